Source: an optimization exercise on an open RTL-to-GDS flow (aim: small area). Production flows keep margins and buffers that such runs may drop.
RTL that was checked went through simulation tests only; none was proved equivalent to the original.
Runs are listed by start time; runs that overlapped did not see each other's results, and the first one shown may already differ from the original design.
Not every run is shown, and edits may drop behaviour that the tests do not exercise.
No functional check of the RTL was part of runs 8 to 11, 13 and 14.
No activity file was given, so power comes from the tool's default toggle rates. The clock port is modelled as an ideal driver; clocking choices that lean on that would not hold on a real chip.

[flow/config.mk]
export PLATFORM = sky130hd
export DESIGN_NAME = Loto
export DESIGN_NICKNAME = Loto
export VERILOG_FILES = /design/flow/design.v
export SDC_FILE = /design/flow/constraint.sdc
export NUM_CORES = 4
export LEC_CHECK = 0
export CAP_MARGIN = 20
export CORE_MARGIN = 2
export CORE_UTILIZATION = 40
export SLEW_MARGIN = 20
[flow/constraint.sdc]
create_clock -name core_clock -period 15.0 [get_ports {Clk}]
set_input_delay 3.0000 -clock core_clock [delete_from_list [all_inputs] [get_ports {Clk}]]
set_output_delay 3.0000 -clock core_clock [all_outputs]
set_load 0.01 [all_outputs]
[flow/design.v]
module Memory(clk, latch, RW, DataBusIn, DataBusOut, addIn);
parameter BUS_SIZE = 7;
parameter MEMORY_SIZE = 90;
parameter BLOCK_SIZE = 7;
parameter POL_LATCH = 1;
parameter POL_RW = 1;
input clk;
input latch, RW;
input [(BUS_SIZE-1):0] addIn;
input [(BLOCK_SIZE-1):0] DataBusIn;
wire ilatch, iRW;
output [(BLOCK_SIZE-1):0] DataBusOut;
reg [(BLOCK_SIZE-1):0] DataBusOut;
reg [(BLOCK_SIZE-1):0] memory[0:(MEMORY_SIZE-1)];
assign ilatch = (POL_LATCH == 1) ? latch : ~latch;
assign iRW = (POL_RW == 1) ? RW : ~RW;
always @(posedge clk)
begin
	if (ilatch)
	begin
		if (iRW)
		begin
			DataBusOut <= memory[addIn];
		end
		else
		begin
			memory[addIn] <= DataBusIn;
		end
	end
end
endmodule
module CmpModuloReglable(clk, S, nSet, nReset, modulo);
parameter MODULO = 90;
parameter BUS_SIZE = 7;
parameter POLARITY_NSET = 0;
parameter POLARITY_NRESET = 1;
input clk;
input nSet, nReset;
input [(BUS_SIZE-1):0] modulo;
output [(BUS_SIZE-1):0] S;
reg [(BUS_SIZE-1):0] S;
always @(posedge clk)
begin
	if (nReset == POLARITY_NRESET)
	begin
		S <= 0;
	end
	else
	begin
		if (nSet == POLARITY_NSET)
		begin
			S <= (MODULO - 1) - modulo;
		end
		else
		begin
			if (S >= (MODULO-1) - modulo)
			begin
				S <= 0;
			end
			else
			begin
				S <= S+1;
			end
		end
	end
end
endmodule
module ModuleTirage (Clk, CntModuloReg, TriggerTirage, NbrTire);
input Clk;
input [6:0] CntModuloReg;
input TriggerTirage;
output [6:0] NbrTire;
reg [6:0] NbrTire;
always @(posedge Clk)
begin
	if (TriggerTirage)
		NbrTire <= CntModuloReg;
end
endmodule
module GestionMemLibre (Clk, Reset, Go, AdModulo, AdMax, DataBusOut, DataOutTir,
                        DataBusIn, AdMem, RW, Latch, Done);
parameter ETAT_INIT = 0;
parameter ETAT_IDLE = 1;
parameter ETAT_RD_IDX = 2;
parameter ETAT_RD_LAST = 3;
parameter ETAT_WR = 4;
parameter SIZE_MEM = 90;
input Clk, Reset, Go;
input [6:0] AdModulo;
input [6:0] AdMax;
input [6:0] DataBusOut;
output [6:0] DataOutTir;
output [6:0] DataBusIn;
output [6:0] AdMem;
output RW;
output Latch;
output Done;
reg [6:0] DataOutTir;
reg [6:0] DataBusIn;
reg [6:0] AdMem;
reg RW, Latch;
reg [2:0] EtatActuel;
reg [6:0] i;
assign Done = (EtatActuel == ETAT_WR);
always @(posedge Clk)
begin
	if (Reset)
	begin
		EtatActuel <= ETAT_INIT;
		i <= 0;
		DataOutTir <= 0;
	end
	else
	begin
		case (EtatActuel)
			ETAT_INIT:
				begin
					i <= i + 1;
					if (i == SIZE_MEM - 1)
						EtatActuel <= ETAT_IDLE;
				end
			ETAT_IDLE:
				if (Go)
					EtatActuel <= ETAT_RD_IDX;
			ETAT_RD_IDX:
				EtatActuel <= ETAT_RD_LAST;
			ETAT_RD_LAST:
				begin
					DataOutTir <= DataBusOut;
					EtatActuel <= ETAT_WR;
				end
			ETAT_WR:
				EtatActuel <= ETAT_IDLE;
			default:
				EtatActuel <= ETAT_IDLE;
		endcase
	end
end
always @(*)
begin
	Latch = 0;
	RW = 1;
	AdMem = AdModulo;
	DataBusIn = DataBusOut;
	case (EtatActuel)
		ETAT_INIT:
			begin
				Latch = ~Reset;
				RW = 0;
				AdMem = i;
				DataBusIn = i + 1;
			end
		ETAT_RD_IDX:
			begin
				Latch = 1;
				RW = 1;
				AdMem = AdModulo;
			end
		ETAT_RD_LAST:
			begin
				Latch = 1;
				RW = 1;
				AdMem = SIZE_MEM - AdMax;
			end
		ETAT_WR:
			begin
				Latch = 1;
				RW = 0;
				AdMem = AdModulo;
				DataBusIn = DataBusOut;
			end
		default: ;
	endcase
end
endmodule
module GestionMemoirSauvegarde(Clk, Write, AddIn, DataIn, AddOut, DataOut);
input Clk, Write;
input [6:0] AddIn;
input [6:0] DataIn;
input [6:0] AddOut;
output [6:0] DataOut;
wire RW;
wire [6:0] AdMem;
assign RW = ~Write;
assign AdMem = Write ? AddIn : AddOut;
Memory #(.BUS_SIZE(7), .MEMORY_SIZE(90), .BLOCK_SIZE(7))
	MemSave(.clk(Clk), .latch(1'b1), .RW(RW), .DataBusIn(DataIn), .DataBusOut(DataOut), .addIn(AdMem));
endmodule
module GestionAd (Clk, Reset, RetourArriere, Mode, AdMax, AdOut1);
parameter MODE = 1;  
input Clk, Reset;
input RetourArriere;
input Mode;
input [6:0] AdMax;
output [6:0] AdOut1;
reg [6:0] AdOut1;
wire PolMode;
assign PolMode = (MODE == 1) ? Mode : ~Mode;
always @(posedge Clk)
begin
	if (Reset)
		AdOut1 <= 0;
	else if (PolMode == 1)
		AdOut1 <= AdMax;
	else if (RetourArriere && AdOut1 > 1)
		AdOut1 <= AdOut1 - 1;
end
endmodule
module ConvertisseurBCD(binaireIn,bcdOut);
    input [7:0] binaireIn;
    output [7:0] bcdOut;
    reg [7 : 0] bcdOut; 
    reg [3:0] i;   
     always @(binaireIn)
        begin
            bcdOut = 0; 
            for (i = 0; i < 8; i = i+1) 
            begin
                bcdOut = {bcdOut[7:0],binaireIn[7-i]}; 
                if(i < 7 && bcdOut[3:0] > 4) 
                    bcdOut[3:0] = bcdOut[3:0] + 3;
                if(i < 7 && bcdOut[7:4] > 4)
                    bcdOut[7:4] = bcdOut[7:4] + 3;
            end
        end     
endmodule
module Aff7SegHexa (Byte, Msq, Lsq);
parameter OUTPUT_POLARITY = 1;  
input [7:0] Byte;
output [0:6] Msq;
output [0:6] Lsq;
reg [0:6] iLsq;
reg [0:6] iMsq;
always @(Byte)
begin
	case (Byte[7:4])
		4'b0000 : iMsq[0:6] <= 7'b1111110;
		4'b0001 : iMsq[0:6] <= 7'b0110000;
		4'b0010 : iMsq[0:6] <= 7'b1101101;
		4'b0011 : iMsq[0:6] <= 7'b1111001;
		4'b0100 : iMsq[0:6] <= 7'b0110011;
		4'b0101 : iMsq[0:6] <= 7'b1011011;
		4'b0110 : iMsq[0:6] <= 7'b1011111;
		4'b0111 : iMsq[0:6] <= 7'b1110000;
		4'b1000 : iMsq[0:6] <= 7'b1111111;
		4'b1001 : iMsq[0:6] <= 7'b1111011;
		4'b1010 : iMsq[0:6] <= 7'b1110111;
		4'b1011 : iMsq[0:6] <= 7'b0011111;
		4'b1100 : iMsq[0:6] <= 7'b1001110;
		4'b1101 : iMsq[0:6] <= 7'b0111101;
		4'b1110 : iMsq[0:6] <= 7'b1001111;
		4'b1111 : iMsq[0:6] <= 7'b1000111;
	endcase
	case (Byte[3:0])
		4'b0000 : iLsq[0:6] <= 7'b1111110;
		4'b0001 : iLsq[0:6] <= 7'b0110000;
		4'b0010 : iLsq[0:6] <= 7'b1101101;
		4'b0011 : iLsq[0:6] <= 7'b1111001;
		4'b0100 : iLsq[0:6] <= 7'b0110011;
		4'b0101 : iLsq[0:6] <= 7'b1011011;
		4'b0110 : iLsq[0:6] <= 7'b1011111;
		4'b0111 : iLsq[0:6] <= 7'b1110000;
		4'b1000 : iLsq[0:6] <= 7'b1111111;
		4'b1001 : iLsq[0:6] <= 7'b1111011;
		4'b1010 : iLsq[0:6] <= 7'b1110111;
		4'b1011 : iLsq[0:6] <= 7'b0011111;
		4'b1100 : iLsq[0:6] <= 7'b1001110;
		4'b1101 : iLsq[0:6] <= 7'b0111101;
		4'b1110 : iLsq[0:6] <= 7'b1001111;
		4'b1111 : iLsq[0:6] <= 7'b1000111;
	endcase
end
assign Msq = (OUTPUT_POLARITY==1)?iMsq:~iMsq;
assign Lsq = (OUTPUT_POLARITY==1)?iLsq:~iLsq;
endmodule
module Loto (Clk, BPBack, BPReview, BPReset, BPTirage, A1, A2, A3, A4);
input Clk, BPBack, BPReview, BPReset, BPTirage;
output [6:0] A1;
output [6:0] A2;
output [6:0] A3;
output [6:0] A4;
reg PrevTirage, PrevBack;
reg [6:0] NbTirages;
reg Go;
wire [6:0] S;
wire [6:0] NbrTire;
wire [6:0] AdLibre, DataLibreIn, DataLibreOut, DataOutTir;
wire RWLibre, LatchLibre, Done;
wire [6:0] AdReview;
wire [6:0] DataSave;
wire [7:0] BCD12, BCD34;
wire EvTirage = BPTirage & ~PrevTirage & ~BPReset & ~BPReview & (NbTirages != 7'd90);
wire EvBack = BPBack & ~PrevBack & ~BPReset & BPReview;
always @(posedge Clk)
begin
	PrevTirage <= BPTirage;
	PrevBack <= BPBack;
	if (BPReset)
	begin
		NbTirages <= 0;
		Go <= 0;
	end
	else
	begin
		Go <= EvTirage;
		if (EvTirage)
			NbTirages <= NbTirages + 1;
	end
end
CmpModuloReglable #(.MODULO(90), .BUS_SIZE(7))
	CntModReg(.clk(Clk), .S(S), .nSet(1'b1), .nReset(BPReset), .modulo(NbTirages));
ModuleTirage
	ModTir(.Clk(Clk), .CntModuloReg(S), .TriggerTirage(EvTirage), .NbrTire(NbrTire));
GestionMemLibre #(.SIZE_MEM(90))
	GestionMemoireLibre(.Clk(Clk), .Reset(BPReset), .Go(Go), .AdModulo(NbrTire), .AdMax(NbTirages),
		.DataBusOut(DataLibreOut), .DataOutTir(DataOutTir), .DataBusIn(DataLibreIn), .AdMem(AdLibre),
		.RW(RWLibre), .Latch(LatchLibre), .Done(Done));
Memory #(.BUS_SIZE(7), .MEMORY_SIZE(90), .BLOCK_SIZE(7))
	MemLibre(.clk(Clk), .latch(LatchLibre), .RW(RWLibre), .DataBusIn(DataLibreIn),
		.DataBusOut(DataLibreOut), .addIn(AdLibre));
GestionAd #(.MODE(0))
	GestionAdresse(.Clk(Clk), .Reset(BPReset), .RetourArriere(EvBack), .Mode(BPReview),
		.AdMax(NbTirages), .AdOut1(AdReview));
GestionMemoirSauvegarde
	GestionMemSave(.Clk(Clk), .Write(Done), .AddIn(NbTirages - 7'd1), .DataIn(DataOutTir),
		.AddOut((AdReview == 0) ? 7'd0 : AdReview - 7'd1), .DataOut(DataSave));
wire [6:0] Nombre = BPReview ? ((AdReview == 0) ? 7'd0 : DataSave) : DataOutTir;
wire [6:0] Rang = BPReview ? AdReview : NbTirages;
ConvertisseurBCD
	ConvAff12(.binaireIn({1'b0, Nombre}), .bcdOut(BCD12));
ConvertisseurBCD
	ConvAff34(.binaireIn({1'b0, Rang}), .bcdOut(BCD34));
Aff7SegHexa #(.OUTPUT_POLARITY(1))
	Aff12(.Byte(BCD12), .Msq(A1), .Lsq(A2));
Aff7SegHexa #(.OUTPUT_POLARITY(1))
	Aff34(.Byte(BCD34), .Msq(A3), .Lsq(A4));
endmodule
[flow/run.sh]
#!/bin/bash
# synth_recipe.tcl (not shown) runs the flow's synth.tcl, then flattens the netlist and writes it again
# the make line also repeats each setting of config.mk as NAME=value (left out here)
make -C /OpenROAD-flow-scripts/flow DESIGN_CONFIG=/design/flow/config.mk WORK_HOME=/design/flow/orfs CLKGATE_MAP_FILE= SYNTH_SCRIPT=/design/flow/synth_recipe.tcl finish
==> results.toml, run 1 <==
[status]
outcome = "no timing/DRC/antenna violations"

[final_layout]
stdcell_area_um2 = 59100
nets = 3540
fillers = 11540
n_antenna_cell = 0
syn2layout_area_growth_pct = 12.0
final_core_util_pct = 45.1
drive_gt1_share_pct = 9.23

[drt]
viasPerCell = 5.98
drc = 0
wl_um = 139000
drt_iter0_markers = 4095
wl_per_cell_um = 26.1
first_pass_iters = 8
ant_nets = 0
vias = 31872

[sta]
setup_ws_ns = 2.63
setup_viol = 0
worstMarginPinSlew_ns = 1.16
rsz0062_at_grt = "no"
post-route-period-util_pct = 82.5
min_period_ns = 12.37
setup_tns_ns = 0
clock_skew_ns = 0.0223
fmaxAchievable_ghz = 0.0808
maxSlewViolCount = 0
hold_viol = 0
slew_headroom_pct = 22.4

[placed_design]
post_dp_cell_area_um2 = 55200
gp_congestion = 0.864
dp_hpwl_um = 79800
io_buffer_count = 32
place_ws_ns = 2.71

[pwr]
p_per_area_nw_per_um2 = 142
p_int_mw = 6.25
p_leak_nw = 18.9
p_clk_share_pct = 36.1
finalPower_mw = 8.40
ir_worst_vdd_mv = 0.0949
pwr-share-comb_pct = 15.7
swShare_pct = 25.6
seqPwrFrac_pct = 48.3
power.switching_mw = 2.15

[job]
maxCapViolCount = 0

[synthesis]
ys_ff_latch = 1322
synth_ff_type = "edfxtp_1"
synth_cell_types = 94
ys_warn_count = 8
syn_nets = 3535
netlist_instances = 3467
syn_avg_cell_area_um2 = 15.2
synth_edf_count = 1281
syn-cell-area_um2 = 52700
async_flop_share_pct = 0
ys_seq_area_share_pct = 74.5

[floorplan]
core_area_um2 = 131000
dieArea_um2 = 135000
dieWidth_um = 367
pin_count = 33
rows = 133
die_h_um = 367
start_util_pct = 40.2

[clock_network]
cts_buffer_depth = 3
cts_tree = "built"
cts_setup_buffers = 0
cts.sink_count = 1322
clk_pin_slew_ns = 0.07
clock_latency_ns = 0.72
root_buffer = "clkbuf_16"
htree_levels = 3
cts_buffers = 118
cts_hold_buf = 0
postCtsResizedCells = 0

[worst_setup_path]
worstPathArrival_ns = 9.37
crit_fanout = 32
required_ns = 12.00
cp-end-kind = "primary output"
startpoint_type = "primary input"
setup.worst_path.class = "in2out"

[grt]
grt_pass1_vias = 30235
grt_max_degree = 116
antenna_found_initial = 1
grt-ovfl-total = 0
groute.usage.overall_pct = 20.2
grt_pass1_wl_um = 206000

[min_path]
hp-class = "reg2reg"
[synth_stat cells (7+ instances only)]
cell type	number	area share [%]
a2111oi_0	13	0.22
a211oi_1	37	0.53
a21o_1	9	0.13
a21oi_1	140	1.3
a221o_1	10	0.19
a221oi_1	104	1.7
a222oi_1	72	1.4
a22o_1	39	0.65
a22oi_1	253	3.6
a31oi_1	34	0.40
and3_1	19	0.23
buf_1	37	0.26
buf_2	42	0.40
clkbuf_1	141	1.0
dfxtp_1	41	1.6
edfxtp_1	1281	73
ha_1	63	1.5
inv_1	39	0.28
mux2_2	10	0.21
mux2i_1	71	1.3
nand2_1	260	1.9
nand2b_1	8	0.095
nand3_1	78	0.74
nand4_1	14	0.17
nor2_1	281	2.0
nor2b_1	7	0.083
nor3_1	39	0.37
nor3b_1	9	0.13
nor4_1	21	0.25
o211ai_1	7	0.10
o21ai_0	66	0.63
o22a_1	9	0.15
o22ai_1	29	0.34
o311ai_0	11	0.18
or3_1	7	0.083
xnor2_1	33	0.55
xor2_1	21	0.35
[layout by cell type, fill, tap and decap left out, types with 23 or more instances in the layout]
cell type | Yosys | layout
ha_1 | 63 | 63
a22oi_1 | 253 | 253
buf_4 | 3 | 74
o21ai_0 | 66 | 60
nor3_1 | 39 | 31
clkdlybuf4s50_1 | 0 | 32
nor2_1 | 281 | 275
inv_1 | 39 | 39
a21oi_1 | 140 | 138
clkbuf_16 | 0 | 120
clkinv_1 | 0 | 33
a22o_1 | 39 | 39
a31oi_1 | 34 | 33
dfxtp_1 | 41 | 34
a211oi_1 | 37 | 37
mux2i_1 | 71 | 71
a222oi_1 | 72 | 72
nand2_1 | 260 | 260
edfxtp_1 | 1281 | 1281
a221oi_1 | 104 | 104
xnor2_1 | 33 | 33
clkbuf_1 | 141 | 23
nand3_1 | 78 | 78
o22ai_1 | 29 | 26
[layer usage]
layer	vias up	wire [um]	global-route usage, %
met5	-	67	0.249
met4	3	3050	5.41
met3	214	12500	3.06
met2	1554	64300	31.3
met1	16183	59300	29.8
li1	13918	-	-
[registers in the layout, indices dropped and copies added (netlist names)]
register	count
GestionMemSave.MemSave.memory	630
MemLibre.memory	630
Go	1
PrevBack	1
GestionMemoireLibre.i	7
PrevTirage	1
ModTir.NbrTire	7
CntModReg.S	7
GestionAdresse.AdOut1	7
GestionMemSave.MemSave.DataBusOut	7
GestionMemoireLibre.EtatActuel	3
MemLibre.DataBusOut	7
GestionMemoireLibre.DataOutTir	7
NbTirages	7
[stage by stage]
stage | instances | hold slack, ns
2_1_floorplan | 3467 | 0.400
3_3_place_gp | 5106 | 0.468
3_5_place_dp | 5106 | 0.464
4_1_cts | 5329 | 0.475
5_1_grt | 5330 | 0.516
6_report | 5330 | 0.478
[final cells by class]
type	instances	area [um^2]	share of cell area [%]
inverter	40	150	0.254
timing repair buffer	110	963	1.63
clock inverter	80	763	1.29
sequential	1322	39300	66.5
tap	1755	2200	3.72
multi-input combinational	1880	12600	21.4
clock buffer	143	3090	5.23
[worst paths after layout]
check / start / endpoint / slack [ns] / cells after the start
setup / recovery: BPReview / A4[5] / 2.63 / 28
hold / removal: Go$_SDFF_PP0_ / GestionMemoireLibre.EtatActuel[1]$_SDFFE_PP0P_ / 0.48 / 2
hold reg to reg: Go$_SDFF_PP0_ / GestionMemoireLibre.EtatActuel[1]$_SDFFE_PP0P_ / 0.48 / 2
setup reg to reg: GestionMemoireLibre.EtatActuel[2]$_SDFFE_PP0P_ / GestionMemSave.MemSave.memory[65][2]$_DFFE_PP_ / 9.56 / 9
[worst max-delay path, cell delays in order]
cell	delay [ns]
clkdlybuf4s50_1	0.48
buf_4	0.35
mux2i_1	0.36
ha_1	0.23
inv_1	0.06
ha_1	0.22
xor2_1	0.27
ha_1	0.26
inv_1	0.05
a21oi_1	0.24
xnor2_1	0.24
ha_1	0.29
inv_1	0.08
a21bo_2	0.21
xor2_1	0.19
ha_1	0.27
inv_1	0.08
o21ai_0	0.08
a22oi_1	0.16
nor2_1	0.06
nor2_1	0.27
xor2_1	0.45
inv_1	0.18
ha_1	0.33
mux2i_1	0.14
nor2_1	0.05
a31oi_1	0.16
clkdlybuf4s50_1	0.57
[power by group through the flow]
stage                     Sequential [mW]  Combinational [mW]  Clock, mW
final                                4.05                1.32       3.03
after global routing                 4.05                1.41       3.20
after CTS                            4.05                1.31       3.06
after detailed placement             4.13                1.30          0
after global placement               4.13                1.29          0
after floorplan                      4.13               0.821          0
[cell families (layout without fill, tap and decap cells)]
family	count (synthesis)	after routing	synth area share, %
adders and majority gates	63	63	1.49
and+or+nand+nor	770	770	6.46
AOI/OAI and AO/OA	904	904	12.8
muxes	88	88	1.83
DFF	1322	1322	74.5
xor gates and xnor gates	55	55	0.927
buffers and inverters	265	373	2.04
==> run 2: changes to the inputs <==
==> flow/design.v (replaced) <==
module Loto (Clk, BPBack, BPReview, BPReset, BPTirage, A1, A2, A3, A4);
input Clk, BPBack, BPReview, BPReset, BPTirage;
output [6:0] A1;
output [6:0] A2;
output [6:0] A3;
output [6:0] A4;
reg [209:0] R0, R1, R2;    
reg [4:0] r;               
reg Fill;                  
reg PrevTirage, PrevBack;
reg [6:0] S;               
reg [6:0] M;               
reg [6:0] D;               
reg [6:0] A;               
reg [6:0] TA;              
reg [6:0] TB;              
reg Busy, First, Pass2, FA, FB;
function [6:0] inc;
	input [6:0] x;
	inc = (x[1:0] == 2'd2) ? {x[6:2] + 5'd1, 2'd0} : {x[6:2], x[1:0] + 2'd1};
endfunction
function [6:0] dec;
	input [6:0] x;
	dec = (x[1:0] == 2'd0) ? {x[6:2] - 5'd1, 2'd2} : {x[6:2], x[1:0] - 2'd1};
endfunction
wire CLt90 = (M[6:2] != 5'd31);
wire EvTirage = BPTirage & ~PrevTirage & ~BPReset & ~BPReview & CLt90;
wire EvBack = BPBack & ~PrevBack & ~BPReset & BPReview;
wire [6:0] H0 = R0[6:0];
wire [6:0] H1 = R1[6:0];
wire [6:0] H2 = R2[6:0];
wire HitAg = (A[6:2] == r);
wire HitDg = (D[6:2] == r);
wire [2:0] HitA = {HitAg & (A[1:0] == 2'd2), HitAg & (A[1:0] == 2'd1), HitAg & (A[1:0] == 2'd0)};
wire [2:0] HitD = {HitDg & (D[1:0] == 2'd2), HitDg & (D[1:0] == 2'd1), HitDg & (D[1:0] == 2'd0)};
wire [1:0] SelT = Busy ? A[1:0] : D[1:0];
wire [6:0] HT = (SelT == 2'd0) ? H0 : (SelT == 2'd1) ? H1 : H2;
wire [6:0] HD = (D[1:0] == 2'd0) ? H0 : (D[1:0] == 2'd1) ? H1 : H2;
wire Pass1 = Busy & ~First & ~Pass2;
wire Wr = Busy & Pass2;
wire [6:0] In0 = Fill ? {r, 2'd0} : (Wr & HitA[0]) ? TB : (Wr & HitD[0]) ? TA : H0;
wire [6:0] In1 = Fill ? {r, 2'd1} : (Wr & HitA[1]) ? TB : (Wr & HitD[1]) ? TA : H1;
wire [6:0] In2 = Fill ? {r, 2'd2} : (Wr & HitA[2]) ? TB : (Wr & HitD[2]) ? TA : H2;
always @(posedge Clk)
begin
	R0 <= {In0, R0[209:7]};
	R1 <= {In1, R1[209:7]};
	R2 <= {In2, R2[209:7]};
	PrevTirage <= BPTirage;
	PrevBack <= BPBack;
	if (BPReset)
	begin
		r <= 0;
		Fill <= 1;
		S <= 0;
		M <= {5'd29, 2'd2};
		D <= {5'd30, 2'd0};
		Busy <= 0;
	end
	else
	begin
		r <= (r == 5'd29) ? 5'd0 : r + 5'd1;
		if (r == 5'd29)
			Fill <= 0;
		if (CLt90)
			S <= (S >= M) ? 7'd0 : inc(S);
		if (EvTirage)
			M <= dec(M);
		if (~BPReview)
			D <= inc(M);
		else if (EvBack && D < {5'd29, 2'd2})
			D <= inc(D);
		if (EvTirage)
		begin
			A <= S;
			Busy <= 1;
			First <= 1;
			Pass2 <= 0;
			FA <= 0;
			FB <= 0;
		end
		else if (First)
			First <= 0;
		else if (Busy)
		begin
			if ((FA | HitAg) & (FB | HitDg))
			begin
				FA <= 0;
				FB <= 0;
				Pass2 <= 1;
				if (Pass2)
					Busy <= 0;
			end
			else
			begin
				FA <= FA | HitAg;
				FB <= FB | HitDg;
			end
		end
	end
	if (Busy ? (Pass1 & HitAg) : HitDg)
		TA <= HT;
	if (Pass1 & HitDg)
		TB <= HD;
end
wire [6:0] Nombre = (D[6:2] == 5'd30) ? 7'd0 : {TA[6:2], 1'b0} + {2'b0, TA[6:2]} + {5'd0, TA[1:0]} + 7'd1;
wire [6:0] Rang = 7'd90 - ({D[6:2], 1'b0} + {2'b0, D[6:2]} + {5'd0, D[1:0]});
function [6:0] seg;
	input [3:0] d;
	case (d)
		4'd0: seg = 7'b1111110;
		4'd1: seg = 7'b0110000;
		4'd2: seg = 7'b1101101;
		4'd3: seg = 7'b1111001;
		4'd4: seg = 7'b0110011;
		4'd5: seg = 7'b1011011;
		4'd6: seg = 7'b1011111;
		4'd7: seg = 7'b1110000;
		4'd8: seg = 7'b1111111;
		default: seg = 7'b1111011;
	endcase
endfunction
assign A1 = seg(Nombre / 7'd10);
assign A2 = seg(Nombre % 7'd10);
assign A3 = seg(Rang / 7'd10);
assign A4 = seg(Rang % 7'd10);
endmodule
==> results.toml, run 2 <==
[status]
outcome = "no timing/DRC/antenna violations"

[floorplan]
start_util_pct = 40.7
die_h_um = 219
dieWidth_um = 219
core_area_um2 = 45600
dieArea_um2 = 48100
pin_count = 33
rows = 78

[synthesis]
ys_ff_latch = 685
yosysMostFrequentCell = "dfxtp_1"
synth_cell_types = 82
ys_seq_area_share_pct = 75.3
syn_nets = 1441
async_flop_share_pct = 0
yosysTopAreaCellShare_pct = 71.3
ys_top_cells_by_count = "dfxtp_1 (660), nor2_1 (78), ha_1 (69)"
syn-cell-area_um2 = 18500
netlist_instances = 1361
synth_top_area_cell = "dfxtp_1"
synth_ff_type = "dfxtp_1"
synth_edf_count = 25
synth.area.top_cells = "dfxtp_1 (71%), ha_1 (4.7%), edfxtp_1 (4.0%)"
ys_warn_count = 1
syn_avg_cell_area_um2 = 13.6

[worst_setup_path]
crit_fanout = 8
cp_num_buf_inv = 7
cpPeakStageDelay_ns = 0.48
r2r_cells = 10
required_ns = 12.00
path_common_cell = "inv_1"
worstPathArrival_ns = 7.93
cp_top_family = "adder cells"
startpoint_type = "register"
setup.worst_path.class = "reg2out"
slowest_stage = "o311ai_2"
critical_path_cell_count = 28
cp-end-kind = "primary output"

[drt]
drc = 0
wl_per_cell_um = 13.1
first_pass_iters = 5
wl_um = 27200
drt_iter0_markers = 482
ant_nets = 0
vias = 9161
viasPerCell = 4.42

[sta]
fmaxAchievable_ghz = 0.0915
setup_tns_ns = 0
worstMarginPinSlew_ns = 1.08
slew_headroom_pct = 27.7
clock_skew_ns = 0.0197
maxSlewViolCount = 0
setup_ws_ns = 4.07
setup_viol = 0
post-route-period-util_pct = 72.9
min_period_ns = 10.93
hold_viol = 0
rsz0062_at_grt = "no"

[placed_design]
gp_congestion = 0.805
dp_hpwl_um = 17300
io_buffer_count = 32
place_ws_ns = 4.70

[pwr]
p_per_area_nw_per_um2 = 187
p_leak_nw = 8.82
ir_worst_vdd_mv = 0.124

[grt]
grt_pass1_wl_um = 45500
grt_max_degree = 28
antenna_found_initial = 0
grt-ovfl-total = 0
groute.usage.overall_pct = 11.7
grt_pass1_vias = 9008

[final_layout]
syn2layout_area_growth_pct = 15.9
drive_gt1_share_pct = 8.35
final_core_util_pct = 47.2
nets = 1507
reg_top3 = "R0 x210, R1 x210, R2 x210"
layout_common_cells = "dfxtp_1 (660), nor2_1 (78), ha_1 (69)"
fillers = 3999
mostFrequentLayoutCell = "dfxtp_1"

[clock_network]
cts_tree = "built"
cts_buffer_depth = 3
htree_levels = 2
root_buffer = "clkbuf_16"
clk_pin_slew_ns = 0.06
cts_buffers = 59
cts_setup_buffers = 0
cts.sink_count = 685
cts_hold_buf = 0
clock_latency_ns = 0.59
postCtsResizedCells = 0

[min_path]
whs_path_depth = 0
hp-class = "reg2reg"

[job]
maxCapViolCount = 0
## run 2: changes by cell type after synthesis, sizes merged, moves of 76 or more
cell,before,now
a22oi,253,5
edfxtp,1281,25
nor2,282,79
buf,84,8
dfxtp,41,660
a221oi,104,1
a21oi,141,52
nand2,260,60
clkbuf,141,22
## run 2: layout make-up
| cell class | count | area, um^2 | share of cell area, % |
|---|---|---|---|
| Antenna cell | 1 | 2.50 | 0.0116 |
| Clock buffer | 86 | 1720 | 8.00 |
| Clock inverter | 21 | 268 | 1.25 |
| Inverter | 58 | 218 | 1.01 |
| Timing Repair Buffer | 35 | 343 | 1.59 |
| Tap cell | 600 | 751 | 3.49 |
| Sequential cell | 685 | 14000 | 65.0 |
| Multi-Input combinational cell | 588 | 4230 | 19.7 |
## run 2: routing by layer
metal  wire length [um]  GRT usage, %  vias to the layer above
met5                  0             0                        -
met4                497          3.81                        0
met3               1030          2.47                       47
met2              11500          17.8                      133
met1              14200          16.5                     4316
li1                   -             -                     4665
## run 2: cell families (layout without fill, tap and decap cells)
family	after synthesis	after routing	synth area share [%]
flip-flops	685	685	75.3
adder cells (fa/ha/maj)	75	75	5.30
XOR/XNOR	42	42	2.10
other	0	1	0
buffers and inverters	88	200	1.94
AO/OA/AOI/OAI	179	179	6.41
AND/OR/NAND/NOR	247	247	6.49
multiplexers	45	45	2.46
## run 2: through the flow
| step | std cells | cell area, um^2 | hold slack (ns) | power, mW |
|---|---|---|---|---|
| global route | 2073 | 21500 | 0.318 | 4.20 |
| CTS | 2073 | 21500 | 0.309 | 4.06 |
| detailed placement | 1966 | 19500 | 0.312 | 2.55 |
| global placement | 1966 | 19500 | 0.310 | 2.54 |
| finish | 2074 | 21500 | 0.312 | 4.01 |
| floorplan | 1361 | 18500 | 0.310 | 2.34 |
## run 2: report_power, final
group | internal (mW) | switching, mW | total [mW]
clock | 0.871 | 0.630 | 1.50
combinational | 0.279 | 0.314 | 0.593
sequential | 1.89 | 0.0221 | 1.92
total | 3.04 | 0.967 | 4.01
## run 2: worst register-to-register path, delay by kind of cell, from the launching register on
family / cells / cell delay (ns)
buffers and inverters: 1 / 0.12
XOR/XNOR: 1 / 0.13
multiplexers: 1 / 0.17
AO/OA/AOI/OAI: 2 / 0.67
AND/OR/NAND/NOR: 5 / 1.27
flip-flops: 1 / 0.53
## run 2: path summary, 6_finish.rpt
kind,start,to,slack (ns)
max,TA[2]$_DFFE_PP_,A2[2],4.07
min,R2[74]$_DFF_P_,R2[67]$_DFF_P_,0.31
max reg2reg,r[3]$_SDFF_PP0_,R2[208]$_DFF_P_,11.95
min reg2reg,R2[74]$_DFF_P_,R2[67]$_DFF_P_,0.31
==> run 3: changes to the inputs <==
--- a/flow/config.mk
+++ b/flow/config.mk
@@ -7,5 +7,8 @@
 export LEC_CHECK = 0
+export ABC_AREA = 1
 export CAP_MARGIN = 20
 export CORE_MARGIN = 2
-export CORE_UTILIZATION = 40
+export CORE_UTILIZATION = 60
+export CTS_BUF_LIST = sky130_fd_sc_hd__clkbuf_8
+export CTS_CLUSTER_SIZE = 50
 export SLEW_MARGIN = 20
==> results.toml, run 3 <==
[worst_setup_path]
slowest_stage = "clkdlybuf4s50_1"
required_ns = 12.00
worstPathArrival_ns = 6.49
setup.worst_path.class = "reg2out"
r2r_end = "R2[209]$_DFF_P_"
cpPeakStageDelay_ns = 0.56
startpoint_type = "register"
cp_num_buf_inv = 8
r2r_cells = 11
cp-end-kind = "primary output"
r2r-start = "D[6]$_SDFFE_PP1P_"
crit_fanout = 10
rrSetupSlack_ns = 11.98
path_common_cell = "inv_1"
cp_top_family = "adder cells"

[drt]
ant_nets = 0
drt_iter0_markers = 464
viasPerCell = 4.71
vias = 9589
drc = 0
wl_um = 26000
first_pass_iters = 5
wl_per_cell_um = 12.8

[floorplan]
dieArea_um2 = 32100
dieWidth_um = 179
core_area_um2 = 30400
die_h_um = 179
start_util_pct = 60.5
rows = 64
pin_count = 33

[clock_network]
cts_setup_buffers = 0
root_buffer = "clkbuf_8"
postCtsResizedCells = 0
cts_tree = "built"
cts_buffer_depth = 3
clk_pin_slew_ns = 0.07
clock_latency_ns = 0.63
cts_buffers = 94
htree_levels = 3
cts_hold_buf = 0
cts.sink_count = 685

[synthesis]
ys_top_cells_by_count = "dfxtp_1 (660), nand2_1 (194), inv_1 (140)"
netlist_instances = 1464
ys_ff_latch = 685
synth_edf_count = 25
yosysTopAreaCellShare_pct = 71.8
ys_seq_area_share_pct = 75.9
synth_ff_type = "dfxtp_1"
syn_nets = 1544
async_flop_share_pct = 0
yosysMostFrequentCell = "dfxtp_1"
syn_avg_cell_area_um2 = 12.6
ys_warn_count = 1
syn-cell-area_um2 = 18400
synth_top_area_cell = "dfxtp_1"
synth.area.top_cells = "dfxtp_1 (72%), ha_1 (4.7%), edfxtp_1 (4.1%)"
synth_cell_types = 42

[grt]
grt_max_degree = 22
antenna_found_initial = 1
grt_pass1_wl_um = 43000
groute.usage.overall_pct = 16.9
grt_pass1_vias = 9081
grt-ovfl-total = 0

[final_layout]
layout_common_cells = "dfxtp_1 (660), nand2_1 (194), inv_1 (171)"
syn2layout_area_growth_pct = 14.1
drive_gt1_share_pct = 11.5
multi_input_area_um2 = 3830
n_antenna_cell = 0
fillers = 2214
nets = 1657
reg_top3 = "R0 x210, R1 x210, R2 x210"
regArea_um2 = 14000
mostFrequentLayoutCell = "dfxtp_1"

[min_path]
min_to = "R0[78]$_DFF_P_"
hp-class = "reg2reg"
min-delay-start = "R0[85]$_DFF_P_"
whs_path_depth = 0

[placed_design]
gp_congestion = 0.872
io_buffer_count = 32
dp_hpwl_um = 16700

[pwr]
ir_worst_vdd_mv = 0.167
p_leak_nw = 9.23
p_per_area_nw_per_um2 = 187
finalPower_mw = 3.92

[sta]
hold_viol = 0
clock_skew_ns = 0.0320
rsz0062_at_grt = "no"
setup_tns_ns = 0
maxSlewViolCount = 0
setup_viol = 0
fmaxAchievable_ghz = 0.105
min_period_ns = 9.49
post-route-period-util_pct = 63.3
slew_headroom_pct = 25.8
worstMarginPinSlew_ns = 1.10

[job]
maxCapViolCount = 0

[status]
outcome = "no timing/DRC/antenna violations"
[run 3: cell types whose count changed in the layout (fill, tap and decap cells not counted), sizes merged, moves of 26 or more]
| cell | before | now |
|---|---|---|
| clkbuf | 86 | 112 |
| inv | 64 | 181 |
| mux2i | 41 | 0 |
| nand2 | 60 | 216 |
| nand3 | 18 | 80 |
| nor2 | 79 | 51 |
[run 3: report_power, final]
part           leakage [nW]  switching [mW]  internal [mW]
Sequential             5.62          0.0224           1.90
Clock                  1.05           0.620          0.714
Combinational          2.55           0.373          0.298
Total                  9.23            1.02           2.91
[run 3: worst max-delay path by stage]
stage,from,endpoint,cells past startpoint
after floorplan,D[1]$_SDFFE_PP0P_,A4[6],28
after global placement,D[1]$_SDFFE_PP0P_,A4[6],30
after detailed placement,D[1]$_SDFFE_PP0P_,A4[6],30
after CTS,D[1]$_SDFFE_PP0P_,A4[6],30
after global routing,D[1]$_SDFFE_PP0P_,A4[6],31
final,D[1]$_SDFFE_PP0P_,A4[6],31
[run 3: layout make-up]
class	instances	share of cell area, %
multi-input combinational	616	18.2
sequential	685	66.5
clock inverter	46	1.39
clock buffer	112	7.34
inverter	147	2.65
timing repair buffer	33	1.56
tap	396	2.36
[run 3: per-stage QoR]
step / util (%) / std cells / hold slack (ns) / setup slack [ns] / cell area (um^2)
floorplan: - / 1464 / 0.310 / 7.19 / 18400
global placement: 63.0 / 1877 / 0.309 / 6.40 / 19200
detailed placement: 63.0 / 1877 / 0.312 / 6.19 / 19200
CTS: 69.0 / 2035 / 0.309 / 5.48 / 21000
global route: 69.0 / 2035 / 0.310 / 4.89 / 21000
finish: 69.0 / 2035 / 0.302 / 5.51 / 21000
[run 3: layer usage]
metal | routed length (um) | GRT usage (%)
met4 | 590 | 7.02
met2 | 11100 | 25.0
met1 | 13000 | 23.5
met5 | 7 | 0
met3 | 1350 | 4.47
[run 3: cells by family after synthesis]
group | Yosys count | synth area share [%]
AOI/OAI and AO/OA | 139 | 4.36
xor gates and xnor gates | 22 | 1.05
adders and majority gates | 75 | 5.34
buffers and inverters | 163 | 3.35
DFF | 685 | 75.9
and+or+nand+nor | 380 | 10.0
==> run 4: changes to the inputs <==
==> flow/config.mk (replaced) <==
export PLATFORM = sky130hd
export DESIGN_NAME = Loto
export DESIGN_NICKNAME = Loto
export VERILOG_FILES = /design/flow/design.v
export SDC_FILE = /design/flow/constraint.sdc
export NUM_CORES = 4
export LEC_CHECK = 0
export CAP_MARGIN = 20
export CORE_MARGIN = 2
export CORE_UTILIZATION = 40
export CTS_BUF_LIST = sky130_fd_sc_hd__clkbuf_4
export CTS_CLUSTER_SIZE = 30
export SLEW_MARGIN = 20
==> results.toml, run 4 <==
[clock_network]
clock_latency_ns = 0.83
clk_pin_slew_ns = 0.06
cts_setup_buffers = 0
root_buffer = "clkbuf_4"
cts_hold_buf = 0
htree_levels = 4
cts_buffer_depth = 3
cts_tree = "built"
postCtsResizedCells = 0
cts.sink_count = 685
cts_buffers = 154

[floorplan]
dieWidth_um = 219
pin_count = 33
rows = 78
dieArea_um2 = 48100
start_util_pct = 40.7
die_h_um = 219
core_area_um2 = 45600

[placed_design]
post_dp_cell_area_um2 = 19500
io_buffer_count = 32
place_ws_ns = 4.70
dpl.cell_count = 1966
dp_hpwl_um = 17300
gp_congestion = 0.805

[synthesis]
yosysTopAreaCellShare_pct = 71.3
yosysMostFrequentCell = "dfxtp_1"
async_flop_share_pct = 0
syn_avg_cell_area_um2 = 13.6
synth.area.top_cells = "dfxtp_1 (71%), ha_1 (4.7%), edfxtp_1 (4.0%)"
ys_top_cells_by_count = "dfxtp_1 (660), nor2_1 (78), ha_1 (69)"
ys_ff_latch = 685
synth_cell_types = 82
ys_warn_count = 1
syn-cell-area_um2 = 18500
synth_top_area_cell = "dfxtp_1"
ys_seq_area_share_pct = 75.3
netlist_instances = 1361
syn_nets = 1441
synth_edf_count = 25
synth_ff_type = "dfxtp_1"

[worst_setup_path]
slowest_stage = "clkdlybuf4s50_1"
cpPeakStageDelay_ns = 0.47
required_ns = 12.00
rrSetupSlack_ns = 11.98
cp_top_family = "compound AO/OA/AOI/OAI gates"
worstPathArrival_ns = 8.16
cp_num_buf_inv = 7
path_common_cell = "inv_1"
cp-end-kind = "primary output"
setup.worst_path.class = "reg2out"
crit_fanout = 8
startpoint_type = "register"

[sta]
maxSlewViolCount = 0
hold_viol = 0
slew_headroom_pct = 25.9
setup_ws_ns = 3.84
min_period_ns = 11.16
setup_viol = 0
rsz0062_at_grt = "no"
clock_skew_ns = 0.0455
post-route-period-util_pct = 74.4
setup_tns_ns = 0
fmaxAchievable_ghz = 0.0896
worstMarginPinSlew_ns = 1.11
holdWs_ns = 0.294

[drt]
vias = 9717
ant_nets = 0
wl_per_cell_um = 12.6
viasPerCell = 4.37
first_pass_iters = 5
drc = 0
drt_iter0_markers = 430
wl_um = 27900

[pwr]
p_per_area_nw_per_um2 = 183
finalPower_mw = 3.93
pwr-share-comb_pct = 15.1
p_clk_share_pct = 36.1
swShare_pct = 24.9
power.switching_uw = 977
p_int_mw = 2.95
p_leak_nw = 8.99
ir_worst_vdd_mv = 0.125
seqPwrFrac_pct = 48.8

[final_layout]
reg_top3 = "R0 x210, R1 x210, R2 x210"
fillers = 4067
syn2layout_area_growth_pct = 15.9
regArea_um2 = 14000
stdcell_area_um2 = 21500
instances_no_fill = 2224
multi_input_area_um2 = 4230
final_core_util_pct = 47.2
nets = 1602
drive_gt1_share_pct = 16.5
mostFrequentLayoutCell = "dfxtp_1"
layout_common_cells = "dfxtp_1 (660), clkbuf_4 (220), nor2_1 (78)"

[grt]
antenna_found_initial = 1
grt_max_degree = 28
grt_pass1_wl_um = 47400
groute.usage.overall_pct = 12.4
grt-ovfl-total = 0
grt_pass1_vias = 9909

[job]
maxCapViolCount = 0

[min_path]
hp-class = "reg2reg"

[status]
outcome = "no timing/DRC/antenna violations"
## run 4: final cells by class
type                    count  area share [%]
diodes                      3          0.0349
clock buffers             220            7.69
clock inverters            35            1.51
inverters                  58            1.01
multi-input cells         588            19.7
flip-flops and latches    685            65.0
well taps                 600            3.49
repair buffers             35            1.60
## run 4: kinds of logic after synthesis
group,count (synthesis),share of synthesized area (%)
AOI/OAI and AO/OA,179,6.41
xor gates and xnor gates,42,2.10
adders and majority gates,75,5.30
buffers and inverters,88,1.94
DFF,685,75.3
muxes,45,2.46
and+or+nand+nor,247,6.49
## run 4: worst register-to-register path: stages, from the launching register on
cell     delay, ns
dfxtp_1       0.52
xor2_1        0.12
nor3_1        0.18
nand3_1       0.10
inv_1         0.12
nand3_1       0.11
nor2_1        0.75
mux2i_1       0.17
nor2_1        0.12
a21oi_1       0.05
o21ai_0       0.61
## run 4: power groups by stage
stage / logic [mW] / clock network [mW] / registers (mW)
CTS: 0.597 / 1.48 / 1.92
detailed placement: 0.592 / 0 / 1.96
global placement: 0.579 / 0 / 1.96
floorplan: 0.394 / 0 / 1.95
finish: 0.592 / 1.42 / 1.92
global route: 0.658 / 1.58 / 1.92
## run 4: final timing paths
path,start,endpoint,cells past startpoint
worst max register to register,r[3]$_SDFF_PP0_,R2[208]$_DFF_P_,10
worst max-delay path,TA[2]$_DFFE_PP_,A2[2],29
worst min-delay path,R1[24]$_DFF_P_,R1[17]$_DFF_P_,0
worst min register to register,R1[24]$_DFF_P_,R1[17]$_DFF_P_,0
## run 4: routing by layer
layer,part of all wire (%),global-route usage (%)
met4,2.3,6.76
met1,50,16.3
met2,43,18.0
met3,4.5,3.98
met5,0,0
==> run 5: changes to the inputs <==
==> flow/design.v (replaced) <==
module Loto (Clk, BPBack, BPReview, BPReset, BPTirage, A1, A2, A3, A4);
input Clk, BPBack, BPReview, BPReset, BPTirage;
output [6:0] A1;
output [6:0] A2;
output [6:0] A3;
output [6:0] A4;
reg [209:0] R0, R1, R2;    
reg [4:0] r;               
reg Fill;                  
reg PrevTirage, PrevBack;
reg [6:0] S;               
reg [6:0] M;               
reg [6:0] D;               
reg [6:0] A;               
reg [6:0] TA;              
reg [6:0] TB;              
reg Busy, First, Pass2, FA, FB;
function [6:0] inc;
	input [6:0] x;
	inc = (x[4:0] == 5'd29) ? {x[6:5] + 2'd1, 5'd0} : {x[6:5], x[4:0] + 5'd1};
endfunction
function [6:0] dec;
	input [6:0] x;
	dec = (x[4:0] == 5'd0) ? {x[6:5] - 2'd1, 5'd29} : {x[6:5], x[4:0] - 5'd1};
endfunction
wire CLt90 = (M[6:5] != 2'd3);
wire EvTirage = BPTirage & ~PrevTirage & ~BPReset & ~BPReview & CLt90;
wire EvBack = BPBack & ~PrevBack & ~BPReset & BPReview;
wire [6:0] H0 = R0[6:0];
wire [6:0] H1 = R1[6:0];
wire [6:0] H2 = R2[6:0];
wire HitAg = (A[4:0] == r);
wire HitDg = (D[4:0] == r);
wire [2:0] HitA = {HitAg & (A[6:5] == 2'd2), HitAg & (A[6:5] == 2'd1), HitAg & (A[6:5] == 2'd0)};
wire [2:0] HitD = {HitDg & (D[6:5] == 2'd2), HitDg & (D[6:5] == 2'd1), HitDg & (D[6:5] == 2'd0)};
wire [1:0] SelT = Busy ? A[6:5] : D[6:5];
wire [6:0] HT = (SelT == 2'd0) ? H0 : (SelT == 2'd1) ? H1 : H2;
wire [6:0] HD = (D[6:5] == 2'd0) ? H0 : (D[6:5] == 2'd1) ? H1 : H2;
wire Pass1 = Busy & ~First & ~Pass2;
wire Wr = Busy & Pass2;
wire [6:0] In0 = Fill ? {2'd0, r} : (Wr & HitA[0]) ? TB : (Wr & HitD[0]) ? TA : H0;
wire [6:0] In1 = Fill ? {2'd1, r} : (Wr & HitA[1]) ? TB : (Wr & HitD[1]) ? TA : H1;
wire [6:0] In2 = Fill ? {2'd2, r} : (Wr & HitA[2]) ? TB : (Wr & HitD[2]) ? TA : H2;
always @(posedge Clk)
begin
	R0 <= {In0, R0[209:7]};
	R1 <= {In1, R1[209:7]};
	R2 <= {In2, R2[209:7]};
	PrevTirage <= BPTirage;
	PrevBack <= BPBack;
	if (BPReset)
	begin
		r <= 0;
		Fill <= 1;
		S <= 0;
		M <= {2'd2, 5'd29};
		D <= {2'd3, 5'd0};
		Busy <= 0;
	end
	else
	begin
		r <= (r == 5'd29) ? 5'd0 : r + 5'd1;
		if (r == 5'd29)
			Fill <= 0;
		if (CLt90)
			S <= (S >= M) ? 7'd0 : inc(S);
		if (EvTirage)
			M <= dec(M);
		if (~BPReview)
			D <= inc(M);
		else if (EvBack && D < {2'd2, 5'd29})
			D <= inc(D);
		if (EvTirage)
		begin
			A <= S;
			Busy <= 1;
			First <= 1;
			Pass2 <= 0;
			FA <= 0;
			FB <= 0;
		end
		else if (First)
			First <= 0;
		else if (Busy)
		begin
			if ((FA | HitAg) & (FB | HitDg))
			begin
				FA <= 0;
				FB <= 0;
				Pass2 <= 1;
				if (Pass2)
					Busy <= 0;
			end
			else
			begin
				FA <= FA | HitAg;
				FB <= FB | HitDg;
			end
		end
	end
	if (Busy ? (Pass1 & HitAg) : HitDg)
		TA <= HT;
	if (Pass1 & HitDg)
		TB <= HD;
end
wire [7:0] NumIn = {D[6:5] == 2'd3, TA};
wire [13:0] NumSeg, RankSeg;
assign A1 = NumSeg[13:7];
assign A2 = NumSeg[6:0];
assign A3 = RankSeg[13:7];
assign A4 = RankSeg[6:0];
  wire dn_000;
  wire dn_001;
  wire dn_002;
  wire dn_003;
  wire dn_004;
  wire dn_005;
  wire dn_006;
  wire dn_007;
  wire dn_008;
  wire dn_009;
  wire dn_010;
  wire dn_011;
  wire dn_012;
  wire dn_013;
  wire dn_014;
  wire dn_015;
  wire dn_016;
  wire dn_017;
  wire dn_018;
  wire dn_019;
  wire dn_020;
  wire dn_021;
  wire dn_022;
  wire dn_023;
  wire dn_024;
  wire dn_025;
  wire dn_026;
  wire dn_027;
  wire dn_028;
  wire dn_029;
  wire dn_030;
  wire dn_031;
  wire dn_032;
  wire dn_033;
  wire dn_034;
  wire dn_035;
  wire dn_036;
  wire dn_037;
  wire dn_038;
  wire dn_039;
  wire dn_040;
  wire dn_041;
  wire dn_042;
  wire dn_043;
  wire dn_044;
  wire dn_045;
  wire dn_046;
  wire dn_047;
  wire dn_048;
  wire dn_049;
  wire dn_050;
  wire dn_051;
  wire dn_052;
  wire dn_053;
  wire dn_054;
  wire dn_055;
  wire dn_056;
  wire dn_057;
  wire dn_058;
  wire dn_059;
  wire dn_060;
  wire dn_061;
  wire dn_062;
  wire dn_063;
  wire dn_064;
  wire dn_065;
  wire dn_066;
  wire dn_067;
  wire dn_068;
  wire dn_069;
  wire dn_070;
  wire dn_071;
  wire dn_072;
  wire dn_073;
  wire dn_074;
  wire dn_075;
  wire dn_076;
  wire dn_077;
  wire dn_078;
  wire dn_079;
  wire dn_080;
  wire dn_081;
  wire dn_082;
  wire dn_083;
  assign dn_017 = ~(NumIn[1] & NumIn[0]);
  assign dn_018 = ~(NumIn[2] | NumIn[3]);
  assign dn_019 = ~(dn_017 & dn_018);
  assign dn_020 = NumIn[4] & dn_019;
  assign dn_021 = ~(NumIn[6] | dn_020);
  assign dn_022 = NumIn[5] & ~(NumIn[6]);
  assign dn_023 = ~(NumIn[1] | NumIn[0]);
  assign dn_024 = NumIn[2] | ~(dn_023);
  assign dn_025 = NumIn[3] & dn_024;
  assign dn_026 = ~(NumIn[4] | dn_025);
  assign dn_027 = dn_022 | dn_026;
  assign dn_028 = NumIn[6] ? dn_026 : NumIn[5];
  assign dn_029 = NumIn[7] | ~(dn_028);
  assign NumSeg[12] = dn_021 | dn_029;
  assign dn_030 = NumIn[7] | ~(dn_020);
  assign dn_031 = NumIn[2] & NumIn[0];
  assign dn_032 = ~(NumIn[3] & dn_031);
  assign dn_033 = dn_020 & dn_032;
  assign dn_034 = ~(NumIn[7] | NumIn[5]);
  assign dn_035 = dn_034 & ~(NumIn[6]);
  assign NumSeg[11] = ~(dn_033 & dn_035);
  assign dn_036 = NumIn[7] | dn_020;
  assign NumSeg[10] = dn_026 | dn_036;
  assign dn_037 = NumIn[4] & ~(dn_032);
  assign dn_038 = dn_037 | ~(dn_022);
  assign dn_039 = dn_027 | dn_033;
  assign dn_040 = dn_038 & dn_039;
  assign NumSeg[9] = NumIn[7] | dn_040;
  assign dn_041 = ~(dn_022 ^ dn_026);
  assign dn_042 = NumIn[6] & dn_020;
  assign dn_043 = ~(NumIn[7] | dn_042);
  assign NumSeg[8] = ~(dn_041 & dn_043);
  assign NumSeg[7] = ~(dn_029 & dn_030);
  assign dn_044 = NumIn[1] & ~(NumIn[0]);
  assign dn_045 = ~(NumIn[1] ^ NumIn[0]);
  assign dn_046 = ~(dn_018 & dn_045);
  assign dn_047 = NumIn[3] & ~(NumIn[1]);
  assign dn_048 = ~(dn_031 & dn_047);
  assign dn_049 = NumIn[3] & ~(NumIn[2]);
  assign dn_050 = ~(dn_044 & dn_049);
  assign dn_051 = dn_046 & dn_050;
  assign dn_052 = ~(dn_048 & dn_051);
  assign dn_053 = NumIn[4] | dn_052;
  assign dn_054 = NumIn[2] & ~(NumIn[3]);
  assign dn_055 = ~(dn_045 & dn_054);
  assign dn_056 = NumIn[4] & dn_055;
  assign dn_057 = ~(NumIn[7] | dn_056);
  assign dn_058 = NumIn[4] & ~(NumIn[3]);
  assign NumSeg[6] = ~(dn_053 & dn_057);
  assign dn_059 = NumIn[1] & ~(NumIn[3]);
  assign dn_060 = ~(dn_047 | dn_059);
  assign dn_061 = NumIn[2] & ~(NumIn[4]);
  assign dn_062 = ~(dn_060 & dn_061);
  assign dn_063 = NumIn[4] & ~(NumIn[2]);
  assign dn_064 = ~(dn_047 & dn_063);
  assign dn_065 = dn_062 & dn_064;
  assign NumSeg[5] = NumIn[7] | dn_065;
  assign dn_066 = dn_060 & ~(NumIn[2]);
  assign dn_067 = ~(dn_031 & dn_058);
  assign dn_068 = NumIn[1] | dn_067;
  assign dn_069 = NumIn[0] & ~(NumIn[4]);
  assign dn_070 = ~(dn_066 & dn_069);
  assign dn_071 = dn_068 & dn_070;
  assign NumSeg[4] = NumIn[7] | dn_071;
  assign dn_072 = NumIn[4] & dn_050;
  assign dn_073 = ~(dn_018 & dn_023);
  assign dn_074 = dn_055 & dn_073;
  assign dn_075 = dn_072 & dn_074;
  assign dn_076 = dn_044 & dn_054;
  assign dn_077 = ~(NumIn[4] | dn_076);
  assign dn_078 = dn_052 | ~(dn_077);
  assign dn_079 = ~(NumIn[7] | dn_075);
  assign NumSeg[3] = ~(dn_078 & dn_079);
  assign dn_080 = ~(dn_061 | dn_063);
  assign dn_081 = ~(dn_059 & dn_080);
  assign dn_082 = ~(dn_047 & dn_061);
  assign dn_083 = NumIn[0] & dn_082;
  assign dn_000 = dn_081 & dn_083;
  assign NumSeg[2] = NumIn[7] | dn_000;
  assign dn_001 = NumIn[0] | dn_049;
  assign dn_002 = dn_060 ? NumIn[2] : dn_001;
  assign dn_003 = NumIn[4] | ~(dn_002);
  assign dn_004 = ~(NumIn[2] | dn_023);
  assign dn_005 = NumIn[3] | ~(dn_017);
  assign dn_006 = dn_004 | dn_005;
  assign dn_007 = dn_072 & dn_006;
  assign dn_008 = ~(NumIn[7] | dn_007);
  assign NumSeg[1] = ~(dn_003 & dn_008);
  assign dn_009 = dn_045 | ~(dn_049);
  assign dn_010 = dn_073 & dn_077;
  assign dn_011 = ~(dn_009 & dn_010);
  assign dn_012 = ~(NumIn[3] | dn_031);
  assign dn_013 = ~(dn_045 & dn_012);
  assign dn_014 = dn_032 & dn_072;
  assign dn_015 = ~(dn_013 & dn_014);
  assign dn_016 = dn_011 & dn_015;
  assign NumSeg[0] = ~(NumIn[7] | dn_016);
  assign NumSeg[13] = NumIn[6] | NumSeg[10];
  wire dr_000;
  wire dr_001;
  wire dr_002;
  wire dr_003;
  wire dr_004;
  wire dr_005;
  wire dr_006;
  wire dr_007;
  wire dr_008;
  wire dr_009;
  wire dr_010;
  wire dr_011;
  wire dr_012;
  wire dr_013;
  wire dr_014;
  wire dr_015;
  wire dr_016;
  wire dr_017;
  wire dr_018;
  wire dr_019;
  wire dr_020;
  wire dr_021;
  wire dr_022;
  wire dr_023;
  wire dr_024;
  wire dr_025;
  wire dr_026;
  wire dr_027;
  wire dr_028;
  wire dr_029;
  wire dr_030;
  wire dr_031;
  wire dr_032;
  wire dr_033;
  wire dr_034;
  wire dr_035;
  wire dr_036;
  wire dr_037;
  wire dr_038;
  wire dr_039;
  wire dr_040;
  wire dr_041;
  wire dr_042;
  wire dr_043;
  wire dr_044;
  wire dr_045;
  wire dr_046;
  wire dr_047;
  wire dr_048;
  wire dr_049;
  wire dr_050;
  wire dr_051;
  wire dr_052;
  wire dr_053;
  wire dr_054;
  wire dr_055;
  wire dr_056;
  wire dr_057;
  wire dr_058;
  wire dr_059;
  wire dr_060;
  wire dr_061;
  wire dr_062;
  wire dr_063;
  wire dr_064;
  wire dr_065;
  wire dr_066;
  wire dr_067;
  wire dr_068;
  wire dr_069;
  wire dr_070;
  wire dr_071;
  wire dr_072;
  wire dr_073;
  wire dr_074;
  wire dr_075;
  wire dr_076;
  wire dr_077;
  wire dr_078;
  wire dr_079;
  wire dr_080;
  wire dr_081;
  wire dr_082;
  wire dr_083;
  wire dr_084;
  wire dr_085;
  wire dr_086;
  wire dr_087;
  wire dr_088;
  assign dr_020 = ~D[3];
  assign dr_021 = D[1] & D[0];
  assign dr_022 = D[2] | dr_021;
  assign dr_023 = D[3] & dr_022;
  assign dr_024 = ~(D[4] | dr_023);
  assign dr_025 = D[5] & ~(dr_024);
  assign dr_026 = ~(D[1] | D[0]);
  assign dr_027 = dr_020 & dr_026;
  assign dr_028 = ~(D[2] | D[3]);
  assign dr_029 = dr_027 | dr_028;
  assign dr_030 = D[4] & ~(dr_029);
  assign dr_031 = D[5] | dr_030;
  assign dr_032 = ~(D[6] | dr_025);
  assign RankSeg[12] = ~(dr_031 & dr_032);
  assign dr_033 = ~(dr_026 & dr_028);
  assign dr_034 = D[6] & ~(D[5]);
  assign dr_035 = dr_024 & dr_034;
  assign RankSeg[11] = ~(dr_033 & dr_035);
  assign dr_036 = D[4] ? dr_029 : dr_023;
  assign dr_037 = ~(D[5] & D[6]);
  assign RankSeg[10] = ~(dr_036 & dr_037);
  assign dr_038 = ~(D[4] | dr_033);
  assign dr_039 = D[6] | dr_038;
  assign dr_040 = ~(D[5] & dr_039);
  assign dr_041 = D[5] | dr_038;
  assign dr_042 = dr_036 | dr_041;
  assign RankSeg[9] = ~(dr_040 & dr_042);
  assign dr_043 = dr_036 & ~(D[5]);
  assign dr_044 = ~(D[6] | dr_043);
  assign dr_045 = ~(D[5] & dr_030);
  assign dr_046 = ~(dr_044 & dr_045);
  assign dr_047 = ~(D[6] & dr_031);
  assign RankSeg[8] = ~(dr_046 & dr_047);
  assign RankSeg[7] = dr_035 | dr_044;
  assign dr_048 = D[0] | ~(D[2]);
  assign dr_049 = D[3] & dr_048;
  assign dr_050 = D[1] & ~(D[0]);
  assign dr_051 = D[2] | dr_050;
  assign dr_052 = ~(dr_049 & dr_051);
  assign dr_053 = dr_021 | dr_026;
  assign dr_054 = ~(dr_028 & dr_053);
  assign dr_055 = ~(dr_052 & dr_054);
  assign dr_056 = ~(D[4] & dr_055);
  assign dr_057 = D[3] & ~(D[1]);
  assign dr_058 = ~(D[0] & dr_057);
  assign dr_059 = D[1] & ~(D[3]);
  assign dr_060 = ~(D[2] & dr_059);
  assign dr_061 = ~(dr_058 & dr_060);
  assign dr_062 = D[0] & D[2];
  assign dr_063 = ~(D[4] | dr_062);
  assign dr_064 = ~(dr_061 & dr_063);
  assign dr_065 = ~(dr_056 & dr_064);
  assign RankSeg[6] = ~(dr_037 & dr_065);
  assign dr_066 = D[4] & ~(D[2]);
  assign dr_067 = ~(dr_057 & dr_066);
  assign dr_068 = ~(dr_057 | dr_059);
  assign dr_069 = D[2] & ~(D[4]);
  assign dr_070 = ~(dr_068 & dr_069);
  assign dr_071 = ~(dr_067 & dr_070);
  assign RankSeg[5] = ~(dr_037 & dr_071);
  assign dr_072 = ~(dr_028 & dr_050);
  assign dr_073 = ~(D[4] & dr_048);
  assign dr_074 = ~(D[3] & dr_073);
  assign dr_075 = ~(dr_072 & dr_074);
  assign dr_076 = D[3] & dr_026;
  assign dr_077 = D[4] | dr_076;
  assign dr_078 = dr_037 & ~(dr_069);
  assign dr_079 = dr_077 & dr_078;
  assign RankSeg[4] = ~(dr_075 & dr_079);
  assign dr_080 = ~(D[0] & dr_059);
  assign dr_081 = D[4] & dr_080;
  assign dr_082 = dr_052 & dr_081;
  assign dr_083 = ~(dr_033 & dr_082);
  assign dr_084 = dr_020 & dr_022;
  assign dr_085 = dr_050 | ~(D[2]);
  assign dr_086 = dr_084 & dr_085;
  assign dr_087 = D[4] | ~(dr_058);
  assign dr_088 = dr_086 | dr_087;
  assign dr_000 = dr_037 & dr_083;
  assign RankSeg[3] = ~(dr_088 & dr_000);
  assign dr_001 = ~(dr_066 & dr_068);
  assign dr_002 = dr_059 & dr_069;
  assign dr_003 = ~(D[0] | dr_002);
  assign dr_004 = ~(dr_001 & dr_003);
  assign RankSeg[2] = ~(dr_037 & dr_004);
  assign dr_005 = dr_028 & ~(dr_026);
  assign dr_006 = dr_023 | dr_005;
  assign dr_007 = ~(D[4] & dr_006);
  assign dr_008 = ~(dr_048 & dr_057);
  assign dr_009 = dr_080 & dr_008;
  assign dr_010 = dr_081 | dr_009;
  assign dr_011 = ~(dr_007 & dr_010);
  assign RankSeg[1] = ~(dr_037 & dr_011);
  assign dr_012 = ~(dr_053 & dr_084);
  assign dr_013 = ~(D[3] & dr_062);
  assign dr_014 = ~(dr_012 & dr_013);
  assign dr_015 = ~(D[4] & dr_014);
  assign dr_016 = dr_053 ? dr_028 : dr_049;
  assign dr_017 = D[4] | ~(dr_016);
  assign dr_018 = dr_037 & dr_017;
  assign RankSeg[0] = dr_015 & dr_018;
  assign dr_019 = ~(D[5] | D[6]);
  assign RankSeg[13] = RankSeg[10] | dr_019;
endmodule
--- a/flow/config.mk
+++ b/flow/config.mk
@@ -10,4 +10,2 @@
 export CORE_UTILIZATION = 40
-export CTS_BUF_LIST = sky130_fd_sc_hd__clkbuf_4
-export CTS_CLUSTER_SIZE = 30
 export SLEW_MARGIN = 20
==> results.toml, run 5 <==
[worst_setup_path]
cp-end-kind = "primary output"
critPathCapture = "A3[6]"
crit_fanout = 17
crit_start = "D[2]$_SDFFE_PP0P_"
required_ns = 12.00
rrSetupSlack_ns = 12.48
r2r_end = "TA[6]$_DFFE_PP_"
r2r-start = "D[4]$_SDFFE_PP0P_"
worstPathArrival_ns = 3.03
startpoint_type = "register"
r2r_cells = 4
setup.worst_path.class = "reg2out"

[clock_network]
cts_setup_buffers = 0
root_buffer = "clkbuf_16"
cts_buffer_depth = 3
cts_hold_buf = 0
htree_levels = 2
clk_pin_slew_ns = 0.07
cts_tree = "built"
cts.sink_count = 685
clock_latency_ns = 0.58
cts_buffers = 57
postCtsResizedCells = 0

[sta]
slew_headroom_pct = 38.2
clock_skew_ns = 0.0175
min_period_ns = 6.03
fmaxAchievable_ghz = 0.166
worstMarginPinSlew_ns = 0.927
setup_viol = 0
post-route-period-util_pct = 40.2
setup_tns_ns = 0
holdWs_ns = 0.318
rsz0062_at_grt = "no"
maxSlewViolCount = 0
setup_ws_ns = 8.97
hold_viol = 0

[drt]
vias = 7997
viasPerCell = 4.43
ant_nets = 0
drt_iter0_markers = 422
first_pass_iters = 5
wl_um = 24300
drc = 0
wl_per_cell_um = 13.5

[synthesis]
syn_nets = 1192
synth_top_area_cell = "dfxtp_1"
ys_ff_latch = 685
ys_top_cells_by_count = "dfxtp_1 (660), nand2_1 (53), nor2_1 (51)"
ys_warn_count = 1
async_flop_share_pct = 0
yosysTopAreaCellShare_pct = 77.6
syn-cell-area_um2 = 17000
synth_edf_count = 25
ys_seq_area_share_pct = 82.0
synth_ff_type = "dfxtp_1"
netlist_instances = 1153
synth_cell_types = 60
synth.area.top_cells = "dfxtp_1 (78%), edfxtp_1 (4.4%), ha_1 (2.5%)"
syn_avg_cell_area_um2 = 14.8
yosysMostFrequentCell = "dfxtp_1"

[final_layout]
syn2layout_area_growth_pct = 16.2
layout_common_cells = "dfxtp_1 (660), clkbuf_16 (58), nand2_1 (53)"
n_antenna_cell = 0
drive_gt1_share_pct = 9.00
reg_top3 = "R0 x210, R1 x210, R2 x210"
nets = 1257
mostFrequentLayoutCell = "dfxtp_1"
stdcell_area_um2 = 19800

[placed_design]
dp_hpwl_um = 14600
post_dp_cell_area_um2 = 17900
place_ws_ns = 9.60
io_buffer_count = 32
gp_congestion = 0.792

[floorplan]
dieArea_um2 = 44200
dieWidth_um = 210
rows = 75
die_h_um = 210
start_util_pct = 40.6
core_area_um2 = 41900
pin_count = 33

[min_path]
hp-class = "reg2reg"

[pwr]
p_leak_nw = 7.95
finalPower_mw = 3.45
ir_worst_vdd_mv = 0.124
p_per_area_nw_per_um2 = 174

[grt]
met2_usage_pct = 16.5
grt_pass1_vias = 7718
groute.usage.overall_pct = 11.2
grt_use_met3_pct = 2.56
met1_usage_pct = 16.1
busiest_layer = "met2"
antenna_found_initial = 0
grt-ovfl-total = 0
grt_pass1_wl_um = 39700
grt_max_degree = 24

[job]
maxCapViolCount = 0

[status]
outcome = "no timing/DRC/antenna violations"
run 5: cell types whose count changed after synthesis, sizes merged, moves of 16 or more:
cell | before | now
o21ai | 48 | 32
a21oi | 52 | 35
ha | 69 | 34
xnor2 | 27 | 8
nor2 | 79 | 52
inv | 58 | 26
run 5: worst max-delay path, stage by stage (launching register included):
cell and delay [ns]:
dfxtp_1 0.70, inv_1 0.19, ha_1 0.26, inv_1 0.09, a21oi_1 0.15, nand2b_1 0.23
or3_1 0.32, clkdlybuf4s50_1 0.49
run 5: cell families (layout without fill, tap and decap cells):
family,after synthesis,in the layout,synth area share [%]
flops,685,685,82.0
fa+ha+maj,34,34,2.50
buf+inv,56,170,1.42
simple gates,180,180,5.37
xor+xnor,24,24,1.24
compound gates,133,133,5.00
mux,41,41,2.43
run 5: how the worst min path moves through the flow:
stage,start,to,slack (ns),cells past startpoint
2_1_floorplan,R0[7]$_DFF_P_,R0[0]$_DFF_P_,0.31,0
3_3_place_gp,R1[196]$_DFF_P_,R1[189]$_DFF_P_,0.31,0
3_5_place_dp,R0[137]$_DFF_P_,R0[130]$_DFF_P_,0.31,0
4_1_cts,R1[149]$_DFF_P_,R1[142]$_DFF_P_,0.32,0
5_1_grt,R0[93]$_DFF_P_,R0[86]$_DFF_P_,0.33,0
6_report,R0[23]$_DFF_P_,R0[16]$_DFF_P_,0.32,0
run 5: cell type report:
type                       instances  area [um^2]
sequential                       685        14000
multi-input combinational        412         2810
fill                            3576        22200
timing repair buffer              33          328
tap                              539          674
inverter                          29          110
clock buffer                      78         1610
clock inverter                    30          283
run 5: stage by stage:
stage | instances | util [%]
global placement | 1698 | 42.6
detailed placement | 1698 | 42.6
finish | 1806 | 47.2
global route | 1806 | 47.2
CTS | 1806 | 47.2
floorplan | 1153 | -
run 5: power breakdown:
group	total, mW	internal [mW]	switching (mW)
sequential	1.93	1.90	0.0322
clock	1.44	0.812	0.624
combinational	0.0846	0.0363	0.0483
total	3.45	2.75	0.704
run 5: layer usage:
layer	part of all wire (%)	up-vias
met5	0	-
met4	2.3	0
met3	4.4	50
met2	43	167
met1	51	3778
li1	-	4002
==> run 6: changes to the inputs <==
==> flow/flow/run.sh (new file) <==
#!/bin/bash
# The standard layout (standard.sh), with clock tree synthesis told to use small
# clock buffers, larger sink clusters and no dummy loads.
set -euo pipefail
export CTS_ARGS="-sink_clustering_enable -repair_clock_nets -dont_use_dummy_load -buf_list {sky130_fd_sc_hd__clkbuf_4 sky130_fd_sc_hd__clkbuf_8} -sink_clustering_size 20 -sink_clustering_max_diameter 60"
bash standard.sh > standard.log 2>&1
==> flow/standard.sh (new file) <==
#!/bin/bash
# synth_recipe.tcl (not shown) runs the flow's synth.tcl, then flattens the netlist and writes it again
# the make line also repeats each setting of config.mk as NAME=value (left out here)
make -C /OpenROAD-flow-scripts/flow DESIGN_CONFIG=/design/flow/config.mk WORK_HOME=/design/flow/orfs CLKGATE_MAP_FILE= SYNTH_SCRIPT=/design/flow/synth_recipe.tcl "${@:-finish}"
removed: flow/run.sh
==> results.toml, run 6 <==
[final_layout]
n_antenna_cell = 0
layout_common_cells = "dfxtp_1 (660), nand2_1 (53), nor2_1 (51)"
mostFrequentLayoutCell = "dfxtp_1"
nets = 1243
drive_gt1_share_pct = 5.07
syn2layout_area_growth_pct = 8.59
reg_top3 = "R0 x210, R1 x210, R2 x210"
instances_no_fill = 1741
fillers = 3710

[floorplan]
core_area_um2 = 41900
rows = 75
dieArea_um2 = 44200
start_util_pct = 40.6
pin_count = 33
dieWidth_um = 210
die_h_um = 210

[sta]
slew_headroom_pct = 38.6
rsz0062_at_grt = "no"
post-route-period-util_pct = 39.7
setup_viol = 0
worstMarginPinSlew_ns = 0.921
maxSlewViolCount = 0
clock_skew_ns = 0.0765
setup_tns_ns = 0
fmaxAchievable_ghz = 0.168
hold_viol = 0
min_period_ns = 5.96

[clock_network]
cts_hold_buf = 0
clock_latency_ns = 0.58
cts_setup_buffers = 0
cts_buffer_depth = 3
cts_tree = "built"
cts_buffers = 43
root_buffer = "clkbuf_8"
clk_pin_slew_ns = 0.11
cts.sink_count = 685
htree_levels = 2
postCtsResizedCells = 0

[synthesis]
synth_cell_types = 60
synth_top_family_by_area = "simple AND/OR/NAND/NOR gates"
syn_nets = 1192
synth-compound-area-share_pct = 5.00
yosysMostFrequentCell = "dfxtp_1"
ys_seq_area_share_pct = 82.0
async_flop_share_pct = 0
synth_top_area_cell = "dfxtp_1"
ys_top_cells_by_count = "dfxtp_1 (660), nand2_1 (53), nor2_1 (51)"
yosysTopAreaCellShare_pct = 77.6
syn_avg_cell_area_um2 = 14.8
synth_edf_count = 25
ys_warn_count = 1
netlist_instances = 1153
ys_ff_latch = 685
synthXorXnorAreaFrac_pct = 1.24
syn-cell-area_um2 = 17000
synth_mux_area_share_pct = 2.43
synth_ff_type = "dfxtp_1"
synth-simple-area-share_pct = 5.37
synth.area.top_cells = "dfxtp_1 (78%), edfxtp_1 (4.4%), ha_1 (2.5%)"
synth_fa_ha_area_share_pct = 2.50

[job]
maxCapViolCount = 0

[grt]
grt_pass1_wl_um = 37900
antenna_found_initial = 0
grt_pass1_vias = 7365
grt_max_degree = 24
groute.usage.overall_pct = 10.7
grt-ovfl-total = 0

[pwr]
ir_worst_vdd_mv = 0.0917
p_leak_nw = 7.33
p_per_area_nw_per_um2 = 149

[placed_design]
gp_congestion = 0.792
io_buffer_count = 32
dpl.cell_count = 1698
dp_hpwl_um = 14600

[drt]
ant_nets = 0
wl_um = 23400
viasPerCell = 4.48
drc = 0
drt_iter0_markers = 396
vias = 7807
wl_per_cell_um = 13.5
first_pass_iters = 4

[min_path]
min-delay-start = "R1[71]$_DFF_P_"
hp-class = "reg2reg"

[worst_setup_path]
startpoint_type = "register"
setup.worst_path.class = "reg2out"
cpPeakStageDelay_ns = 0.57
r2r-start = "D[4]$_SDFFE_PP0P_"
cp_num_buf_inv = 3
crit_fanout = 11
worstPathArrival_ns = 2.96
cp-end-kind = "primary output"
crit_start = "TA[0]$_DFFE_PP_"
required_ns = 12.00
cp_top_family = "buffers and inverters"
path_cells = "inv_1 -> ha_1 -> nand2b_1 -> a21oi_1 -> inv_1 -> ha_1 -> a211o_1 -> clkdlybuf4s50_1"
slowest_stage = "edfxtp_1"

[status]
outcome = "no timing/DRC/antenna violations"
-- run 6: cell counts after synthesis --
Identical to the previous run, type by type.
-- run 6: metrics by stage --
stage	area [um^2]	setup slack (ns)	hold WS, ns	power [mW]	util (%)
final	18500	9.04	0.284	2.75	44.1
after global routing	18500	8.81	0.293	2.88	44.1
after CTS	18500	8.99	0.293	2.80	44.1
after detailed placement	17900	9.60	0.312	2.06	42.6
after global placement	17900	9.66	0.310	2.05	42.6
after floorplan	17000	10.27	0.310	2.02	-
-- run 6: path summary, 6_finish.rpt --
check | end | slack (ns) | cells after the start
setup / recovery | A1[1] | 9.04 | 8
hold / removal | R1[64]$_DFF_P_ | 0.28 | 0
setup reg to reg | TA[4]$_DFFE_PP_ | 12.49 | 4
hold reg to reg | R1[64]$_DFF_P_ | 0.28 | 0
-- run 6: final cells by class --
cell class                      count  area, um^2  share of cell area (%)
Sequential cell                   685       14000                    75.6
Tap cell                          539         674                    3.65
Inverter                           29         110                   0.596
Clock buffer                       43         592                    3.20
Timing Repair Buffer               33         328                    1.77
Multi-Input combinational cell    412        2810                    15.2
-- run 6: worst reg2reg max path, delay by kind of cell (launching register included) --
kind,cells,cell delay (ns)
and+or+nand+nor,2,0.46
AOI/OAI and AO/OA,1,0.72
DFF,1,0.75
xor gates and xnor gates,1,0.21
-- run 6: kinds of logic (layout without fill, tap and decap cells) --
family | after synthesis | in the layout
flops | 685 | 685
simple gates | 180 | 180
compound gates | 133 | 133
buf+inv | 56 | 105
mux | 41 | 41
fa+ha+maj | 34 | 34
xor+xnor | 24 | 24
-- run 6: report_power, final --
part           total (mW)  leakage (nW)  switching, mW  internal [mW]
sequential           1.93          5.62         0.0316           1.90
combinational      0.0845          1.40         0.0482         0.0363
clock               0.741         0.309          0.481          0.259
total                2.75          7.33          0.561           2.19
-- run 6: metal layers --
layer | vias to the layer above | global-route usage (%) | part of all wire [%]
li1 | 3897 | - | -
met5 | - | 0 | 0
met4 | 0 | 3.62 | 1.9
met1 | 3730 | 15.7 | 52
met2 | 143 | 15.6 | 42
met3 | 37 | 2.49 | 4.8
==> run 7: changes to the inputs <==
--- a/flow/design.v
+++ b/flow/design.v
@@ -6,3 +6,3 @@
 output [6:0] A4;
-reg [209:0] R0, R1, R2;    
+reg [149:0] R0, R1, R2, RJ;   
 reg [4:0] r;               
@@ -11,3 +11,3 @@
 reg [6:0] S;               
-reg [6:0] M;               
+reg [6:0] K;               
 reg [6:0] D;               
@@ -25,8 +25,17 @@
 endfunction
-wire CLt90 = (M[6:5] != 2'd3);
-wire EvTirage = BPTirage & ~PrevTirage & ~BPReset & ~BPReview & CLt90;
+function [4:0] jpack;
+	input [1:0] j0, j1, j2;
+	jpack = ~j2[1] ? {j0, j1, j2[0]} : ~j1[1] ? {j0, 2'b11, j1[0]} : {2'b11, j0, 1'b0};
+endfunction
+function [5:0] junpack;
+	input [4:0] c;
+	junpack = (c[4:3] == 2'b11) ? {c[2:1], 2'd2, 2'd2} :
+		(c[2:1] == 2'b11) ? {c[4:3], 1'b0, c[0], 2'd2} : {c[4:1], 1'b0, c[0]};
+endfunction
+wire EvTirage = BPTirage & ~PrevTirage & ~BPReset & ~BPReview & (K != 7'd0);
 wire EvBack = BPBack & ~PrevBack & ~BPReset & BPReview;
-wire [6:0] H0 = R0[6:0];
-wire [6:0] H1 = R1[6:0];
-wire [6:0] H2 = R2[6:0];
+wire [5:0] J = junpack(RJ[4:0]);
+wire [6:0] H0 = {J[5:4], R0[4:0]};
+wire [6:0] H1 = {J[3:2], R1[4:0]};
+wire [6:0] H2 = {J[1:0], R2[4:0]};
 wire HitAg = (A[4:0] == r);
@@ -43,7 +52,9 @@
 wire [6:0] In2 = Fill ? {2'd2, r} : (Wr & HitA[2]) ? TB : (Wr & HitD[2]) ? TA : H2;
+wire [6:0] IncS = inc(S);
 always @(posedge Clk)
 begin
-	R0 <= {In0, R0[209:7]};
-	R1 <= {In1, R1[209:7]};
-	R2 <= {In2, R2[209:7]};
+	R0 <= {In0[4:0], R0[149:5]};
+	R1 <= {In1[4:0], R1[149:5]};
+	R2 <= {In2[4:0], R2[149:5]};
+	RJ <= {jpack(In0[6:5], In1[6:5], In2[6:5]), RJ[149:5]};
 	PrevTirage <= BPTirage;
@@ -55,3 +66,3 @@
 		S <= 0;
-		M <= {2'd2, 5'd29};
+		K <= {2'd3, 5'd0};
 		D <= {2'd3, 5'd0};
@@ -64,8 +75,8 @@
 			Fill <= 0;
-		if (CLt90)
-			S <= (S >= M) ? 7'd0 : inc(S);
+		if (K != 7'd0)
+			S <= (IncS == K || S == K) ? 7'd0 : IncS;
 		if (EvTirage)
-			M <= dec(M);
+			K <= dec(K);
 		if (~BPReview)
-			D <= inc(M);
+			D <= K;
 		else if (EvBack && D < {2'd2, 5'd29})
==> flow/flow/run.sh (replaced) <==
#!/bin/bash
# The standard layout (standard.sh) with three changes that save cell area:
# clock tree synthesis uses small clock buffers, larger sink clusters and no
# dummy loads; ports get the smallest buffer; and after global routing the
# resizer's power recovery downsizes gates that have timing slack to spare.
set -euo pipefail
export CTS_ARGS="-sink_clustering_enable -repair_clock_nets -dont_use_dummy_load -buf_list {sky130_fd_sc_hd__clkbuf_4 sky130_fd_sc_hd__clkbuf_8} -sink_clustering_size 20 -sink_clustering_max_diameter 60"
export BUFFER_PORTS_ARGS="-buffer_cell sky130_fd_sc_hd__buf_1"
export RECOVER_POWER=100
bash standard.sh > standard.log 2>&1
==> results.toml, run 7 <==
[status]
outcome = "no timing/DRC/antenna violations"

[sta]
hold_viol = 0
maxSlewViolCount = 0
setup_ws_ns = 9.32
holdWs_ns = 0.260
setup_viol = 0
min_period_ns = 5.68
fmaxAchievable_ghz = 0.176
rsz0062_at_grt = "no"
slew_headroom_pct = 26.6
clock_skew_ns = 0.0801
setup_tns_ns = 0
worstMarginPinSlew_ns = 1.09
post-route-period-util_pct = 37.9

[worst_setup_path]
r2r_end = "RJ[147]$_DFF_P_"
worstPathArrival_ns = 2.68
setup.worst_path.class = "reg2out"
crit_start = "TA[2]$_DFFE_PP_"
required_ns = 12.00
r2r-start = "D[4]$_SDFFE_PP0P_"
cp-end-kind = "primary output"
crit_fanout = 16
r2r_cells = 7
rrSetupSlack_ns = 11.38
startpoint_type = "register"
critPathCapture = "A1[2]"

[synthesis]
ys_ff_latch = 655
syn_nets = 1240
synth_edf_count = 25
async_flop_share_pct = 0
netlist_instances = 1210
synth.area.top_cells = "dfxtp_1 (76%), edfxtp_1 (4.5%), ha_1 (1.9%)"
synth_cell_types = 62
syn_avg_cell_area_um2 = 13.8
synth_top_area_cell = "dfxtp_1"
yosysTopAreaCellShare_pct = 75.6
yosysMostFrequentCell = "dfxtp_1"
synth_ff_type = "dfxtp_1"
ys_seq_area_share_pct = 80.1
ys_top_cells_by_count = "dfxtp_1 (630), nand2_1 (81), o21ai_0 (60)"
ys_warn_count = 1
syn-cell-area_um2 = 16700

[job]
maxCapViolCount = 0

[clock_network]
cts_buffers = 41
clock_latency_ns = 0.59
cts_setup_buffers = 0
postCtsResizedCells = 0
htree_levels = 2
clk_pin_slew_ns = 0.10
cts.sink_count = 655
cts_buffer_depth = 3
root_buffer = "clkbuf_8"
cts_hold_buf = 0
cts_tree = "built"

[final_layout]
final_core_util_pct = 43.4
drive_gt1_share_pct = 4.67
regArea_um2 = 13400
fillers = 3775
mostFrequentLayoutCell = "dfxtp_1"
syn2layout_area_growth_pct = 6.82
nets = 1273
n_antenna_cell = 0
layout_common_cells = "dfxtp_1 (630), nand2_1 (81), o21ai_0 (65)"
multi_input_area_um2 = 2980

[drt]
drt_iter0_markers = 522
drc = 0
wl_um = 24600
vias = 8069
wl_per_cell_um = 13.9
ant_nets = 0
first_pass_iters = 5
viasPerCell = 4.55

[grt]
grt_pass1_wl_um = 40700
groute.usage.overall_pct = 11.6
grt-ovfl-total = 0
grt_pass1_vias = 7858
met2_usage_pct = 16.5
busiest_layer = "met1"
grt_max_degree = 28
antenna_found_initial = 0
met1_usage_pct = 17.3
grt_use_met3_pct = 2.55

[floorplan]
dieArea_um2 = 43300
core_area_um2 = 41000
rows = 74
start_util_pct = 40.7
dieWidth_um = 208
die_h_um = 208
pin_count = 33

[pwr]
p_leak_nw = 6.83
ir_worst_vdd_mv = 0.0552
finalPower_mw = 2.63
p_per_area_nw_per_um2 = 148

[min_path]
hp-class = "reg2reg"
min-delay-start = "RJ[142]$_DFF_P_"

[placed_design]
place_ws_ns = 9.91
io_buffer_count = 32
dp_hpwl_um = 15200
gp_congestion = 0.829
## run 7: worst min-delay path by stage
| stage | to | slack, ns | cells after the start |
|---|---|---|---|
| after floorplan | R0[0]$_DFF_P_ | 0.31 | 0 |
| after global placement | RJ[69]$_DFF_P_ | 0.31 | 0 |
| after detailed placement | R0[111]$_DFF_P_ | 0.31 | 0 |
| after CTS | RJ[137]$_DFF_P_ | 0.26 | 0 |
| after global routing | RJ[137]$_DFF_P_ | 0.25 | 0 |
| final | RJ[137]$_DFF_P_ | 0.26 | 0 |
## run 7: area by class of cell
cell class | count | share of cell area (%)
timing repair buffer | 36 | 0.780
sequential | 655 | 75.0
multi-input combinational | 481 | 16.7
clock buffer | 41 | 3.17
inverter | 28 | 0.590
tap | 532 | 3.74
## run 7: through the flow
| stage | cells | cell area [um^2] |
|---|---|---|
| after floorplan | 1210 | 16700 |
| after global placement | 1732 | 17300 |
| after detailed placement | 1732 | 17300 |
| after CTS | 1773 | 17900 |
| after global routing | 1773 | 17800 |
| final | 1773 | 17800 |
## run 7: kinds of logic (layout without fill, tap and decap cells)
family / after synthesis / after routing / synth area share (%)
AOI/OAI and AO/OA: 176 / 176 / 6.51
xor gates and xnor gates: 26 / 26 / 1.37
adders and majority gates: 25 / 25 / 1.88
buffers and inverters: 74 / 105 / 1.84
DFF: 655 / 655 / 80.1
muxes: 24 / 24 / 1.51
and+or+nand+nor: 230 / 230 / 6.78
## run 7: power by group
group	switching [mW]	leakage [nW]	internal (mW)
Clock	0.467	0.295	0.247
Combinational	0.0427	1.16	0.0265
Sequential	0.0308	5.37	1.82
Total	0.540	6.83	2.09
## run 7: critical path: stages, from the launching register on
cell and delay [ns]:
edfxtp_1 0.66, clkinv_1 0.36, a21oi_1 0.23, nor2_1 0.10
inv_1 0.11, ha_1 0.17, nand2_1 0.06, a211o_1 0.28
buf_1 0.13
## run 7: layer usage
metal	vias up	wire length, um
met2	152	9920
li1	4061	-
met5	-	0
met3	51	1130
met1	3805	13000
met4	0	599
==> run 8: changes to the inputs <==
--- a/flow/design.v
+++ b/flow/design.v
@@ -8,3 +8,2 @@
 reg [4:0] r;               
-reg Fill;                  
 reg PrevTirage, PrevBack;
@@ -17,2 +16,3 @@
 reg Busy, First, Pass2, FA, FB;
+wire Fill = First & ~Busy;  
 function [6:0] inc;
@@ -49,5 +49,6 @@
 wire Wr = Busy & Pass2;
-wire [6:0] In0 = Fill ? {2'd0, r} : (Wr & HitA[0]) ? TB : (Wr & HitD[0]) ? TA : H0;
-wire [6:0] In1 = Fill ? {2'd1, r} : (Wr & HitA[1]) ? TB : (Wr & HitD[1]) ? TA : H1;
-wire [6:0] In2 = Fill ? {2'd2, r} : (Wr & HitA[2]) ? TB : (Wr & HitD[2]) ? TA : H2;
+wire [6:0] In0 = (Wr & HitA[0]) ? TB : (Fill | Wr & HitD[0]) ? TA : H0;
+wire [6:0] In1 = (Wr & HitA[1]) ? TB : (Fill | Wr & HitD[1]) ? TA : H1;
+wire [6:0] In2 = (Wr & HitA[2]) ? TB : (Fill | Wr & HitD[2]) ? TA : H2;
+wire [4:0] RNext = (r == 5'd29) ? 5'd0 : r + 5'd1;
 wire [6:0] IncS = inc(S);
@@ -58,3 +59,3 @@
 	R2 <= {In2[4:0], R2[149:5]};
-	RJ <= {jpack(In0[6:5], In1[6:5], In2[6:5]), RJ[149:5]};
+	RJ <= {Fill ? jpack(2'd0, 2'd1, 2'd2) : jpack(In0[6:5], In1[6:5], In2[6:5]), RJ[149:5]};
 	PrevTirage <= BPTirage;
@@ -64,3 +65,3 @@
 		r <= 0;
-		Fill <= 1;
+		First <= 1;
 		S <= 0;
@@ -72,7 +73,5 @@
 	begin
-		r <= (r == 5'd29) ? 5'd0 : r + 5'd1;
-		if (r == 5'd29)
-			Fill <= 0;
+		r <= RNext;
 		if (K != 7'd0)
-			S <= (IncS == K || S == K) ? 7'd0 : IncS;
+			S <= (IncS >= K) ? 7'd0 : IncS;
 		if (EvTirage)
@@ -93,3 +92,6 @@
 		else if (First)
-			First <= 0;
+		begin
+			if (Busy | r == 5'd29)
+				First <= 0;
+		end
 		else if (Busy)
@@ -111,3 +113,5 @@
 	end
-	if (Busy ? (Pass1 & HitAg) : HitDg)
+	if (BPReset | Fill)
+		TA[4:0] <= BPReset ? 5'd0 : RNext;
+	else if (Busy ? (Pass1 & HitAg) : HitDg)
 		TA <= HT;
==> flow/flow/run.sh (replaced) <==
#!/bin/bash
# The standard layout (standard.sh) with changes that save cell area:
# - after placement resizing, the resizer's power recovery downsizes gates that
#   have timing slack to spare, then repair_design fixes slew and capacitance
#   again (flow/post_resize.tcl);
# - ports get the smallest buffer;
# - clock tree synthesis uses small clock buffers, larger sink clusters and no
#   dummy loads.
set -euo pipefail
export POST_RESIZE_TCL="$PWD/flow/post_resize.tcl"
export BUFFER_PORTS_ARGS="-buffer_cell sky130_fd_sc_hd__buf_1"
export CTS_ARGS="-sink_clustering_enable -repair_clock_nets -dont_use_dummy_load -buf_list {sky130_fd_sc_hd__clkbuf_4 sky130_fd_sc_hd__clkbuf_8} -sink_clustering_size 20 -sink_clustering_max_diameter 60"
bash standard.sh > standard.log 2>&1
==> flow/flow/post_resize.tcl (new file) <==
# Sourced by ORFS's resize.tcl after repair_design (POST_RESIZE_TCL).
log_cmd estimate_parasitics -placement
log_cmd repair_timing -recover_power 100 -verbose
log_cmd estimate_parasitics -placement
repair_design_helper
==> results.toml, run 8 <==
[status]
outcome = "no timing/DRC/antenna violations"

[final_layout]
syn2layout_area_growth_pct = 7.49
layout_common_cells = "dfxtp_1 (630), nor2_1 (69), nand2_1 (60)"
fillers = 3688
mostFrequentLayoutCell = "dfxtp_1"
drive_gt1_share_pct = 5.20
nets = 1249

[synthesis]
synth_mux_area_share_pct = 2.21
synth-compound-area-share_pct = 5.67
async_flop_share_pct = 0
syn_avg_cell_area_um2 = 14.1
syn_nets = 1204
synth_top_area_cell = "dfxtp_1"
syn-cell-area_um2 = 16500
ys_warn_count = 1
synth_ff_type = "dfxtp_1"
synth.area.top_cells = "dfxtp_1 (77%), edfxtp_1 (4.4%), ha_1 (2.4%)"
synth_cell_types = 56
yosysTopAreaCellShare_pct = 76.7
ys_seq_area_share_pct = 81.0
synthXorXnorAreaFrac_pct = 1.06
synth-simple-area-share_pct = 6.05
yosysMostFrequentCell = "dfxtp_1"
ys_ff_latch = 654
synth_fa_ha_area_share_pct = 2.36
synth_top_family_by_area = "simple AND/OR/NAND/NOR gates"
synth_edf_count = 24
ys_top_cells_by_count = "dfxtp_1 (630), nor2_1 (69), nand2_1 (60)"
netlist_instances = 1168

[grt]
groute.usage.overall_pct = 11.0
grt_pass1_vias = 7341
grt_max_degree = 32
grt-ovfl-total = 0
antenna_found_initial = 0
grt_pass1_wl_um = 37000

[floorplan]
pin_count = 33
die_h_um = 207
rows = 74
core_area_um2 = 40700
dieArea_um2 = 42800
dieWidth_um = 207
start_util_pct = 40.4

[clock_network]
clock_latency_ns = 0.63
cts_setup_buffers = 0
clk_pin_slew_ns = 0.11
cts_buffers = 42
htree_levels = 2
postCtsResizedCells = 0
root_buffer = "clkbuf_8"
cts_tree = "built"
cts_hold_buf = 0
cts_buffer_depth = 3
cts.sink_count = 654

[drt]
wl_um = 22700
wl_per_cell_um = 13.0
first_pass_iters = 5
drc = 0
ant_nets = 0
viasPerCell = 4.39
vias = 7669
drt_iter0_markers = 429

[min_path]
whs_path_depth = 0
hp-class = "reg2reg"

[sta]
setup_tns_ns = 0
slew_headroom_pct = 20.1
min_period_ns = 5.57
clock_skew_ns = 0.0899
rsz0062_at_grt = "no"
maxSlewViolCount = 0
post-route-period-util_pct = 37.1
holdWs_ns = 0.282
worstMarginPinSlew_ns = 1.17
fmaxAchievable_ghz = 0.179
setup_viol = 0
hold_viol = 0

[worst_setup_path]
worstPathArrival_ns = 2.57
path_cells = "inv_1 -> ha_1 -> nand2_1 -> a21oi_1 -> inv_1 -> ha_1 -> nor3_1 -> a211o_1 -> buf_1"
setup.worst_path.class = "reg2out"
cpPeakStageDelay_ns = 0.52
crit_fanout = 7
required_ns = 12.00
r2r_cells = 7
cp-end-kind = "primary output"
startpoint_type = "register"
slowest_stage = "edfxtp_1"

[placed_design]
dp_hpwl_um = 14500
io_buffer_count = 32
gp_congestion = 0.811

[pwr]
p_leak_nw = 6.85
p_per_area_nw_per_um2 = 154
ir_worst_vdd_mv = 0.0803
finalPower_mw = 2.73

[job]
maxCapViolCount = 0
==> run 8: cell types whose count changed after synthesis, sizes merged, moves of 8 or more <==
cell / change
nor2: +12
clkbuf: -8
o21ai: -33
a21oi: +21
o211ai: -14
xor2: -9
nand2: -22
==> run 8: area by class of cell <==
| cell class | instances | area, um^2 | area share (%) |
|---|---|---|---|
| Antenna cell | 2 | 5.00 | 0.0283 |
| Multi-Input combinational cell | 448 | 2850 | 16.1 |
| Timing Repair Buffer | 35 | 133 | 0.750 |
| Inverter | 32 | 120 | 0.679 |
| Tap cell | 532 | 666 | 3.76 |
| Clock buffer | 42 | 578 | 3.27 |
| Sequential cell | 654 | 13300 | 75.4 |
==> run 8: worst max-delay path: cells and delay by family, from the launching register on <==
kind                     cells  cell delay (ns)
flip-flops                   1             0.52
adder cells (fa/ha/maj)      2             0.39
buffers and inverters        3             0.45
AND/OR/NAND/NOR              2             0.26
AO/OA/AOI/OAI                2             0.37
==> run 8: cells by family (layout without fill, tap and decap cells) <==
logic type | Yosys count | count (layout)
other | 0 | 2
adder cells (fa/ha/maj) | 31 | 31
AO/OA/AOI/OAI | 152 | 152
flip-flops | 654 | 654
buffers and inverters | 66 | 109
AND/OR/NAND/NOR | 211 | 211
multiplexers | 34 | 34
XOR/XNOR | 20 | 20
==> run 8: path summary, 6_finish.rpt <==
check / slack [ns] / end / startpoint
worst max-delay path: 9.43 / A1[2] / TA[0]$_DFFE_PP_
worst min-delay path: 0.28 / R1[65]$_DFF_P_ / R1[70]$_DFF_P_
worst max register to register: 11.95 / RJ[149]$_SDFF_PP0_ / D[6]$_SDFFE_PP1P_
worst min register to register: 0.28 / R1[65]$_DFF_P_ / R1[70]$_DFF_P_
==> run 8: where the power goes <==
group,switching (mW),internal [mW],leakage [nW],total (mW)
combinational,0.0477,0.0291,1.14,0.0768
sequential,0.0432,1.90,5.40,1.94
clock,0.459,0.253,0.302,0.712
==> run 8: layer usage <==
metal | part of all wire (%) | track usage [%] | up-vias
met3 | 4.5 | 2.51 | 42
met1 | 53 | 15.8 | 3562
li1 | - | - | 3928
met2 | 40 | 15.8 | 137
met4 | 2.7 | 4.66 | 0
met5 | 0 | 0 | -
==> run 8: per-stage QoR <==
step / util, % / worst slack, ns / cells / area (um^2)
after CTS: 43.4 / 9.38 / 1743 / 17700
final: 43.4 / 9.43 / 1745 / 17700
after global routing: 43.4 / 9.20 / 1743 / 17700
after global placement: 42.0 / 10.03 / 1701 / 17100
after detailed placement: 42.0 / 9.73 / 1701 / 17100
after floorplan: - / 10.36 / 1168 / 16500
==> run 9: changes to the inputs <==
--- a/flow/design.v
+++ b/flow/design.v
@@ -80,4 +80,4 @@
 			D <= K;
-		else if (EvBack && D < {2'd2, 5'd29})
-			D <= inc(D);
+		else if (FA & ~Busy & HitDg)
+			D <= {D[6:5] + {1'b0, r == 5'd29}, RNext};
 		if (EvTirage)
@@ -96,3 +96,5 @@
 		end
-		else if (Busy)
+		else if (~Busy)
+			FA <= FA & ~HitDg | EvBack & (D < {2'd2, 5'd29});
+		else
 		begin
--- a/flow/flow/run.sh
+++ b/flow/flow/run.sh
@@ -11,3 +11,3 @@
 export BUFFER_PORTS_ARGS="-buffer_cell sky130_fd_sc_hd__buf_1"
-export CTS_ARGS="-sink_clustering_enable -repair_clock_nets -dont_use_dummy_load -buf_list {sky130_fd_sc_hd__clkbuf_4 sky130_fd_sc_hd__clkbuf_8} -sink_clustering_size 20 -sink_clustering_max_diameter 60"
+export CTS_ARGS="-sink_clustering_enable -repair_clock_nets -dont_use_dummy_load -buf_list {sky130_fd_sc_hd__clkbuf_16} -sink_clustering_size 35 -sink_clustering_max_diameter 50"
 bash standard.sh > standard.log 2>&1
==> results.toml, run 9 <==
[pwr]
pwr-share-comb_pct = 3.1
seqPwrFrac_pct = 65.1
swShare_pct = 19.9
p_leak_nw = 7.16
ir_worst_vdd_mv = 0.0878
p_int_mw = 2.40
p_clk_share_pct = 31.8
power.switching_uw = 595
p_per_area_nw_per_um2 = 165

[synthesis]
ys_top_cells_by_count = "dfxtp_1 (630), nor2_1 (78), a21oi_1 (67)"
async_flop_share_pct = 0
synth_fa_ha_area_share_pct = 1.98
syn_nets = 1200
synth_ff_type = "dfxtp_1"
synth_top_area_cell = "dfxtp_1"
synth-compound-area-share_pct = 6.04
syn-cell-area_um2 = 16500
synth.area.top_cells = "dfxtp_1 (77%), edfxtp_1 (4.4%), mux2i_1 (2.1%)"
synth_mux_area_share_pct = 2.70
ys_seq_area_share_pct = 80.9
synth-simple-area-share_pct = 5.74
ys_ff_latch = 654
synth_cell_types = 62
syn_avg_cell_area_um2 = 14.1
netlist_instances = 1169
yosysMostFrequentCell = "dfxtp_1"
yosysTopAreaCellShare_pct = 76.6
ys_warn_count = 1
synthXorXnorAreaFrac_pct = 1.01
synth_edf_count = 24
synth_top_family_by_area = "compound AO/OA/AOI/OAI gates"

[job]
maxCapViolCount = 0

[worst_setup_path]
crit_fanout = 18
setup.worst_path.class = "reg2out"
worstPathArrival_ns = 2.68
r2r-start = "D[2]$_SDFFE_PP0P_"
cp-end-kind = "primary output"
startpoint_type = "register"
required_ns = 12.00
r2r_cells = 7
r2r_end = "RJ[147]$_SDFF_PP1_"
rrSetupSlack_ns = 11.25

[floorplan]
pin_count = 33
dieArea_um2 = 42800
dieWidth_um = 207
die_h_um = 207
start_util_pct = 40.4
rows = 74
core_area_um2 = 40700

[final_layout]
nets = 1244
layout_common_cells = "dfxtp_1 (630), nor2_1 (77), a21oi_1 (67)"
drive_gt1_share_pct = 5.45
instances_no_fill = 1743
regArea_um2 = 13300
syn2layout_area_growth_pct = 10.0
mostFrequentLayoutCell = "dfxtp_1"
fillers = 3669
stdcell_area_um2 = 18100
n_antenna_cell = 0
final_core_util_pct = 44.5
multi_input_area_um2 = 2870

[clock_network]
htree_levels = 2
postCtsResizedCells = 0
cts_hold_buf = 0
clock_latency_ns = 0.58
cts_tree = "built"
cts_buffers = 39
clk_pin_slew_ns = 0.11
cts_buffer_depth = 3
root_buffer = "clkbuf_16"
cts_setup_buffers = 0
cts.sink_count = 654

[placed_design]
io_buffer_count = 32
dp_hpwl_um = 15300
place_ws_ns = 9.52
dpl.cell_count = 1703
gp_congestion = 0.800
post_dp_cell_area_um2 = 17100

[grt]
grt_pass1_vias = 7316
antenna_found_initial = 1
grt-ovfl-total = 0
groute.usage.overall_pct = 11.3
grt_pass1_wl_um = 38000
grt_max_degree = 36

[sta]
setup_tns_ns = 0
slew_headroom_pct = 41.7
worstMarginPinSlew_ns = 0.858
maxSlewViolCount = 0
fmaxAchievable_ghz = 0.176
hold_viol = 0
rsz0062_at_grt = "no"
setup_viol = 0
min_period_ns = 5.68
setup_ws_ns = 9.32
clock_skew_ns = 0.0800
post-route-period-util_pct = 37.8

[status]
outcome = "no timing/DRC/antenna violations"

[drt]
ant_nets = 0
drc = 0
vias = 7911
wl_per_cell_um = 13.6
wl_um = 23700
drt_iter0_markers = 479
first_pass_iters = 5
viasPerCell = 4.54

[min_path]
whs_path_depth = 0
hp-class = "reg2reg"
min-delay-start = "R2[110]$_DFF_P_"
min_to = "R2[105]$_DFF_P_"
## run 9: changes by cell type after synthesis, sizes merged, moves of 4 or more
cell | previous run | this run
mux2i | 24 | 34
nand3 | 12 | 22
nor2 | 69 | 78
a21oi | 59 | 67
nand2 | 60 | 52
clkbuf | 25 | 32
a211oi | 5 | 11
inv | 30 | 24
ha | 31 | 26
o2bb2ai | 5 | 0
or2 | 7 | 2
buf | 9 | 5
nand2b | 10 | 6
or3 | 8 | 4
## run 9: worst max-delay path by stage
| stage | start | end |
|---|---|---|
| 2_1_floorplan | D[0]$_SDFFE_PP0P_ | A3[2] |
| 3_3_place_gp | TA[2]$_DFFE_PP_ | A2[2] |
| 3_5_place_dp | BPReset | K[3]$_SDFFE_PP0P_ |
| 4_1_cts | TA[2]$_DFFE_PP_ | A2[2] |
| 5_1_grt | TA[2]$_DFFE_PP_ | A2[2] |
| 6_report | TA[2]$_DFFE_PP_ | A2[2] |
## run 9: routing by layer
layer / global-route usage [%] / up-vias / part of all wire (%)
met2: 16.2 / 144 / 40
met3: 2.65 / 54 / 5.1
li1: - / 3958 / -
met5: 0 / - / 0
met4: 4.31 / 0 / 2.9
met1: 16.5 / 3755 / 52
## run 9: power groups by stage
stage               sequential, mW  combinational (mW)  clock (mW)
finish                        1.95              0.0935       0.952
detailed placement            1.99              0.0917           0
floorplan                     1.97              0.0736           0
global placement              1.99              0.0922           0
CTS                           1.95              0.0925       0.988
global route                  1.97               0.104        1.05
## run 9: per-stage QoR
step	power [mW]	hold WS [ns]
after floorplan	2.04	0.310
after global placement	2.08	0.310
after detailed placement	2.08	0.312
after CTS	3.03	0.256
after global routing	3.12	0.259
final	2.99	0.253
## run 9: logic make-up (layout without fill, tap and decap cells)
family,Yosys count,after routing
AO/OA/AOI/OAI,160,160
XOR/XNOR,19,19
adder cells (fa/ha/maj),26,26
buffers and inverters,64,106
flip-flops,654,654
multiplexers,43,43
AND/OR/NAND/NOR,203,203
## run 9: worst max-delay path, stage by stage, from the launching register on
cell and delay (ns):
edfxtp_1 0.70, clkinv_1 0.38, ha_1 0.39, a22o_1 0.20, o21ai_0 0.21, buf_1 0.26
## run 9: layout make-up
cell class	count	share of cell area (%)
well taps	532	3.67
multi-input cells	451	15.8
clock buffers	39	5.38
flip-flops and latches	654	73.6
repair buffers	40	1.01
inverters	27	0.559
==> run 10: changes to the inputs <==
--- a/flow/design.v
+++ b/flow/design.v
@@ -80,4 +80,4 @@
 			D <= K;
-		else if (FA & ~Busy & HitDg)
-			D <= {D[6:5] + {1'b0, r == 5'd29}, RNext};
+		else if (EvBack && D < {2'd2, 5'd29})
+			D <= inc(D);
 		if (EvTirage)
@@ -96,5 +96,3 @@
 		end
-		else if (~Busy)
-			FA <= FA & ~HitDg | EvBack & (D < {2'd2, 5'd29});
-		else
+		else if (Busy)
 		begin
--- a/flow/flow/run.sh
+++ b/flow/flow/run.sh
@@ -11,3 +11,3 @@
 export BUFFER_PORTS_ARGS="-buffer_cell sky130_fd_sc_hd__buf_1"
-export CTS_ARGS="-sink_clustering_enable -repair_clock_nets -dont_use_dummy_load -buf_list {sky130_fd_sc_hd__clkbuf_16} -sink_clustering_size 35 -sink_clustering_max_diameter 50"
+export CTS_ARGS="-sink_clustering_enable -repair_clock_nets -dont_use_dummy_load -buf_list {sky130_fd_sc_hd__clkbuf_4 sky130_fd_sc_hd__clkbuf_8} -sink_clustering_size 20 -sink_clustering_max_diameter 60"
 bash standard.sh > standard.log 2>&1
--- a/flow/config.mk
+++ b/flow/config.mk
@@ -9,3 +9,3 @@
 export CORE_MARGIN = 2
-export CORE_UTILIZATION = 40
+export CORE_UTILIZATION = 60
 export SLEW_MARGIN = 20
==> results.toml, run 10 <==
[worst_setup_path]
cp_num_buf_inv = 3
worstPathArrival_ns = 2.54
path_cells = "ha_1 -> inv_1 -> ha_1 -> inv_1 -> nand2_1 -> nand2b_1 -> nand2_1 -> or3_1 -> buf_1"
required_ns = 12.00
cpPeakStageDelay_ns = 0.62
cp-end-kind = "primary output"
setup.worst_path.class = "reg2out"
cp_top_family = "simple AND/OR/NAND/NOR gates"
slowest_stage = "dfxtp_1"
startpoint_type = "register"
crit_fanout = 13

[drt]
ant_nets = 0
wl_um = 22200
vias = 7617
wl_per_cell_um = 14.3
drc = 0
viasPerCell = 4.90
first_pass_iters = 11
drt_iter0_markers = 505

[pwr]
p_clk_share_pct = 25.5
p_per_area_nw_per_um2 = 155
power.switching_uw = 541
p_leak_nw = 6.84
seqPwrFrac_pct = 71.7
ir_worst_vdd_mv = 0.113
swShare_pct = 20.0
finalPower_mw = 2.71
pwr-share-comb_pct = 2.8
p_int_mw = 2.17

[grt]
antenna_found_initial = 0
grt_max_degree = 32
grt-ovfl-total = 0
groute.usage.overall_pct = 15.6
grt_pass1_vias = 7013
grt_pass1_wl_um = 35400

[synthesis]
yosysMostFrequentCell = "dfxtp_1"
ys_seq_area_share_pct = 81.0
syn-cell-area_um2 = 16500
synth_cell_types = 56
netlist_instances = 1168
syn_avg_cell_area_um2 = 14.1
synth_ff_type = "dfxtp_1"
ys_top_cells_by_count = "dfxtp_1 (630), nor2_1 (69), nand2_1 (60)"
synth_edf_count = 24
syn_nets = 1204
ys_ff_latch = 654
synth.area.top_cells = "dfxtp_1 (77%), edfxtp_1 (4.4%), ha_1 (2.4%)"
ys_warn_count = 1
async_flop_share_pct = 0
synth_top_area_cell = "dfxtp_1"
yosysTopAreaCellShare_pct = 76.7

[final_layout]
fillers = 2062
nets = 1248
layout_common_cells = "dfxtp_1 (630), nor2_1 (69), nand2_1 (60)"
final_core_util_pct = 64.7
mostFrequentLayoutCell = "dfxtp_1"
syn2layout_area_growth_pct = 5.95
drive_gt1_share_pct = 5.29

[placed_design]
dp_hpwl_um = 14000
gp_congestion = 0.830
io_buffer_count = 32
place_ws_ns = 9.70

[sta]
setup_viol = 0
slew_headroom_pct = 33.3
setup_ws_ns = 9.46
rsz0062_at_grt = "no"
post-route-period-util_pct = 36.9
maxSlewViolCount = 0
setup_tns_ns = 0
worstMarginPinSlew_ns = 0.999
hold_viol = 0
fmaxAchievable_ghz = 0.181
clock_skew_ns = 0.0831
min_period_ns = 5.54

[clock_network]
cts_tree = "built"
root_buffer = "clkbuf_8"
cts.sink_count = 654
clock_latency_ns = 0.58
htree_levels = 2
cts_buffers = 40
cts_hold_buf = 0
cts_buffer_depth = 3
postCtsResizedCells = 0
clk_pin_slew_ns = 0.12
cts_setup_buffers = 0

[status]
outcome = "no timing/DRC/antenna violations"

[floorplan]
die_h_um = 170
start_util_pct = 61.0
dieWidth_um = 170
dieArea_um2 = 28800
pin_count = 33
rows = 60
core_area_um2 = 27000

[job]
maxCapViolCount = 0

[min_path]
hp-class = "reg2reg"
[run 10: cell types whose count changed after synthesis, sizes merged, moves of 7 or more]
cell,change
nand2,+8
nand3,-10
a21oi,-8
nor2,-9
mux2i,-10
clkbuf,-7
[run 10: final timing paths]
check | from | to | slack, ns | cells past startpoint
max | D[0]$_SDFFE_PP0P_ | A3[6] | 9.46 | 9
min | R0[140]$_DFF_P_ | R0[135]$_DFF_P_ | 0.28 | 0
min reg2reg | R0[140]$_DFF_P_ | R0[135]$_DFF_P_ | 0.28 | 0
max reg2reg | D[3]$_SDFFE_PP0P_ | RJ[149]$_SDFF_PP0_ | 11.89 | 7
[run 10: cells by family after synthesis]
family | Yosys count | synth area share, %
flops | 654 | 81.0
simple gates | 211 | 6.05
compound gates | 152 | 5.67
buf+inv | 66 | 1.61
mux | 34 | 2.21
fa+ha+maj | 31 | 2.36
xor+xnor | 20 | 1.06
[run 10: stage by stage]
stage          instances  cell area, um^2  hold slack, ns
4_1_cts             1550            17400           0.282
3_5_place_dp        1510            16900           0.312
3_3_place_gp        1510            16900           0.310
6_report            1553            17400           0.281
2_1_floorplan       1168            16500           0.310
5_1_grt             1551            17400           0.276
[run 10: per-layer routing]
metal  vias up  global-route usage, %  part of all wire (%)
li1       3923                      -                     -
met1      3512                   24.3                    53
met4         0                   5.05                   2.4
met5         -                      0                     0
met2       136                   21.8                    40
met3        46                   2.96                   4.5
[run 10: power by group through the flow]
stage	combinational (mW)	clock (mW)	sequential, mW
after floorplan	0.0606	0	1.96
after global placement	0.0748	0	1.98
after detailed placement	0.0743	0	1.98
after CTS	0.0751	0.723	1.94
after global routing	0.0850	0.785	1.96
final	0.0761	0.691	1.94
[run 10: final cells by class]
cell class / count / area (um^2) / area share (%)
flip-flops and latches: 654 / 13300 / 76.5
multi-input cells: 448 / 2860 / 16.4
clock buffers: 40 / 551 / 3.16
well taps: 341 / 427 / 2.45
repair buffers: 36 / 141 / 0.811
inverters: 32 / 120 / 0.689
diodes: 2 / 5.00 / 0.0287
==> run 11: changes to the inputs <==
--- a/flow/flow/run.sh
+++ b/flow/flow/run.sh
@@ -11,3 +11,3 @@
 export BUFFER_PORTS_ARGS="-buffer_cell sky130_fd_sc_hd__buf_1"
-export CTS_ARGS="-sink_clustering_enable -repair_clock_nets -dont_use_dummy_load -buf_list {sky130_fd_sc_hd__clkbuf_4 sky130_fd_sc_hd__clkbuf_8} -sink_clustering_size 20 -sink_clustering_max_diameter 60"
+export CTS_ARGS="-sink_clustering_enable -repair_clock_nets -dont_use_dummy_load -buf_list {sky130_fd_sc_hd__clkbuf_4 sky130_fd_sc_hd__clkbuf_8} -sink_clustering_size 14 -sink_clustering_max_diameter 40"
 bash standard.sh > standard.log 2>&1
--- a/flow/config.mk
+++ b/flow/config.mk
@@ -9,3 +9,3 @@
 export CORE_MARGIN = 2
-export CORE_UTILIZATION = 60
+export CORE_UTILIZATION = 40
 export SLEW_MARGIN = 20
==> results.toml, run 11 <==
[grt]
grt_max_degree = 32
grt-ovfl-total = 0
groute.usage.overall_pct = 11.1
grt_pass1_wl_um = 37400
antenna_found_initial = 0
grt_pass1_vias = 7512

[drt]
wl_per_cell_um = 13.1
vias = 7827
drc = 0
first_pass_iters = 5
drt_iter0_markers = 481
viasPerCell = 4.44
wl_um = 23000
ant_nets = 0

[sta]
post-route-period-util_pct = 37.3
fmaxAchievable_ghz = 0.179
hold_viol = 0
worstMarginPinSlew_ns = 1.16
setup_ws_ns = 9.41
holdWs_ns = 0.271
min_period_ns = 5.59
setup_tns_ns = 0
maxSlewViolCount = 0
slew_headroom_pct = 20.5
rsz0062_at_grt = "no"
setup_viol = 0
clock_skew_ns = 0.108

[worst_setup_path]
startpoint_type = "register"
path_cells = "ha_1 -> inv_1 -> ha_1 -> inv_1 -> nand2_1 -> nand2b_1 -> nand2_1 -> or3_1 -> buf_1"
required_ns = 12.00
cpPeakStageDelay_ns = 0.61
cp-end-kind = "primary output"
slowest_stage = "dfxtp_1"
setup.worst_path.class = "reg2out"
worstPathArrival_ns = 2.59
crit_fanout = 13

[clock_network]
cts_buffers = 60
cts_tree = "built"
clock_latency_ns = 0.67
cts_buffer_depth = 3
clk_pin_slew_ns = 0.08
cts_hold_buf = 0
root_buffer = "clkbuf_8"
postCtsResizedCells = 0
cts.sink_count = 654
cts_setup_buffers = 0
htree_levels = 2

[synthesis]
synth_fa_ha_area_share_pct = 2.36
synth_mux_area_share_pct = 2.21
synth_top_family_by_area = "simple AND/OR/NAND/NOR gates"
synth.area.top_cells = "dfxtp_1 (77%), edfxtp_1 (4.4%), ha_1 (2.4%)"
synth-simple-area-share_pct = 6.05
synth-compound-area-share_pct = 5.67
yosysMostFrequentCell = "dfxtp_1"
ys_warn_count = 1
synthXorXnorAreaFrac_pct = 1.06
ys_top_cells_by_count = "dfxtp_1 (630), nor2_1 (69), nand2_1 (60)"
syn-cell-area_um2 = 16500
netlist_instances = 1168
ys_ff_latch = 654
synth_cell_types = 56
async_flop_share_pct = 0
synth_ff_type = "dfxtp_1"
yosysTopAreaCellShare_pct = 76.7
synth_top_area_cell = "dfxtp_1"
synth_edf_count = 24
syn_avg_cell_area_um2 = 14.1
ys_seq_area_share_pct = 81.0
syn_nets = 1204

[final_layout]
syn2layout_area_growth_pct = 9.00
stdcell_area_um2 = 17900
mostFrequentLayoutCell = "dfxtp_1"
layout_common_cells = "dfxtp_1 (630), nor2_1 (69), nand2_1 (60), clkbuf_8 (60), a21oi_1 (59)"
drive_gt1_share_pct = 6.59
instances_no_fill = 1763
fillers = 3691
nets = 1267

[job]
maxCapViolCount = 0

[pwr]
p_per_area_nw_per_um2 = 159
p_leak_nw = 6.98
ir_worst_vdd_mv = 0.109

[floorplan]
dieWidth_um = 207
rows = 74
dieArea_um2 = 42800
pin_count = 33
core_area_um2 = 40700
start_util_pct = 40.4
die_h_um = 207

[placed_design]
dpl.cell_count = 1701
io_buffer_count = 32
gp_congestion = 0.811
post_dp_cell_area_um2 = 17100
place_ws_ns = 9.73
dp_hpwl_um = 14500

[min_path]
hp-class = "reg2reg"

[status]
outcome = "no timing/DRC/antenna violations"
[run 11: path summary, 6_finish.rpt]
path	startpoint	endpoint	slack, ns	cells past startpoint
setup / recovery	D[0]$_SDFFE_PP0P_	A3[6]	9.41	9
hold / removal	R1[120]$_DFF_P_	R1[115]$_DFF_P_	0.27	0
setup reg to reg	D[6]$_SDFFE_PP1P_	RJ[149]$_SDFF_PP0_	11.92	7
hold reg to reg	R1[120]$_DFF_P_	R1[115]$_DFF_P_	0.27	0
[run 11: layout make-up]
class,instances,area (um^2),area share (%)
Tap cell,532,666,3.71
Sequential cell,654,13300,74.3
Timing Repair Buffer,35,133,0.740
Inverter,32,120,0.670
Clock buffer,60,826,4.60
Antenna cell,2,5.00,0.0279
Multi-Input combinational cell,448,2850,15.9
[run 11: stage by stage]
| step | total power, mW | utilization [%] |
|---|---|---|
| final | 2.86 | 44.0 |
| after global routing | 2.99 | 44.0 |
| after CTS | 2.90 | 44.0 |
| after floorplan | 2.02 | - |
| after detailed placement | 2.06 | 42.0 |
| after global placement | 2.06 | 42.0 |
[run 11: worst max-delay path: cells and delay by family, from the launching register on]
kind | cells | cell delay [ns]
DFF | 1 | 0.61
buffers and inverters | 3 | 0.29
and+or+nand+nor | 4 | 0.67
adders and majority gates | 2 | 0.43
[run 11: routing by layer]
metal	vias up	global-route usage (%)	wire length (um)
met5	-	0	0
met1	3659	15.6	12000
met2	155	16.1	9220
met4	0	5.14	707
li1	3957	-	-
met3	56	2.61	1100
[run 11: logic make-up after synthesis]
logic type	count (synthesis)
xor+xnor	20
simple gates	211
fa+ha+maj	31
compound gates	152
buf+inv	66
mux	34
flops	654
[run 11: where the power goes]
| group | internal [mW] | total, mW | switching [mW] |
|---|---|---|---|
| clock network | 0.354 | 0.839 | 0.485 |
| registers | 1.90 | 1.94 | 0.0434 |
| logic | 0.0291 | 0.0769 | 0.0478 |
| total | 2.28 | 2.86 | 0.576 |
==> run 12: changes to the inputs <==
==> flow/design.v (replaced) <==
module Loto (Clk, BPBack, BPReview, BPReset, BPTirage, A1, A2, A3, A4);
input Clk, BPBack, BPReview, BPReset, BPTirage;
output [6:0] A1;
output [6:0] A2;
output [6:0] A3;
output [6:0] A4;
reg [149:0] R0, R1, R2, RJ;   
reg [4:0] r;               
reg PrevTirage, PrevBack;
reg [6:0] S;               
reg [6:0] K;               
reg [6:0] D;               
reg [6:0] A;               
reg [6:0] TA;              
reg [6:0] TB;              
reg Busy, First, Pass2, FA, FB;
wire Fill = First & ~Busy;  
function [6:0] inc;
	input [6:0] x;
	inc = (x[4:0] == 5'd29) ? {x[6:5] + 2'd1, 5'd0} : {x[6:5], x[4:0] + 5'd1};
endfunction
function [6:0] dec;
	input [6:0] x;
	dec = (x[4:0] == 5'd0) ? {x[6:5] - 2'd1, 5'd29} : {x[6:5], x[4:0] - 5'd1};
endfunction
function [4:0] jpack;
	input [1:0] j0, j1, j2;
	jpack = ~j2[1] ? {j0, j1, j2[0]} : ~j1[1] ? {j0, 2'b11, j1[0]} : {2'b11, j0, 1'b0};
endfunction
function [5:0] junpack;
	input [4:0] c;
	junpack = (c[4:3] == 2'b11) ? {c[2:1], 2'd2, 2'd2} :
		(c[2:1] == 2'b11) ? {c[4:3], 1'b0, c[0], 2'd2} : {c[4:1], 1'b0, c[0]};
endfunction
wire EvTirage = BPTirage & ~PrevTirage & ~BPReset & ~BPReview & (K != 7'd0);
wire EvBack = BPBack & ~PrevBack & ~BPReset & BPReview;
wire [5:0] J = junpack(RJ[4:0]);
wire [6:0] H0 = {J[5:4], R0[4:0]};
wire [6:0] H1 = {J[3:2], R1[4:0]};
wire [6:0] H2 = {J[1:0], R2[4:0]};
wire HitAg = (A[4:0] == r);
wire HitDg = (D[4:0] == r);
wire [2:0] HitA = {HitAg & (A[6:5] == 2'd2), HitAg & (A[6:5] == 2'd1), HitAg & (A[6:5] == 2'd0)};
wire [2:0] HitD = {HitDg & (D[6:5] == 2'd2), HitDg & (D[6:5] == 2'd1), HitDg & (D[6:5] == 2'd0)};
wire [1:0] SelT = Busy ? A[6:5] : D[6:5];
wire [6:0] HT = (SelT == 2'd0) ? H0 : (SelT == 2'd1) ? H1 : H2;
wire [6:0] HD = (D[6:5] == 2'd0) ? H0 : (D[6:5] == 2'd1) ? H1 : H2;
wire Pass1 = Busy & ~First & ~Pass2;
wire Wr = Busy & Pass2;
wire [6:0] In0 = (Wr & HitA[0]) ? TB : (Fill | Wr & HitD[0]) ? TA : H0;
wire [6:0] In1 = (Wr & HitA[1]) ? TB : (Fill | Wr & HitD[1]) ? TA : H1;
wire [6:0] In2 = (Wr & HitA[2]) ? TB : (Fill | Wr & HitD[2]) ? TA : H2;
wire [4:0] RNext = (r == 5'd29) ? 5'd0 : r + 5'd1;
wire [6:0] IncS = inc(S);
always @(posedge Clk)
begin
	R0 <= {In0[4:0], R0[149:5]};
	R1 <= {In1[4:0], R1[149:5]};
	R2 <= {In2[4:0], R2[149:5]};
	RJ <= {Fill ? jpack(2'd0, 2'd1, 2'd2) : jpack(In0[6:5], In1[6:5], In2[6:5]), RJ[149:5]};
	PrevTirage <= BPTirage;
	PrevBack <= BPBack;
	if (BPReset)
	begin
		r <= 0;
		First <= 1;
		S <= 0;
		K <= {2'd3, 5'd0};
		D <= {2'd3, 5'd0};
		Busy <= 0;
	end
	else
	begin
		r <= RNext;
		if (K != 7'd0)
			S <= (IncS >= K) ? 7'd0 : IncS;
		if (EvTirage)
			K <= dec(K);
		if (~BPReview)
			D <= K;
		else if (EvBack && D < {2'd2, 5'd29})
			D <= inc(D);
		if (EvTirage)
		begin
			A <= S;
			Busy <= 1;
			First <= 1;
			Pass2 <= 0;
			FA <= 0;
			FB <= 0;
		end
		else if (First)
		begin
			if (Busy | r == 5'd29)
				First <= 0;
		end
		else if (Busy)
		begin
			if ((FA | HitAg) & (FB | HitDg))
			begin
				FA <= 0;
				FB <= 0;
				Pass2 <= 1;
				if (Pass2)
					Busy <= 0;
			end
			else
			begin
				FA <= FA | HitAg;
				FB <= FB | HitDg;
			end
		end
	end
	if (BPReset | Fill)
		TA[4:0] <= BPReset ? 5'd0 : RNext;
	else if (Busy ? (Pass1 & HitAg) : HitDg)
		TA <= HT;
	if (Pass1 & HitDg)
		TB <= HD;
end
wire [7:0] NumIn = {D[6:5] == 2'd3, TA};
wire [13:0] NumSeg, RankSeg;
assign A1 = NumSeg[13:7];
assign A2 = NumSeg[6:0];
assign A3 = RankSeg[13:7];
assign A4 = RankSeg[6:0];
  wire dn_000;
  wire dn_001;
  wire dn_002;
  wire dn_003;
  wire dn_004;
  wire dn_005;
  wire dn_006;
  wire dn_007;
  wire dn_008;
  wire dn_009;
  wire dn_010;
  wire dn_011;
  wire dn_012;
  wire dn_013;
  wire dn_014;
  wire dn_015;
  wire dn_016;
  wire dn_017;
  wire dn_018;
  wire dn_019;
  wire dn_020;
  wire dn_021;
  wire dn_022;
  wire dn_023;
  wire dn_024;
  wire dn_025;
  wire dn_026;
  wire dn_027;
  wire dn_028;
  wire dn_029;
  wire dn_030;
  wire dn_031;
  wire dn_032;
  wire dn_033;
  wire dn_034;
  wire dn_035;
  wire dn_036;
  wire dn_037;
  wire dn_038;
  wire dn_039;
  wire dn_040;
  wire dn_041;
  wire dn_042;
  wire dn_043;
  wire dn_044;
  wire dn_045;
  wire dn_046;
  wire dn_047;
  wire dn_048;
  wire dn_049;
  wire dn_050;
  wire dn_051;
  assign dn_000 = ~NumIn[6];
  assign dn_001 = ~NumIn[5];
  assign dn_002 = ~NumIn[0];
  assign dn_003 = NumIn[1] | NumIn[2];
  assign dn_004 = dn_002 & ~(dn_003);
  assign dn_005 = NumIn[3] & ~(dn_004);
  assign dn_006 = dn_005 | NumIn[4];
  assign dn_007 = dn_000 ? dn_001 : dn_006;
  assign dn_008 = ~(NumIn[0] & NumIn[1]);
  assign dn_009 = NumIn[3] | NumIn[2];
  assign dn_010 = dn_008 & ~(dn_009);
  assign dn_011 = NumIn[4] & ~(dn_010);
  assign dn_012 = dn_000 & ~(dn_011);
  assign dn_013 = dn_012 | NumIn[7];
  assign NumSeg[12] = dn_013 | dn_007;
  assign dn_014 = NumIn[6] | ~(NumIn[5]);
  assign dn_015 = dn_006 & ~(dn_014);
  assign dn_016 = ~NumIn[7];
  assign dn_017 = dn_007 & ~(dn_011);
  assign NumSeg[7] = dn_016 & ~(dn_017);
  assign dn_018 = ~(NumSeg[7] & dn_000);
  assign dn_019 = ~(dn_006 & dn_016);
  assign dn_020 = ~(dn_019 | dn_011);
  assign dn_021 = dn_018 & ~(dn_020);
  assign NumSeg[8] = dn_021 | dn_015;
  assign dn_022 = ~(NumIn[3] & NumIn[2]);
  assign dn_023 = NumIn[0] & ~(dn_022);
  assign dn_024 = dn_014 | ~(dn_023);
  assign dn_025 = dn_014 & ~(dn_023);
  assign dn_026 = dn_025 | NumIn[7];
  assign dn_027 = dn_026 | ~(dn_024);
  assign NumSeg[9] = dn_027 & ~(dn_020);
  assign NumSeg[11] = NumSeg[8] | ~(NumSeg[9]);
  assign NumSeg[10] = ~dn_020;
  assign dn_028 = NumIn[4] | ~(NumIn[2]);
  assign dn_029 = dn_028 & ~(NumIn[3]);
  assign dn_030 = ~(dn_022 & NumIn[1]);
  assign dn_031 = dn_029 ? NumIn[1] : dn_030;
  assign dn_032 = dn_031 | NumIn[7];
  assign dn_033 = NumIn[2] | ~(NumIn[4]);
  assign dn_034 = dn_033 & dn_028;
  assign dn_035 = dn_034 & ~(dn_032);
  assign dn_036 = dn_002 & ~(dn_035);
  assign dn_037 = ~(NumIn[7] | NumIn[0]);
  assign dn_038 = NumIn[3] | ~(NumIn[1]);
  assign dn_039 = dn_033 & ~(dn_038);
  assign dn_040 = ~(NumIn[4] | NumIn[1]);
  assign dn_041 = dn_040 & ~(dn_022);
  assign dn_042 = dn_041 | dn_039;
  assign dn_043 = ~(dn_042 & dn_016);
  assign dn_044 = dn_031 & ~(dn_043);
  assign NumSeg[2] = ~(dn_044 | dn_037);
  assign NumSeg[6] = NumSeg[2] | dn_036;
  assign dn_045 = dn_042 | ~(dn_031);
  assign dn_046 = ~(dn_038 & dn_016);
  assign dn_047 = dn_046 | dn_034;
  assign NumSeg[5] = dn_047 | dn_045;
  assign NumSeg[4] = ~(dn_035 & NumIn[0]);
  assign dn_048 = dn_002 & ~(dn_032);
  assign NumSeg[3] = NumSeg[6] & ~(dn_048);
  assign dn_049 = ~(dn_045 & dn_037);
  assign NumSeg[1] = dn_049 & ~(dn_035);
  assign dn_050 = ~(NumSeg[2] & dn_032);
  assign dn_051 = dn_050 | ~(NumSeg[5]);
  assign NumSeg[0] = dn_051 & ~(dn_048);
  assign NumSeg[13] = dn_019 | ~(dn_012);
  wire dr_000;
  wire dr_001;
  wire dr_002;
  wire dr_003;
  wire dr_004;
  wire dr_005;
  wire dr_006;
  wire dr_007;
  wire dr_008;
  wire dr_009;
  wire dr_010;
  wire dr_011;
  wire dr_012;
  wire dr_013;
  wire dr_014;
  wire dr_015;
  wire dr_016;
  wire dr_017;
  wire dr_018;
  wire dr_019;
  wire dr_020;
  wire dr_021;
  wire dr_022;
  wire dr_023;
  wire dr_024;
  wire dr_025;
  wire dr_026;
  wire dr_027;
  wire dr_028;
  wire dr_029;
  wire dr_030;
  wire dr_031;
  wire dr_032;
  wire dr_033;
  wire dr_034;
  wire dr_035;
  wire dr_036;
  wire dr_037;
  wire dr_038;
  wire dr_039;
  wire dr_040;
  wire dr_041;
  wire dr_042;
  wire dr_043;
  wire dr_044;
  wire dr_045;
  wire dr_046;
  wire dr_047;
  assign dr_000 = D[4] | ~(D[3]);
  assign dr_001 = D[2] & ~(dr_000);
  assign dr_002 = ~D[3];
  assign dr_003 = D[2] | ~(D[4]);
  assign dr_004 = dr_002 & ~(dr_003);
  assign dr_005 = ~(dr_004 | dr_001);
  assign dr_006 = D[3] | D[1];
  assign dr_007 = dr_006 | D[0];
  assign dr_008 = D[4] & ~(dr_007);
  assign dr_009 = ~D[1];
  assign dr_010 = dr_000 | dr_009;
  assign dr_011 = D[0] & ~(dr_010);
  assign dr_012 = dr_011 | dr_008;
  assign dr_013 = dr_005 & ~(dr_012);
  assign dr_014 = ~(D[5] & D[4]);
  assign dr_015 = dr_013 & ~(dr_014);
  assign dr_016 = dr_015 | D[6];
  assign dr_017 = ~(D[5] | D[4]);
  assign dr_018 = dr_017 | ~(dr_013);
  assign RankSeg[12] = dr_018 | dr_016;
  assign dr_019 = dr_013 | D[5];
  assign dr_020 = D[6] ? dr_017 : dr_015;
  assign RankSeg[8] = dr_019 & ~(dr_020);
  assign dr_021 = D[6] & D[5];
  assign RankSeg[10] = dr_021 | dr_013;
  assign dr_022 = dr_007 | D[2];
  assign dr_023 = D[5] | ~(dr_022);
  assign dr_024 = D[5] & ~(dr_022);
  assign dr_025 = dr_024 | dr_021;
  assign dr_026 = dr_023 & ~(dr_025);
  assign RankSeg[9] = RankSeg[10] & ~(dr_026);
  assign RankSeg[11] = RankSeg[8] | ~(RankSeg[9]);
  assign dr_027 = D[6] & ~(dr_017);
  assign RankSeg[7] = dr_019 & ~(dr_027);
  assign dr_028 = ~(D[4] ^ D[2]);
  assign dr_029 = ~dr_028;
  assign dr_030 = ~(dr_029 & dr_005);
  assign dr_031 = dr_009 ? D[3] : dr_000;
  assign dr_032 = dr_031 & dr_030;
  assign dr_033 = ~(dr_000 & dr_009);
  assign dr_034 = ~(dr_033 | dr_004);
  assign dr_035 = dr_034 | ~(dr_010);
  assign dr_036 = dr_035 | dr_032;
  assign dr_037 = dr_036 & ~(D[0]);
  assign RankSeg[2] = dr_037 | dr_021;
  assign dr_038 = D[0] & ~(dr_032);
  assign RankSeg[3] = dr_038 | RankSeg[2];
  assign dr_039 = dr_028 & ~(D[3]);
  assign dr_040 = dr_039 | dr_001;
  assign RankSeg[6] = dr_040 | RankSeg[3];
  assign dr_041 = dr_028 | dr_021;
  assign RankSeg[5] = dr_041 | ~(dr_035);
  assign dr_042 = dr_028 & ~(dr_031);
  assign dr_043 = D[0] ? dr_032 : dr_042;
  assign RankSeg[0] = ~(dr_043 | dr_021);
  assign dr_044 = dr_040 | ~(dr_032);
  assign RankSeg[4] = dr_044 | ~(RankSeg[0]);
  assign dr_045 = D[0] & ~(dr_035);
  assign dr_046 = dr_044 & ~(dr_045);
  assign RankSeg[1] = dr_046 | dr_021;
  assign dr_047 = ~(D[6] | D[5]);
  assign RankSeg[13] = dr_047 | RankSeg[10];
endmodule
--- a/flow/flow/run.sh
+++ b/flow/flow/run.sh
@@ -11,3 +11,3 @@
 export BUFFER_PORTS_ARGS="-buffer_cell sky130_fd_sc_hd__buf_1"
-export CTS_ARGS="-sink_clustering_enable -repair_clock_nets -dont_use_dummy_load -buf_list {sky130_fd_sc_hd__clkbuf_4 sky130_fd_sc_hd__clkbuf_8} -sink_clustering_size 14 -sink_clustering_max_diameter 40"
+export CTS_ARGS="-sink_clustering_enable -repair_clock_nets -dont_use_dummy_load -buf_list {sky130_fd_sc_hd__clkbuf_4 sky130_fd_sc_hd__clkbuf_8} -sink_clustering_size 20 -sink_clustering_max_diameter 60"
 bash standard.sh > standard.log 2>&1
==> results.toml, run 12 <==
[synthesis]
syn-cell-area_um2 = 16300
synth_cell_types = 65
ys_top_cells_by_count = "dfxtp_1 (630), nor2_1 (61), a21oi_1 (54)"
ys_seq_area_share_pct = 81.9
synth_edf_count = 24
ys_ff_latch = 654
syn_nets = 1151
async_flop_share_pct = 0
synth.area.top_cells = "dfxtp_1 (77%), edfxtp_1 (4.4%), a21oi_1 (1.7%)"
yosysMostFrequentCell = "dfxtp_1"
synth_top_area_cell = "dfxtp_1"
ys_warn_count = 1
syn_avg_cell_area_um2 = 14.5
synth_ff_type = "dfxtp_1"
yosysTopAreaCellShare_pct = 77.5
netlist_instances = 1125

[sta]
clock_skew_ns = 0.0851
holdWs_ns = 0.277
post-route-period-util_pct = 39.4
setup_tns_ns = 0
rsz0062_at_grt = "no"
min_period_ns = 5.92
worstMarginPinSlew_ns = 0.824
hold_viol = 0
setup_viol = 0
setup_ws_ns = 9.08
fmaxAchievable_ghz = 0.169
slew_headroom_pct = 44.5
maxSlewViolCount = 0

[drt]
drt_iter0_markers = 424
wl_um = 22200
drc = 0
vias = 7485
first_pass_iters = 5
viasPerCell = 4.41
wl_per_cell_um = 13.1
ant_nets = 0

[grt]
grt_pass1_wl_um = 35300
groute.usage.overall_pct = 10.6
grt_max_degree = 32
antenna_found_initial = 2
grt_pass1_vias = 6914
grt-ovfl-total = 0

[floorplan]
start_util_pct = 40.8
dieArea_um2 = 42300
pin_count = 33
rows = 73
die_h_um = 206
core_area_um2 = 39900
dieWidth_um = 206

[final_layout]
mostFrequentLayoutCell = "dfxtp_1"
layout_common_cells = "dfxtp_1 (630), nor2_1 (61), a21oi_1 (54)"
stdcell_area_um2 = 17400
drive_gt1_share_pct = 5.12
final_core_util_pct = 43.7
instances_no_fill = 1696
nets = 1199
n_antenna_cell = 0
syn2layout_area_growth_pct = 7.13

[worst_setup_path]
crit_fanout = 10
startpoint_type = "register"
worstPathArrival_ns = 2.92
cp-end-kind = "primary output"
required_ns = 12.00
setup.worst_path.class = "reg2out"

[clock_network]
cts_buffers = 40
cts_setup_buffers = 0
root_buffer = "clkbuf_8"
cts_buffer_depth = 3
cts.sink_count = 654
clock_latency_ns = 0.61
cts_tree = "built"
postCtsResizedCells = 0
htree_levels = 2
clk_pin_slew_ns = 0.10
cts_hold_buf = 0

[placed_design]
post_dp_cell_area_um2 = 16900
io_buffer_count = 32
dpl.cell_count = 1656
dp_hpwl_um = 13700
gp_congestion = 0.804
place_ws_ns = 9.71

[pwr]
ir_worst_vdd_mv = 0.0872
finalPower_mw = 2.72
p_per_area_nw_per_um2 = 156
p_leak_nw = 6.72

[status]
outcome = "no timing/DRC/antenna violations"

[min_path]
hp-class = "reg2reg"

[job]
maxCapViolCount = 0
## run 12: changes by cell type in the layout (fill, tap and decap cells not counted), sizes merged, moves of 4 or more
cell and delta:
clkbuf -19, nand2 -14, ha -10, inv -7, nor2 -7, a21oi -5
mux2 -4, o21ai -4
## run 12: cells by family (layout without fill, tap and decap cells)
| group | after synthesis | in the layout | synth area share [%] |
|---|---|---|---|
| buffers and inverters | 55 | 101 | 1.55 |
| flip-flops | 654 | 654 | 81.9 |
| adder cells (fa/ha/maj) | 21 | 21 | 1.61 |
| multiplexers | 33 | 33 | 2.14 |
| AO/OA/AOI/OAI | 138 | 138 | 5.35 |
| XOR/XNOR | 25 | 25 | 1.39 |
| AND/OR/NAND/NOR | 199 | 199 | 6.06 |
## run 12: path summary, 6_finish.rpt
path	startpoint	cells past startpoint	endpoint	slack (ns)
worst max-delay path	D[2]$_SDFFE_PP0P_	10	A4[6]	9.08
worst min-delay path	R2[131]$_DFF_P_	0	R2[126]$_DFF_P_	0.28
worst max register to register	D[5]$_SDFFE_PP1P_	6	RJ[149]$_SDFF_PP0_	11.69
worst min register to register	R2[131]$_DFF_P_	0	R2[126]$_DFF_P_	0.28
## run 12: routing by layer
metal | GRT usage (%) | vias up | routed length [um]
met5 | 0 | - | 0
met4 | 4.27 | 0 | 670
met3 | 2.50 | 54 | 1100
met2 | 15.0 | 151 | 8610
met1 | 15.4 | 3512 | 11800
li1 | - | 3768 | -
## run 12: final cells by class
class | instances | area (um^2)
Clock buffer | 40 | 551
Fill cell | 3567 | 22500
Inverter | 24 | 90.1
Multi-Input combinational cell | 416 | 2670
Sequential cell | 654 | 13300
Tap cell | 525 | 657
Timing Repair Buffer | 37 | 144
## run 12: worst max-delay path, cell delays in order (launching register included)
cell	delay, ns
dfxtp_1	0.56
inv_1	0.14
ha_1	0.38
o21ai_0	0.16
nor2_1	0.05
o22a_1	0.23
nand2b_1	0.16
a21o_1	0.19
o21bai_1	0.17
nand2b_1	0.15
buf_1	0.13
## run 12: power by group
group / leakage [nW] / internal (mW) / total [mW] / switching, mW
registers: 5.40 / 1.90 / 1.94 / 0.0417
logic: 1.03 / 0.0279 / 0.0732 / 0.0452
clock network: 0.288 / 0.242 / 0.701 / 0.459
total: 6.72 / 2.17 / 2.72 / 0.546
==> run 13: changes to the inputs <==
--- a/flow/design.v
+++ b/flow/design.v
@@ -74,4 +74,3 @@
 		r <= RNext;
-		if (K != 7'd0)
-			S <= (IncS >= K) ? 7'd0 : IncS;
+		S <= (IncS >= K) ? 7'd0 : IncS;    
 		if (EvTirage)
--- a/flow/flow/run.sh
+++ b/flow/flow/run.sh
@@ -11,3 +11,3 @@
 export BUFFER_PORTS_ARGS="-buffer_cell sky130_fd_sc_hd__buf_1"
-export CTS_ARGS="-sink_clustering_enable -repair_clock_nets -dont_use_dummy_load -buf_list {sky130_fd_sc_hd__clkbuf_4 sky130_fd_sc_hd__clkbuf_8} -sink_clustering_size 20 -sink_clustering_max_diameter 60"
+export CTS_ARGS="-sink_clustering_enable -repair_clock_nets -dont_use_dummy_load -buf_list {sky130_fd_sc_hd__clkbuf_4 sky130_fd_sc_hd__clkbuf_8} -sink_clustering_size 20 -sink_clustering_max_diameter 80"
 bash standard.sh > standard.log 2>&1
==> results.toml, run 13 <==
[clock_network]
cts_buffers = 39
htree_levels = 2
cts_hold_buf = 0
postCtsResizedCells = 0
cts_setup_buffers = 0
cts_tree = "built"
cts_buffer_depth = 3
root_buffer = "clkbuf_8"
clock_latency_ns = 0.59
clk_pin_slew_ns = 0.11
cts.sink_count = 654

[floorplan]
dieArea_um2 = 42200
dieWidth_um = 205
rows = 73
core_area_um2 = 39900
die_h_um = 205
pin_count = 33
start_util_pct = 40.6

[worst_setup_path]
startpoint_type = "register"
setup.worst_path.class = "reg2out"
slowest_stage = "dfxtp_1"
crit_fanout = 10
cp_top_family = "compound AO/OA/AOI/OAI gates"
cp_num_buf_inv = 2
path_common_cell = "nand2b_1"
required_ns = 12.00
r2r_end = "RJ[149]$_SDFF_PP0_"
worstPathArrival_ns = 2.96
r2r_cells = 7
rrSetupSlack_ns = 11.95
cpPeakStageDelay_ns = 0.56
path_cells = "inv_1 -> ha_1 -> o21ai_0 -> nor2_1 -> o22a_1 -> nand2b_1 -> a21o_1 -> o21bai_1 -> nand2b_1 -> buf_1"
r2r-start = "D[5]$_SDFFE_PP1P_"
cp-end-kind = "primary output"

[final_layout]
final_core_util_pct = 43.4
drive_gt1_share_pct = 4.67
syn2layout_area_growth_pct = 6.95
layout_common_cells = "dfxtp_1 (630), nand2_1 (58), nor2_1 (50)"
mostFrequentLayoutCell = "dfxtp_1"
instances_no_fill = 1683
nets = 1185

[sta]
holdWs_ns = 0.279
slew_headroom_pct = 33.0
post-route-period-util_pct = 39.7
setup_tns_ns = 0
rsz0062_at_grt = "no"
maxSlewViolCount = 0
min_period_ns = 5.96
clock_skew_ns = 0.0611
fmaxAchievable_ghz = 0.168
worstMarginPinSlew_ns = 0.991
hold_viol = 0
setup_viol = 0

[drt]
drt_iter0_markers = 394
drc = 0
ant_nets = 0
vias = 7291
first_pass_iters = 5
viasPerCell = 4.33
wl_per_cell_um = 12.9
wl_um = 21700

[pwr]
p_per_area_nw_per_um2 = 156
p_clk_share_pct = 25.7
seqPwrFrac_pct = 71.7
p_int_mw = 2.16
finalPower_mw = 2.71
power.switching_uw = 547
p_leak_nw = 6.66
ir_worst_vdd_mv = 0.105
swShare_pct = 20.2
pwr-share-comb_pct = 2.7

[grt]
grt_max_degree = 26
groute.usage.overall_pct = 10.4
grt_pass1_vias = 6831
grt_pass1_wl_um = 34800
antenna_found_initial = 1
grt-ovfl-total = 0

[placed_design]
gp_congestion = 0.815
dp_hpwl_um = 13500
io_buffer_count = 32
dpl.cell_count = 1643

[synthesis]
synth_top_area_cell = "dfxtp_1"
synth_edf_count = 24
synth_ff_type = "dfxtp_1"
yosysMostFrequentCell = "dfxtp_1"
synth_cell_types = 58
ys_top_cells_by_count = "dfxtp_1 (630), nand2_1 (58), nor2_1 (49)"
ys_warn_count = 1
async_flop_share_pct = 0
ys_ff_latch = 654
syn_avg_cell_area_um2 = 14.6
syn-cell-area_um2 = 16200
ys_seq_area_share_pct = 82.2
yosysTopAreaCellShare_pct = 77.8
syn_nets = 1140
netlist_instances = 1114
synth.area.top_cells = "dfxtp_1 (78%), edfxtp_1 (4.4%), mux2i_1 (2.0%)"

[min_path]
min_to = "R2[65]$_DFF_P_"
whs_path_depth = 0
min-delay-start = "R2[70]$_DFF_P_"
hp-class = "reg2reg"

[status]
outcome = "no timing/DRC/antenna violations"

[job]
maxCapViolCount = 0
==> run 13: worst max-delay path by stage <==
stage / depth (start not counted) / end / from / slack (ns)
floorplan: 10 / A4[6] / D[2]$_SDFFE_PP0P_ / 9.99
global placement: 10 / A4[6] / D[2]$_SDFFE_PP0P_ / 9.79
detailed placement: 7 / FA$_SDFFCE_PN0P_ / BPReset / 9.02
CTS: 10 / A4[6] / D[2]$_SDFFE_PP0P_ / 9.05
global route: 10 / A4[6] / D[2]$_SDFFE_PP0P_ / 8.82
finish: 10 / A4[6] / D[2]$_SDFFE_PP0P_ / 9.04
==> run 13: cells by family after synthesis <==
logic type | share of synthesized area, %
AO/OA/AOI/OAI | 5.26
XOR/XNOR | 1.23
adder cells (fa/ha/maj) | 1.62
buffers and inverters | 1.51
flip-flops | 82.2
multiplexers | 2.26
AND/OR/NAND/NOR | 5.87
==> run 13: worst register-to-register path, cell delays in order, from the launching register on <==
cell and delay [ns]:
dfxtp_1 0.59, ha_1 0.63, nand3_1 0.16, o31a_1 0.49
mux2i_1 0.22, o21ai_2 0.23, nand2_1 0.10, a21oi_1 0.47
==> run 13: area by class of cell <==
class,count,area [um^2]
Fill cell,3565,22600
Clock buffer,39,537
Tap cell,525,657
Timing Repair Buffer,34,133
Multi-Input combinational cell,404,2580
Antenna cell,1,2.50
Sequential cell,654,13300
Inverter,26,97.6
==> run 13: power by group through the flow <==
stage	sequential (mW)	clock, mW	combinational, mW
after floorplan	1.96	0	0.0606
after global placement	1.98	0	0.0734
after detailed placement	1.98	0	0.0722
after CTS	1.95	0.733	0.0728
after global routing	1.96	0.796	0.0817
final	1.94	0.695	0.0728
==> run 13: per-layer routing <==
| layer | vias up | GRT usage, % | wire, um |
|---|---|---|---|
| met5 | - | 0 | 0 |
| met4 | 0 | 4.34 | 625 |
| met1 | 3398 | 15.3 | 11400 |
| met3 | 53 | 2.61 | 1110 |
| met2 | 124 | 14.6 | 8500 |
| li1 | 3716 | - | - |
==> run 13: through the flow <==
| step | instance area (um^2) | worst slack [ns] |
|---|---|---|
| 2_1_floorplan | 16200 | 9.99 |
| 3_3_place_gp | 16900 | 9.79 |
| 3_5_place_dp | 16800 | 9.02 |
| 4_1_cts | 17300 | 9.05 |
| 5_1_grt | 17300 | 8.82 |
| 6_report | 17300 | 9.04 |
==> run 14: changes to the inputs <==
--- a/flow/flow/run.sh
+++ b/flow/flow/run.sh
@@ -11,3 +11,3 @@
 export BUFFER_PORTS_ARGS="-buffer_cell sky130_fd_sc_hd__buf_1"
-export CTS_ARGS="-sink_clustering_enable -repair_clock_nets -dont_use_dummy_load -buf_list {sky130_fd_sc_hd__clkbuf_4 sky130_fd_sc_hd__clkbuf_8} -sink_clustering_size 20 -sink_clustering_max_diameter 80"
+export CTS_ARGS="-sink_clustering_enable -repair_clock_nets -dont_use_dummy_load -buf_list {sky130_fd_sc_hd__clkbuf_8} -sink_clustering_size 22 -sink_clustering_max_diameter 60"
 bash standard.sh > standard.log 2>&1
==> results.toml, run 14 <==
[clock_network]
clock_latency_ns = 0.54
cts_buffers = 38
cts_setup_buffers = 0
cts.sink_count = 654
cts_buffer_depth = 3
root_buffer = "clkbuf_8"
htree_levels = 2
postCtsResizedCells = 0
cts_hold_buf = 0
cts_tree = "built"
clk_pin_slew_ns = 0.11

[floorplan]
rows = 73
die_h_um = 205
pin_count = 33
core_area_um2 = 39900
dieArea_um2 = 42200
start_util_pct = 40.6
dieWidth_um = 205

[synthesis]
syn_avg_cell_area_um2 = 14.6
synth.area.top_cells = "dfxtp_1 (78%), edfxtp_1 (4.4%), mux2i_1 (2.0%)"
yosysTopAreaCellShare_pct = 77.8
async_flop_share_pct = 0
yosysMostFrequentCell = "dfxtp_1"
netlist_instances = 1114
ys_ff_latch = 654
syn-cell-area_um2 = 16200
synth_ff_type = "dfxtp_1"
ys_top_cells_by_count = "dfxtp_1 (630), nand2_1 (58), nor2_1 (49)"
syn_nets = 1140
synth_cell_types = 58
ys_seq_area_share_pct = 82.2
ys_warn_count = 1
synth_edf_count = 24
synth_top_area_cell = "dfxtp_1"

[worst_setup_path]
required_ns = 12.00
setup.worst_path.class = "reg2out"
cp-end-kind = "primary output"
startpoint_type = "register"
crit_fanout = 10
worstPathArrival_ns = 2.92

[final_layout]
syn2layout_area_growth_pct = 6.88
fillers = 3552
nets = 1184
drive_gt1_share_pct = 4.58
mostFrequentLayoutCell = "dfxtp_1"
instances_no_fill = 1683
multi_input_area_um2 = 2580
layout_common_cells = "dfxtp_1 (630), nand2_1 (58), nor2_1 (50)"
regArea_um2 = 13300
stdcell_area_um2 = 17300

[pwr]
p_per_area_nw_per_um2 = 156
ir_worst_vdd_mv = 0.0854
p_leak_nw = 6.65
finalPower_mw = 2.70

[sta]
maxSlewViolCount = 0
setup_viol = 0
rsz0062_at_grt = "no"
min_period_ns = 5.92
worstMarginPinSlew_ns = 0.995
setup_tns_ns = 0
fmaxAchievable_ghz = 0.169
hold_viol = 0
setup_ws_ns = 9.08
post-route-period-util_pct = 39.5
clock_skew_ns = 0.0719
slew_headroom_pct = 32.8

[grt]
groute.usage.overall_pct = 10.4
met1_usage_pct = 15.1
grt_pass1_vias = 6790
grt_pass1_wl_um = 34500
grt_use_met3_pct = 2.60
antenna_found_initial = 1
busiest_layer = "met1"
grt-ovfl-total = 0
grt_max_degree = 26
met2_usage_pct = 14.6

[drt]
drt_iter0_markers = 414
viasPerCell = 4.33
first_pass_iters = 4
drc = 0
wl_um = 21700
wl_per_cell_um = 12.9
ant_nets = 0
vias = 7290

[placed_design]
post_dp_cell_area_um2 = 16800
io_buffer_count = 32
gp_congestion = 0.815
dpl.cell_count = 1643
dp_hpwl_um = 13500
place_ws_ns = 9.02

[min_path]
hp-class = "reg2reg"

[job]
maxCapViolCount = 0

[status]
outcome = "no timing/DRC/antenna violations"
run 14: cell counts after synthesis:
No cell type changed its count.
run 14: through the flow:
step | util, % | hold WS [ns]
after floorplan | - | 0.310
after global placement | 42.2 | 0.310
after detailed placement | 42.1 | 0.312
after CTS | 43.4 | 0.253
after global routing | 43.4 | 0.245
final | 43.4 | 0.251
run 14: final cells by class:
| class | count | share of cell area [%] |
|---|---|---|
| multi-input combinational | 404 | 14.9 |
| tap | 525 | 3.79 |
| inverter | 26 | 0.563 |
| antenna | 2 | 0.0289 |
| sequential | 654 | 76.9 |
| timing repair buffer | 34 | 0.765 |
| clock buffer | 38 | 3.02 |
run 14: worst max-delay path, stage by stage (launching register included):
cell and delay, ns:
dfxtp_1 0.56, inv_1 0.14, ha_1 0.38, o21ai_0 0.17
nor2_1 0.06, o22a_1 0.24, nand2b_1 0.17, a21o_1 0.21
o21bai_1 0.19, nand2b_1 0.15, buf_1 0.13
run 14: cells by family (layout without fill, tap and decap cells):
logic type / Yosys count / count (layout) / synth area share [%]
AO/OA/AOI/OAI: 134 / 134 / 5.26
AND/OR/NAND/NOR: 191 / 191 / 5.87
buffers and inverters: 56 / 98 / 1.51
other: 0 / 2 / 0
adder cells (fa/ha/maj): 21 / 21 / 1.62
flip-flops: 654 / 654 / 82.2
XOR/XNOR: 22 / 22 / 1.23
multiplexers: 36 / 36 / 2.26
run 14: worst paths after layout:
kind	from	end	slack, ns	cells past startpoint
worst min register to register	R2[103]$_DFF_P_	R2[98]$_DFF_P_	0.25	0
worst max-delay path	D[2]$_SDFFE_PP0P_	A4[6]	9.08	10
worst min-delay path	R2[103]$_DFF_P_	R2[98]$_DFF_P_	0.25	0
worst max register to register	D[5]$_SDFFE_PP1P_	RJ[148]$_SDFF_PP0_	11.97	7
run 14: routing by layer:
layer,up-vias,routed length (um)
met5,-,0
li1,3713,-
met4,0,666
met1,3387,11300
met2,142,8440
met3,48,1240
run 14: power breakdown:
group	internal (mW)	switching, mW	leakage (nW)
registers	1.90	0.0438	5.40
clock network	0.230	0.458	0.273
logic	0.0284	0.0449	0.977
==> run 15: changes to the inputs <==
--- a/flow/design.v
+++ b/flow/design.v
@@ -45,3 +45,3 @@
 wire [1:0] SelT = Busy ? A[6:5] : D[6:5];
-wire [6:0] HT = (SelT == 2'd0) ? H0 : (SelT == 2'd1) ? H1 : H2;
+wire [6:0] HT = (SelT == 2'd0) ? H0 : (SelT == 2'd1) ? H1 : (SelT == 2'd2) ? H2 : {2'd3, H2[4:0]};
 wire [6:0] HD = (D[6:5] == 2'd0) ? H0 : (D[6:5] == 2'd1) ? H1 : H2;
@@ -52,3 +52,3 @@
 wire [6:0] In2 = (Wr & HitA[2]) ? TB : (Fill | Wr & HitD[2]) ? TA : H2;
-wire [4:0] RNext = (r == 5'd29) ? 5'd0 : r + 5'd1;
+wire [4:0] RNext = (BPReset | r == 5'd29) ? 5'd0 : r + 5'd1;
 wire [6:0] IncS = inc(S);
@@ -56,2 +56,3 @@
 begin
+	r <= RNext;
 	R0 <= {In0[4:0], R0[149:5]};
@@ -64,3 +65,2 @@
 	begin
-		r <= 0;
 		First <= 1;
@@ -73,3 +73,2 @@
 	begin
-		r <= RNext;
 		S <= (IncS >= K) ? 7'd0 : IncS;    
@@ -113,3 +112,3 @@
 	if (BPReset | Fill)
-		TA[4:0] <= BPReset ? 5'd0 : RNext;
+		TA[4:0] <= RNext;
 	else if (Busy ? (Pass1 & HitAg) : HitDg)
@@ -119,3 +118,2 @@
 end
-wire [7:0] NumIn = {D[6:5] == 2'd3, TA};
 wire [13:0] NumSeg, RankSeg;
@@ -169,76 +167,60 @@
   wire dn_043;
-  wire dn_044;
-  wire dn_045;
-  wire dn_046;
-  wire dn_047;
-  wire dn_048;
-  wire dn_049;
-  wire dn_050;
-  wire dn_051;
-  assign dn_000 = ~NumIn[6];
-  assign dn_001 = ~NumIn[5];
-  assign dn_002 = ~NumIn[0];
-  assign dn_003 = NumIn[1] | NumIn[2];
-  assign dn_004 = dn_002 & ~(dn_003);
-  assign dn_005 = NumIn[3] & ~(dn_004);
-  assign dn_006 = dn_005 | NumIn[4];
-  assign dn_007 = dn_000 ? dn_001 : dn_006;
-  assign dn_008 = ~(NumIn[0] & NumIn[1]);
-  assign dn_009 = NumIn[3] | NumIn[2];
-  assign dn_010 = dn_008 & ~(dn_009);
-  assign dn_011 = NumIn[4] & ~(dn_010);
-  assign dn_012 = dn_000 & ~(dn_011);
-  assign dn_013 = dn_012 | NumIn[7];
-  assign NumSeg[12] = dn_013 | dn_007;
-  assign dn_014 = NumIn[6] | ~(NumIn[5]);
-  assign dn_015 = dn_006 & ~(dn_014);
-  assign dn_016 = ~NumIn[7];
-  assign dn_017 = dn_007 & ~(dn_011);
-  assign NumSeg[7] = dn_016 & ~(dn_017);
-  assign dn_018 = ~(NumSeg[7] & dn_000);
-  assign dn_019 = ~(dn_006 & dn_016);
-  assign dn_020 = ~(dn_019 | dn_011);
-  assign dn_021 = dn_018 & ~(dn_020);
-  assign NumSeg[8] = dn_021 | dn_015;
-  assign dn_022 = ~(NumIn[3] & NumIn[2]);
-  assign dn_023 = NumIn[0] & ~(dn_022);
-  assign dn_024 = dn_014 | ~(dn_023);
-  assign dn_025 = dn_014 & ~(dn_023);
-  assign dn_026 = dn_025 | NumIn[7];
-  assign dn_027 = dn_026 | ~(dn_024);
-  assign NumSeg[9] = dn_027 & ~(dn_020);
+  assign dn_000 = ~TA[0];
+  assign dn_001 = ~TA[1];
+  assign dn_002 = TA[4] | ~(TA[2]);
+  assign dn_003 = dn_002 & ~(TA[3]);
+  assign dn_004 = TA[3] & TA[2];
+  assign dn_005 = TA[1] & ~(dn_004);
+  assign dn_006 = dn_003 ? dn_001 : dn_005;
+  assign dn_007 = dn_006 | dn_000;
+  assign dn_008 = TA[3] | TA[2];
+  assign dn_009 = dn_007 & ~(dn_008);
+  assign dn_010 = dn_009 | ~(TA[4]);
+  assign dn_011 = TA[6] ? TA[5] : dn_010;
+  assign dn_012 = dn_004 | TA[4];
+  assign dn_013 = ~(TA[4] | TA[1]);
+  assign dn_014 = TA[3] & ~(dn_013);
+  assign dn_015 = dn_012 & ~(dn_014);
+  assign dn_016 = dn_015 | dn_005;
+  assign dn_017 = TA[2] | ~(TA[4]);
+  assign dn_018 = dn_017 & dn_002;
+  assign dn_019 = ~(dn_018 | dn_016);
+  assign dn_020 = ~(dn_019 | dn_007);
+  assign dn_021 = ~(dn_017 | dn_006);
+  assign dn_022 = dn_016 & ~(dn_021);
+  assign dn_023 = dn_022 | ~(dn_020);
+  assign dn_024 = dn_014 | dn_012;
+  assign dn_025 = dn_023 & ~(dn_024);
+  assign dn_026 = dn_025 ^ TA[5];
+  assign NumSeg[12] = dn_011 | ~(dn_026);
+  assign dn_027 = dn_025 | ~(dn_010);
+  assign dn_028 = dn_027 & TA[6];
+  assign NumSeg[8] = dn_028 | dn_026;
+  assign dn_029 = TA[6] & TA[5];
+  assign NumSeg[10] = dn_027 | dn_029;
+  assign dn_030 = ~TA[5];
+  assign dn_031 = dn_004 & ~(dn_000);
+  assign dn_032 = TA[5] & ~(TA[6]);
+  assign dn_033 = dn_031 ? dn_030 : dn_032;
+  assign NumSeg[9] = NumSeg[10] & ~(dn_033);
   assign NumSeg[11] = NumSeg[8] | ~(NumSeg[9]);
-  assign NumSeg[10] = ~dn_020;
-  assign dn_028 = NumIn[4] | ~(NumIn[2]);
-  assign dn_029 = dn_028 & ~(NumIn[3]);
-  assign dn_030 = ~(dn_022 & NumIn[1]);
-  assign dn_031 = dn_029 ? NumIn[1] : dn_030;
-  assign dn_032 = dn_031 | NumIn[7];
-  assign dn_033 = NumIn[2] | ~(NumIn[4]);
-  assign dn_034 = dn_033 & dn_028;
-  assign dn_035 = dn_034 & ~(dn_032);
-  assign dn_036 = dn_002 & ~(dn_035);
-  assign dn_037 = ~(NumIn[7] | NumIn[0]);
-  assign dn_038 = NumIn[3] | ~(NumIn[1]);
-  assign dn_039 = dn_033 & ~(dn_038);
-  assign dn_040 = ~(NumIn[4] | NumIn[1]);
-  assign dn_041 = dn_040 & ~(dn_022);
-  assign dn_042 = dn_041 | dn_039;
-  assign dn_043 = ~(dn_042 & dn_016);
-  assign dn_044 = dn_031 & ~(dn_043);
-  assign NumSeg[2] = ~(dn_044 | dn_037);
-  assign NumSeg[6] = NumSeg[2] | dn_036;
-  assign dn_045 = dn_042 | ~(dn_031);
-  assign dn_046 = ~(dn_038 & dn_016);
-  assign dn_047 = dn_046 | dn_034;
-  assign NumSeg[5] = dn_047 | dn_045;
-  assign NumSeg[4] = ~(dn_035 & NumIn[0]);
-  assign dn_048 = dn_002 & ~(dn_032);
-  assign NumSeg[3] = NumSeg[6] & ~(dn_048);
-  assign dn_049 = ~(dn_045 & dn_037);
-  assign NumSeg[1] = dn_049 & ~(dn_035);
-  assign dn_050 = ~(NumSeg[2] & dn_032);
-  assign dn_051 = dn_050 | ~(NumSeg[5]);
-  assign NumSeg[0] = dn_051 & ~(dn_048);
-  assign NumSeg[13] = dn_019 | ~(dn_012);
+  assign dn_034 = dn_027 & ~(dn_011);
+  assign NumSeg[7] = dn_034 | dn_032;
+  assign dn_035 = dn_000 & ~(dn_029);
+  assign dn_036 = ~dn_035;
+  assign dn_037 = dn_006 & ~(dn_036);
+  assign dn_038 = dn_037 | dn_029;
+  assign NumSeg[0] = dn_023 & ~(dn_038);
+  assign dn_039 = NumSeg[0] & dn_020;
+  assign dn_040 = ~(dn_018 & dn_006);
+  assign dn_041 = dn_035 & ~(dn_040);
+  assign NumSeg[6] = ~(dn_041 | dn_039);
+  assign NumSeg[5] = dn_029 | ~(dn_019);
+  assign dn_042 = dn_040 | dn_029;
+  assign NumSeg[4] = dn_042 | dn_000;
+  assign NumSeg[3] = ~(dn_039 | dn_037);
+  assign NumSeg[2] = dn_036 & ~(dn_039);
+  assign dn_043 = dn_022 & ~(dn_036);
+  assign NumSeg[1] = dn_042 & ~(dn_043);
+  assign NumSeg[13] = dn_027 | TA[6];
   wire dr_000;
==> flow/flow/run.sh (replaced) <==
#!/bin/bash
# The standard layout (standard.sh), with changes that save cell area:
# - after the standard synthesis, the combinational logic of its netlist is
#   re-mapped by Yosys/ABC with an area-oriented script (flow/reopt.ys); the
#   flip-flops are kept exactly as the standard synthesis made them;
# - after placement resizing, the resizer's power recovery downsizes gates that
#   have timing slack to spare, then repair_design fixes slew and capacitance
#   again (flow/post_resize.tcl);
# - ports get the smallest buffer;
# - clock tree synthesis uses clkbuf_4/clkbuf_8, sink clusters of up to 20
#   and no dummy loads.
# Each tool's full output goes to a log file in this folder.
set -euo pipefail
export POST_RESIZE_TCL="$PWD/flow/post_resize.tcl"
export BUFFER_PORTS_ARGS="-buffer_cell sky130_fd_sc_hd__buf_1"
export CTS_ARGS="-sink_clustering_enable -repair_clock_nets -dont_use_dummy_load -buf_list {sky130_fd_sc_hd__clkbuf_4 sky130_fd_sc_hd__clkbuf_8} -sink_clustering_size 20 -sink_clustering_max_diameter 60"

R="$PWD/orfs/results/$FLOW_PLATFORM/Loto/base"
bash standard.sh synth > standard_synth.log 2>&1
cp "$R/1_2_yosys.v" "$PWD/standard_1_2_yosys.v"

LIB="$FLOW_HOME/platforms/$FLOW_PLATFORM/lib/sky130_fd_sc_hd__tt_025C_1v80.lib"
DONT_USE=$(grep -o 'cell *( *"\?sky130_fd_sc_hd__\(lpflow_[a-z0-9_]*\|probec\?_p_8\)' "$LIB" \
  | sed 's/.*\(sky130_fd_sc_hd__[a-z0-9_]*\)/-dont_use \1/' | sort -u | tr '\n' ' ')
sed -e "s|{LIB}|$LIB|g" -e "s|{DONT_USE}|$DONT_USE|" -e "s|{NETLIST}|$R/1_2_yosys.v|g" \
  -e "s|{TOP}|$FLOW_TOP|" flow/reopt.ys > reopt_run.ys
yosys -s reopt_run.ys > yosys_reopt.log 2>&1
rm -f "$R/1_synth.odb" "$R/1_synth.sdc"

bash standard.sh > standard.log 2>&1
==> flow/flow/reopt.ys (new file) <==
# Re-maps the combinational logic of the standard synthesis netlist for area,
# keeping every flip-flop instance (name, cell type, connections) as it is.
# Run by run.sh with LIB and DONT_USE set (yosys -s after the script's header).
read_liberty -overwrite -setattr liberty_cell -ignore_miss_func {LIB}
blackbox sky130_fd_sc_hd__*df* sky130_fd_sc_hd__*dl* sky130_fd_sc_hd__conb_1
read_verilog {NETLIST}
hierarchy -top {TOP}
flatten
opt_clean
abc -liberty {LIB} {DONT_USE} -script +strash;dch,-f;amap;strash;dch,-f;amap
opt_clean -purge
splitnets
hilomap -singleton -hicell sky130_fd_sc_hd__conb_1 HI -locell sky130_fd_sc_hd__conb_1 LO
insbuf -buf sky130_fd_sc_hd__buf_4 A X
opt_clean -purge
stat -liberty {LIB}
write_verilog -noattr -nohex -nodec {NETLIST}
==> results.toml, run 15 <==
[sta]
post-route-period-util_pct = 39.3
maxSlewViolCount = 0
hold_viol = 0
fmaxAchievable_ghz = 0.170
rsz0062_at_grt = "no"
setup_viol = 0
clock_skew_ns = 0.0739
slew_headroom_pct = 27.4
min_period_ns = 5.89
worstMarginPinSlew_ns = 1.08
holdWs_ns = 0.252
setup_tns_ns = 0

[synthesis]
syn_avg_cell_area_um2 = 14.3
syn_nets = 1089
ys_warn_count = 1
syn-cell-area_um2 = 15500
netlist_instances = 1084

[final_layout]
regArea_um2 = 13300
multi_input_area_um2 = 1910
fillers = 3464
drive_gt1_share_pct = 3.97
syn2layout_area_growth_pct = 8.83
mostFrequentLayoutCell = "dfxtp_1"
nets = 1167
stdcell_area_um2 = 16900
layout_common_cells = "dfxtp_1 (630), nor2_1 (111), clkinv_1 (74)"

[drt]
vias = 7488
first_pass_iters = 5
viasPerCell = 4.46
wl_um = 22300
drc = 0
wl_per_cell_um = 13.3
drt_iter0_markers = 670
ant_nets = 0

[grt]
grt_pass1_vias = 7203
grt_max_degree = 21
groute.usage.overall_pct = 11.3
grt-ovfl-total = 0
grt_pass1_wl_um = 37000
antenna_found_initial = 0

[placed_design]
dp_hpwl_um = 14500
gp_congestion = 0.858
post_dp_cell_area_um2 = 16300
io_buffer_count = 32

[floorplan]
pin_count = 33
die_h_um = 201
dieArea_um2 = 40400
dieWidth_um = 201
rows = 72
core_area_um2 = 38500
start_util_pct = 40.3

[clock_network]
cts_buffers = 41
cts.sink_count = 654
cts_tree = "built"
clk_pin_slew_ns = 0.11
cts_setup_buffers = 0
clock_latency_ns = 0.59
htree_levels = 2
postCtsResizedCells = 0
root_buffer = "clkbuf_8"
cts_hold_buf = 0
cts_buffer_depth = 3

[pwr]
p_clk_share_pct = 23.9
p_leak_nw = 6.47
ir_worst_vdd_mv = 0.114
seqPwrFrac_pct = 72.6
p_per_area_nw_per_um2 = 176
pwr-share-comb_pct = 3.5
power.switching_uw = 615
swShare_pct = 20.7
p_int_mw = 2.35

[worst_setup_path]
slowest_stage = "edfxtp_1"
required_ns = 12.00
cp_top_family = "simple AND/OR/NAND/NOR gates"
startpoint_type = "register"
worstPathArrival_ns = 2.89
cpPeakStageDelay_ns = 0.51
cp-end-kind = "primary output"
path_cells = "clkinv_1 -> nor2_1 -> nor2_1 -> o21ai_0 -> o21ai_0 -> nand2_1 -> nor2_1 -> nor2_1 -> clkinv_1 -> nand2_1 -> o21ai_0 -> o21ai_0 -> buf_1"
setup.worst_path.class = "reg2out"
cp_num_buf_inv = 3
crit_fanout = 6

[job]
maxCapViolCount = 0

[status]
outcome = "no timing/DRC/antenna violations"

[min_path]
hp-class = "reg2reg"
[run 15: cell count changes in the layout (fill, tap and decap cells not counted), sizes merged, moves of 11 or more]
cell	delta
nand2	-11
nor2	+61
a21oi	-21
xnor2	-12
inv	-26
nand2b	-14
ha	-21
o21ai	-14
mux2i	-34
o22ai	+26
clkinv	+74
[run 15: layer usage]
metal / track usage [%] / share of wire (%) / up-vias
li1: - / - / 3725
met1: 16.9 / 52 / 3511
met2: 15.7 / 39 / 203
met3: 2.71 / 6.4 / 49
met4: 4.74 / 2.6 / 0
met5: 0 / 0 / -
[run 15: stage by stage]
stage               utilization [%]  worst slack, ns  power [mW]  instances
CTS                            43.8             9.08        3.01       1678
floorplan                         -            10.17        2.23       1084
finish                         43.9             9.11        2.97       1679
global placement               42.4             9.46        2.29       1637
global route                   43.9             8.86        3.11       1678
detailed placement             42.4             9.27        2.30       1637
[run 15: path summary, 6_finish.rpt]
kind,to,depth (start not counted),start,slack [ns]
worst max register to register,RJ[146]$_SDFF_PP1_,13,Busy$_SDFFE_PP0N_,11.34
worst max-delay path,A1[1],13,TA[2]$_DFFE_PP_,9.11
worst min register to register,RJ[100]$_DFF_P_,0,RJ[105]$_DFF_P_,0.25
worst min-delay path,RJ[100]$_DFF_P_,0,RJ[105]$_DFF_P_,0.25
[run 15: final cells by class]
cell class              count  area share (%)
flip-flops and latches    654            79.0
multi-input cells         356            11.3
well taps                 518            3.84
clock buffers              41            3.34
inverters                  74            1.65
repair buffers             35           0.823
diodes                      1          0.0148
[run 15: worst register-to-register path: cells and delay by family, from the launching register on]
family                 cells  cell delay [ns]
buffers and inverters      3             0.94
AOI/OAI and AO/OA          4             0.66
and+or+nand+nor            6             1.64
DFF                        1             0.40
[run 15: power groups by stage]
| stage | registers (mW) | logic [mW] | clock network, mW |
|---|---|---|---|
| after CTS | 2.16 | 0.103 | 0.744 |
| final | 2.15 | 0.104 | 0.709 |
| after global placement | 2.19 | 0.103 | 0 |
| after floorplan | 2.16 | 0.0711 | 0 |
| after detailed placement | 2.20 | 0.102 | 0 |
| after global routing | 2.19 | 0.116 | 0.809 |
==> run 16: changes to the inputs <==
==> flow/flow/reopt.ys (replaced) <==
# Re-maps the combinational logic of the standard synthesis netlist for area,
# keeping every flip-flop instance (name, cell type, connections) as it is.
# run.sh fills in {LIB}, {DONT_USE}, {NETLIST} and {TOP} and runs it with yosys -s.
read_liberty -overwrite -setattr liberty_cell -ignore_miss_func {LIB}
blackbox sky130_fd_sc_hd__*df* sky130_fd_sc_hd__*dl* sky130_fd_sc_hd__conb_1
read_verilog {NETLIST}
hierarchy -top {TOP}
flatten
opt_clean
abc -liberty {LIB} {DONT_USE} -script +strash;dc2;dch,-f;amap;strash;dch,-f;amap
opt_clean -purge
splitnets
hilomap -singleton -hicell sky130_fd_sc_hd__conb_1 HI -locell sky130_fd_sc_hd__conb_1 LO
insbuf -buf sky130_fd_sc_hd__buf_1 A X
opt_clean -purge
stat -liberty {LIB}
write_verilog -noattr -nohex -nodec {NETLIST}
==> results.toml, run 16 <==
[placed_design]
gp_congestion = 0.836
dp_hpwl_um = 14100
io_buffer_count = 32
post_dp_cell_area_um2 = 16300

[synthesis]
syn-cell-area_um2 = 15500
syn_avg_cell_area_um2 = 14.2
ys_warn_count = 1
syn_nets = 1094
netlist_instances = 1089

[worst_setup_path]
r2r-start = "r[0]$_DFF_P_"
r2r_cells = 13
setup.worst_path.class = "reg2out"
rrSetupSlack_ns = 10.59
r2r_end = "RJ[146]$_SDFF_PP1_"
required_ns = 12.00
crit_fanout = 6
cp-end-kind = "primary output"
worstPathArrival_ns = 3.00
crit_start = "TA[2]$_DFFE_PP_"
critPathCapture = "A1[0]"
startpoint_type = "register"

[drt]
m1WireLength_um = 12000
viasPerCell = 4.45
top_layer = "met4"
route.met2.wl_um = 7970
drt_iter0_markers = 480
wl_um = 22000
wl_per_cell_um = 13.1
first_pass_iters = 5
wl_met3_um = 1590
ant_nets = 0
drc = 0
vias = 7481

[clock_network]
htree_levels = 2
cts_buffers = 41
clock_latency_ns = 0.58
root_buffer = "clkbuf_8"
cts_tree = "built"
clk_pin_slew_ns = 0.11
cts.sink_count = 654
postCtsResizedCells = 0
cts_hold_buf = 0
cts_buffer_depth = 3
cts_setup_buffers = 0

[floorplan]
pin_count = 33
dieArea_um2 = 40300
core_area_um2 = 38500
start_util_pct = 40.2
dieWidth_um = 201
die_h_um = 201
rows = 72

[final_layout]
nets = 1171
regArea_um2 = 13300
layout_common_cells = "dfxtp_1 (630), nor2_1 (103), clkinv_1 (77)"
multi_input_area_um2 = 1860
final_core_util_pct = 43.7
fillers = 3538
stdcell_area_um2 = 16800
mostFrequentLayoutCell = "dfxtp_1"
drive_gt1_share_pct = 3.61
syn2layout_area_growth_pct = 8.70

[job]
maxCapViolCount = 0

[sta]
hold_viol = 0
clock_skew_ns = 0.0424
worstMarginPinSlew_ns = 1.11
post-route-period-util_pct = 40.0
slew_headroom_pct = 25.3
setup_tns_ns = 0
min_period_ns = 6.00
maxSlewViolCount = 0
setup_viol = 0
fmaxAchievable_ghz = 0.167
rsz0062_at_grt = "no"

[grt]
groute.usage.overall_pct = 11.2
grt_pass1_wl_um = 36400
grt_pass1_vias = 6977
grt-ovfl-total = 0
antenna_found_initial = 0
grt_max_degree = 21

[min_path]
min-delay-start = "R1[52]$_DFF_P_"
hp-class = "reg2reg"

[pwr]
p_per_area_nw_per_um2 = 167
p_leak_nw = 6.40
ir_worst_vdd_mv = 0.0745
finalPower_mw = 2.81

[status]
outcome = "no timing/DRC/antenna violations"
==> run 16: metrics by stage <==
stage | hold WS, ns | worst slack [ns] | cells
final | 0.284 | 9.00 | 1683
after global routing | 0.277 | 8.66 | 1682
after CTS | 0.286 | 9.01 | 1682
after detailed placement | 0.312 | 9.32 | 1641
after global placement | 0.310 | 9.49 | 1641
after floorplan | 0.310 | 10.21 | 1089
==> run 16: where the power goes <==
group          internal, mW  total [mW]  switching, mW
clock                 0.248       0.711          0.463
combinational        0.0268      0.0813         0.0545
sequential             1.96        2.02         0.0579
==> run 16: how the worst min path moves through the flow <==
stage | end | slack (ns) | cells past startpoint
after floorplan | R0[0]$_DFF_P_ | 0.31 | 0
after global placement | R0[1]$_DFF_P_ | 0.31 | 0
after detailed placement | R2[142]$_DFF_P_ | 0.31 | 0
after CTS | R1[47]$_DFF_P_ | 0.29 | 0
after global routing | R1[32]$_DFF_P_ | 0.28 | 0
final | R1[47]$_DFF_P_ | 0.28 | 0
==> run 16: area by class of cell <==
type	count	area share, %
sequential	654	79.2
multi-input combinational	358	11.1
tap	518	3.85
clock buffer	41	3.35
inverter	77	1.72
timing repair buffer	34	0.781
antenna	1	0.0149
==> run 16: metal layers <==
metal,vias up,track usage (%)
li1,3722,-
met1,3490,17.9
met2,225,14.4
met3,44,2.73
met4,0,3.73
met5,-,0
==> run 16: worst max-delay path, cell delays in order, from the launching register on <==
cell	delay [ns]
edfxtp_1	0.43
clkinv_1	0.19
nor2_1	0.27
nor2_1	0.09
o22ai_1	0.28
o21ai_0	0.24
nand2_1	0.14
nor2_1	0.07
nor2_1	0.21
nor2_1	0.13
o22ai_1	0.20
buf_1	0.17
==> run 17: changes to the inputs <==
--- a/flow/flow/run.sh
+++ b/flow/flow/run.sh
@@ -15,3 +15,3 @@
 export BUFFER_PORTS_ARGS="-buffer_cell sky130_fd_sc_hd__buf_1"
-export CTS_ARGS="-sink_clustering_enable -repair_clock_nets -dont_use_dummy_load -buf_list {sky130_fd_sc_hd__clkbuf_4 sky130_fd_sc_hd__clkbuf_8} -sink_clustering_size 20 -sink_clustering_max_diameter 60"
+export CTS_ARGS="-sink_clustering_enable -repair_clock_nets -dont_use_dummy_load -buf_list {sky130_fd_sc_hd__clkbuf_16} -sink_clustering_size 30 -sink_clustering_max_diameter 80"
 
==> results.toml, run 17 <==
[sta]
setup_tns_ns = 0
clock_skew_ns = 0.0232
worstMarginPinSlew_ns = 1.15
fmaxAchievable_ghz = 0.166
rsz0062_at_grt = "no"
slew_headroom_pct = 22.4
min_period_ns = 6.03
maxSlewViolCount = 0
post-route-period-util_pct = 40.2
setup_viol = 0
hold_viol = 0

[clock_network]
postCtsResizedCells = 0
cts_buffer_depth = 3
cts.sink_count = 654
root_buffer = "clkbuf_16"
cts_tree = "built"
clk_pin_slew_ns = 0.11
cts_buffers = 25
clock_latency_ns = 0.56
htree_levels = 1
cts_setup_buffers = 0
cts_hold_buf = 0

[synthesis]
netlist_instances = 1089
syn_nets = 1094
syn-cell-area_um2 = 15500
syn_avg_cell_area_um2 = 14.2
ys_warn_count = 1

[drt]
first_pass_iters = 5
wl_um = 21800
drc = 0
vias = 7449
wl_per_cell_um = 13.1
viasPerCell = 4.47
drt_iter0_markers = 528
ant_nets = 0

[grt]
grt-ovfl-total = 0
grt_max_degree = 31
antenna_found_initial = 0
grt_pass1_wl_um = 36000
grt_pass1_vias = 6823
groute.usage.overall_pct = 10.9

[floorplan]
dieWidth_um = 201
rows = 72
core_area_um2 = 38500
pin_count = 33
dieArea_um2 = 40300
die_h_um = 201
start_util_pct = 40.2

[worst_setup_path]
setup.worst_path.class = "reg2out"
required_ns = 12.00
cp-end-kind = "primary output"
worstPathArrival_ns = 3.03
crit_fanout = 6
startpoint_type = "register"

[final_layout]
n_antenna_cell = 0
nets = 1155
instances_no_fill = 1666
syn2layout_area_growth_pct = 9.08
final_core_util_pct = 43.9
mostFrequentLayoutCell = "dfxtp_1"
drive_gt1_share_pct = 2.26
layout_common_cells = "dfxtp_1 (630), nor2_1 (103), clkinv_1 (77)"

[pwr]
swShare_pct = 20.0
power.switching_uw = 573
ir_worst_vdd_mv = 0.0813
p_int_mw = 2.29
pwr-share-comb_pct = 2.8
p_leak_nw = 6.42
seqPwrFrac_pct = 70.6
p_clk_share_pct = 26.6
p_per_area_nw_per_um2 = 169

[status]
outcome = "no timing/DRC/antenna violations"

[min_path]
hp-class = "reg2reg"

[placed_design]
dpl.cell_count = 1641
io_buffer_count = 32
gp_congestion = 0.836
dp_hpwl_um = 14100

[job]
maxCapViolCount = 0
-- run 17: cell count changes in the layout (fill, tap and decap cells not counted), sizes merged --
cell    previous run  this run
diode              1         0
clkbuf            43        27
-- run 17: final cells by class --
type	count	area (um^2)
Multi-Input combinational cell	358	1860
Fill cell	3513	21600
Timing Repair Buffer	34	131
Inverter	77	289
Tap cell	518	648
Sequential cell	654	13300
Clock buffer	25	626
-- run 17: layer usage --
metal | vias to the layer above | GRT usage, % | routed length (um)
li1 | 3695 | - | -
met1 | 3505 | 17.9 | 11900
met2 | 217 | 14.3 | 7990
met3 | 32 | 2.26 | 1470
met4 | 0 | 2.80 | 469
met5 | - | 0 | 0
-- run 17: critical path: stages, from the launching register on --
cell	delay [ns]
edfxtp_1	0.42
clkinv_1	0.20
nor2_1	0.30
nor2_1	0.10
o22ai_1	0.28
o21ai_0	0.24
nand2_1	0.14
nor2_1	0.07
nor2_1	0.21
nor2_1	0.13
o22ai_1	0.20
buf_1	0.17
-- run 17: per-stage QoR --
stage                     hold WS (ns)  setup WS (ns)  power [mW]  instance area (um^2)
after global placement           0.310           9.49        2.14                 16300
after floorplan                  0.310          10.21        2.09                 15500
after detailed placement         0.312           9.32        2.14                 16300
after CTS                        0.310           9.00        2.89                 16900
final                            0.315           8.97        2.86                 16900
after global routing             0.320           8.67        2.99                 16900
-- run 17: power groups by stage --
stage | clock network, mW | logic, mW | registers [mW]
floorplan | 0 | 0.0556 | 2.03
global placement | 0 | 0.0791 | 2.06
detailed placement | 0 | 0.0796 | 2.06
CTS | 0.790 | 0.0800 | 2.02
global route | 0.856 | 0.0901 | 2.04
finish | 0.761 | 0.0810 | 2.02
-- run 17: path summary, 6_finish.rpt --
kind / startpoint / endpoint / slack [ns] / depth (start not counted)
setup reg to reg: r[0]$_DFF_P_ / RJ[146]$_SDFF_PP1_ / 10.55 / 13
hold reg to reg: R2[69]$_DFF_P_ / R2[64]$_DFF_P_ / 0.32 / 0
hold / removal: R2[69]$_DFF_P_ / R2[64]$_DFF_P_ / 0.32 / 0
setup / recovery: TA[2]$_DFFE_PP_ / A1[0] / 8.97 / 11
==> run 18: changes to the inputs <==
--- a/flow/flow/run.sh
+++ b/flow/flow/run.sh
@@ -15,3 +15,3 @@
 export BUFFER_PORTS_ARGS="-buffer_cell sky130_fd_sc_hd__buf_1"
-export CTS_ARGS="-sink_clustering_enable -repair_clock_nets -dont_use_dummy_load -buf_list {sky130_fd_sc_hd__clkbuf_16} -sink_clustering_size 30 -sink_clustering_max_diameter 80"
+export CTS_ARGS="-sink_clustering_enable -repair_clock_nets -dont_use_dummy_load -buf_list {sky130_fd_sc_hd__clkbuf_4 sky130_fd_sc_hd__clkbuf_8} -sink_clustering_size 20 -sink_clustering_max_diameter 60"
 
--- a/flow/config.mk
+++ b/flow/config.mk
@@ -9,3 +9,3 @@
 export CORE_MARGIN = 2
-export CORE_UTILIZATION = 40
+export CORE_UTILIZATION = 55
 export SLEW_MARGIN = 20
==> results.toml, run 18 <==
[worst_setup_path]
r2r-start = "r[0]$_DFF_P_"
setup.worst_path.class = "reg2out"
startpoint_type = "register"
r2r_cells = 16
cp-end-kind = "primary output"
worstPathArrival_ns = 2.88
crit_fanout = 6
rrSetupSlack_ns = 10.73
r2r_end = "RJ[146]$_SDFF_PP1_"
required_ns = 12.00

[final_layout]
mostFrequentLayoutCell = "dfxtp_1"
layout_common_cells = "dfxtp_1 (630), nor2_1 (103), clkinv_1 (77)"
nets = 1171
stdcell_area_um2 = 16700
syn2layout_area_growth_pct = 7.60
fillers = 2226
n_antenna_cell = 0
drive_gt1_share_pct = 3.69

[placed_design]
dp_hpwl_um = 13700
gp_congestion = 0.849
post_dp_cell_area_um2 = 16100
io_buffer_count = 32

[clock_network]
cts_setup_buffers = 0
root_buffer = "clkbuf_8"
htree_levels = 2
cts_hold_buf = 0
cts_tree = "built"
cts.sink_count = 654
cts_buffer_depth = 3
clk_pin_slew_ns = 0.12
clock_latency_ns = 0.57
postCtsResizedCells = 0
cts_buffers = 41

[pwr]
p_leak_nw = 6.40
power.switching_uw = 568
pwr-share-comb_pct = 2.9
p_per_area_nw_per_um2 = 168
p_int_mw = 2.23
ir_worst_vdd_mv = 0.112
swShare_pct = 20.3
seqPwrFrac_pct = 72.0
p_clk_share_pct = 25.2

[sta]
maxSlewViolCount = 0
fmaxAchievable_ghz = 0.170
setup_tns_ns = 0
hold_viol = 0
clock_skew_ns = 0.0519
slew_headroom_pct = 31.9
rsz0062_at_grt = "no"
setup_viol = 0
post-route-period-util_pct = 39.2
min_period_ns = 5.88
worstMarginPinSlew_ns = 1.02

[synthesis]
syn_avg_cell_area_um2 = 14.2
syn-cell-area_um2 = 15500
syn_nets = 1094
netlist_instances = 1089
ys_warn_count = 1

[floorplan]
die_h_um = 172
dieWidth_um = 172
core_area_um2 = 27800
dieArea_um2 = 29500
pin_count = 33
start_util_pct = 55.7
rows = 61

[drt]
wl_per_cell_um = 13.9
ant_nets = 0
drt_iter0_markers = 597
drc = 0
vias = 7497
viasPerCell = 4.86
first_pass_iters = 5
wl_um = 21500

[status]
outcome = "no timing/DRC/antenna violations"

[grt]
antenna_found_initial = 1
grt-ovfl-total = 0
grt_pass1_vias = 6871
grt_pass1_wl_um = 34400
groute.usage.overall_pct = 14.9
grt_max_degree = 21

[min_path]
min_to = "R0[113]$_DFF_P_"
min-delay-start = "R0[118]$_DFF_P_"
whs_path_depth = 0
hp-class = "reg2reg"

[job]
maxCapViolCount = 0
## run 18: cell count changes in the layout (fill, tap and decap cells not counted)
cell,before,now
clkbuf_8,0,41
clkbuf_16,25,0
a2111oi_0,1,0
a2111oi_1,0,1
nor4_1,4,3
nor4_2,0,1
## run 18: final cells by class
class	instances	area, um^2	share of cell area [%]
Timing Repair Buffer	34	131	0.789
Sequential cell	654	13300	80.0
Inverter	77	289	1.74
Clock buffer	41	564	3.39
Tap cell	378	473	2.84
Multi-Input combinational cell	358	1870	11.2
## run 18: worst max path at each step
| stage | start | end | slack [ns] | cells past startpoint |
|---|---|---|---|---|
| finish | TA[2]$_DFFE_PP_ | A1[0] | 9.12 | 11 |
| floorplan | TA[2]$_DFFE_PP_ | A1[2] | 10.21 | 10 |
| detailed placement | BPReset | FA$_SDFFCE_PN0P_ | 9.35 | 9 |
| global route | TA[2]$_DFFE_PP_ | A1[0] | 8.82 | 11 |
| CTS | TA[2]$_DFFE_PP_ | A1[0] | 9.10 | 11 |
| global placement | BPReset | FA$_SDFFCE_PN0P_ | 9.50 | 9 |
## run 18: layer usage
metal	vias to the layer above	part of all wire, %	GRT usage [%]
li1	3727	-	-
met1	3498	53	23.3
met2	232	38	20.3
met3	40	6.9	3.43
met4	0	2.0	4.71
met5	-	0	0
## run 18: per-stage QoR
step	total power, mW	hold slack (ns)	setup slack (ns)	instances	util (%)
floorplan	2.09	0.310	10.21	1089	-
global placement	2.14	0.310	9.50	1501	57.9
detailed placement	2.14	0.312	9.35	1501	57.9
CTS	2.84	0.289	9.10	1542	59.9
global route	2.93	0.287	8.82	1542	60.0
finish	2.80	0.291	9.12	1542	60.0
## run 18: power groups by stage
stage | Sequential, mW | Clock, mW | Combinational [mW]
2_1_floorplan | 2.03 | 0 | 0.0556
3_3_place_gp | 2.06 | 0 | 0.0781
3_5_place_dp | 2.06 | 0 | 0.0788
4_1_cts | 2.02 | 0.738 | 0.0791
5_1_grt | 2.04 | 0.797 | 0.0901
6_report | 2.02 | 0.706 | 0.0804
## run 18: critical path, cell delays in order, from the launching register on
cell and delay, ns:
edfxtp_1 0.44, clkinv_1 0.20, nor2_1 0.26, nor2_1 0.09, o22ai_1 0.23, o21ai_0 0.17
nand2_1 0.11, nor2_1 0.07, nor2_1 0.22, nor2_1 0.14, o22ai_1 0.21, buf_1 0.17
==> run 19: changes to the inputs <==
--- a/flow/config.mk
+++ b/flow/config.mk
@@ -9,3 +9,4 @@
 export CORE_MARGIN = 2
-export CORE_UTILIZATION = 55
+export CORE_UTILIZATION = 40
+export PLACE_DENSITY = 0.8
 export SLEW_MARGIN = 20
==> results.toml, run 19 <==
[clock_network]
cts_tree = "built"
cts_buffer_depth = 3
clk_pin_slew_ns = 0.11
cts_hold_buf = 0
root_buffer = "clkbuf_8"
cts_setup_buffers = 0
cts.sink_count = 654
postCtsResizedCells = 0
clock_latency_ns = 0.58
htree_levels = 2
cts_buffers = 38

[min_path]
min-delay-start = "RJ[79]$_DFF_P_"
hp-class = "reg2reg"
min_to = "RJ[74]$_DFF_P_"
whs_path_depth = 0

[sta]
slew_headroom_pct = 28.8
maxSlewViolCount = 0
fmaxAchievable_ghz = 0.163
min_period_ns = 6.13
rsz0062_at_grt = "no"
worstMarginPinSlew_ns = 1.06
hold_viol = 0
setup_tns_ns = 0
post-route-period-util_pct = 40.8
setup_viol = 0
holdWs_ns = 0.305
clock_skew_ns = 0.0247

[final_layout]
final_core_util_pct = 43.6
drive_gt1_share_pct = 3.27
layout_common_cells = "dfxtp_1 (630), nor2_1 (103), clkinv_1 (77)"
nets = 1169
syn2layout_area_growth_pct = 8.41
n_antenna_cell = 0
instances_no_fill = 1680
mostFrequentLayoutCell = "dfxtp_1"

[worst_setup_path]
r2r_end = "RJ[146]$_SDFF_PP1_"
r2r_cells = 16
cp-end-kind = "primary output"
startpoint_type = "register"
rrSetupSlack_ns = 10.34
required_ns = 12.00
setup.worst_path.class = "reg2out"
r2r-start = "r[0]$_DFF_P_"
worstPathArrival_ns = 3.13
crit_fanout = 6

[floorplan]
pin_count = 33
dieWidth_um = 201
dieArea_um2 = 40300
die_h_um = 201
core_area_um2 = 38500
start_util_pct = 40.2
rows = 72

[placed_design]
dpl.cell_count = 1642
gp_congestion = 0.900
io_buffer_count = 32
dp_hpwl_um = 15500

[grt]
grt_pass1_vias = 7133
grt_pass1_wl_um = 37100
groute.usage.overall_pct = 11.6
antenna_found_initial = 0
grt-ovfl-total = 0
grt_max_degree = 21

[synthesis]
syn_nets = 1094
syn-cell-area_um2 = 15500
ys_warn_count = 1
syn_avg_cell_area_um2 = 14.2
netlist_instances = 1089

[pwr]
p_per_area_nw_per_um2 = 166
p_leak_nw = 6.38
ir_worst_vdd_mv = 0.0638

[drt]
vias = 7542
drt_iter0_markers = 600
wl_per_cell_um = 13.8
first_pass_iters = 6
drc = 0
ant_nets = 0
wl_um = 23300
viasPerCell = 4.49

[status]
outcome = "no timing/DRC/antenna violations"

[job]
maxCapViolCount = 0
run 19: layer usage:
metal / wire length [um] / global-route usage (%) / up-vias
met1: 11900 / 17.7 / 3549
met2: 8980 / 15.8 / 228
met4: 397 / 3.17 / 0
met5: 0 / 0 / -
met3: 1950 / 3.44 / 42
li1: - / - / 3723
run 19: critical path: stages, from the launching register on:
cell and delay [ns]:
edfxtp_1 0.43, clkinv_1 0.20, nor2_1 0.30, nor2_1 0.11, o22ai_1 0.34, o21ai_0 0.25, nand2_1 0.15, nor2_1 0.07
nor2_1 0.20, nor2_1 0.13, o22ai_1 0.20, buf_1 0.17
run 19: where the power goes:
part,switching (mW),internal [mW],total (mW)
Combinational,0.0544,0.0265,0.0809
Sequential,0.0618,1.96,2.02
Clock,0.459,0.231,0.690
run 19: worst max path at each step:
stage / to / depth (start not counted) / startpoint / slack [ns]
4_1_cts: A1[0] / 11 / TA[2]$_DFFE_PP_ / 8.91
6_report: A1[0] / 11 / TA[2]$_DFFE_PP_ / 8.87
3_5_place_dp: FB$_SDFFCE_PN0P_ / 9 / BPReset / 9.45
2_1_floorplan: A1[2] / 10 / TA[2]$_DFFE_PP_ / 10.21
3_3_place_gp: FA$_SDFFCE_PN0P_ / 9 / BPReset / 9.57
5_1_grt: A1[0] / 11 / TA[2]$_DFFE_PP_ / 8.54
run 19: per-stage QoR:
step	instance area [um^2]	power [mW]	setup WS (ns)
global placement	16300	2.13	9.57
detailed placement	16300	2.14	9.45
CTS	16800	2.83	8.91
finish	16800	2.79	8.87
global route	16800	2.91	8.54
floorplan	15500	2.09	10.21
run 19: area by class of cell:
cell class	count	area, um^2
Timing Repair Buffer	35	131
Inverter	77	289
Sequential cell	654	13300
Tap cell	518	648
Clock buffer	38	523
Fill cell	3464	21700
Multi-Input combinational cell	358	1860
==> run 20: changes to the inputs <==
--- a/flow/flow/run.sh
+++ b/flow/flow/run.sh
@@ -15,3 +15,3 @@
 export BUFFER_PORTS_ARGS="-buffer_cell sky130_fd_sc_hd__buf_1"
-export CTS_ARGS="-sink_clustering_enable -repair_clock_nets -dont_use_dummy_load -buf_list {sky130_fd_sc_hd__clkbuf_4 sky130_fd_sc_hd__clkbuf_8} -sink_clustering_size 20 -sink_clustering_max_diameter 60"
+export CTS_ARGS="-sink_clustering_enable -repair_clock_nets -dont_use_dummy_load -buf_list {sky130_fd_sc_hd__clkbuf_8 sky130_fd_sc_hd__clkbuf_16} -sink_clustering_size 20 -sink_clustering_max_diameter 60"
 
--- a/flow/config.mk
+++ b/flow/config.mk
@@ -10,3 +10,2 @@
 export CORE_UTILIZATION = 40
-export PLACE_DENSITY = 0.8
 export SLEW_MARGIN = 20
==> results.toml, run 20 <==
[grt]
antenna_found_initial = 0
grt_max_degree = 21
grt-ovfl-total = 0
grt_pass1_wl_um = 36900
groute.usage.overall_pct = 11.3
grt_pass1_vias = 7042

[placed_design]
dp_hpwl_um = 14100
io_buffer_count = 32
gp_congestion = 0.836
dpl.cell_count = 1641

[final_layout]
mostFrequentLayoutCell = "dfxtp_1"
instances_no_fill = 1683
layout_common_cells = "dfxtp_1 (630), nor2_1 (103), clkinv_1 (77)"
nets = 1171
syn2layout_area_growth_pct = 11.7
drive_gt1_share_pct = 3.61

[worst_setup_path]
rrSetupSlack_ns = 10.57
cp-end-kind = "primary output"
startpoint_type = "register"
crit_fanout = 6
r2r_cells = 13
r2r_end = "RJ[146]$_SDFF_PP1_"
required_ns = 12.00
worstPathArrival_ns = 2.99
r2r-start = "r[0]$_DFF_P_"
setup.worst_path.class = "reg2out"

[floorplan]
core_area_um2 = 38500
dieWidth_um = 201
die_h_um = 201
start_util_pct = 40.2
dieArea_um2 = 40300
pin_count = 33
rows = 72

[sta]
maxSlewViolCount = 0
setup_tns_ns = 0
setup_viol = 0
min_period_ns = 5.99
hold_viol = 0
slew_headroom_pct = 22.7
worstMarginPinSlew_ns = 1.15
clock_skew_ns = 0.0266
fmaxAchievable_ghz = 0.167
post-route-period-util_pct = 39.9
rsz0062_at_grt = "no"
holdWs_ns = 0.299

[clock_network]
clock_latency_ns = 0.54
cts_buffers = 41
cts.sink_count = 654
clk_pin_slew_ns = 0.08
cts_tree = "built"
htree_levels = 2
root_buffer = "clkbuf_16"
cts_buffer_depth = 3
cts_setup_buffers = 0
cts_hold_buf = 0
postCtsResizedCells = 0

[drt]
drt_iter0_markers = 517
ant_nets = 0
drc = 0
vias = 7506
first_pass_iters = 6
wl_per_cell_um = 13.2
wl_um = 22300
viasPerCell = 4.46

[min_path]
hp-class = "reg2reg"
whs_path_depth = 0
min_to = "R1[47]$_DFF_P_"
min-delay-start = "R1[52]$_DFF_P_"

[pwr]
p_leak_nw = 6.61
p_int_mw = 2.47
pwr-share-comb_pct = 2.6
p_per_area_nw_per_um2 = 179
power.switching_uw = 616
finalPower_mw = 3.09
swShare_pct = 19.9
p_clk_share_pct = 32.0
seqPwrFrac_pct = 65.4
ir_worst_vdd_mv = 0.0688

[status]
outcome = "no timing/DRC/antenna violations"

[synthesis]
syn_avg_cell_area_um2 = 14.2
netlist_instances = 1089
syn-cell-area_um2 = 15500
ys_warn_count = 1
syn_nets = 1094

[job]
maxCapViolCount = 0
[run 20: how the worst max path moves through the flow]
stage / endpoint / cells past startpoint / from
floorplan: A1[2] / 10 / TA[2]$_DFFE_PP_
global placement: FA$_SDFFCE_PN0P_ / 9 / BPReset
detailed placement: FA$_SDFFCE_PN0P_ / 9 / BPReset
CTS: A1[0] / 11 / TA[2]$_DFFE_PP_
global route: A1[2] / 11 / TA[2]$_DFFE_PP_
finish: A1[0] / 11 / TA[2]$_DFFE_PP_
[run 20: layout make-up]
class	count	area [um^2]
fillers	3483	21200
flip-flops and latches	654	13300
multi-input cells	358	1860
clock buffers	41	1030
well taps	518	648
inverters	77	289
repair buffers	34	131
diodes	1	2.50
[run 20: power groups by stage]
stage	Sequential [mW]	Combinational, mW	Clock (mW)
4_1_cts	2.02	0.0800	1.02
3_5_place_dp	2.06	0.0796	0
3_3_place_gp	2.06	0.0791	0
2_1_floorplan	2.03	0.0556	0
6_report	2.02	0.0812	0.988
5_1_grt	2.04	0.0901	1.09
[run 20: worst max-delay path: stages, from the launching register on]
cell	delay (ns)
edfxtp_1	0.41
clkinv_1	0.20
nor2_1	0.28
nor2_1	0.09
o22ai_1	0.30
o21ai_0	0.25
nand2_1	0.14
nor2_1	0.07
nor2_1	0.21
nor2_1	0.13
o22ai_1	0.20
buf_1	0.17
[run 20: per-stage QoR]
step | cell area, um^2 | setup WS [ns] | util [%]
3_5_place_dp | 16300 | 9.32 | 42.3
6_report | 17300 | 9.01 | 44.9
4_1_cts | 17300 | 9.07 | 44.9
5_1_grt | 17300 | 8.72 | 44.9
3_3_place_gp | 16300 | 9.49 | 42.3
2_1_floorplan | 15500 | 10.21 | -
[run 20: per-layer routing]
layer / up-vias / part of all wire, % / track usage [%]
met4: 0 / 2.6 / 4.13
met5: - / 0 / 0
met2: 203 / 36 / 14.6
met1: 3523 / 54 / 18.1
met3: 49 / 6.9 / 2.78
li1: 3731 / - / -

port drivers added, routing unchanged:
In the flow no input, the clock included, has a driving cell. The finished layouts below were timed again as built, in two steps.
Step 1 (the two cells are an assumption about what drives the block):
set clk [get_ports {Clk}]
set_driving_cell -lib_cell sky130_fd_sc_hd__clkbuf_16 $clk
set_driving_cell -lib_cell sky130_fd_sc_hd__buf_2 [delete_from_list [all_inputs] $clk]
Step 2 moves the port delays by t, midway between the first and last clock arrival at a register: inputs arrive t later, outputs are due t later. That takes back most of the time a late clock gives input paths.
a / b / c = ideal / step 1 / step 2; a / b = the first two.
| run | shift t [ns] | slack for setup (ns) | worst setup path at the end |
|---|---|---|---|
| run 1 | 0.798 | 2.627 / 2.601 / 2.601 | input to output |
| run 2 | 0.633 | 4.069 / 4.016 / 4.649 | register to output |
| run 3 | 0.658 | 5.507 / 5.460 / 6.118 | register to output |
| run 4 | 0.850 | 3.841 / 3.795 / 4.645 | register to output |
| run 5 | 0.625 | 8.974 / 8.920 / 9.546 | register to output |
| run 6 | 0.591 | 9.042 / 8.997 / 9.588 | register to output |
| run 7 | 0.597 | 9.320 / 9.274 / 9.519 | input to register |
| run 8 | 0.614 | 9.429 / 9.384 / 9.855 | input to register |
| run 9 | 0.576 | 9.323 / 9.274 / 9.511 | input to register |
| run 10 | 0.579 | 9.460 / 9.419 / 9.936 | input to register |
| run 11 | 0.654 | 9.411 / 9.366 / 9.851 | input to register |
| run 12 | 0.609 | 9.083 / 9.040 / 9.649 | register to output |
| run 13 | 0.591 | 9.042 / 8.999 / 9.261 | input to register |
| run 14 | 0.575 | 9.077 / 9.034 / 9.249 | input to register |
| run 15 | 0.601 | 9.108 / 9.065 / 9.661 | input to register |
| run 16 | 0.600 | 9.003 / 8.959 / 9.288 | input to register |
| run 17 | 0.599 | 8.970 / 8.916 / 9.336 | input to register |
| run 18 | 0.590 | 9.117 / 9.069 / 9.315 | input to register |
| run 19 | 0.605 | 8.874 / 8.829 / 9.434 | register to output |
| run 20 | 0.579 | 9.013 / 8.960 / 9.298 | input to register |
After both steps setup and hold are still met in every run listed. The setup slack of run 1, which loses most, moves by -0.026 ns with the drivers and by -0.026 ns with both steps.
